Context: an optimization exercise on an open-source flow, tuned for small area. The choices shown serve that exercise and are no tape-out recipe.
The RTL was checked by simulation tests, not by an equivalence proof against the original design.
Runs are listed by start time; runs that overlapped did not see each other's results, and the first one shown may already differ from the original design.
The series may have gaps, and a smaller design here may also do less where the tests do not look.
The flow treats the clock pin as an ideal source, which a real chip does not have.

==> flow/design.v <==
module edge_detector_s
(
  input clock, reset, din,
  output reg rising_confirma
);
  reg [16:0] contador;
  reg [1:0] EA;
  always @(posedge clock or posedge reset)
  begin
    if (reset == 1'b1) begin
	  EA <= 2'd0;
      rising_confirma <= 1'b0;
	  contador <= 17'd0;
    end
    else begin
      case (EA)
        2'd0 : begin
          if (din == 1'b1) begin
            contador <= 17'd0;
			EA <= 2'd1;
			rising_confirma <= 1'b1;
          end
        end
        2'd1 : begin
	      EA <= 2'd2;
	      rising_confirma <= 1'b0;
        end	
        default : begin
          if (din == 1'b0 && contador > 1300) begin  
            EA <= 2'd0;
		  end
		  else begin
		    contador <= contador + 1;
          end
        end
      endcase
    end
  end
endmodule
module dspl_drv_NexysA7 
#(parameter HALF_MS_COUNT = 500)
(
  input clock, reset,
  input [6:0] d1, d2, d3, d4, d5, d6, d7, d8, 
  output reg [7:0] an, dec_ddp
);
  reg ck_1KHz;
  reg [2:0] dig_selection;
  reg [5:0] selected_dig;
  reg [31:0] count_50K;
  always @(posedge clock or posedge reset)
  begin
    if (reset == 1'b1) begin
      ck_1KHz   <= 1'b0;
      count_50K <= 32'd0;
    end
    else begin
      if (count_50K == HALF_MS_COUNT-1) begin
        ck_1KHz   <= ~ck_1KHz;
        count_50K <= 32'd0;
      end
      else begin
        count_50K <= count_50K + 1;
      end
    end
  end
  always @(posedge clock or posedge reset)
  begin
    if (reset == 1'b1) begin
      dig_selection <= 3'd0;
      selected_dig  <= 5'd0;
      an            <= 8'b11111111;  
    end
    else if (count_50K == HALF_MS_COUNT-1 && ck_1KHz == 1'b0) begin
      if (dig_selection == 3'b111) begin
        dig_selection <= 3'd0;
      end
      else begin
        dig_selection <= dig_selection + 1;
      end
      case (dig_selection) 
        3'd0 : begin
          selected_dig <= d1[5:0];
          an <= {7'b1111111, ~d1[6]};
        end
        3'd1 : begin
          selected_dig <= d2[5:0];
          an <= {6'b111111, ~d2[6], 1'b1};
        end
        3'd2 : begin
          selected_dig <= d3[5:0];
          an <= {5'b11111, ~d3[6], 2'b11};
        end
        3'd3 : begin
          selected_dig <= d4[5:0];
          an <= {4'b1111, ~d4[6], 3'b111};
        end
        3'd4 : begin
          selected_dig <= d5[5:0];
          an <= {3'b111, ~d5[6], 4'b1111};
        end
        3'd5 : begin
          selected_dig <= d6[5:0];
          an <= {2'b11, ~d6[6], 5'b11111};
        end
        3'd6 : begin
          selected_dig <= d7[5:0];
          an <= {1'b1, ~d7[6], 6'b111111};
        end
        default : begin
          selected_dig <= d8[5:0];
          an <= {~d8[6], 7'b1111111};
        end
      endcase
    end
  end
  always @*
  begin
    case (selected_dig[5:1])
      5'h0 : dec_ddp[7:1] = 7'b0000001;  
      5'h1 : dec_ddp[7:1] = 7'b1001111;  
      5'h2 : dec_ddp[7:1] = 7'b0010010;  
      5'h3 : dec_ddp[7:1] = 7'b0000110;  
      5'h4 : dec_ddp[7:1] = 7'b1001100;  
      5'h5 : dec_ddp[7:1] = 7'b1000111;  
      5'h6 : dec_ddp[7:1] = 7'b0100100;  
      5'h7 : dec_ddp[7:1] = 7'b0110000;  
      5'h8 : dec_ddp[7:1] = 7'b0001111;  
      5'h9 : dec_ddp[7:1] = 7'b1000001;  
      5'hA : dec_ddp[7:1] = 7'b0011000;  
      5'hB : dec_ddp[7:1] = 7'b1100000;  
      5'hC : dec_ddp[7:1] = 7'b0110001;  
      5'hD : dec_ddp[7:1] = 7'b1110001;  
      5'hE : dec_ddp[7:1] = 7'b1000100;  
      5'hF : dec_ddp[7:1] = 7'b0100001;  
      5'h10: dec_ddp[7:1] = 7'b1111111;  
      5'h11: dec_ddp[7:1] = 7'b1111110;  
      default : dec_ddp[7:1] = 7'b1111111;  
    endcase
    dec_ddp[0] = selected_dig[0];  
  end
endmodule
module BullsAndCows (
    input clock,  
    input reset,  
    input confirma_rising,  
    input logic[15:0] SW,     
    output logic[15:0] led,   
    output logic[6:0] d1, d2, d3, d4, d5, d6, d7, d8  
);
localparam NULL = 4'b1111;
logic [3:0] num1, num2, num3, num4;
logic is_diff;
assign is_diff = (num1 != num2 && num1 != num3 && num1 != num4 && num2 != num3 && num2 != num4 && num3 != num4) ? 1 : 0;
assign led = 16'b0;
typedef enum logic [2:0] {  
    P1SETUP,
    P2SETUP,
    P1GUESS,
    P2GUESS,
    CHECK_IF_EQUAL,
    RESULT,
    PRINT_BC,
    WIN
} state_t;
state_t EA, PE, UE;
always_ff @(posedge clock or posedge reset) begin
    if(reset)begin
    EA <= P1SETUP;
    end else
    EA <= PE;
end
logic [15:0] P1SECRET;
logic [15:0] P2SECRET;
logic switchguess;  
logic [2:0]verifica;
logic [2:0] bulls;
logic [2:0] cows;
logic check_done;  
logic [15:0] SECRET;
assign SECRET = switchguess ? P1SECRET : P2SECRET;
always_comb begin
   PE = EA;
   case(EA)
    P1SETUP:
    begin
        if(confirma_rising) PE = CHECK_IF_EQUAL;
    end
    P2SETUP:
    begin
        if(confirma_rising) PE = CHECK_IF_EQUAL;
    end
    CHECK_IF_EQUAL:
    begin
        if(is_diff) begin
                if(UE == P1SETUP) begin PE = P2SETUP; end
        else    if(UE == P2SETUP) begin PE = P1GUESS; end
        else    if(UE == P1GUESS) begin PE = RESULT; end
        else    if(UE == P2GUESS) begin PE = RESULT; end
        end else begin
            PE = UE;
        end
    end
    P1GUESS:
    begin
        if(confirma_rising) PE = CHECK_IF_EQUAL;
    end
    P2GUESS:
    begin
        if(confirma_rising) PE = CHECK_IF_EQUAL;
    end
    RESULT:
    begin
        if( confirma_rising ) begin
        if(bulls == 4) begin
            PE = WIN;
        end else if (switchguess && verifica == 4) begin
            PE = P1GUESS;
        end else if (!switchguess && verifica == 4) begin
            PE = P2GUESS;
        end
        end
    end
    PRINT_BC:
    begin
    end
    WIN:
    begin
        if(confirma_rising ) PE = P1SETUP;
    end
   endcase
end
always_ff @(posedge clock) begin
    case(EA)
        P1SETUP: UE <= P1SETUP;
        P2SETUP: UE <= P2SETUP;
        P1GUESS: UE <= P1GUESS;
        P2GUESS: UE <= P2GUESS;
        default: ;
    endcase
end
always @(posedge clock or posedge reset) begin
    if(reset)begin
        P1SECRET <= 0;
        P2SECRET <= 0;
        bulls <= 0;
        cows <= 0;
        switchguess <= 0;
        verifica <= 0;
        check_done <=0;
    end
    else begin  
        case(EA)
            P1SETUP:
            begin
                num1 <= SW[3:0];
                num2 <= SW[7:4];
                num3 <= SW[11:8];
                num4 <= SW[15:12];
                P1SECRET <= SW;
            end
            P2SETUP:
            begin
                num1 <= SW[3:0];
                num2 <= SW[7:4];
                num3 <= SW[11:8];
                num4 <= SW[15:12];
                P2SECRET <= SW;
            end
            CHECK_IF_EQUAL:
            begin
            end
            P1GUESS:
            begin
                num1 <= SW[3:0];
                num2 <= SW[7:4];
                num3 <= SW[11:8];
                num4 <= SW[15:12];
                cows <= 0;
                bulls <= 0;
                verifica <= 0;
                if(confirma_rising) switchguess <= 0;
            end
            P2GUESS:
            begin
                num1 <= SW[3:0];
                num2 <= SW[7:4];
                num3 <= SW[11:8];
                num4 <= SW[15:12];
                bulls <= 0;
                cows <=0;
                verifica <= 0;
                if(confirma_rising) switchguess <= 1;
            end
            RESULT:  
            begin
                case(verifica)
                    0: begin
                        if (num4 == SECRET[15:12]) begin
                        bulls <= bulls + 1;
                        num4 <= NULL;
                        end else if (
                        (num4 == SECRET[11:8] || num4 == SECRET[7:4] || num4 == SECRET[3:0])) begin
                        cows <= cows + 1;
                        num4 <= NULL;
                        end
                        verifica <= verifica + 1;
                    end
                    1: begin
                        if (num3 == SECRET[11:8]) begin
                            bulls <= bulls + 1;
                            num3 <= NULL;
                        end else if (
                            (num3 == SECRET[15:12] || num3 == SECRET[7:4] || num3 == SECRET[3:0])) begin
                            cows <= cows + 1;
                            num3 <= NULL;
                        end
                        verifica <= verifica + 1;
                    end
                    2: begin
                        if (num2 == SECRET[7:4]) begin
                                bulls <= bulls + 1;
                                num2 <= NULL;
                            end else if (
                                (num2 == SECRET[15:12] || num2 == SECRET[11:8] || num2 == SECRET[3:0])) begin
                                cows <= cows + 1;
                                num2 <= NULL;
                            end
                            verifica <= verifica + 1;
                    end
                    3: begin
                            if (num1 == SECRET[3:0] && verifica == 3) begin
                                bulls <= bulls + 1;
                                num1 <= NULL;
                            end else if ((num1 == SECRET[15:12] || num1 == SECRET[11:8] || num1 == SECRET[7:4])) begin
                                cows <= cows + 1;
                                num1 <= NULL;
                            end
                            verifica <= verifica + 1;
                    end
                    4: begin
                    end
                    default: ;
                endcase
            end  
                WIN:
                begin
                end
                default: ;
        endcase
        end  
    end  
    always @(posedge clock) begin
        case (EA)
            CHECK_IF_EQUAL: begin
                d8 <= {1'b1, 5'h11, 1'b1};
                d7 <= {1'b1, 5'h11, 1'b1};
                d6 <= {1'b1, 5'h11, 1'b1};
                d5 <= {1'b1, 5'h11, 1'b1};
                d4 <= {1'b1, 5'h11, 1'b1};
                d3 <= {1'b1, 5'h11, 1'b1};
                d2 <= {1'b1, 5'h11, 1'b1};
                d1 <= {1'b1, 5'h11, 1'b1};
            end
            P1SETUP: begin
                d8 <= {1'b1, 5'h5, 1'b1};
                d7 <= {1'b1, 5'h1, 1'b1};
                d6 <= {1'b1, 5'h10, 1'b1};
                d5 <= {1'b1, 5'h6, 1'b1};
                d4 <= {1'b1, 5'h7, 1'b1};
                d3 <= {1'b1, 5'h8, 1'b1};
                d2 <= {1'b1, 5'h9, 1'b1};
                d1 <= {1'b1, 5'hA, 1'b1};
            end
            P2SETUP: begin
                d8 <= {1'b1, 5'h5, 1'b1};
                d7 <= {1'b1, 5'h2, 1'b1};
                d6 <= {1'b1, 5'h10, 1'b1};
                d5 <= {1'b1, 5'h6, 1'b1};
                d4 <= {1'b1, 5'h7, 1'b1};
                d3 <= {1'b1, 5'h8, 1'b1};
                d2 <= {1'b1, 5'h9, 1'b1};
                d1 <= {1'b1, 5'hA, 1'b1};
            end
            P1GUESS: begin
                d8 <= {1'b1, 5'h5, 1'b1};
                d7 <= {1'b1, 5'h1, 1'b1};
                d6 <= {1'b1, 5'h10, 1'b1};
                d5 <= {1'b1, 5'hF, 1'b1};
                d4 <= {1'b1, 5'h9, 1'b1};
                d3 <= {1'b1, 5'h7, 1'b1};
                d2 <= {1'b1, 5'h6, 1'b1};
                d1 <= {1'b1, 5'h6, 1'b1};
            end
            P2GUESS: begin
                d8 <= {1'b1, 5'h5, 1'b1};
                d7 <= {1'b1, 5'h2, 1'b1};
                d6 <= {1'b1, 5'h10, 1'b1};
                d5 <= {1'b1, 5'hF, 1'b1};
                d4 <= {1'b1, 5'h9, 1'b1};
                d3 <= {1'b1, 5'h7, 1'b1};
                d2 <= {1'b1, 5'h6, 1'b1};
                d1 <= {1'b1, 5'h6, 1'b1};
            end
            RESULT: begin
                d8 <= {1'b1, 2'b00, bulls, 1'b1};  
                d7 <= {1'b1, 5'h10, 1'b1};  
                d6 <= {1'b1, 5'hB, 1'b1};  
                d5 <= {1'b1, 5'h10, 1'b1};  
                d4 <= {1'b1, 5'h10, 1'b1};  
                d3 <= {1'b1, 2'b00, cows, 1'b1};  
                d2 <= {1'b1, 5'h10, 1'b1};  
                d1 <= {1'b1, 5'hC, 1'b1};  
            end
            PRINT_BC:begin
                d8 <= {1'b1, 2'b00, bulls, 1'b1};  
                d7 <= {1'b1, 5'h10, 1'b1};  
                d6 <= {1'b1, 5'hB, 1'b1};  
                d5 <= {1'b1, 5'h10, 1'b1};  
                d4 <= {1'b1, 5'h10, 1'b1};  
                d3 <= {1'b1, 2'b00, cows, 1'b1};  
                d2 <= {1'b1, 5'h10, 1'b1};  
                d1 <= {1'b1, 5'hC, 1'b1};  
            end
            WIN: begin
                d8 <= {1'b1, 5'hB, 1'b1};
                d7 <= {1'b1, 5'h9, 1'b1};
                d6 <= {1'b1, 5'hD, 1'b1};
                d5 <= {1'b1, 5'hD, 1'b1};
                d4 <= {1'b1, 5'h6, 1'b1};
                d3 <= {1'b1, 5'h7, 1'b1};
                d2 <= {1'b1, 5'hE, 1'b1};
                d1 <= {1'b1, 5'h7, 1'b1};
            end
            default: begin
                d8 <= {1'b1, 5'h10, 1'b1};  
                d7 <= {1'b1, 5'h10, 1'b1};  
                d6 <= {1'b1, 5'h10, 1'b1};  
                d5 <= {1'b1, 5'h10, 1'b1};  
                d4 <= {1'b1, 5'h10, 1'b1};  
                d3 <= {1'b1, 5'h10, 1'b1};  
                d2 <= {1'b1, 5'h10, 1'b1};  
                d1 <= {1'b1, 5'h10, 1'b1};  
            end
        endcase
    end
endmodule
module top_nexys_a7 (
    input clock,  
    input reset,  
    input confirma,  
    input logic[15:0] SW,     
    output logic[15:0] LED,   
    output logic [7:0] AN,  
    output logic [7:0] DIGIT  
);
logic[6:0] d1, d2, d3, d4, d5, d6, d7, d8;
logic confirma_rising;
dspl_drv_NexysA7 display(
    .clock(clock),
    .reset(reset),
    .d1(d1),
    .d2(d2),
    .d3(d3),
    .d4(d4),
    .d5(d5),
    .d6(d6),
    .d7(d7),
    .d8(d8),
    .an(AN),
    .dec_ddp(DIGIT)
);
BullsAndCows game(
    .clock(clock),
    .reset(reset),
    .confirma_rising(confirma_rising),
    .led(LED),
    .SW(SW),
    .d1(d1),
    .d2(d2),
    .d3(d3),
    .d4(d4),
    .d5(d5),
    .d6(d6),
    .d7(d7),
    .d8(d8)
);
edge_detector_s borda(
    .clock(clock),
    .reset(reset),
    .din(confirma),
    .rising_confirma(confirma_rising)
);
endmodule
==> flow/run.sh <==
#!/bin/bash
# synth_recipe.tcl (not shown) runs the flow's synth.tcl, then flattens the netlist and writes it again
# the make line also repeats each setting of config.mk as NAME=value (left out here)
make -C /OpenROAD-flow-scripts/flow DESIGN_CONFIG=/design/flow/config.mk WORK_HOME=/design/flow/orfs CLKGATE_MAP_FILE= SYNTH_SCRIPT=/design/flow/synth_recipe.tcl finish
==> flow/config.mk <==
export PLATFORM = sky130hd
export DESIGN_NAME = top_nexys_a7
export DESIGN_NICKNAME = top_nexys_a7
export VERILOG_FILES = /design/flow/design.v
export SDC_FILE = /design/flow/constraint.sdc
export NUM_CORES = 4
export LEC_CHECK = 0
export CAP_MARGIN = 20
export CORE_MARGIN = 2
export CORE_UTILIZATION = 40
export SLEW_MARGIN = 20
==> flow/constraint.sdc <==
create_clock -name core_clock -period 10.0 [get_ports {clock}]
set_input_delay 2.0000 -clock core_clock [delete_from_list [all_inputs] [get_ports {clock}]]
set_output_delay 2.0000 -clock core_clock [all_outputs]
set_load 0.01 [all_outputs]
==> run_results.csv, run 1 <==
group,metric,value,unit
status,status,"no timing/DRC/antenna violations",
global_route,grt_use_total,15.7,%
sta,final_max_slew_viol_count,0,
floorplanning,core_area,0.0217,mm^2
synth,synth_cells,863,
cells_and_area,antenna_cells,0,
clock_network,clkLatencyLatePin,0.44,ns
global_route,grt_max_degree,71,
floorplanning,dieHeight,152,um
synth,ys_seq_area_share,45.5,%
clock_network,path_clk_slew,0.06,ns
route,wl_per_cell,15.2,um
floorplanning,ios,51,
cells_and_area,fill_cells,2030,
sta,hold_viol,0,
route,drc,0,
cells_and_area,drive_above_1_share,11.4,%
global_route,antenna_found_initial,0,
sta,max-slew-margin-rel,33.4,%
placement,hpwlAfterDp,11.8,mm
setup_path,crit_path_top_delay_cell,"dfrtp_1",
synth,synth_edf_count,18,
sta,period_share,45.8,%
synth,synthArstFlopShare,71.0,%
route,vias_per_cell,5.15,
clock_network,numCtsBuffers,17,
global_route,grt_overflow,0,
cells_and_area,nNetsFinal,917,
floorplanning,die_area,0.0232,mm^2
cells_and_area,area_delta_synth_final,11.9,%
hold_path,holdPathEnd,"display.an[6]$_DFFE_PP1P_",
placement,numPortBuffers,34,
route,dr.pass1.iters,5,
floorplanning,die_w,152,um
setup_path,cpPeakStageDelay,0.51,ns
sta,max_freq,218,MHz
clock_network,cts_resized,0,
sta,setup_viol,0,
placement,dp_cells,1131,
setup_path,critPathKind,"reg -> out",
clock_network,holdBufCountCts,0,
route,drt_wl_total,17.6,mm
synth,ys.flop_type,"dfrtp_1",
clock_network,clock_sinks,162,
placement,gp_congestion,0.821,
clock_network,postCtsSetupBuffers,0,
floorplanning,start_util,40.6,%
setup_path,cp.required,8.00,ns
sta,tightestPinTransition,0.997,ns
synth,syn_avg_cell_area,10.2,um^2
sta,period_minus_slack,4.58,ns
route,ant_nets,0,
hold_path,min_path_type,"reg -> reg",
sta,whs,0.475,ns
clock_network,cts_tree,"done",
synth,yosysWarnings,3,
setup_path,r2r_slack,6.61,ns
setup_path,cp-end-kind,"output pin",
hold_path,hold_depth,2,
clock_network,max-clock-path-buffers,2,
setup_path,cp-start-kind,"register",
route,num_vias,5984,
run,max_cap_viol_count,0,
route,drt_iter0_drc,326,
hold_path,holdCritStartpoint,"display.an[6]$_DFFE_PP1P_",
floorplanning,std_cell_rows,54,
global_route,grt_pass1_wl,30.2,mm
sta,rsz0062_at_grt,"no",
synth,ys_types,67,
global_route,grt_pass1_vias,5842,
synth,synth-seq-cells,162,
setup_path,crit_fanout,9,
sta,clock_skew,0.0185,ns
clock_network,cts_root_buf,"clkbuf_16",
clock_network,htreeDepth,4,
setup_path,worstReg2RegEnd,"game.bulls[2]$_DFFE_PP0P_",
setup_path,reg2regPathDepth,7,
setup_path,rr_startpoint,"game.EA[2]$_DFFE_PP0P_",
sta,fin_setup_tns,0,ns
setup_path,path_cells,"inv_1, ha_1, mux4_2, or2_2, clkdlybuf4s50_1",
cells_and_area,final_cells,1163,
setup_path,cp_data_arrival_time,2.58,ns
synth,syn_area,0.00881,mm^2
area by class of cell:
class	count	area, um^2	share of cell area (%)
Sequential cell	162	4010	40.7
Timing Repair Buffer	38	370	3.76
Clock inverter	12	115	1.17
Multi-Input combinational cell	616	4400	44.6
Tap cell	280	350	3.55
Clock buffer	20	479	4.86
Inverter	35	134	1.36
kinds of logic after synthesis:
| group | synth area share (%) |
|---|---|
| multiplexers | 7.84 |
| other | 0.0426 |
| buffers and inverters | 5.27 |
| AO/OA/AOI/OAI | 8.25 |
| flip-flops | 45.5 |
| AND/OR/NAND/NOR | 15.9 |
| adder cells (fa/ha/maj) | 3.98 |
| XOR/XNOR | 13.2 |
cell usage in the layout (no fill, tap or decap), drive strengths merged, types with 8 or more instances in the layout:
cell and instances:
nand3 13, o21ai 34, a21oi 27, and3 16, xor2 40, nand4 17, dfxtp 29, dfrtp 107
nor4 24, mux2 34, xnor2 93, dfstp 8, clkdlybuf4s50 34, mux2i 19, conb 16, clkbuf 20
nand2 67, nand2b 21, nor2 67, edfxtp 18, ha 28, nor2b 9, inv 40, nor3 14
state kept, by name, indices dropped and copies added, names as in the netlist, 5 cells and up:
name / cells
display.an: 8
display.count_50K: 32
borda.contador: 17
game.d3: 5
game.P2SECRET: 16
display.selected_dig: 6
game.P1SECRET: 16
game.d1: 5
Yosys cell counts (all sizes together), types with 4 or more instances:
cell	count	area, um^2
edfxtp	18	541
nand4	17	106
a222oi	5	50.1
mux2	34	383
nand2b	21	131
or2	4	25.0
a41oi	4	35.0
nand2	67	251
dfrtp	107	2680
ha	28	350
inv	34	128
a22oi	4	35.0
and3	16	100
nor2	67	254
a221oi	6	52.6
mux2i	19	263
xor2	40	350
buf	27	190
clkbuf	38	143
or3	4	25.0
o21ai	34	170
dfstp	8	210
nor4	24	163
nor3	14	70.1
a21oi	27	135
nor2b	9	56.3
a31oi	6	37.5
xnor2	93	815
dfxtp	29	581
nand3	13	65.1
worst max-delay path: cells and delay by family, from the launching register on:
kind | cells | cell delay, ns
buffers and inverters | 2 | 0.62
flip-flops | 1 | 0.51
multiplexers | 1 | 0.44
adder cells (fa/ha/maj) | 1 | 0.30
AND/OR/NAND/NOR | 1 | 0.27
per-layer routing:
metal	share of wire [%]	vias up	global-route usage [%]
li1	-	2959	-
met4	1.6	0	4.76
met5	0	-	0
met1	49	2898	21.8
met3	3.2	19	3.33
met2	46	108	24.9
stage by stage:
stage          worst slack, ns  utilization, %  area (um^2)
6_report                  5.42            45.5         9860
5_1_grt                   5.28            45.5         9860
4_1_cts                   5.40            45.5         9860
3_5_place_dp              5.87            42.7         9270
3_3_place_gp              5.89            42.7         9270
2_1_floorplan             4.97               -         8860
worst max-delay path by stage:
stage	start	endpoint	slack (ns)	cells past startpoint
3_5_place_dp	display.selected_dig[1]$_DFFE_PP0P_	DIGIT[7]	5.87	5
3_3_place_gp	display.selected_dig[1]$_DFFE_PP0P_	DIGIT[7]	5.89	5
5_1_grt	display.selected_dig[1]$_DFFE_PP0P_	DIGIT[7]	5.28	5
6_report	display.selected_dig[1]$_DFFE_PP0P_	DIGIT[7]	5.42	5
2_1_floorplan	reset	borda.EA[0]$_DFFE_PP0P_	4.97	1
4_1_cts	display.selected_dig[1]$_DFFE_PP0P_	DIGIT[7]	5.40	5
Power of run 1 is not shown: the default activity estimate is doubtful for this run.
==> run 2: changes to the inputs <==
==> flow/design.v (replaced) <==
module edge_detector_s
(
  input clock, reset, din,
  output rising_confirma
);
  reg        m;
  reg        c0;
  reg [16:1] ch;
  wire [16:0] c   = {ch, c0};
  wire [16:0] inc = c + 17'd1;
  wire rearm = !din && (c > 17'd1300);
  always @(posedge clock or posedge reset)
    if (reset) begin
      m  <= 1'b0;
      c0 <= 1'b0;
    end else begin
      m  <= m ? !rearm : c0;
      c0 <= !c0 && (m ? !rearm : din);
    end
  always @(posedge clock)
    ch <= m ? inc[16:1] : 16'd0;
  assign rising_confirma = !m && c0;
endmodule
module dspl_drv_NexysA7
(
  input clock, reset,
  input [4:0] code,           
  output reg [2:0] nxt,       
  output reg [7:0] an,
  output reg [7:0] dec_ddp
);
  reg [9:0] ph;
  reg       shown;
  reg [4:0] pend, sel;
  wire adv = (ph == 10'd499);
  always @(posedge clock or posedge reset)
    if (reset) begin
      ph    <= 10'd0;
      nxt   <= 3'd0;
      shown <= 1'b0;
    end else begin
      ph <= (ph == 10'd999) ? 10'd0 : ph + 10'd1;
      if (adv) begin
        nxt   <= nxt + 3'd1;
        shown <= 1'b1;
      end
    end
  always @(posedge clock) begin
    pend <= code;
    if (adv) sel <= pend;
  end
  wire [2:0] cur = nxt - 3'd1;
  always @* begin
    an = 8'hFF;
    if (shown) an[cur] = 1'b0;
    case (sel)
      5'h0 : dec_ddp[7:1] = 7'b0000001;  
      5'h1 : dec_ddp[7:1] = 7'b1001111;  
      5'h2 : dec_ddp[7:1] = 7'b0010010;  
      5'h3 : dec_ddp[7:1] = 7'b0000110;  
      5'h4 : dec_ddp[7:1] = 7'b1001100;  
      5'h5 : dec_ddp[7:1] = 7'b1000111;  
      5'h6 : dec_ddp[7:1] = 7'b0100100;  
      5'h7 : dec_ddp[7:1] = 7'b0110000;  
      5'h8 : dec_ddp[7:1] = 7'b0001111;  
      5'h9 : dec_ddp[7:1] = 7'b1000001;  
      5'hA : dec_ddp[7:1] = 7'b0011000;  
      5'hB : dec_ddp[7:1] = 7'b1100000;  
      5'hC : dec_ddp[7:1] = 7'b0110001;  
      5'hD : dec_ddp[7:1] = 7'b1110001;  
      5'hE : dec_ddp[7:1] = 7'b1000100;  
      5'hF : dec_ddp[7:1] = 7'b0100001;  
      5'h10: dec_ddp[7:1] = 7'b1111111;  
      default: dec_ddp[7:1] = 7'b1111110;  
    endcase
    if (!shown) dec_ddp[7:1] = 7'b0000001;
    dec_ddp[0] = shown;
  end
endmodule
module BullsAndCows (
    input clock,
    input reset,
    input confirma_rising,
    input [15:0] SW,
    input [2:0] nxt,             
    output [15:0] led,
    output reg [4:0] code        
);
localparam [3:0] S1  = 4'd0,   
                 S2  = 4'd1,   
                 G   = 4'd2,   
                 WIN = 4'd3,
                 CK1 = 4'd4,   
                 CK2 = 4'd5,
                 CKG = 4'd6,
                 R0  = 4'd8,   
                 R1  = 4'd9,
                 R2  = 4'd10,
                 R3  = 4'd11,
                 R4  = 4'd12;
assign led = 16'b0;
reg [3:0]  st;
reg        p;         
reg [15:0] sec1, sec2, g;
wire cr = confirma_rising;
wire is_diff = (g[3:0]  != g[7:4])  && (g[3:0]  != g[11:8]) && (g[3:0] != g[15:12]) &&
               (g[7:4]  != g[11:8]) && (g[7:4]  != g[15:12]) &&
               (g[11:8] != g[15:12]);
wire [15:0] sec = p ? sec1 : sec2;
wire [3:0] eq = {g[3:0] == sec[15:12], g[3:0] == sec[11:8],
                 g[3:0] == sec[7:4],   g[3:0] == sec[3:0]};
wire bull = eq[~st[1:0]];
wire cow  = !bull && (eq != 4'd0);
wire inR    = st[3];
wire load   = (st == S1) || (st == S2) || (st == G);
wire allbull = g[0] && g[4] && g[8] && g[12];
always @(posedge clock or posedge reset)
    if (reset) st <= S1;
    else case (st)
        S1:  if (cr) st <= CK1;
        S2:  if (cr) st <= CK2;
        G:   if (cr) st <= CKG;
        CK1: st <= is_diff ? S2 : S1;
        CK2: st <= is_diff ? G  : S2;
        CKG: st <= is_diff ? R0 : G;
        R0:  st <= R1;
        R1:  st <= R2;
        R2:  st <= R3;
        R3:  st <= R4;
        R4:  if (cr) st <= allbull ? WIN : G;
        WIN: if (cr) st <= S1;
        default: st <= S1;
    endcase
always @(posedge clock) begin
    if (st == CK2) p <= 1'b0;
    else if (st == R4 && cr) p <= !p;
    if (st == S1) sec1 <= SW;
    if (st == S2) sec2 <= SW;
    if (load) g <= SW;
    else begin
        g <= {g[11:0], g[15:12]};
        if (inR && !st[2]) g[5:4] <= {cow, bull};
    end
end
wire [3:0] done = {st[2] | (st[1] & st[0]), st[2] | st[1], st[2] | st[1] | st[0], st[2]} & {4{inR}};
wire [3:0] cnt_bits = (nxt == 3'd7) ? {g[12], g[8], g[4], g[0]} : {g[13], g[9], g[5], g[1]};
wire [3:0] cb = cnt_bits & {done[3], done[2], done[1], done[0]};
wire [2:0] count = cb[0] + cb[1] + cb[2] + cb[3];
localparam [4:0] C_J = 5'h5, C_S = 5'h6, C_E = 5'h7, C_T = 5'h8, C_U = 5'h9, C_P = 5'hA,
                 C_B = 5'hB, C_C = 5'hC, C_L = 5'hD, C_Y = 5'hE, C_G = 5'hF,
                 C_SP = 5'h10, C_DASH = 5'h11;
always @* begin
    code = C_SP;
    if (inR) begin
        case (nxt)
            3'd7: code = {2'b00, count};
            3'd5: code = C_B;
            3'd2: code = {2'b00, count};
            3'd0: code = C_C;
            default: code = C_SP;
        endcase
    end else if (st[2]) code = C_DASH;
    else case (st[1:0])
        2'd3:  
            case (nxt)
                3'd7: code = C_B;  3'd6: code = C_U;  3'd5: code = C_L;  3'd4: code = C_L;
                3'd3: code = C_S;  3'd2: code = C_E;  3'd1: code = C_Y;  default: code = C_E;
            endcase
        2'd2:  
            case (nxt)
                3'd7: code = C_J;  3'd6: code = p ? 5'h2 : 5'h1;  3'd5: code = C_SP;  3'd4: code = C_G;
                3'd3: code = C_U;  3'd2: code = C_E;  3'd1: code = C_S;  default: code = C_S;
            endcase
        default:  
            case (nxt)
                3'd7: code = C_J;  3'd6: code = st[0] ? 5'h2 : 5'h1;  3'd5: code = C_SP;  3'd4: code = C_S;
                3'd3: code = C_E;  3'd2: code = C_T;  3'd1: code = C_U;  default: code = C_P;
            endcase
    endcase
end
endmodule
module top_nexys_a7 (
    input clock,
    input reset,
    input confirma,
    input logic[15:0] SW,
    output logic[15:0] LED,
    output logic [7:0] AN,
    output logic [7:0] DIGIT
);
logic confirma_rising;
logic [4:0] code;
logic [2:0] nxt;
dspl_drv_NexysA7 display(
    .clock(clock),
    .reset(reset),
    .code(code),
    .nxt(nxt),
    .an(AN),
    .dec_ddp(DIGIT)
);
BullsAndCows game(
    .clock(clock),
    .reset(reset),
    .confirma_rising(confirma_rising),
    .SW(SW),
    .nxt(nxt),
    .led(LED),
    .code(code)
);
edge_detector_s borda(
    .clock(clock),
    .reset(reset),
    .din(confirma),
    .rising_confirma(confirma_rising)
);
endmodule
==> run_results.csv, run 2 <==
group,metric,value,unit
status,status,"no timing/DRC/antenna violations",
route,drt_iter0_drc,171,
cells_and_area,drive_above_1_share,7.81,%
clock_network,cts_root_buf,"clkbuf_16",
placement,hpwlAfterDp,7.81,mm
setup_path,crit_fanout,9,
hold_path,hold_depth,0,
sta,rsz0062_at_grt,"no",
setup_path,r2r_slack,6.66,ns
setup_path,cp-start-kind,"register",
sta,tightestPinTransition,0.930,ns
setup_path,cp_data_arrival_time,2.42,ns
route,dr.pass1.iters,5,
floorplanning,core_area,0.0138,mm^2
placement,numPortBuffers,34,
synth,synth_edf_count,37,
floorplanning,die_area,0.0150,mm^2
cells_and_area,area_delta_synth_final,12.5,%
clock_network,clock_sinks,102,
setup_path,cp.required,8.00,ns
setup_path,cp-end-kind,"output pin",
synth,yosysWarnings,3,
synth,synthTopCellsByArea,"edfxtp_1, dfxtp_1, dfrtp_1",
global_route,grt_use_total,15.5,%
cells_and_area,fill_cells,1301,
clock_network,clkLatencyLatePin,0.35,ns
synth,ys.flop_type,"dfxtp_1",
synth,syn_area,0.00561,mm^2
cells_and_area,antenna_cells,0,
synth,synthArstFlopShare,19.6,%
floorplanning,dieHeight,122,um
floorplanning,die_w,122,um
synth,synth_top_cells_by_count,"dfxtp_1, edfxtp_1, nor2_1, nand2_1, xnor2_1",
clock_network,holdBufCountCts,0,
synth,ys_types,63,
global_route,grt_pass1_vias,3709,
hold_path,min_path_type,"reg -> reg",
floorplanning,std_cell_rows,43,
sta,max-slew-margin-rel,37.9,%
sta,period_minus_slack,4.42,ns
synth,synth_most_common_cell,"dfxtp_1",
cells_and_area,final_cell_mix,"dfxtp_1, edfxtp_1, nor2_1, nand2_1, clkdlybuf4s50_1",
run,max_cap_viol_count,0,
clock_network,postCtsSetupBuffers,0,
setup_path,rr_startpoint,"display.nxt[0]$_DFFE_PP0P_",
cells_and_area,layout_commonest_cell,"dfxtp_1",
synth,synth_cells,553,
clock_network,cts_tree,"done",
synth,yosys.area.top_type_share,19.8,%
sta,period_share,44.2,%
setup_path,worstReg2RegEnd,"display.pend[1]$_DFF_P_",
route,vias_per_cell,5.18,
sta,clock_skew,0.00675,ns
global_route,grt_pass1_wl,18.1,mm
floorplanning,ios,51,
setup_path,startpoint,"display.nxt[0]$_DFFE_PP0P_",
route,drc,0,
sta,setup_viol,0,
synth,synth_top_area_cell,"edfxtp_1",
sta,fin_setup_tns,0,ns
clock_network,cts_resized,0,
sta,max_freq,226,MHz
hold_path,holdCritStartpoint,"display.pend[4]$_DFF_P_",
route,drt_wl_total,10.9,mm
sta,hold_viol,0,
hold_path,holdPathEnd,"display.sel[4]$_DFFE_PP_",
setup_path,critPathKind,"reg -> out",
route,ant_nets,0,
synth,ys_seq_area_share,44.8,%
floorplanning,start_util,40.7,%
sta,final_max_slew_viol_count,0,
route,num_vias,3915,
global_route,grt_max_degree,28,
route,wl_per_cell,14.4,um
global_route,antenna_found_initial,0,
synth,syn_avg_cell_area,10.1,um^2
clock_network,htreeDepth,3,
synth,synth-seq-cells,102,
cells_and_area,nNetsFinal,614,
clock_network,numCtsBuffers,9,
placement,gp_congestion,0.840,
setup_path,reg2regPathDepth,11,
clock_network,path_clk_slew,0.07,ns
global_route,grt_overflow,0,
clock_network,max-clock-path-buffers,2,
[run 2: layout make-up]
type	count	area [um^2]	area share, %
Sequential cell	102	2510	39.8
Inverter	11	41.3	0.655
Clock inverter	6	77.6	1.23
Tap cell	180	225	3.57
Timing Repair Buffer	37	363	5.75
Clock buffer	10	229	3.63
Multi-Input combinational cell	410	2860	45.3
[run 2: layer usage]
layer | global-route usage [%] | vias to the layer above | wire length [um]
met2 | 25.3 | 103 | 5240
met1 | 20.0 | 1827 | 4870
li1 | - | 1963 | -
met4 | 6.25 | 0 | 281
met3 | 3.53 | 22 | 496
met5 | 0 | - | 0
[run 2: worst max-delay path, stage by stage, from the launching register on]
cell	delay, ns
dfrtp_1	0.50
inv_1	0.17
ha_1	0.24
xnor2_1	0.23
xnor2_1	0.18
and2_1	0.19
nand2_1	0.07
clkdlybuf4s50_1	0.49
[run 2: metrics by stage]
stage	worst slack [ns]	utilization, %	hold WS, ns	instances	cell area (um^2)
after floorplan	6.56	-	0.403	568	5660
after global placement	5.99	43.6	0.421	740	6000
after detailed placement	5.93	43.6	0.427	740	6000
after CTS	5.54	45.8	0.444	756	6310
after global routing	5.36	45.8	0.456	756	6310
final	5.58	45.8	0.440	756	6310
[run 2: worst max path at each step]
stage | to | slack [ns] | cells after the start
floorplan | AN[5] | 6.56 | 6
global route | AN[1] | 5.36 | 7
CTS | AN[7] | 5.54 | 7
finish | AN[7] | 5.58 | 7
global placement | AN[5] | 5.99 | 7
detailed placement | AN[7] | 5.93 | 7
[run 2: cell families (layout without fill, tap and decap cells)]
| group | after synthesis | in the layout | share of synthesized area, % |
|---|---|---|---|
| AND/OR/NAND/NOR | 177 | 177 | 16.6 |
| flip-flops | 102 | 102 | 44.8 |
| AO/OA/AOI/OAI | 89 | 89 | 9.88 |
| XOR/XNOR | 61 | 61 | 9.53 |
| buffers and inverters | 56 | 64 | 5.33 |
| multiplexers | 43 | 43 | 8.26 |
| adder cells (fa/ha/maj) | 24 | 24 | 5.49 |
| other | 1 | 16 | 0.0669 |
Power of run 2 is not shown: the default activity estimate is doubtful for this run.
==> run 3: changes to the inputs <==
==> flow/design.v (replaced) <==
module edge_detector_s
(
  input clock, reset, din,
  output rising_confirma
);
  localparam [16:0] S1300 = 17'b11101100010001000;   
  reg        m;
  reg        s0;
  reg [16:1] sh;
  reg        rdy;
  wire [16:0] s = {sh, s0};
  wire zero15 = (s[15:0] == 16'd0);
  wire fb     = s[16] ^ s[13] ^ zero15;
  wire last   = s[16] && zero15;                     
  wire rearm  = !din && rdy;
  always @(posedge clock or posedge reset)
    if (reset) begin
      m  <= 1'b0;
      s0 <= 1'b0;
    end else begin
      m  <= m ? !rearm : s0;
      s0 <= m ? (!rearm && fb) : (!s0 && din);
    end
  always @(posedge clock) begin
    sh  <= m ? s[15:0] : 16'd0;
    rdy <= m && ((s == S1300) || (rdy && !last));
  end
  assign rising_confirma = !m && s0;
endmodule
module dspl_drv_NexysA7
(
  input clock, reset,
  input [2:0] code,           
  output reg [2:0] nxt,       
  output reg [7:0] an,
  output reg [7:0] dec_ddp
);
  localparam [9:0] PH_RESET = 10'b1111100000, PH_ADV = 10'b0000111000;
  reg [9:0] ph;
  reg       shown;
  reg [2:0] pend, sel;
  wire adv = (ph == PH_ADV);
  always @(posedge clock or posedge reset)
    if (reset) begin
      ph    <= PH_RESET;
      nxt   <= 3'd0;
      shown <= 1'b0;
    end else begin
      ph <= {ph[8:0], (ph[9] ^ ph[2]) | adv};
      if (adv) begin
        nxt   <= nxt + 3'd1;
        shown <= 1'b1;
      end
    end
  always @(posedge clock) begin
    pend <= code;
    if (adv) sel <= pend;
  end
  wire [2:0] cur = nxt - 3'd1;    
  localparam [6:0] G_0 = 7'b0000001, G_1 = 7'b1001111, G_2 = 7'b0010010, G_3 = 7'b0000110,
                   G_4 = 7'b1001100, G_J = 7'b1000111, G_S = 7'b0100100, G_E = 7'b0110000,
                   G_T = 7'b0001111, G_U = 7'b1000001, G_P = 7'b0011000, G_B = 7'b1100000,
                   G_C = 7'b0110001, G_L = 7'b1110001, G_Y = 7'b1000100, G_G = 7'b0100001,
                   G_SP = 7'b1111111, G_DASH = 7'b1111110;
  reg [6:0] seg;
  always @* begin
    if (cur == 3'd7 || cur == 3'd2)
      case (sel)
        3'd0: seg = G_0;
        3'd1: seg = G_1;
        3'd2: seg = G_2;
        3'd3: seg = G_3;
        3'd4: seg = G_4;
        3'd5: seg = G_DASH;
        3'd6: seg = (cur == 3'd7) ? G_B : G_E;
        default: seg = (cur == 3'd7) ? G_J : G_T;
      endcase
    else if (sel == 3'd5) seg = G_DASH;
    else
      case (cur)
        3'd0: case (sel) 3'd0, 3'd1: seg = G_P; 3'd2, 3'd3: seg = G_S; 3'd4: seg = G_C; default: seg = G_E; endcase
        3'd1: case (sel) 3'd0, 3'd1: seg = G_U; 3'd2, 3'd3: seg = G_S; 3'd4: seg = G_SP; default: seg = G_Y; endcase
        3'd3: case (sel) 3'd0, 3'd1: seg = G_E; 3'd2, 3'd3: seg = G_U; 3'd4: seg = G_SP; default: seg = G_S; endcase
        3'd4: case (sel) 3'd0, 3'd1: seg = G_S; 3'd2, 3'd3: seg = G_G; 3'd4: seg = G_SP; default: seg = G_L; endcase
        3'd5: case (sel) 3'd4: seg = G_B; 3'd6, 3'd7: seg = G_L; default: seg = G_SP; endcase
        default: case (sel) 3'd0, 3'd2: seg = G_1; 3'd1, 3'd3: seg = G_2; 3'd4: seg = G_SP; default: seg = G_U; endcase
      endcase
  end
  always @* begin
    an = 8'hFF;
    if (shown) an[cur] = 1'b0;
    dec_ddp = shown ? {seg, 1'b1} : 8'b00000010;
  end
endmodule
module BullsAndCows (
    input clock,
    input reset,
    input confirma_rising,
    input [15:0] SW,
    input [2:0] nxt,             
    output [15:0] led,
    output reg [2:0] code        
);
localparam [3:0] S1  = 4'd0,   
                 S2  = 4'd1,   
                 G   = 4'd2,   
                 WIN = 4'd3,
                 CK1 = 4'd4,   
                 CK2 = 4'd5,
                 CKG = 4'd6,
                 R0  = 4'd8,   
                 R1  = 4'd9,
                 R2  = 4'd10,
                 R3  = 4'd11,
                 R4  = 4'd12;
assign led = 16'b0;
reg [3:0]  st;
reg        p;         
reg [15:0] sec1, sec2, g;
wire cr = confirma_rising;
wire is_diff = (g[3:0]  != g[7:4])  && (g[3:0]  != g[11:8]) && (g[3:0] != g[15:12]) &&
               (g[7:4]  != g[11:8]) && (g[7:4]  != g[15:12]) &&
               (g[11:8] != g[15:12]);
wire [15:0] sec = p ? sec1 : sec2;
wire [3:0] eq = {g[3:0] == sec[15:12], g[3:0] == sec[11:8],
                 g[3:0] == sec[7:4],   g[3:0] == sec[3:0]};
wire bull = eq[~st[1:0]];
wire cow  = !bull && (eq != 4'd0);
wire inR    = st[3];
wire load   = (st == S1) || (st == S2) || (st == G);
wire allbull = g[0] && g[4] && g[8] && g[12];
always @(posedge clock or posedge reset)
    if (reset) st <= S1;
    else case (st)
        S1:  if (cr) st <= CK1;
        S2:  if (cr) st <= CK2;
        G:   if (cr) st <= CKG;
        CK1: st <= is_diff ? S2 : S1;
        CK2: st <= is_diff ? G  : S2;
        CKG: st <= is_diff ? R0 : G;
        R0:  st <= R1;
        R1:  st <= R2;
        R2:  st <= R3;
        R3:  st <= R4;
        R4:  if (cr) st <= allbull ? WIN : G;
        WIN: if (cr) st <= S1;
        default: st <= S1;
    endcase
always @(posedge clock) begin
    if (st == CK2) p <= 1'b0;
    else if (st == R4 && cr) p <= !p;
    if (st == S1) sec1 <= SW;
    if (st == S2) sec2 <= SW;
    if (load) g <= SW;
    else begin
        g <= {g[11:0], g[15:12]};
        if (inR && !st[2]) g[5:4] <= {cow, bull};
    end
end
wire [3:0] done = {st[2] | (st[1] & st[0]), st[2] | st[1], st[2] | st[1] | st[0], st[2]} & {4{inR}};
wire [3:0] cnt_bits = (nxt == 3'd7) ? {g[12], g[8], g[4], g[0]} : {g[13], g[9], g[5], g[1]};
wire [3:0] cb = cnt_bits & {done[3], done[2], done[1], done[0]};
wire [2:0] count = cb[0] + cb[1] + cb[2] + cb[3];
wire cpos = (nxt == 3'd7) || (nxt == 3'd2);
always @* begin
    if (inR)                 code = cpos ? count : 3'd4;
    else if (st[2])          code = 3'd5;
    else case (st[1:0])
        2'd3:    code = 3'd6;                                         
        2'd2:    code = (nxt == 3'd7) ? 3'd7 : cpos ? 3'd6 : {2'b01, p};  
        default: code = cpos ? 3'd7 : {2'b00, st[0]};                 
    endcase
end
endmodule
module top_nexys_a7 (
    input clock,
    input reset,
    input confirma,
    input logic[15:0] SW,
    output logic[15:0] LED,
    output logic [7:0] AN,
    output logic [7:0] DIGIT
);
logic confirma_rising;
logic [2:0] code;
logic [2:0] nxt;
dspl_drv_NexysA7 display(
    .clock(clock),
    .reset(reset),
    .code(code),
    .nxt(nxt),
    .an(AN),
    .dec_ddp(DIGIT)
);
BullsAndCows game(
    .clock(clock),
    .reset(reset),
    .confirma_rising(confirma_rising),
    .SW(SW),
    .nxt(nxt),
    .led(LED),
    .code(code)
);
edge_detector_s borda(
    .clock(clock),
    .reset(reset),
    .din(confirma),
    .rising_confirma(confirma_rising)
);
endmodule
--- a/flow/config.mk
+++ b/flow/config.mk
@@ -8,4 +8,5 @@
 export CAP_MARGIN = 20
 export CORE_MARGIN = 2
 export CORE_UTILIZATION = 40
+export CTS_BUF_LIST = sky130_fd_sc_hd__clkbuf_8
 export SLEW_MARGIN = 20
==> run_results.csv, run 3 <==
group,metric,value,unit
setup_path,cp.required,8.00,ns
sta,clock_skew,0.00918,ns
setup_path,cp_data_arrival_time,3.56,ns
route,drt_iter0_drc,332,
cells_and_area,layout_commonest_cell,"nand2_1",
clock_network,htreeDepth,3,
sta,max-slew-margin-rel,44.3,%
cells_and_area,final_core_util,45.0,%
clock_network,clkLatencyLatePin,0.35,ns
sta,period_minus_slack,5.56,ns
clock_network,cts_tree,"done",
clock_network,cts_root_buf,"clkbuf_8",
run,max_cap_viol_count,0,
sta,whs,0.370,ns
clock_network,holdBufCountCts,0,
route,wl_per_cell,15.7,um
cells_and_area,drive_above_1_share,9.29,%
setup_path,path_common_cell,"ha_1",
sta,tightestPinTransition,0.836,ns
synth,synth_cells,473,
placement,gp_congestion,0.878,
sta,hold_viol,0,
synth,ys_seq_area_share,47.4,%
global_route,grt_pass1_vias,3306,
global_route,grt_use_total,16.4,%
clock_network,path_clk_slew,0.07,ns
clock_network,cts_resized,0,
synth,synth_edf_count,35,
synth,ys_types,56,
cells_and_area,nNetsFinal,522,
route,drc,0,
synth,synth_top_family_by_area,"simple AND/OR/NAND/NOR gates",
global_route,antenna_found_initial,0,
synth,synthTopCellsByArea,"edfxtp_1, dfxtp_1, dfrtp_1",
synth,synthArstFlopShare,21.7,%
synth,synth-compound-area-share,11.4,%
synth,ys.flop_type,"dfxtp_1",
route,dr.pass1.iters,4,
hold_path,min_path_type,"reg -> reg",
route,vias_per_cell,5.36,
synth,synth-simple-area-share,15.7,%
setup_path,critPathKind,"reg -> out",
synth,synth-seq-cells,92,
setup_path,crit_family,"compound AO/OA/AOI/OAI gates",
synth,synth_most_common_cell,"nand2_1",
synth,syn_area,0.00485,mm^2
floorplanning,start_util,40.7,%
synth,synth_xor_area_share,7.95,%
global_route,grt_overflow,0,
floorplanning,dieHeight,114,um
floorplanning,die_w,114,um
cells_and_area,antenna_cells,0,
global_route,grt_pass1_wl,16.9,mm
setup_path,path_cells,"inv_1, ha_1, xor2_1, inv_2, ha_1, a21oi_1, nand2_1, a221oi_1, o21a_1, clkdlybuf4s50_1",
setup_path,crit_buf_inv,3,
global_route,grt_max_degree,21,
floorplanning,ios,51,
placement,hpwlAfterDp,7.11,mm
sta,fin_setup_tns,0,ns
clock_network,numCtsBuffers,9,
synth,yosys.area_share.adder,3.51,%
setup_path,cp-start-kind,"register",
route,ant_nets,0,
clock_network,max-clock-path-buffers,2,
synth,yosys.area.top_type_share,21.7,%
clock_network,postCtsSetupBuffers,0,
synth,muxShareOfSynthArea,7.59,%
floorplanning,die_area,0.0130,mm^2
setup_path,cpPeakStageDelay,0.52,ns
sta,final_max_slew_viol_count,0,
status,status,"no timing/DRC/antenna violations",
floorplanning,core_area,0.0119,mm^2
route,drt_wl_total,10.1,mm
sta,period_share,55.6,%
synth,syn_avg_cell_area,10.2,um^2
synth,synth_top_cells_by_count,"nand2_1, dfxtp_1, xor2_1, edfxtp_1",
synth,yosysWarnings,3,
sta,max_freq,180,MHz
cells_and_area,final_cell_mix,"nand2_1, xor2_1, dfxtp_1, edfxtp_1, clkdlybuf4s50_1",
sta,rsz0062_at_grt,"no",
placement,pre_cts_ws,4.86,ns
setup_path,crit_fanout,16,
setup_path,crit_path_top_delay_cell,"clkdlybuf4s50_1",
placement,numPortBuffers,34,
setup_path,cp-end-kind,"output pin",
clock_network,clock_sinks,92,
route,num_vias,3439,
synth,synth_top_area_cell,"edfxtp_1",
sta,layout_setup_ws,4.44,ns
sta,setup_viol,0,
floorplanning,std_cell_rows,40,
cells_and_area,area_delta_synth_final,10.6,%
## run 3: worst paths after layout
path | endpoint | startpoint | cells after the start | slack (ns)
max | DIGIT[6] | display.nxt[0]$_DFFE_PP0P_ | 10 | 4.44
min | display.ph[9]$_DFF_PP1_ | display.ph[8]$_DFF_PP1_ | 0 | 0.37
max reg2reg | display.pend[1]$_DFF_P_ | display.nxt[1]$_DFFE_PP0P_ | 9 | 7.20
min reg2reg | display.ph[9]$_DFF_PP1_ | display.ph[8]$_DFF_PP1_ | 0 | 0.37
max in group asynchronous | display.ph[3]$_DFF_PP0_ | reset | 2 | 7.39
min in group asynchronous | display.nxt[1]$_DFFE_PP0P_ | reset | 2 | 2.10
## run 3: layer usage
metal,global-route usage (%),vias to the layer above,share of wire [%]
met4,5.77,0,1.5
met3,2.81,9,3.6
met1,23.4,1658,50
met2,25.2,85,45
li1,-,1687,-
met5,0,-,0
## run 3: final cells by class
type,instances,area [um^2]
clock buffers,9,124
fillers,1128,6550
well taps,147,184
flip-flops and latches,92,2300
multi-input cells,338,2310
repair buffers,37,363
inverters,12,45.0
clock inverters,7,36.3
## run 3: through the flow
step / cells / area [um^2]
2_1_floorplan: 488 / 4900
3_3_place_gp: 626 / 5200
3_5_place_dp: 626 / 5200
4_1_cts: 642 / 5360
5_1_grt: 642 / 5360
6_report: 642 / 5360
## run 3: logic make-up after synthesis
family          after synthesis
xor+xnor                     44
other cells                   1
compound gates               87
mux                          35
flops                        92
buf+inv                      58
simple gates                143
fa+ha+maj                    13
## run 3: worst register-to-register path: cells and delay by family, from the launching register on
kind	cells	cell delay, ns
simple gates	1	0.07
compound gates	2	0.34
flops	1	0.43
fa+ha+maj	5	1.70
mux	1	0.12
Power of run 3 is not shown: the default activity estimate is doubtful for this run.
==> run 4: changes to the inputs <==
==> flow/flow/run.sh (new file) <==
#!/bin/bash
# The standard layout (standard.sh), with three changes: ports are buffered
# with the smallest buffer, clock tree synthesis inserts no dummy loads, and
# the single constant driver of LED is not split into one tie cell per port.
set -euo pipefail
export BUFFER_PORTS_ARGS="-buffer_cell sky130_fd_sc_hd__buf_1"
export CTS_ARGS="-sink_clustering_enable -repair_clock_nets -buf_list sky130_fd_sc_hd__clkbuf_8 -dont_use_dummy_load"
export SKIP_REPAIR_TIE_FANOUT=1
bash standard.sh > standard.log 2>&1
==> flow/standard.sh (new file) <==
#!/bin/bash
# synth_recipe.tcl (not shown) runs the flow's synth.tcl, then flattens the netlist and writes it again
# the make line also repeats each setting of config.mk as NAME=value (left out here)
make -C /OpenROAD-flow-scripts/flow DESIGN_CONFIG=/design/flow/config.mk WORK_HOME=/design/flow/orfs CLKGATE_MAP_FILE= SYNTH_SCRIPT=/design/flow/synth_recipe.tcl "${@:-finish}"
removed: flow/run.sh
==> run_results.csv, run 4 <==
group,metric,value,unit
status,status,"no timing/DRC/antenna violations",
route,wl_per_cell,15.8,um
floorplanning,dieHeight,114,um
sta,max_freq,192,MHz
setup_path,path_common_cell,"ha_1",
sta,fin_setup_tns,0,ns
global_route,grt_use_total,15.9,%
synth,ys_types,56,
sta,max-slew-margin-rel,41.8,%
placement,numPortBuffers,34,
route,drt_wl_total,9.76,mm
floorplanning,ios,51,
sta,hold_viol,0,
synth,synthArstFlopShare,21.7,%
floorplanning,core_area,0.0119,mm^2
setup_path,r2r_slack,7.18,ns
floorplanning,start_util,40.7,%
setup_path,worstReg2RegEnd,"display.pend[2]$_DFF_P_",
hold_path,holdPathEnd,"display.ph[7]$_DFF_PP1_",
hold_path,hold_depth,0,
setup_path,cpPeakStageDelay,0.52,ns
synth,yosysWarnings,3,
sta,period_share,52.1,%
setup_path,crit_buf_inv,3,
synth,ys_seq_area_share,47.4,%
sta,tightestPinTransition,0.874,ns
synth,syn_area,0.00485,mm^2
clock_network,cts_resized,0,
floorplanning,std_cell_rows,40,
synth,yosys.area.top_type_share,21.7,%
cells_and_area,drive_above_1_share,9.11,%
sta,rsz0062_at_grt,"no",
global_route,grt_overflow,0,
sta,layout_setup_ws,4.79,ns
setup_path,reg2regPathDepth,9,
synth,synth_top_cells_by_count,"nand2_1, dfxtp_1, xor2_1, edfxtp_1",
cells_and_area,final_cell_mix,"nand2_1, xor2_1, dfxtp_1, edfxtp_1, buf_1",
placement,pre_cts_ws,5.22,ns
clock_network,path_clk_slew,0.07,ns
cells_and_area,antenna_cells,0,
clock_network,numCtsBuffers,9,
setup_path,rr_startpoint,"display.nxt[0]$_DFFE_PP0P_",
run,max_cap_viol_count,0,
synth,synth_top_area_cell,"edfxtp_1",
global_route,grt_max_degree,21,
synth,synth_most_common_cell,"nand2_1",
setup_path,cp.required,8.00,ns
hold_path,min_path_type,"reg -> reg",
setup_path,cp-end-kind,"output pin",
clock_network,postCtsSetupBuffers,0,
synth,ys.flop_type,"dfxtp_1",
clock_network,htreeDepth,3,
placement,hpwlAfterDp,6.89,mm
cells_and_area,layout_commonest_cell,"nand2_1",
global_route,grt_pass1_wl,16.3,mm
clock_network,max-clock-path-buffers,2,
synth,synth_cells,473,
setup_path,critPathKind,"reg -> out",
route,num_vias,3394,
global_route,grt_pass1_vias,3352,
placement,gp_congestion,0.855,
setup_path,crit_family,"compound AO/OA/AOI/OAI gates",
setup_path,cp-start-kind,"register",
hold_path,holdCritStartpoint,"display.ph[6]$_DFF_PP1_",
synth,syn_avg_cell_area,10.2,um^2
floorplanning,die_area,0.0130,mm^2
setup_path,crit_fanout,16,
setup_path,cp_data_arrival_time,3.21,ns
synth,synth_edf_count,35,
clock_network,cts_root_buf,"clkbuf_8",
route,vias_per_cell,5.48,
cells_and_area,area_delta_synth_final,4.18,%
synth,synthTopCellsByArea,"edfxtp_1, dfxtp_1, dfrtp_1",
synth,synth-seq-cells,92,
route,drt_iter0_drc,355,
global_route,antenna_found_initial,0,
clock_network,clock_sinks,92,
clock_network,clkLatencyLatePin,0.36,ns
floorplanning,die_w,114,um
placement,place_area,0.00492,mm^2
sta,final_max_slew_viol_count,0,
cells_and_area,nNetsFinal,506,
cells_and_area,finalInstanceArea,0.00505,mm^2
sta,clock_skew,0.0227,ns
setup_path,crit_path_top_delay_cell,"a21oi_1",
clock_network,cts_tree,"done",
setup_path,path_cells,"inv_1, ha_1, xor2_1, inv_2, ha_1, a21oi_1, nand2_1, a222oi_1, o21ai_0, buf_1",
route,drc,0,
sta,setup_viol,0,
route,ant_nets,0,
clock_network,holdBufCountCts,0,
route,dr.pass1.iters,5,
sta,period_minus_slack,5.21,ns
==> run 4: cell counts after synthesis <==
No cell type changed its count.
==> run 4: cell families (layout without fill, tap and decap cells) <==
logic type / count (synthesis) / after routing / synth area share, %
fa+ha+maj: 13 / 13 / 3.51
compound gates: 87 / 87 / 11.4
flops: 92 / 92 / 47.4
other cells: 1 / 1 / 0.0774
simple gates: 143 / 143 / 15.7
buf+inv: 58 / 57 / 6.30
xor+xnor: 44 / 44 / 7.95
mux: 35 / 35 / 7.59
==> run 4: worst max-delay path by stage <==
stage                                          start        to  cells past startpoint
after floorplan           display.nxt[0]$_DFFE_PP0P_  DIGIT[5]                     12
after global placement    display.nxt[0]$_DFFE_PP0P_  DIGIT[5]                     12
after detailed placement  display.nxt[0]$_DFFE_PP0P_  DIGIT[6]                     10
after CTS                 display.nxt[0]$_DFFE_PP0P_  DIGIT[6]                     10
after global routing      display.nxt[0]$_DFFE_PP0P_  DIGIT[1]                     10
final                     display.nxt[0]$_DFFE_PP0P_  DIGIT[1]                     10
==> run 4: layout make-up <==
cell class	instances	area, um^2
multi-input cells	323	2250
inverters	12	45.0
clock buffers	9	124
well taps	147	184
repair buffers	36	143
fillers	1154	6860
flip-flops and latches	92	2300
==> run 4: metal layers <==
layer / vias to the layer above / wire length (um) / global-route usage, %
met2: 87 / 4560 / 25.0
met5: - / 0 / 0
li1: 1661 / - / -
met1: 1630 / 4640 / 21.9
met4: 0 / 165 / 6.10
met3: 16 / 395 / 2.75
==> run 4: through the flow <==
stage | hold slack [ns] | instances | utilization (%)
CTS | 0.368 | 619 | 42.4
detailed placement | 0.359 | 610 | 41.3
finish | 0.368 | 619 | 42.4
global route | 0.373 | 619 | 42.4
global placement | 0.356 | 610 | 41.3
floorplan | 0.346 | 473 | -
Power of run 4 is not shown: the default activity estimate is doubtful for this run.
==> run 5: changes to the inputs <==
==> flow/flow/run.sh (replaced) <==
#!/bin/bash
# The standard layout (standard.sh), with three changes: ports are buffered
# with the smallest buffer, clock tree synthesis inserts no dummy loads, and
# the single constant driver of LED is not split into one tie cell per port.
set -euo pipefail
export BUFFER_PORTS_ARGS="-buffer_cell sky130_fd_sc_hd__buf_1"
export CTS_ARGS="-sink_clustering_enable -sink_clustering_size 100 -sink_clustering_max_diameter 1000 -repair_clock_nets -buf_list sky130_fd_sc_hd__clkbuf_16 -root_buf sky130_fd_sc_hd__clkbuf_16 -dont_use_dummy_load"
export SKIP_REPAIR_TIE_FANOUT=1
bash standard.sh > standard.log 2>&1
==> run_results.csv, run 5 <==
group,metric,value,unit
setup_path,cp-end-kind,"output pin",
synth,yosys.area_share.adder,3.51,%
clock_network,clkLatencyLatePin,0.34,ns
route,drt_wl_total,9.87,mm
route,drc,0,
floorplanning,die_w,114,um
sta,hold_viol,0,
sta,period_share,51.7,%
global_route,grt_pass1_vias,3362,
clock_network,holdBufCountCts,0,
run,max_cap_viol_count,0,
synth,ys.flop_type,"dfxtp_1",
clock_network,numCtsBuffers,9,
cells_and_area,seq_area,0.00230,mm^2
synth,ys_types,56,
clock_network,cts_tree,"done",
synth,synth-simple-area-share,15.7,%
clock_network,clock_sinks,92,
cells_and_area,fill_cells,1142,
hold_path,hold_depth,0,
sta,rsz0062_at_grt,"no",
clock_network,path_clk_slew,0.05,ns
clock_network,cts_root_buf,"clkbuf_16",
synth,muxShareOfSynthArea,7.59,%
setup_path,crit_fanout,16,
global_route,grt_overflow,0,
cells_and_area,final_cell_mix,"nand2_1, xor2_1, dfxtp_1, edfxtp_1, buf_1",
sta,max_freq,194,MHz
synth,yosysWarnings,3,
global_route,grt_max_degree,21,
global_route,grt_pass1_wl,16.5,mm
floorplanning,ios,51,
synth,synth_top_family_by_area,"simple AND/OR/NAND/NOR gates",
sta,period_minus_slack,5.17,ns
sta,setup_viol,0,
sta,max-slew-margin-rel,41.0,%
cells_and_area,multi_input_area,0.00225,mm^2
cells_and_area,final_core_util,43.2,%
synth,synth_xor_area_share,7.95,%
synth,synth_cells,473,
clock_network,htreeDepth,3,
route,wl_per_cell,15.9,um
sta,final_max_slew_viol_count,0,
clock_network,max-clock-path-buffers,2,
clock_network,postCtsSetupBuffers,0,
synth,synthTopCellsByArea,"edfxtp_1, dfxtp_1, dfrtp_1",
synth,synth-seq-cells,92,
route,vias_per_cell,5.47,
sta,fin_setup_tns,0,ns
placement,hpwlAfterDp,6.89,mm
route,dr.pass1.iters,4,
synth,synth_most_common_cell,"nand2_1",
cells_and_area,drive_above_1_share,9.11,%
setup_path,cp.required,8.00,ns
cells_and_area,nNetsFinal,506,
clock_network,cts_resized,0,
global_route,antenna_found_initial,0,
sta,clock_skew,0.0145,ns
setup_path,cp_data_arrival_time,3.17,ns
synth,ys_seq_area_share,47.4,%
route,drt_iter0_drc,351,
placement,gp_congestion,0.855,
sta,tightestPinTransition,0.886,ns
setup_path,reg2regPathDepth,9,
synth,syn_avg_cell_area,10.2,um^2
status,status,"no timing/DRC/antenna violations",
synth,synthArstFlopShare,21.7,%
setup_path,cp-start-kind,"register",
floorplanning,die_area,0.0130,mm^2
route,ant_nets,0,
cells_and_area,antenna_cells,0,
synth,syn_area,0.00485,mm^2
route,num_vias,3388,
synth,synth_top_area_cell,"edfxtp_1",
floorplanning,core_area,0.0119,mm^2
floorplanning,dieHeight,114,um
floorplanning,start_util,40.7,%
placement,numPortBuffers,34,
global_route,grt_use_total,16.1,%
floorplanning,std_cell_rows,40,
synth,synth_top_cells_by_count,"nand2_1, dfxtp_1, xor2_1, edfxtp_1",
synth,yosys.area.top_type_share,21.7,%
synth,synth-compound-area-share,11.4,%
cells_and_area,area_delta_synth_final,6.27,%
hold_path,min_path_type,"reg -> reg",
synth,synth_edf_count,35,
cells_and_area,layout_commonest_cell,"nand2_1",
setup_path,critPathKind,"reg -> out",
-- run 5: critical path, cell delays in order, from the launching register on --
cell	delay, ns
dfrtp_1	0.44
inv_1	0.17
ha_1	0.18
xor2_1	0.30
inv_2	0.19
ha_1	0.33
a21oi_1	0.51
nand2_1	0.15
a222oi_1	0.28
o21ai_0	0.12
buf_1	0.15
-- run 5: logic make-up after synthesis --
family,count (synthesis)
buffers and inverters,58
muxes,35
AOI/OAI and AO/OA,87
other,1
adders and majority gates,13
xor gates and xnor gates,44
DFF,92
and+or+nand+nor,143
-- run 5: final timing paths --
kind | startpoint | end | slack [ns]
min reg2reg | display.ph[8]$_DFF_PP1_ | display.ph[9]$_DFF_PP1_ | 0.37
max reg2reg | display.nxt[0]$_DFFE_PP0P_ | display.pend[2]$_DFF_P_ | 7.19
min in group asynchronous | reset | display.nxt[2]$_DFFE_PP0P_ | 1.75
max | display.nxt[0]$_DFFE_PP0P_ | DIGIT[1] | 4.83
min | display.ph[8]$_DFF_PP1_ | display.ph[9]$_DFF_PP1_ | 0.37
max in group asynchronous | reset | game.st[0]$_DFFE_PP0P_ | 7.78
-- run 5: cell type report --
class,count,share of cell area (%)
flip-flops and latches,92,44.6
multi-input cells,323,43.8
clock buffers,9,4.37
well taps,147,3.57
repair buffers,36,2.77
inverters,12,0.874
-- run 5: layer usage --
layer	routed length, um	GRT usage [%]	part of all wire [%]
met1	4620	22.2	47
met2	4680	25.2	47
met3	401	2.75	4.1
met4	169	6.59	1.7
met5	0	0	0
-- run 5: stage by stage --
| stage | worst slack, ns | area, um^2 | instances | hold WS (ns) |
|---|---|---|---|---|
| detailed placement | 5.22 | 4920 | 610 | 0.359 |
| CTS | 4.85 | 5150 | 619 | 0.366 |
| global route | 4.54 | 5150 | 619 | 0.370 |
| floorplan | 5.51 | 4850 | 473 | 0.346 |
| finish | 4.83 | 5150 | 619 | 0.365 |
| global placement | 5.34 | 4920 | 610 | 0.356 |
Power of run 5 is not shown: the default activity estimate is doubtful for this run.
==> run 6: changes to the inputs <==
==> flow/flow/run.sh (replaced) <==
#!/bin/bash
# The standard layout (standard.sh), with three changes: ports are buffered
# with the smallest buffer, clock tree synthesis inserts no dummy loads, and
# the single constant driver of LED is not split into one tie cell per port.
set -euo pipefail
export BUFFER_PORTS_ARGS="-buffer_cell sky130_fd_sc_hd__buf_1"
export CTS_ARGS="-sink_clustering_enable -sink_clustering_size 50 -sink_clustering_max_diameter 1000 -repair_clock_nets -buf_list sky130_fd_sc_hd__clkbuf_8 -root_buf sky130_fd_sc_hd__clkbuf_8 -dont_use_dummy_load"
export SKIP_REPAIR_TIE_FANOUT=1
bash standard.sh > standard.log 2>&1
==> run_results.csv, run 6 <==
group,metric,value,unit
clock_network,postCtsSetupBuffers,0,
setup_path,cp.required,8.00,ns
sta,hold_viol,0,
setup_path,critPathKind,"reg -> out",
setup_path,cp_data_arrival_time,3.21,ns
setup_path,worstReg2RegEnd,"display.pend[2]$_DFF_P_",
route,wl_met2,4.56,mm
placement,gp_congestion,0.855,
clock_network,numCtsBuffers,9,
floorplanning,die_area,0.0130,mm^2
synth,synthArstFlopShare,21.7,%
clock_network,cts_resized,0,
route,ant_nets,0,
setup_path,r2r_slack,7.18,ns
setup_path,path_cells,"inv_1, ha_1, xor2_1, inv_2, ha_1, a21oi_1, nand2_1, a222oi_1, o21ai_0, buf_1",
clock_network,clkLatencyLatePin,0.36,ns
sta,fin_setup_tns,0,ns
floorplanning,ios,51,
synth,ys_types,56,
sta,setup_viol,0,
sta,clock_skew,0.0227,ns
clock_network,cts_root_buf,"clkbuf_8",
floorplanning,die_w,114,um
setup_path,crit_fanout,16,
global_route,grt_max_degree,21,
floorplanning,std_cell_rows,40,
floorplanning,core_area,0.0119,mm^2
floorplanning,start_util,40.7,%
clock_network,clock_sinks,92,
global_route,grt_pass1_wl,16.3,mm
sta,max_freq,192,MHz
synth,synth_most_common_cell,"nand2_1",
placement,hpwlAfterDp,6.89,mm
global_route,grt_overflow,0,
cells_and_area,antenna_cells,0,
cells_and_area,final_cell_mix,"nand2_1, xor2_1, dfxtp_1, edfxtp_1, buf_1",
synth,synth_top_cells_by_count,"nand2_1, dfxtp_1, xor2_1, edfxtp_1",
cells_and_area,nNetsFinal,506,
route,met3_length,395,um
setup_path,rr_startpoint,"display.nxt[0]$_DFFE_PP0P_",
clock_network,cts_tree,"done",
sta,tightestPinTransition,0.874,ns
sta,rsz0062_at_grt,"no",
synth,yosys.area.top_type_share,21.7,%
synth,syn_area,0.00485,mm^2
clock_network,holdBufCountCts,0,
synth,syn_avg_cell_area,10.2,um^2
route,wl_per_cell,15.8,um
route,num_vias,3394,
cells_and_area,area_delta_synth_final,4.18,%
cells_and_area,layout_commonest_cell,"nand2_1",
global_route,grt_pass1_vias,3352,
route,drt_iter0_drc,355,
global_route,grt_use_total,15.9,%
synth,ys_seq_area_share,47.4,%
clock_network,path_clk_slew,0.07,ns
global_route,antenna_found_initial,0,
synth,ys.flop_type,"dfxtp_1",
status,status,"no timing/DRC/antenna violations",
sta,final_max_slew_viol_count,0,
setup_path,crit_path_top_delay_cell,"a21oi_1",
synth,synth_edf_count,35,
synth,synth-seq-cells,92,
route,vias_per_cell,5.48,
setup_path,cp-start-kind,"register",
sta,period_share,52.1,%
run,max_cap_viol_count,0,
hold_path,holdCritStartpoint,"display.ph[6]$_DFF_PP1_",
synth,synthTopCellsByArea,"edfxtp_1, dfxtp_1, dfrtp_1",
clock_network,htreeDepth,3,
sta,max-slew-margin-rel,41.8,%
synth,synth_top_area_cell,"edfxtp_1",
placement,numPortBuffers,34,
setup_path,path_common_cell,"ha_1",
hold_path,holdPathEnd,"display.ph[7]$_DFF_PP1_",
route,top_layer,"met4",
clock_network,max-clock-path-buffers,2,
cells_and_area,drive_above_1_share,9.11,%
setup_path,cp-end-kind,"output pin",
setup_path,cpPeakStageDelay,0.52,ns
synth,yosysWarnings,3,
hold_path,min_path_type,"reg -> reg",
sta,period_minus_slack,5.21,ns
setup_path,reg2regPathDepth,9,
route,drc,0,
hold_path,hold_depth,0,
floorplanning,dieHeight,114,um
route,wl_met1,4.64,mm
route,dr.pass1.iters,5,
synth,synth_cells,473,
route,drt_wl_total,9.76,mm
[run 6: worst max path at each step]
stage	cells past startpoint	endpoint	slack, ns	startpoint
finish	10	DIGIT[1]	4.79	display.nxt[0]$_DFFE_PP0P_
global route	10	DIGIT[1]	4.51	display.nxt[0]$_DFFE_PP0P_
CTS	10	DIGIT[6]	4.82	display.nxt[0]$_DFFE_PP0P_
detailed placement	10	DIGIT[6]	5.22	display.nxt[0]$_DFFE_PP0P_
global placement	12	DIGIT[5]	5.34	display.nxt[0]$_DFFE_PP0P_
floorplan	12	DIGIT[5]	5.51	display.nxt[0]$_DFFE_PP0P_
[run 6: metrics by stage]
step                instance area (um^2)  hold WS (ns)  instances  util, %  worst slack, ns
floorplan                           4850         0.346        473        -             5.51
global placement                    4920         0.356        610     41.3             5.34
detailed placement                  4920         0.359        610     41.3             5.22
CTS                                 5050         0.368        619     42.4             4.82
global route                        5050         0.373        619     42.4             4.51
finish                              5050         0.368        619     42.4             4.79
[run 6: logic make-up after synthesis]
group | share of synthesized area, %
other | 0.0774
AND/OR/NAND/NOR | 15.7
multiplexers | 7.59
XOR/XNOR | 7.95
buffers and inverters | 6.30
flip-flops | 47.4
AO/OA/AOI/OAI | 11.4
adder cells (fa/ha/maj) | 3.51
[run 6: metal layers]
layer | track usage (%) | up-vias
met5 | 0 | -
met4 | 6.10 | 0
met3 | 2.75 | 16
met2 | 25.0 | 87
met1 | 21.9 | 1630
li1 | - | 1661
[run 6: worst max-delay path, delay by kind of cell, from the launching register on]
kind | cells | cell delay [ns]
AND/OR/NAND/NOR | 1 | 0.15
XOR/XNOR | 1 | 0.30
AO/OA/AOI/OAI | 3 | 0.92
buffers and inverters | 3 | 0.51
adder cells (fa/ha/maj) | 2 | 0.51
flip-flops | 1 | 0.45
[run 6: cell type report]
class	instances	area (um^2)
well taps	147	184
clock buffers	9	124
flip-flops and latches	92	2300
fillers	1154	6860
inverters	12	45.0
multi-input cells	323	2250
repair buffers	36	143
Power of run 6 is not shown: the default activity estimate is doubtful for this run.
==> run 7: changes to the inputs <==
--- a/flow/design.v
+++ b/flow/design.v
@@ -38,7 +38,7 @@
   localparam [9:0] PH_RESET = 10'b1111100000, PH_ADV = 10'b0000111000;
   reg [9:0] ph;
   reg       shown;
-  reg [2:0] pend, sel;
+  reg [2:0] sel;
   wire adv = (ph == PH_ADV);
   always @(posedge clock or posedge reset)
     if (reset) begin
@@ -52,10 +52,8 @@
         shown <= 1'b1;
       end
     end
-  always @(posedge clock) begin
-    pend <= code;
-    if (adv) sel <= pend;
-  end
+  always @(posedge clock)
+    if (adv) sel <= code;
   wire [2:0] cur = nxt - 3'd1;    
   localparam [6:0] G_0 = 7'b0000001, G_1 = 7'b1001111, G_2 = 7'b0010010, G_3 = 7'b0000110,
                    G_4 = 7'b1001100, G_J = 7'b1000111, G_S = 7'b0100100, G_E = 7'b0110000,
@@ -117,17 +115,19 @@
 reg [3:0]  st;
 reg        p;         
 reg [15:0] sec1, sec2, g;
-wire cr = confirma_rising;
+reg crd;       
+always @(posedge clock) crd <= confirma_rising;
+wire cr = crd;
 wire is_diff = (g[3:0]  != g[7:4])  && (g[3:0]  != g[11:8]) && (g[3:0] != g[15:12]) &&
                (g[7:4]  != g[11:8]) && (g[7:4]  != g[15:12]) &&
                (g[11:8] != g[15:12]);
 wire [15:0] sec = p ? sec1 : sec2;
-wire [3:0] eq = {g[3:0] == sec[15:12], g[3:0] == sec[11:8],
-                 g[3:0] == sec[7:4],   g[3:0] == sec[3:0]};
+wire [3:0] eq = {g[7:4] == sec[15:12], g[7:4] == sec[11:8],
+                 g[7:4] == sec[7:4],   g[7:4] == sec[3:0]};
 wire bull = eq[~st[1:0]];
 wire cow  = !bull && (eq != 4'd0);
 wire inR    = st[3];
-wire load   = (st == S1) || (st == S2) || (st == G);
+wire load   = ((st == S1) || (st == S2) || (st == G)) && !cr;
 wire allbull = g[0] && g[4] && g[8] && g[12];
 always @(posedge clock or posedge reset)
     if (reset) st <= S1;
@@ -149,15 +149,15 @@
 always @(posedge clock) begin
     if (st == CK2) p <= 1'b0;
     else if (st == R4 && cr) p <= !p;
-    if (st == S1) sec1 <= SW;
-    if (st == S2) sec2 <= SW;
+    if (st == S1 && !cr) sec1 <= SW;
+    if (st == S2 && !cr) sec2 <= SW;
     if (load) g <= SW;
     else begin
         g <= {g[11:0], g[15:12]};
-        if (inR && !st[2]) g[5:4] <= {cow, bull};
+        if (inR && !st[2]) g[9:8] <= {cow, bull};
     end
 end
-wire [3:0] done = {st[2] | (st[1] & st[0]), st[2] | st[1], st[2] | st[1] | st[0], st[2]} & {4{inR}};
+wire [3:0] done = {st[2] | st[1], st[2] | st[1] | st[0], st[2], st[2] | (st[1] & st[0])} & {4{inR}};
 wire [3:0] cnt_bits = (nxt == 3'd7) ? {g[12], g[8], g[4], g[0]} : {g[13], g[9], g[5], g[1]};
 wire [3:0] cb = cnt_bits & {done[3], done[2], done[1], done[0]};
 wire [2:0] count = cb[0] + cb[1] + cb[2] + cb[3];
==> flow/flow/run.sh (replaced) <==
#!/bin/bash
# The standard layout (standard.sh), with three changes: ports are buffered
# with the smallest buffer, clock tree synthesis inserts no dummy loads, and
# the single constant driver of LED is not split into one tie cell per port.
set -euo pipefail
export BUFFER_PORTS_ARGS="-buffer_cell sky130_fd_sc_hd__buf_1"
export CTS_ARGS="-sink_clustering_enable -repair_clock_nets -buf_list sky130_fd_sc_hd__clkbuf_8 -dont_use_dummy_load"
export SKIP_REPAIR_TIE_FANOUT=1
bash standard.sh > standard.log 2>&1
==> run_results.csv, run 7 <==
group,metric,value,unit
sta,rsz0062_at_grt,"no",
status,status,"no timing/DRC/antenna violations",
route,drt_wl_total,9.62,mm
synth,yosysWarnings,3,
synth,ys.flop_type,"edfxtp_1",
sta,layout_setup_ws,4.89,ns
route,wl_per_cell,15.5,um
floorplanning,std_cell_rows,40,
setup_path,cp.required,8.00,ns
placement,pre_cts_ws,5.31,ns
synth,synth_cells,472,
cells_and_area,drive_above_1_share,8.26,%
synth,synthTopCellsByArea,"edfxtp_1, dfxtp_1, dfrtp_1",
floorplanning,core_area,0.0119,mm^2
setup_path,critPathKind,"reg -> out",
sta,max-slew-margin-rel,43.4,%
placement,hpwlAfterDp,6.85,mm
cells_and_area,area_delta_synth_final,4.41,%
clock_network,holdBufCountCts,0,
setup_path,path_common_cell,"ha_1",
synth,synth-seq-cells,90,
synth,synth_top_cells_by_count,"dfxtp_1, edfxtp_1, nand2_1, xor2_1, o21ai_0",
setup_path,cp-start-kind,"register",
clock_network,cts_root_buf,"clkbuf_8",
floorplanning,ios,51,
floorplanning,start_util,40.5,%
sta,period_minus_slack,5.11,ns
synth,yosys.area.top_type_share,21.8,%
clock_network,cts_resized,0,
clock_network,cts_tree,"done",
global_route,grt_overflow,0,
clock_network,postCtsSetupBuffers,0,
clock_network,numCtsBuffers,9,
floorplanning,die_w,114,um
clock_network,path_clk_slew,0.08,ns
floorplanning,die_area,0.0129,mm^2
route,num_vias,3381,
route,dr.pass1.iters,7,
global_route,antenna_found_initial,0,
synth,synth_edf_count,35,
placement,gp_congestion,0.930,
sta,fin_setup_tns,0,ns
cells_and_area,nNetsFinal,506,
route,ant_nets,0,
synth,syn_area,0.00482,mm^2
sta,tightestPinTransition,0.848,ns
global_route,grt_pass1_wl,16.3,mm
route,vias_per_cell,5.46,
synth,ys_types,60,
synth,syn_avg_cell_area,10.2,um^2
sta,period_share,51.1,%
floorplanning,dieHeight,114,um
cells_and_area,antenna_cells,0,
setup_path,crit_path_top_delay_cell,"dfrtp_1",
sta,max_freq,196,MHz
clock_network,clock_sinks,90,
setup_path,crit_fanout,16,
sta,clock_skew,0.0260,ns
setup_path,cp_data_arrival_time,3.11,ns
placement,numPortBuffers,34,
route,drc,0,
global_route,grt_pass1_vias,3289,
setup_path,path_cells,"inv_1, ha_1, xor2_2, inv_2, ha_1, a21o_1, o2111ai_1, o41ai_1, o21ai_1, and3_1, buf_1",
setup_path,cp-end-kind,"output pin",
run,max_cap_viol_count,0,
route,drt_iter0_drc,325,
sta,setup_viol,0,
synth,ys_seq_area_share,46.8,%
global_route,grt_max_degree,25,
hold_path,min_path_type,"reg -> reg",
clock_network,max-clock-path-buffers,2,
synth,synth_top_area_cell,"edfxtp_1",
clock_network,clkLatencyLatePin,0.36,ns
cells_and_area,final_cell_mix,"dfxtp_1, edfxtp_1, buf_1, nand2_1, xor2_1",
clock_network,htreeDepth,3,
synth,synthArstFlopShare,22.2,%
sta,hold_viol,0,
global_route,grt_use_total,15.6,%
sta,final_max_slew_viol_count,0,
setup_path,cpPeakStageDelay,0.44,ns
==> run 7: final timing paths <==
path,startpoint,endpoint,slack (ns),cells past startpoint
worst max-delay path,display.nxt[0]$_DFFE_PP0P_,DIGIT[7],4.89,11
worst min-delay path,display.ph[6]$_DFF_PP1_,display.ph[7]$_DFF_PP1_,0.37,0
worst max register to register,display.nxt[0]$_DFFE_PP0P_,display.sel[1]$_DFFE_PP_,7.07,9
worst min register to register,display.ph[6]$_DFF_PP1_,display.ph[7]$_DFF_PP1_,0.37,0
max in group asynchronous,reset,display.ph[0]$_DFF_PP0_,7.72,2
min in group asynchronous,reset,display.nxt[1]$_DFFE_PP0P_,1.77,2
==> run 7: area by class of cell <==
| cell class | instances | area (um^2) |
|---|---|---|
| clock buffer | 9 | 124 |
| inverter | 11 | 41.3 |
| fill | 1169 | 6880 |
| timing repair buffer | 37 | 150 |
| multi-input combinational | 325 | 2280 |
| sequential | 90 | 2260 |
| tap | 147 | 184 |
==> run 7: critical path: cells and delay by family, from the launching register on <==
| family | cells | cell delay, ns |
|---|---|---|
| compound gates | 4 | 0.85 |
| simple gates | 1 | 0.19 |
| flops | 1 | 0.44 |
| buf+inv | 3 | 0.50 |
| fa+ha+maj | 2 | 0.57 |
| xor+xnor | 1 | 0.20 |
==> run 7: per-stage QoR <==
step / util, % / hold slack, ns / cell area (um^2) / instances
after detailed placement: 41.2 / 0.358 / 4910 / 610
after floorplan: - / 0.346 / 4820 / 472
after CTS: 42.3 / 0.369 / 5030 / 619
after global routing: 42.3 / 0.372 / 5030 / 619
final: 42.3 / 0.369 / 5030 / 619
after global placement: 41.2 / 0.356 / 4910 / 610
==> run 7: cell families (layout without fill, tap and decap cells) <==
| family | count (synthesis) | after routing | share of synthesized area, % |
|---|---|---|---|
| AND/OR/NAND/NOR | 135 | 135 | 14.9 |
| adder cells (fa/ha/maj) | 13 | 13 | 3.53 |
| multiplexers | 39 | 39 | 8.49 |
| XOR/XNOR | 44 | 44 | 8.15 |
| AO/OA/AOI/OAI | 93 | 93 | 12.1 |
| other | 1 | 1 | 0.0778 |
| flip-flops | 90 | 90 | 46.8 |
| buffers and inverters | 57 | 57 | 5.94 |
==> run 7: routing by layer <==
| metal | wire length, um | vias up | track usage [%] |
|---|---|---|---|
| met5 | 0 | - | 0 |
| met1 | 4570 | 1595 | 20.8 |
| met2 | 4450 | 98 | 25.7 |
| li1 | - | 1671 | - |
| met3 | 417 | 17 | 2.60 |
| met4 | 178 | 0 | 5.69 |
Power of run 7 is not shown: the default activity estimate is doubtful for this run.
==> run 8: changes to the inputs <==
--- a/flow/config.mk
+++ b/flow/config.mk
@@ -7,6 +7,7 @@
 export LEC_CHECK = 0
 export CAP_MARGIN = 20
 export CORE_MARGIN = 2
-export CORE_UTILIZATION = 40
+export CORE_UTILIZATION = 70
 export CTS_BUF_LIST = sky130_fd_sc_hd__clkbuf_8
+export PLACE_DENSITY = 0.8
 export SLEW_MARGIN = 20
==> run_results.csv, run 8 <==
group,metric,value,unit
clock_network,htreeDepth,3,
clock_network,path_clk_slew,0.07,ns
setup_path,crit_family,"compound AO/OA/AOI/OAI gates",
route,drt_wl_total,9.75,mm
sta,period_minus_slack,5.07,ns
synth,synth_edf_count,35,
sta,hold_viol,0,
clock_network,clock_sinks,90,
synth,synth_top_cells_by_count,"dfxtp_1, edfxtp_1, nand2_1, xor2_1, o21ai_0",
cells_and_area,final_cells,552,
clock_network,cts_tree,"done",
setup_path,path_cells,"inv_1, ha_1, xor2_2, inv_2, ha_1, a21o_1, o2111ai_1, o41ai_1, o21ai_1, and3_1, buf_1",
setup_path,crit_fanout,16,
cells_and_area,nNetsFinal,506,
synth,synth_xor_area_share,8.15,%
run,max_cap_viol_count,0,
synth,synthTopCellsByArea,"edfxtp_1, dfxtp_1, dfrtp_1",
setup_path,critPathKind,"reg -> out",
clock_network,max-clock-path-buffers,2,
setup_path,reg2regPathDepth,9,
synth,syn_area,0.00482,mm^2
synth,ys_types,60,
sta,setup_viol,0,
setup_path,path_common_cell,"ha_1",
synth,muxShareOfSynthArea,8.49,%
setup_path,cp-start-kind,"register",
placement,gp_congestion,0.914,
clock_network,numCtsBuffers,9,
cells_and_area,final_core_util,73.7,%
global_route,grt_pass1_vias,3308,
hold_path,min_path_type,"reg -> reg",
route,wl_per_cell,17.7,um
setup_path,r2r_slack,6.99,ns
clock_network,cts_root_buf,"clkbuf_8",
synth,synth-simple-area-share,14.9,%
sta,tightestPinTransition,0.840,ns
floorplanning,core_area,0.00672,mm^2
setup_path,worstReg2RegEnd,"display.sel[2]$_DFFE_PP_",
synth,ys.flop_type,"edfxtp_1",
setup_path,rr_startpoint,"display.nxt[1]$_DFFE_PP0P_",
clock_network,postCtsSetupBuffers,0,
cells_and_area,antenna_cells,0,
sta,rsz0062_at_grt,"no",
synth,yosys.area.top_type_share,21.8,%
cells_and_area,final_cell_mix,"dfxtp_1, edfxtp_1, buf_1, nand2_1, xor2_1",
placement,dp_cells,543,
setup_path,cp-end-kind,"output pin",
sta,fin_setup_tns,0,ns
route,drt_iter0_drc,173,
floorplanning,die_area,0.00757,mm^2
global_route,antenna_found_initial,0,
route,dr.pass1.iters,5,
floorplanning,dieHeight,87.0,um
cells_and_area,drive_above_1_share,8.26,%
hold_path,holdPathEnd,"display.ph[7]$_DFF_PP1_",
cells_and_area,area_delta_synth_final,2.67,%
floorplanning,std_cell_rows,30,
hold_path,holdCritStartpoint,"display.ph[6]$_DFF_PP1_",
setup_path,cp_data_arrival_time,3.07,ns
floorplanning,start_util,71.8,%
synth,ys_seq_area_share,46.8,%
setup_path,crit_buf_inv,3,
placement,hpwlAfterDp,6.99,mm
sta,max_freq,197,MHz
setup_path,cp.required,8.00,ns
synth,yosys.area_share.adder,3.53,%
route,drc,0,
synth,synth_top_family_by_area,"simple AND/OR/NAND/NOR gates",
synth,synth-seq-cells,90,
synth,synth_top_area_cell,"edfxtp_1",
route,num_vias,3454,
sta,period_share,50.7,%
global_route,grt_max_degree,25,
clock_network,cts_resized,0,
route,ant_nets,0,
clock_network,clkLatencyLatePin,0.36,ns
route,vias_per_cell,6.26,
sta,max-slew-margin-rel,44.0,%
global_route,grt_overflow,0,
floorplanning,ios,51,
clock_network,holdBufCountCts,0,
status,status,"no timing/DRC/antenna violations",
synth,synthArstFlopShare,22.2,%
synth,synth_cells,472,
synth,yosysWarnings,3,
synth,synth-compound-area-share,12.1,%
sta,clock_skew,0.0256,ns
hold_path,hold_depth,0,
placement,numPortBuffers,34,
global_route,grt_use_total,27.1,%
sta,final_max_slew_viol_count,0,
floorplanning,die_w,87.0,um
global_route,grt_pass1_wl,15.8,mm
setup_path,crit_path_top_delay_cell,"dfrtp_1",
synth,syn_avg_cell_area,10.2,um^2
setup_path,cpPeakStageDelay,0.43,ns
## run 8: cell counts in the layout (fill, tap and decap cells not counted)
No cell type changed its count.
## run 8: kinds of logic after synthesis
family / Yosys count
flip-flops: 90
buffers and inverters: 57
AND/OR/NAND/NOR: 135
AO/OA/AOI/OAI: 93
adder cells (fa/ha/maj): 13
multiplexers: 39
XOR/XNOR: 44
other: 1
## run 8: final cells by class
type,count,area (um^2)
Clock buffer,9,124
Timing Repair Buffer,37,150
Sequential cell,90,2260
Tap cell,80,100
Fill cell,505,1770
Inverter,11,41.3
Multi-Input combinational cell,325,2280
## run 8: worst max path at each step
stage | startpoint | endpoint | slack (ns) | depth (start not counted)
6_report | display.nxt[0]$_DFFE_PP0P_ | DIGIT[7] | 4.93 | 11
5_1_grt | display.nxt[0]$_DFFE_PP0P_ | DIGIT[7] | 4.68 | 11
2_1_floorplan | display.nxt[0]$_DFFE_PP0P_ | DIGIT[7] | 5.51 | 12
3_3_place_gp | display.nxt[0]$_DFFE_PP0P_ | DIGIT[7] | 5.43 | 11
4_1_cts | display.nxt[0]$_DFFE_PP0P_ | DIGIT[7] | 4.96 | 11
3_5_place_dp | display.nxt[0]$_DFFE_PP0P_ | DIGIT[7] | 5.32 | 11
## run 8: stage by stage
step           setup WS (ns)  cell area [um^2]  hold WS (ns)
2_1_floorplan           5.51              4820         0.346
3_3_place_gp            5.43              4830         0.357
3_5_place_dp            5.32              4830         0.359
4_1_cts                 4.96              4950         0.370
5_1_grt                 4.68              4950         0.376
6_report                4.93              4950         0.370
## run 8: layer usage
layer,share of wire [%],wire [um],GRT usage [%],up-vias
met5,0,0,0,-
met4,2.7,262,10.2,0
met3,5.1,494,5.31,24
met2,48,4700,44.2,117
met1,44,4290,35.9,1644
li1,-,-,-,1669
Power of run 8 is not shown: the default activity estimate is doubtful for this run.
==> run 9: changes to the inputs <==
--- a/flow/design.v
+++ b/flow/design.v
@@ -6,12 +6,13 @@
   localparam [16:0] S1300 = 17'b11101100010001000;   
   reg        m;
   reg        s0;
-  reg [16:1] sh;
+  reg [16:1] sh;      
   reg        rdy;
-  wire [16:0] s = {sh, s0};
-  wire zero15 = (s[15:0] == 16'd0);
-  wire fb     = s[16] ^ s[13] ^ zero15;
-  wire last   = s[16] && zero15;                     
+  localparam [16:1] INV = 16'b0101010101010101;
+  wire [16:0] s = {sh ^ INV, s0};
+  wire zero16 = (s[15:0] == 16'd0);
+  wire fb     = s[16] ^ s[13] ^ zero16;
+  wire last   = s[16] && zero16;                     
   wire rearm  = !din && rdy;
   always @(posedge clock or posedge reset)
     if (reset) begin
@@ -22,7 +23,7 @@
       s0 <= m ? (!rearm && fb) : (!s0 && din);
     end
   always @(posedge clock) begin
-    sh  <= m ? s[15:0] : 16'd0;
+    sh  <= (m ? s[15:0] : 16'd0) ^ INV;
     rdy <= m && ((s == S1300) || (rdy && !last));
   end
   assign rising_confirma = !m && s0;
@@ -118,9 +119,10 @@
 reg crd;       
 always @(posedge clock) crd <= confirma_rising;
 wire cr = crd;
-wire is_diff = (g[3:0]  != g[7:4])  && (g[3:0]  != g[11:8]) && (g[3:0] != g[15:12]) &&
-               (g[7:4]  != g[11:8]) && (g[7:4]  != g[15:12]) &&
-               (g[11:8] != g[15:12]);
+wire half_diff = (g[3:0] != g[7:4]) && (g[11:8] != g[15:12]) && (g[3:0] != g[11:8]);
+reg  diff1;
+always @(posedge clock) diff1 <= half_diff;
+wire is_diff = diff1 && half_diff;
 wire [15:0] sec = p ? sec1 : sec2;
 wire [3:0] eq = {g[7:4] == sec[15:12], g[7:4] == sec[11:8],
                  g[7:4] == sec[7:4],   g[7:4] == sec[3:0]};
--- a/flow/config.mk
+++ b/flow/config.mk
@@ -7,7 +7,6 @@
 export LEC_CHECK = 0
 export CAP_MARGIN = 20
 export CORE_MARGIN = 2
-export CORE_UTILIZATION = 70
+export CORE_UTILIZATION = 40
 export CTS_BUF_LIST = sky130_fd_sc_hd__clkbuf_8
-export PLACE_DENSITY = 0.8
 export SLEW_MARGIN = 20
==> run_results.csv, run 9 <==
group,metric,value,unit
global_route,grt_pass1_vias,3128,
clock_network,cts_tree,"done",
placement,place_area,0.00475,mm^2
setup_path,crit_path_top_delay_cell,"dfrtp_1",
hold_path,min_path_type,"reg -> reg",
placement,numPortBuffers,34,
sta,clock_skew,0.0170,ns
synth,syn_area,0.00467,mm^2
run,max_cap_viol_count,0,
cells_and_area,final_cell_mix,"nand2_1, dfxtp_1, edfxtp_1, buf_1, xor2_1",
setup_path,cp_data_arrival_time,3.25,ns
route,drt_wl_total,9.12,mm
floorplanning,ios,51,
floorplanning,std_cell_rows,39,
setup_path,path_common_cell,"ha_1",
sta,max_freq,190,MHz
cells_and_area,final_core_util,42.7,%
clock_network,holdBufCountCts,0,
setup_path,worstReg2RegEnd,"display.sel[1]$_DFFE_PP_",
global_route,antenna_found_initial,0,
floorplanning,dieHeight,112,um
sta,tightestPinTransition,1.13,ns
global_route,grt_overflow,0,
synth,ys_types,60,
route,drc,0,
sta,fin_setup_tns,0,ns
sta,hold_viol,0,
synth,synthArstFlopShare,22.0,%
setup_path,cp_num_cells,11,
placement,gp_congestion,0.842,
synth,synth-seq-cells,91,
setup_path,crit_fanout,14,
setup_path,r2r_slack,7.09,ns
clock_network,postCtsSetupBuffers,0,
placement,hpwlAfterDp,6.37,mm
status,status,"no timing/DRC/antenna violations",
global_route,grt_use_total,15.0,%
cells_and_area,finalInstanceArea,0.00487,mm^2
clock_network,clock_sinks,91,
clock_network,path_clk_slew,0.08,ns
synth,yosysWarnings,3,
global_route,grt_pass1_wl,15.2,mm
synth,synth_top_cells_by_count,"nand2_1, dfxtp_1, edfxtp_1, xor2_1, a21oi_1",
setup_path,cp-end-kind,"output pin",
synth,synth_edf_count,35,
clock_network,cts_root_buf,"clkbuf_8",
setup_path,path_cells,"inv_1, ha_1, xor2_2, inv_2, ha_1, a211oi_1, buf_4, a21oi_1, a2111oi_0, nor3b_1, buf_1",
synth,synth_cells,450,
clock_network,cts_resized,0,
setup_path,crit_buf_inv,4,
sta,period_share,52.5,%
setup_path,cpPeakStageDelay,0.45,ns
setup_path,rr_startpoint,"display.nxt[0]$_DFFE_PP0P_",
clock_network,numCtsBuffers,9,
sta,max-slew-margin-rel,24.8,%
synth,synthTopCellsByArea,"edfxtp_1, dfxtp_1, dfrtp_1",
route,ant_nets,0,
sta,final_max_slew_viol_count,0,
cells_and_area,area_delta_synth_final,4.34,%
cells_and_area,multi_input_area,0.00210,mm^2
clock_network,htreeDepth,3,
synth,ys.flop_type,"dfxtp_1",
setup_path,reg2regPathDepth,9,
route,vias_per_cell,5.44,
floorplanning,die_w,112,um
setup_path,critPathKind,"reg -> out",
setup_path,cp.required,8.00,ns
setup_path,startpoint,"display.nxt[0]$_DFFE_PP0P_",
cells_and_area,fill_cells,1120,
synth,synth_top_area_cell,"edfxtp_1",
cells_and_area,drive_above_1_share,9.58,%
synth,ys_seq_area_share,48.8,%
cells_and_area,antenna_cells,0,
sta,period_minus_slack,5.25,ns
floorplanning,die_area,0.0126,mm^2
clock_network,max-clock-path-buffers,2,
route,dr.pass1.iters,4,
setup_path,cp-start-kind,"register",
route,drt_iter0_drc,278,
cells_and_area,layout_commonest_cell,"nand2_1",
sta,setup_viol,0,
hold_path,holdCritStartpoint,"display.ph[5]$_DFF_PP1_",
setup_path,crit_family,"compound AO/OA/AOI/OAI gates",
cells_and_area,nNetsFinal,483,
sta,rsz0062_at_grt,"no",
setup_path,setup.worst_path.end,"DIGIT[4]",
synth,syn_avg_cell_area,10.4,um^2
floorplanning,core_area,0.0114,mm^2
route,num_vias,3219,
synth,synth_most_common_cell,"nand2_1",
floorplanning,start_util,40.9,%
synth,yosys.area.top_type_share,22.5,%
clock_network,clkLatencyLatePin,0.36,ns
global_route,grt_max_degree,26,
route,wl_per_cell,15.4,um
cells_and_area,seq_area,0.00228,mm^2
-- run 9: stage by stage --
stage / worst slack [ns] / hold slack, ns / cells
after floorplan: 5.13 / 0.346 / 450
after global placement: 5.28 / 0.354 / 583
after detailed placement: 5.14 / 0.358 / 583
after CTS: 4.73 / 0.373 / 592
after global routing: 4.41 / 0.380 / 592
final: 4.75 / 0.372 / 592
-- run 9: final cells by class --
class                   count  share of cell area, %
multi-input cells         301                   43.1
clock buffers               9                   2.54
flip-flops and latches     91                   46.8
repair buffers             37                   3.08
well taps                 143                   3.67
inverters                  11                  0.847
-- run 9: kinds of logic after synthesis --
group                      synth area share, %
xor gates and xnor gates                  6.54
AOI/OAI and AO/OA                         11.7
and+or+nand+nor                           14.3
muxes                                     8.57
DFF                                       48.8
other                                   0.0803
buffers and inverters                     6.40
adders and majority gates                 3.64
-- run 9: worst min-delay path by stage --
stage / slack (ns) / to / cells after the start
after floorplan: 0.35 / display.ph[4]$_DFF_PP0_ / 0
after global placement: 0.35 / display.ph[4]$_DFF_PP0_ / 0
after detailed placement: 0.36 / display.ph[8]$_DFF_PP1_ / 0
after CTS: 0.37 / display.ph[9]$_DFF_PP1_ / 0
after global routing: 0.38 / display.ph[8]$_DFF_PP1_ / 0
final: 0.37 / display.ph[6]$_DFF_PP1_ / 0
-- run 9: layer usage --
metal | GRT usage [%] | up-vias | wire (um)
met3 | 2.92 | 15 | 391
met5 | 0 | - | 0
li1 | - | 1575 | -
met1 | 20.9 | 1559 | 4350
met2 | 23.5 | 70 | 4230
met4 | 5.69 | 0 | 156
Power of run 9 is not shown: the default activity estimate is doubtful for this run.
==> run 10: changes to the inputs <==
==> flow/flow/run.sh (replaced) <==
#!/bin/bash
# The standard layout (standard.sh), with these changes: ports are buffered
# with the smallest buffer; the clock tree is built from small buffers with
# no dummy loads, and flow/cts_pre.tcl then upsizes the clock buffers whose
# loads see too large a slew; the single constant driver of LED is not split
# into one tie cell per port.
set -euo pipefail
export BUFFER_PORTS_ARGS="-buffer_cell sky130_fd_sc_hd__buf_1"
export CTS_ARGS="-sink_clustering_enable -repair_clock_nets -buf_list sky130_fd_sc_hd__clkbuf_4 -dont_use_dummy_load"
export PRE_CTS_TCL="$(pwd)/flow/cts_pre.tcl"
export CLK_SLEW_LIMIT_NS=0.110 CLK_UPSIZE=sky130_fd_sc_hd__clkbuf_8
export SKIP_REPAIR_TIE_FANOUT=1
bash standard.sh > standard.log 2>&1
==> flow/flow/cts_pre.tcl (new file) <==
# Clock tree: clock_tree_synthesis builds the tree from small buffers
# (CTS_ARGS), then each clock buffer whose loads see a slew above
# CLK_SLEW_LIMIT_NS (placement estimate) is upsized to CLK_UPSIZE, the
# largest slews first, until none is left above the limit.
rename clock_tree_synthesis orig_clock_tree_synthesis
proc clock_tree_synthesis {args} {
  orig_clock_tree_synthesis {*}$args
  set limit $::env(CLK_SLEW_LIMIT_NS)
  set big $::env(CLK_UPSIZE)
  set_propagated_clock [all_clocks]
  for {set round 0} {$round < 20} {incr round} {
    estimate_parasitics -placement
    set worst 0; set worst_buf ""
    foreach b [get_cells -filter "ref_name =~ sky130_fd_sc_hd__clkbuf_*"] {
      if {[get_property $b ref_name] eq $big} { continue }
      set net [get_nets -of_objects [get_pins -of_objects $b -filter "direction == output"]]
      set w 0
      foreach p [get_pins -of_objects $net -filter "direction == input"] {
        foreach e {rise fall} { set s [get_property $p slew_max_$e]; if {$s > $w} { set w $s } }
      }
      if {$w > $limit && $w > $worst} { set worst $w; set worst_buf $b }
    }
    if {$worst_buf eq ""} { break }
    puts "clock buffer [get_full_name $worst_buf]: load slew $worst ns, upsized to $big"
    replace_cell $worst_buf $big
  }
}
--- a/flow/config.mk
+++ b/flow/config.mk
@@ -7,6 +7,6 @@
 export LEC_CHECK = 0
 export CAP_MARGIN = 20
 export CORE_MARGIN = 2
-export CORE_UTILIZATION = 40
-export CTS_BUF_LIST = sky130_fd_sc_hd__clkbuf_8
+export CORE_UTILIZATION = 80
+export PLACE_DENSITY = 0.9
 export SLEW_MARGIN = 20
==> run_results.csv, run 10 <==
group,metric,value,unit
setup_path,cpPeakStageDelay,0.47,ns
sta,max-slew-margin-rel,28.4,%
synth,synth_xor_area_share,6.54,%
clock_network,numCtsBuffers,9,
floorplanning,dieHeight,80.4,um
floorplanning,die_area,0.00647,mm^2
synth,ys.flop_type,"dfxtp_1",
placement,hpwlAfterDp,6.54,mm
setup_path,crit_path_top_delay_cell,"a2111oi_0",
setup_path,critPathKind,"reg -> out",
clock_network,postCtsSetupBuffers,0,
cells_and_area,multi_input_area,0.00210,mm^2
synth,syn_avg_cell_area,10.4,um^2
route,num_vias,3337,
floorplanning,die_w,80.4,um
synth,ys_seq_area_share,48.8,%
global_route,grt_overflow,0,
setup_path,crit_family,"compound AO/OA/AOI/OAI gates",
sta,tightestPinTransition,1.07,ns
cells_and_area,layout_commonest_cell,"nand2_1",
global_route,grt_pass1_vias,3162,
synth,synth_top_cells_by_count,"nand2_1, dfxtp_1, edfxtp_1, xor2_1, a21oi_1",
setup_path,crit_fanout,14,
sta,max_freq,190,MHz
route,vias_per_cell,6.39,
cells_and_area,drive_above_1_share,9.56,%
setup_path,r2r_slack,7.02,ns
clock_network,path_clk_slew,0.10,ns
synth,synth_top_area_cell,"edfxtp_1",
floorplanning,start_util,83.8,%
clock_network,holdBufCountCts,0,
setup_path,path_common_cell,"ha_1",
synth,syn_area,0.00467,mm^2
sta,clock_skew,0.0354,ns
synth,synthArstFlopShare,22.0,%
synth,synth_top_family_by_area,"simple AND/OR/NAND/NOR gates",
sta,final_max_slew_viol_count,0,
sta,setup_viol,0,
run,max_cap_viol_count,0,
synth,synthTopCellsByArea,"edfxtp_1, dfxtp_1, dfrtp_1",
setup_path,rr_startpoint,"display.nxt[0]$_DFFE_PP0P_",
sta,period_minus_slack,5.26,ns
floorplanning,core_area,0.00557,mm^2
hold_path,min_path_type,"reg -> reg",
clock_network,cts_resized,0,
setup_path,startpoint,"display.nxt[0]$_DFFE_PP0P_",
sta,fin_setup_tns,0,ns
synth,muxShareOfSynthArea,8.57,%
cells_and_area,nNetsFinal,484,
synth,yosys.area.top_type_share,22.5,%
placement,gp_congestion,0.901,
clock_network,cts_tree,"done",
synth,ys_types,60,
cells_and_area,area_delta_synth_final,2.01,%
route,dr.pass1.iters,5,
synth,synth-seq-cells,91,
placement,numPortBuffers,34,
cells_and_area,fill_cells,315,
route,drt_iter0_drc,257,
synth,synth_most_common_cell,"nand2_1",
floorplanning,ios,51,
route,wl_per_cell,17.6,um
status,status,"no timing/DRC/antenna violations",
sta,period_share,52.6,%
synth,synth-compound-area-share,11.7,%
cells_and_area,seq_area,0.00228,mm^2
clock_network,clkLatencyLatePin,0.36,ns
synth,yosys.area_share.adder,3.64,%
cells_and_area,antenna_cells,0,
route,ant_nets,0,
route,drc,0,
setup_path,path_cells,"inv_1, ha_1, xor2_2, inv_2, ha_1, a211oi_1, buf_4, a21oi_1, a2111oi_0, nor3b_1, buf_1",
cells_and_area,final_cell_mix,"nand2_1, dfxtp_1, edfxtp_1, buf_1, xor2_1",
setup_path,cp-end-kind,"output pin",
synth,synth_cells,450,
synth,synth_edf_count,35,
sta,hold_viol,0,
clock_network,clock_sinks,91,
hold_path,holdCritStartpoint,"display.ph[6]$_DFF_PP1_",
floorplanning,std_cell_rows,27,
global_route,grt_use_total,31.3,%
global_route,grt_pass1_wl,15.2,mm
synth,yosysWarnings,3,
global_route,grt_max_degree,26,
sta,rsz0062_at_grt,"no",
sta,whs,0.351,ns
setup_path,crit_buf_inv,4,
setup_path,cp.required,8.00,ns
synth,synth-simple-area-share,14.3,%
setup_path,cp_data_arrival_time,3.26,ns
setup_path,cp-start-kind,"register",
route,drt_wl_total,9.18,mm
global_route,antenna_found_initial,0,
==> run 10: final cells by class <==
cell class | count | area share [%]
Clock buffer | 9 | 2.07
Sequential cell | 91 | 47.8
Timing Repair Buffer | 38 | 3.31
Multi-Input combinational cell | 301 | 44.0
Tap cell | 72 | 1.89
Inverter | 11 | 0.867
==> run 10: cells by family after synthesis <==
logic type                 Yosys count
and+or+nand+nor                    134
other                                1
AOI/OAI and AO/OA                   81
muxes                               38
buffers and inverters               58
adders and majority gates           13
DFF                                 91
xor gates and xnor gates            34
==> run 10: worst register-to-register path, delay by kind of cell (launching register included) <==
kind | cells | cell delay, ns
fa+ha+maj | 5 | 1.70
flops | 1 | 0.45
simple gates | 2 | 0.26
mux | 1 | 0.24
compound gates | 1 | 0.06
==> run 10: path summary, 6_finish.rpt <==
kind                       cells past startpoint                        to
max reg2reg                                    9  display.sel[2]$_DFFE_PP_
min                                            0   display.ph[7]$_DFF_PP1_
min reg2reg                                    0   display.ph[7]$_DFF_PP1_
max                                           11                  DIGIT[4]
min in group asynchronous                      2    game.st[1]$_DFFE_PP0P_
max in group asynchronous                      2        borda.s0$_DFF_PP0_
==> run 10: through the flow <==
stage / worst slack, ns / area, um^2 / utilization, % / cells
finish: 4.74 / 4760 / 85.5 / 522
detailed placement: 5.12 / 4670 / 83.7 / 513
global route: 4.49 / 4760 / 85.5 / 522
global placement: 5.19 / 4670 / 83.7 / 513
floorplan: 5.13 / 4670 / - / 450
CTS: 4.71 / 4760 / 85.5 / 522
==> run 10: per-layer routing <==
layer	part of all wire [%]	vias up	routed length [um]	track usage (%)
met2	49	139	4540	52.3
met3	6.5	18	593	7.98
met5	0	-	0	0
li1	-	1592	-	-
met1	43	1588	3910	40.5
met4	1.6	0	144	9.32
Power of run 10 is not shown: the default activity estimate is doubtful for this run.
==> run 11: changes to the inputs <==
--- a/flow/config.mk
+++ b/flow/config.mk
@@ -7,6 +7,5 @@
 export LEC_CHECK = 0
 export CAP_MARGIN = 20
 export CORE_MARGIN = 2
-export CORE_UTILIZATION = 80
-export PLACE_DENSITY = 0.9
+export CORE_UTILIZATION = 40
 export SLEW_MARGIN = 20
==> run_results.csv, run 11 <==
group,metric,value,unit
clock_network,clkLatencyLatePin,0.37,ns
setup_path,cp-start-kind,"register",
setup_path,critPathKind,"reg -> out",
clock_network,clock_sinks,91,
sta,whs,0.369,ns
sta,final_max_slew_viol_count,0,
cells_and_area,layout_commonest_cell,"nand2_1",
global_route,grt_pass1_wl,15.2,mm
setup_path,rr_startpoint,"display.nxt[0]$_DFFE_PP0P_",
placement,hpwlAfterDp,6.37,mm
setup_path,r2r_slack,7.13,ns
floorplanning,ios,51,
synth,synth_edf_count,35,
floorplanning,start_util,40.9,%
cells_and_area,drive_above_1_share,9.58,%
hold_path,min_path_type,"reg -> reg",
setup_path,cp.required,8.00,ns
clock_network,path_clk_slew,0.10,ns
setup_path,reg2regPathDepth,9,
route,drc,0,
hold_path,holdCritStartpoint,"borda.sh[2]$_SDFF_PN0_",
synth,synth_top_cells_by_count,"nand2_1, dfxtp_1, edfxtp_1, xor2_1, a21oi_1",
floorplanning,core_area,0.0114,mm^2
sta,period_share,52.3,%
cells_and_area,final_core_util,42.5,%
hold_path,holdPathEnd,"borda.sh[3]$_DFF_P_",
route,wl_per_cell,15.5,um
sta,max_freq,191,MHz
run,max_cap_viol_count,0,
cells_and_area,antenna_cells,0,
clock_network,cts_tree,"done",
synth,yosysWarnings,3,
placement,gp_congestion,0.842,
route,ant_nets,0,
global_route,antenna_found_initial,0,
global_route,grt_pass1_vias,3128,
placement,numPortBuffers,34,
synth,synth_top_area_cell,"edfxtp_1",
clock_network,holdBufCountCts,0,
sta,clock_skew,0.0334,ns
synth,synthTopCellsByArea,"edfxtp_1, dfxtp_1, dfrtp_1",
synth,ys_types,60,
floorplanning,std_cell_rows,39,
clock_network,postCtsSetupBuffers,0,
sta,max-slew-margin-rel,25.8,%
clock_network,cts_resized,0,
sta,period_minus_slack,5.23,ns
setup_path,cp-end-kind,"output pin",
global_route,grt_max_degree,26,
global_route,grt_overflow,0,
cells_and_area,area_delta_synth_final,3.80,%
synth,synthArstFlopShare,22.0,%
synth,synth_cells,450,
sta,setup_viol,0,
setup_path,crit_fanout,14,
route,drt_wl_total,9.15,mm
synth,synth-seq-cells,91,
synth,yosys.area.top_type_share,22.5,%
route,dr.pass1.iters,4,
floorplanning,dieHeight,112,um
cells_and_area,nNetsFinal,483,
hold_path,hold_depth,1,
synth,ys_seq_area_share,48.8,%
synth,syn_area,0.00467,mm^2
clock_network,numCtsBuffers,9,
setup_path,cp_data_arrival_time,3.23,ns
setup_path,worstReg2RegEnd,"display.sel[1]$_DFFE_PP_",
route,drt_iter0_drc,267,
floorplanning,die_w,112,um
synth,synth_most_common_cell,"nand2_1",
synth,ys.flop_type,"dfxtp_1",
sta,rsz0062_at_grt,"no",
sta,fin_setup_tns,0,ns
sta,tightestPinTransition,1.11,ns
synth,syn_avg_cell_area,10.4,um^2
sta,hold_viol,0,
floorplanning,die_area,0.0126,mm^2
status,status,"no timing/DRC/antenna violations",
cells_and_area,final_cell_mix,"nand2_1, dfxtp_1, edfxtp_1, buf_1, xor2_1",
global_route,grt_use_total,15.0,%
route,vias_per_cell,5.48,
route,num_vias,3243,
-- run 11: layout make-up --
class	instances	area, um^2
multi-input cells	301	2100
repair buffers	37	150
inverters	11	41.3
well taps	143	179
flip-flops and latches	91	2280
fillers	1126	6570
clock buffers	9	98.8
-- run 11: logic make-up after synthesis --
| group | after synthesis | share of synthesized area, % |
|---|---|---|
| AO/OA/AOI/OAI | 81 | 11.7 |
| XOR/XNOR | 34 | 6.54 |
| adder cells (fa/ha/maj) | 13 | 3.64 |
| buffers and inverters | 58 | 6.40 |
| flip-flops | 91 | 48.8 |
| multiplexers | 38 | 8.57 |
| other | 1 | 0.0803 |
| AND/OR/NAND/NOR | 134 | 14.3 |
-- run 11: worst max path at each step --
stage / from / endpoint / slack (ns) / cells past startpoint
2_1_floorplan: display.nxt[0]$_DFFE_PP0P_ / DIGIT[5] / 5.13 / 13
3_5_place_dp: display.nxt[0]$_DFFE_PP0P_ / DIGIT[4] / 5.14 / 11
4_1_cts: display.nxt[1]$_DFFE_PP0P_ / DIGIT[4] / 4.74 / 11
3_3_place_gp: display.nxt[0]$_DFFE_PP0P_ / DIGIT[4] / 5.28 / 11
6_report: display.nxt[1]$_DFFE_PP0P_ / DIGIT[4] / 4.77 / 11
5_1_grt: display.nxt[0]$_DFFE_PP0P_ / DIGIT[4] / 4.43 / 11
-- run 11: worst max-delay path: stages, from the launching register on --
cell and delay, ns:
dfrtp_1 0.42, inv_1 0.16, ha_1 0.22, xor2_2 0.32, inv_2 0.18, ha_1 0.35, a211oi_1 0.25, buf_4 0.24
a21oi_1 0.08, a2111oi_0 0.42, nor3b_1 0.09, buf_1 0.14
-- run 11: per-layer routing --
metal  GRT usage, %  wire length, um  vias up  share of wire [%]
li1               -                -     1580                  -
met1           20.9             4440     1568                 48
met2           23.5             4160       78                 45
met3           2.75              389       17                4.2
met4           5.69              165        0                1.8
met5              0                0        -                  0
-- run 11: through the flow --
step	cells	worst slack [ns]	instance area (um^2)
floorplan	450	5.13	4670
global placement	583	5.28	4750
detailed placement	583	5.14	4750
CTS	592	4.74	4850
global route	592	4.43	4850
finish	592	4.77	4850
Power of run 11 is not shown: the default activity estimate is doubtful for this run.
==> run 12: changes to the inputs <==
--- a/flow/design.v
+++ b/flow/design.v
@@ -56,35 +56,15 @@
   always @(posedge clock)
     if (adv) sel <= code;
   wire [2:0] cur = nxt - 3'd1;    
-  localparam [6:0] G_0 = 7'b0000001, G_1 = 7'b1001111, G_2 = 7'b0010010, G_3 = 7'b0000110,
-                   G_4 = 7'b1001100, G_J = 7'b1000111, G_S = 7'b0100100, G_E = 7'b0110000,
-                   G_T = 7'b0001111, G_U = 7'b1000001, G_P = 7'b0011000, G_B = 7'b1100000,
-                   G_C = 7'b0110001, G_L = 7'b1110001, G_Y = 7'b1000100, G_G = 7'b0100001,
-                   G_SP = 7'b1111111, G_DASH = 7'b1111110;
-  reg [6:0] seg;
-  always @* begin
-    if (cur == 3'd7 || cur == 3'd2)
-      case (sel)
-        3'd0: seg = G_0;
-        3'd1: seg = G_1;
-        3'd2: seg = G_2;
-        3'd3: seg = G_3;
-        3'd4: seg = G_4;
-        3'd5: seg = G_DASH;
-        3'd6: seg = (cur == 3'd7) ? G_B : G_E;
-        default: seg = (cur == 3'd7) ? G_J : G_T;
-      endcase
-    else if (sel == 3'd5) seg = G_DASH;
-    else
-      case (cur)
-        3'd0: case (sel) 3'd0, 3'd1: seg = G_P; 3'd2, 3'd3: seg = G_S; 3'd4: seg = G_C; default: seg = G_E; endcase
-        3'd1: case (sel) 3'd0, 3'd1: seg = G_U; 3'd2, 3'd3: seg = G_S; 3'd4: seg = G_SP; default: seg = G_Y; endcase
-        3'd3: case (sel) 3'd0, 3'd1: seg = G_E; 3'd2, 3'd3: seg = G_U; 3'd4: seg = G_SP; default: seg = G_S; endcase
-        3'd4: case (sel) 3'd0, 3'd1: seg = G_S; 3'd2, 3'd3: seg = G_G; 3'd4: seg = G_SP; default: seg = G_L; endcase
-        3'd5: case (sel) 3'd4: seg = G_B; 3'd6, 3'd7: seg = G_L; default: seg = G_SP; endcase
-        default: case (sel) 3'd0, 3'd2: seg = G_1; 3'd1, 3'd3: seg = G_2; 3'd4: seg = G_SP; default: seg = G_U; endcase
-      endcase
-  end
+  wire [5:0] x = {cur, sel};
+  wire [6:0] seg;
+  assign seg[6] = (x[0] & !x[1]) | (x[2] & x[5]) | (!x[2] & x[3] & !x[4]) | (!x[1] & !x[3] & x[5]) | (!x[1] & x[2] & x[4]) | (!x[0] & x[2] & x[3]);
+  assign seg[5] = (x[0] & x[2]) | (!x[4] & x[5]) | (!x[0] & !x[3] & !x[4]) | (!x[2] & x[3] & x[4] & !x[5]) | (x[0] & !x[1] & !x[4]);
+  assign seg[4] = (x[0] & x[2] & !x[3]) | (x[0] & !x[1] & x[2]) | (!x[0] & x[1] & !x[2] & x[4]) | (!x[1] & !x[4] & x[5]) | (x[1] & !x[3] & !x[4] & !x[5]) | (x[0] & !x[1] & x[3] & !x[5]);
+  assign seg[3] = (x[0] & !x[1]) | (x[2] & !x[3] & x[5]) | (!x[1] & x[2] & x[3]) | (!x[0] & x[2] & !x[3] & x[4]) | (x[0] & !x[2] & !x[3] & !x[4] & !x[5]);
+  assign seg[2] = (x[0] & !x[1]) | (!x[1] & x[2]) | (x[0] & x[3] & !x[5]) | (x[0] & !x[3] & x[5]) | (x[0] & !x[2] & x[4]) | (!x[0] & x[2] & x[5]) | (!x[0] & x[2] & !x[3]);
+  assign seg[1] = (x[0] & !x[1]) | (!x[0] & x[1] & x[4] & x[5]) | (x[2] & !x[3] & x[5]) | (x[0] & !x[2] & x[4]) | (!x[0] & x[1] & !x[3] & x[4]) | (!x[1] & x[2] & x[3] & !x[4]);
+  assign seg[0] = (!x[1] & !x[2]) | (!x[0] & x[1] & x[2]) | (!x[0] & !x[4] & x[5]) | (x[1] & x[2] & !x[3] & !x[4]) | (x[1] & x[2] & !x[3] & x[5]);
   always @* begin
     an = 8'hFF;
     if (shown) an[cur] = 1'b0;
@@ -164,15 +144,13 @@
 wire [3:0] cb = cnt_bits & {done[3], done[2], done[1], done[0]};
 wire [2:0] count = cb[0] + cb[1] + cb[2] + cb[3];
 wire cpos = (nxt == 3'd7) || (nxt == 3'd2);
-always @* begin
-    if (inR)                 code = cpos ? count : 3'd4;
-    else if (st[2])          code = 3'd5;
-    else case (st[1:0])
-        2'd3:    code = 3'd6;                                         
-        2'd2:    code = (nxt == 3'd7) ? 3'd7 : cpos ? 3'd6 : {2'b01, p};  
-        default: code = cpos ? 3'd7 : {2'b00, st[0]};                 
-    endcase
-end
+wire [2:0] mode = inR ? 3'd4 : st[2] ? 3'd5 : (st[1:0] == 2'd3) ? 3'd6 : st[1] ? {2'b01, p} : {2'b00, st[0]};
+wire [5:0] y = {nxt, mode};
+wire [2:0] mcode;
+assign mcode[0] = (!y[1] & y[2]) | (!y[1] & !y[3] & !y[4]) | (y[1] & y[3] & !y[4] & !y[5]) | (y[1] & !y[3] & y[4] & !y[5]) | (y[2] & y[3] & y[4]);
+assign mcode[1] = (!y[2] & y[4]) | (!y[0] & !y[1] & !y[3]) | (y[1] & y[3] & !y[5]) | (!y[2] & !y[3] & y[5]) | (y[1] & y[2] & !y[5]) | (!y[1] & !y[2] & !y[3]) | (y[1] & y[3] & y[4]) | (!y[0] & !y[1] & y[2] & y[5]);
+assign mcode[2] = (y[0] & y[2]) | (y[1] & !y[2] & y[3]) | (!y[1] & y[3] & y[5]) | (!y[3] & y[4] & !y[5]) | (!y[1] & y[2] & !y[3]) | (y[1] & !y[2] & !y[5]) | (y[1] & y[3] & y[4]) | (!y[0] & !y[2] & y[4] & y[5]);
+always @* code = (inR && cpos) ? count : mcode;
 endmodule
 module top_nexys_a7 (
     input clock,
--- a/flow/flow/run.sh
+++ b/flow/flow/run.sh
@@ -8,6 +8,6 @@
 export BUFFER_PORTS_ARGS="-buffer_cell sky130_fd_sc_hd__buf_1"
 export CTS_ARGS="-sink_clustering_enable -repair_clock_nets -buf_list sky130_fd_sc_hd__clkbuf_4 -dont_use_dummy_load"
 export PRE_CTS_TCL="$(pwd)/flow/cts_pre.tcl"
-export CLK_SLEW_LIMIT_NS=0.110 CLK_UPSIZE=sky130_fd_sc_hd__clkbuf_8
+export CLK_SLEW_LIMIT_NS=0.120 CLK_UPSIZE=sky130_fd_sc_hd__clkbuf_8
 export SKIP_REPAIR_TIE_FANOUT=1
 bash standard.sh > standard.log 2>&1
==> run_results.csv, run 12 <==
group,metric,value,unit
status,status,"no timing/DRC/antenna violations",
synth,synthTopCellsByArea,"edfxtp_1, dfxtp_1, dfrtp_1",
global_route,grt_pass1_vias,2791,
route,drt_wl_total,8.21,mm
sta,hold_viol,0,
cells_and_area,multi_input_area,0.00188,mm^2
sta,setup_viol,0,
placement,numPortBuffers,34,
floorplanning,start_util,41.2,%
cells_and_area,area_delta_synth_final,2.93,%
synth,synth_most_common_cell,"nand2_1",
setup_path,crit_fanout,20,
global_route,grt_pass1_wl,13.6,mm
floorplanning,core_area,0.0109,mm^2
synth,yosys.area.top_type_share,23.4,%
route,vias_per_cell,5.26,
clock_network,path_clk_slew,0.10,ns
route,ant_nets,0,
floorplanning,std_cell_rows,38,
sta,max-slew-margin-rel,40.1,%
clock_network,clkLatencyLatePin,0.36,ns
synth,synth_top_area_cell,"edfxtp_1",
cells_and_area,seq_area,0.00228,mm^2
setup_path,reg2regPathDepth,11,
floorplanning,ios,51,
synth,yosysWarnings,3,
route,dr.pass1.iters,4,
sta,rsz0062_at_grt,"no",
synth,ys_seq_area_share,50.8,%
floorplanning,dieHeight,110,um
setup_path,cp-end-kind,"output pin",
setup_path,cp_data_arrival_time,3.16,ns
floorplanning,die_area,0.0121,mm^2
route,num_vias,2926,
cells_and_area,nNetsFinal,447,
synth,synth_top_cells_by_count,"nand2_1, dfxtp_1, edfxtp_1, xor2_1",
route,drt_iter0_drc,310,
setup_path,r2r_slack,6.84,ns
synth,synth_edf_count,35,
setup_path,critPathKind,"reg -> out",
clock_network,postCtsSetupBuffers,0,
cells_and_area,final_cell_mix,"nand2_1, dfxtp_1, edfxtp_1, buf_1, xor2_1",
global_route,grt_max_degree,26,
sta,max_freq,194,MHz
setup_path,worstReg2RegEnd,"display.sel[1]$_DFFE_PP_",
route,wl_per_cell,14.8,um
setup_path,cp.required,8.00,ns
synth,synthArstFlopShare,22.0,%
synth,synth_cells,417,
synth,synth-seq-cells,91,
sta,period_minus_slack,5.16,ns
clock_network,clock_sinks,91,
synth,syn_avg_cell_area,10.8,um^2
setup_path,rr_startpoint,"display.nxt[0]$_DFFE_PP0P_",
placement,hpwlAfterDp,5.62,mm
floorplanning,die_w,110,um
sta,period_share,51.6,%
hold_path,min_path_type,"reg -> reg",
sta,fin_setup_tns,0,ns
synth,ys_types,58,
cells_and_area,antenna_cells,0,
sta,clock_skew,0.0303,ns
setup_path,cp-start-kind,"register",
synth,ys.flop_type,"dfxtp_1",
global_route,grt_overflow,0,
clock_network,cts_tree,"done",
cells_and_area,fill_cells,1032,
run,max_cap_viol_count,0,
route,drc,0,
setup_path,setup.worst_path.end,"DIGIT[5]",
cells_and_area,drive_above_1_share,9.38,%
sta,tightestPinTransition,0.898,ns
clock_network,numCtsBuffers,9,
clock_network,cts_resized,0,
placement,gp_congestion,0.778,
cells_and_area,layout_commonest_cell,"nand2_1",
global_route,antenna_found_initial,0,
sta,final_max_slew_viol_count,0,
setup_path,startpoint,"display.nxt[0]$_DFFE_PP0P_",
clock_network,holdBufCountCts,0,
global_route,grt_use_total,14.6,%
synth,syn_area,0.00448,mm^2
-- run 12: through the flow --
stage / worst slack, ns / area (um^2) / cells / hold WS, ns / util, %
after CTS: 4.88 / 4610 / 556 / 0.366 / 42.4
after floorplan: 6.04 / 4480 / 417 / 0.346 / -
final: 4.84 / 4620 / 556 / 0.366 / 42.4
after global placement: 5.39 / 4520 / 547 / 0.354 / 41.5
after detailed placement: 5.26 / 4520 / 547 / 0.357 / 41.5
after global routing: 4.53 / 4620 / 556 / 0.375 / 42.4
-- run 12: worst min-delay path by stage --
stage / from / endpoint / slack [ns] / depth (start not counted)
after floorplan: display.ph[3]$_DFF_PP0_ / display.ph[4]$_DFF_PP0_ / 0.35 / 0
after global placement: display.ph[3]$_DFF_PP0_ / display.ph[4]$_DFF_PP0_ / 0.35 / 0
after detailed placement: display.ph[8]$_DFF_PP1_ / display.ph[9]$_DFF_PP1_ / 0.36 / 0
after CTS: display.ph[0]$_DFF_PP0_ / display.ph[1]$_DFF_PP0_ / 0.37 / 0
after global routing: display.ph[6]$_DFF_PP1_ / display.ph[7]$_DFF_PP1_ / 0.37 / 0
final: display.ph[0]$_DFF_PP0_ / display.ph[1]$_DFF_PP0_ / 0.37 / 0
-- run 12: final cells by class --
type	count	share of cell area, %
Sequential cell	91	49.4
Multi-Input combinational cell	268	40.8
Clock buffer	9	2.01
Timing Repair Buffer	35	2.93
Inverter	13	1.06
Tap cell	140	3.80
-- run 12: cell families (layout without fill, tap and decap cells) --
group	Yosys count	after routing	share of synthesized area [%]
xor gates and xnor gates	36	36	7.03
and+or+nand+nor	118	118	12.9
other	1	1	0.0836
muxes	36	36	8.48
adders and majority gates	10	10	2.96
AOI/OAI and AO/OA	67	67	10.4
DFF	91	91	50.8
buffers and inverters	58	57	7.34
-- run 12: critical path: stages, from the launching register on --
cell and delay [ns]:
dfrtp_1 0.78, inv_1 0.32, ha_1 0.32, xor2_1 0.61
nor2_1 0.15, o21ai_0 0.18, a21oi_1 0.08, a211oi_1 0.19
nor2_1 0.06, buf_1 0.13
-- run 12: per-layer routing --
layer	track usage (%)	vias to the layer above	share of wire, %
met5	0	-	0
met2	23.5	70	46
li1	-	1455	-
met4	5.52	0	1.7
met3	2.96	11	5.1
met1	19.3	1390	47
Power of run 12 is not shown: the default activity estimate is doubtful for this run.
==> run 13: changes to the inputs <==
--- a/flow/config.mk
+++ b/flow/config.mk
@@ -5,7 +5,7 @@
 export SDC_FILE = /design/flow/constraint.sdc
 export NUM_CORES = 4
 export LEC_CHECK = 0
-export CAP_MARGIN = 20
+export CAP_MARGIN = 0
 export CORE_MARGIN = 2
 export CORE_UTILIZATION = 40
-export SLEW_MARGIN = 20
+export SLEW_MARGIN = 0
==> run_results.csv, run 13 <==
group,metric,value,unit
sta,max_freq,194,MHz
floorplanning,dieHeight,110,um
setup_path,crit_fanout,20,
global_route,grt_pass1_wl,13.6,mm
global_route,grtUsageMet2,23.5,%
setup_path,cpPeakStageDelay,0.77,ns
global_route,met3_usage,2.96,%
clock_network,cts_resized,0,
global_route,grt_use_total,14.6,%
placement,hpwlAfterDp,5.62,mm
placement,place_area,0.00452,mm^2
synth,synth_cells,417,
sta,fin_setup_tns,0,ns
cells_and_area,finalInstanceArea,0.00461,mm^2
route,drt_iter0_drc,330,
synth,synth_most_common_cell,"nand2_1",
cells_and_area,antenna_cells,0,
route,drt_wl_total,8.21,mm
route,vias_per_cell,5.25,
synth,ys_seq_area_share,50.8,%
hold_path,min_path_type,"reg -> reg",
cells_and_area,layout_commonest_cell,"nand2_1",
setup_path,path_common_cell,"nor2_1",
sta,period_share,51.5,%
sta,final_max_slew_viol_count,0,
sta,clock_skew,0.0303,ns
clock_network,postCtsSetupBuffers,0,
setup_path,critPathKind,"reg -> out",
clock_network,clock_sinks,91,
global_route,met1_usage,19.3,%
setup_path,path_cells,"inv_1, ha_1, xor2_1, nor2_1, o21ai_0, a21oi_1, a211oi_1, nor2_1, buf_1",
floorplanning,ios,51,
sta,hold_viol,0,
clock_network,path_clk_slew,0.11,ns
route,dr.pass1.iters,4,
sta,tightestPinTransition,1.10,ns
status,status,"no timing/DRC/antenna violations",
sta,rsz0062_at_grt,"no",
clock_network,holdBufCountCts,0,
sta,setup_viol,0,
run,max_cap_viol_count,0,
synth,synth_edf_count,35,
route,num_vias,2919,
placement,pre_cts_ws,5.26,ns
synth,syn_avg_cell_area,10.8,um^2
clock_network,clkLatencyLatePin,0.36,ns
global_route,grt_max_degree,26,
global_route,antenna_found_initial,0,
floorplanning,die_w,110,um
setup_path,cp-end-kind,"output pin",
setup_path,cp_data_arrival_time,3.15,ns
floorplanning,std_cell_rows,38,
global_route,grt_overflow,0,
synth,ys_types,58,
sta,period_minus_slack,5.15,ns
synth,yosys.area.top_type_share,23.4,%
setup_path,cp.required,8.00,ns
synth,syn_area,0.00448,mm^2
floorplanning,start_util,41.2,%
clock_network,cts_tree,"done",
cells_and_area,area_delta_synth_final,2.90,%
cells_and_area,nNetsFinal,447,
synth,synthArstFlopShare,22.0,%
synth,synth_top_cells_by_count,"nand2_1, dfxtp_1, edfxtp_1, xor2_1",
synth,synth-seq-cells,91,
sta,max-slew-margin-rel,26.7,%
floorplanning,die_area,0.0121,mm^2
cells_and_area,final_cell_mix,"nand2_1, dfxtp_1, edfxtp_1, buf_1, xor2_1",
route,wl_per_cell,14.8,um
placement,numPortBuffers,34,
global_route,grt_pass1_vias,2791,
floorplanning,core_area,0.0109,mm^2
route,ant_nets,0,
route,drc,0,
synth,ys.flop_type,"dfxtp_1",
synth,synth_top_area_cell,"edfxtp_1",
synth,synthTopCellsByArea,"edfxtp_1, dfxtp_1, dfrtp_1",
setup_path,cp-start-kind,"register",
placement,gp_congestion,0.778,
clock_network,numCtsBuffers,9,
global_route,gr-max-usage-layer,"met2",
cells_and_area,drive_above_1_share,9.13,%
setup_path,crit_path_top_delay_cell,"dfrtp_1",
sta,layout_setup_ws,4.85,ns
synth,yosysWarnings,3,
==> run 13: worst paths after layout <==
path / slack, ns / to / start / cells past startpoint
worst min register to register: 0.36 / display.ph[1]$_DFF_PP0_ / display.ph[0]$_DFF_PP0_ / 0
worst min-delay path: 0.36 / display.ph[1]$_DFF_PP0_ / display.ph[0]$_DFF_PP0_ / 0
max in group asynchronous: 7.79 / display.ph[4]$_DFF_PP0_ / reset / 2
worst max register to register: 6.85 / display.sel[1]$_DFFE_PP_ / display.nxt[0]$_DFFE_PP0P_ / 11
worst max-delay path: 4.85 / DIGIT[5] / display.nxt[0]$_DFFE_PP0P_ / 9
min in group asynchronous: 1.73 / game.st[1]$_DFFE_PP0P_ / reset / 2
==> run 13: metal layers <==
layer	vias up	part of all wire, %
met2	60	46
met1	1394	48
li1	1454	-
met5	-	0
met3	11	4.4
met4	0	1.7
==> run 13: kinds of logic after synthesis <==
group	count (synthesis)	share of synthesized area [%]
buffers and inverters	58	7.34
multiplexers	36	8.48
flip-flops	91	50.8
AO/OA/AOI/OAI	67	10.4
XOR/XNOR	36	7.03
adder cells (fa/ha/maj)	10	2.96
other	1	0.0836
AND/OR/NAND/NOR	118	12.9
==> run 13: critical path: cells and delay by family, from the launching register on <==
kind,cells,cell delay (ns)
XOR/XNOR,1,0.61
AND/OR/NAND/NOR,2,0.21
flip-flops,1,0.77
AO/OA/AOI/OAI,3,0.45
adder cells (fa/ha/maj),1,0.32
buffers and inverters,2,0.45
==> run 13: final cells by class <==
cell class | count | area (um^2)
tap | 140 | 175
multi-input combinational | 268 | 1880
timing repair buffer | 35 | 135
clock buffer | 9 | 92.6
inverter | 13 | 48.8
sequential | 91 | 2280
fill | 1029 | 6270
==> run 13: through the flow <==
step                hold WS (ns)  util, %  std cells
CTS                        0.366     42.4        556
global placement           0.354     41.5        547
global route               0.375     42.4        556
finish                     0.364     42.4        556
floorplan                  0.346        -        417
detailed placement         0.357     41.5        547
Power of run 13 is not shown: the default activity estimate is doubtful for this run.
==> run 14: changes to the inputs <==
--- a/flow/flow/run.sh
+++ b/flow/flow/run.sh
@@ -10,4 +10,5 @@
 export PRE_CTS_TCL="$(pwd)/flow/cts_pre.tcl"
 export CLK_SLEW_LIMIT_NS=0.120 CLK_UPSIZE=sky130_fd_sc_hd__clkbuf_8
 export SKIP_REPAIR_TIE_FANOUT=1
+export PRE_GLOBAL_PLACE_TCL="$(pwd)/flow/downsize.tcl"
 bash standard.sh > standard.log 2>&1
==> flow/flow/downsize.tcl (new file) <==
# Before global placement: put every upsized combinational cell that
# synthesis left (drive _2 and up) back to its drive-1 version (drive 0
# where there is no drive 1); placement's repair then upsizes what needs it.
set n 0
foreach inst [get_cells *] {
  set ref [get_property $inst ref_name]
  if {![regexp {^(sky130_fd_sc_hd__[a-z0-9]+)_([0-9]+)$} $ref -> base size]} { continue }
  if {$size <= 1} { continue }
  if {[regexp {__(df|edf|sdf|sedf|dl|clk|conb|tap|fill|decap)} $base]} { continue }
  foreach s {1 0} {
    set lc [get_lib_cells -quiet */${base}_$s]
    if {[llength $lc] && ![get_property [lindex $lc 0] dont_use]} {
      replace_cell $inst [lindex $lc 0]
      incr n
      break
    }
  }
}
puts "downsize.tcl: $n cells set back to drive 1"
==> run_results.csv, run 14 <==
group,metric,value,unit
route,num_vias,2956,
sta,tightestPinTransition,1.07,ns
sta,setup_viol,0,
synth,synth_cells,417,
synth,yosysWarnings,3,
route,drt_iter0_drc,447,
sta,clock_skew,0.0309,ns
synth,synth_edf_count,35,
sta,hold_viol,0,
global_route,grt_max_degree,26,
floorplanning,die_w,110,um
hold_path,min_path_type,"reg -> reg",
sta,max_freq,195,MHz
sta,period_share,51.4,%
sta,period_minus_slack,5.14,ns
synth,syn_area,0.00448,mm^2
sta,final_max_slew_viol_count,0,
sta,max-slew-margin-rel,28.7,%
synth,syn_avg_cell_area,10.8,um^2
clock_network,cts_tree,"done",
clock_network,clkLatencyLatePin,0.36,ns
floorplanning,core_area,0.0109,mm^2
route,drt_wl_total,8.22,mm
synth,ys_types,58,
floorplanning,dieHeight,110,um
setup_path,worstReg2RegEnd,"display.sel[1]$_DFFE_PP_",
run,max_cap_viol_count,0,
setup_path,r2r_slack,6.88,ns
setup_path,rr_startpoint,"display.nxt[0]$_DFFE_PP0P_",
setup_path,crit_fanout,20,
cells_and_area,final_core_util,42.3,%
cells_and_area,layout_commonest_cell,"nand2_1",
clock_network,cts_resized,0,
synth,yosys.area.top_type_share,23.4,%
route,drc,0,
floorplanning,start_util,41.2,%
clock_network,clock_sinks,91,
setup_path,cp-end-kind,"output pin",
cells_and_area,nNetsFinal,448,
synth,ys_seq_area_share,50.8,%
global_route,grt_pass1_vias,2877,
cells_and_area,area_delta_synth_final,2.79,%
global_route,grt_use_total,14.8,%
floorplanning,die_area,0.0121,mm^2
synth,synth_top_cells_by_count,"nand2_1, dfxtp_1, edfxtp_1, xor2_1",
synth,ys.flop_type,"dfxtp_1",
sta,layout_setup_ws,4.86,ns
placement,gp_congestion,0.793,
synth,synth-seq-cells,91,
clock_network,numCtsBuffers,9,
cells_and_area,final_cell_mix,"nand2_1, dfxtp_1, edfxtp_1, buf_1, xor2_1",
synth,synthArstFlopShare,22.0,%
setup_path,critPathKind,"reg -> out",
setup_path,cp-start-kind,"register",
route,wl_per_cell,14.8,um
placement,hpwlAfterDp,5.74,mm
cells_and_area,fill_cells,1040,
global_route,grt_overflow,0,
placement,numPortBuffers,34,
global_route,grt_pass1_wl,13.8,mm
setup_path,startpoint,"display.nxt[0]$_DFFE_PP0P_",
status,status,"no timing/DRC/antenna violations",
setup_path,cp.required,8.00,ns
setup_path,setup.worst_path.end,"DIGIT[5]",
floorplanning,std_cell_rows,38,
synth,synth_most_common_cell,"nand2_1",
synth,synthTopCellsByArea,"edfxtp_1, dfxtp_1, dfrtp_1",
clock_network,postCtsSetupBuffers,0,
cells_and_area,drive_above_1_share,4.32,%
synth,synth_top_area_cell,"edfxtp_1",
global_route,antenna_found_initial,0,
clock_network,path_clk_slew,0.10,ns
route,ant_nets,0,
setup_path,reg2regPathDepth,11,
cells_and_area,antenna_cells,0,
setup_path,cp_data_arrival_time,3.14,ns
placement,pre_cts_ws,5.29,ns
clock_network,holdBufCountCts,0,
sta,fin_setup_tns,0,ns
sta,rsz0062_at_grt,"no",
route,vias_per_cell,5.31,
route,dr.pass1.iters,4,
floorplanning,ios,51,
run 14: cell counts after synthesis:
Identical to the previous run, type by type.
run 14: critical path, cell delays in order (launching register included):
cell      delay, ns
dfrtp_1        0.75
inv_1          0.32
ha_1           0.31
xor2_1         0.61
nor2_1         0.14
o21ai_0        0.19
a21oi_1        0.09
a211oi_1       0.18
nor2_1         0.06
buf_1          0.13
run 14: area by class of cell:
cell class	count	area (um^2)	area share, %
Clock buffer	9	98.8	2.14
Multi-Input combinational cell	268	1870	40.5
Timing Repair Buffer	36	143	3.09
Tap cell	140	175	3.80
Inverter	13	48.8	1.06
Sequential cell	91	2280	49.4
run 14: worst min path at each step:
stage / from / end / cells past startpoint
2_1_floorplan: display.ph[3]$_DFF_PP0_ / display.ph[4]$_DFF_PP0_ / 0
3_3_place_gp: display.ph[3]$_DFF_PP0_ / display.ph[4]$_DFF_PP0_ / 0
3_5_place_dp: display.ph[6]$_DFF_PP1_ / display.ph[7]$_DFF_PP1_ / 0
4_1_cts: display.ph[6]$_DFF_PP1_ / display.ph[7]$_DFF_PP1_ / 0
5_1_grt: display.ph[6]$_DFF_PP1_ / display.ph[7]$_DFF_PP1_ / 0
6_report: display.ph[7]$_DFF_PP1_ / display.ph[8]$_DFF_PP1_ / 0
run 14: kinds of logic after synthesis:
kind of cell | share of synthesized area, %
adders and majority gates | 2.96
muxes | 8.48
other | 0.0836
AOI/OAI and AO/OA | 10.4
and+or+nand+nor | 12.9
xor gates and xnor gates | 7.03
DFF | 50.8
buffers and inverters | 7.34
run 14: per-layer routing:
metal	wire length [um]	GRT usage (%)	vias to the layer above
met5	0	0	-
met4	132	5.97	0
met3	371	2.96	8
met2	3840	23.5	63
met1	3870	19.7	1431
li1	-	-	1454
run 14: stage by stage:
step                      area [um^2]  hold WS (ns)  instances
final                            4610         0.367        557
after global routing             4610         0.372        557
after CTS                        4610         0.369        557
after detailed placement         4510         0.357        548
after global placement           4510         0.355        548
after floorplan                  4480         0.346        417
Power of run 14 is not shown: the default activity estimate is doubtful for this run.
==> run 15: changes to the inputs <==
==> flow/design.v (replaced) <==
module edge_detector_s
(
  input clock, reset, din,
  output rising_confirma
);
  localparam [16:0] S1300 = 17'b11101100010001000;   
  reg        m;
  reg        s0;
  reg [16:1] sh;      
  reg        rdy;
  localparam [16:1] INV = 16'b0101010101010101;
  wire [16:0] s = {sh ^ INV, s0};
  wire zero16 = (s[15:0] == 16'd0);
  wire fb     = s[16] ^ s[13] ^ zero16;
  wire last   = s[16] && zero16;                     
  wire rearm  = !din && rdy;
  always @(posedge clock or posedge reset)
    if (reset) begin
      m  <= 1'b0;
      s0 <= 1'b0;
    end else begin
      m  <= m ? !rearm : s0;
      s0 <= m ? (!rearm && fb) : (!s0 && din);
    end
  always @(posedge clock) begin
    sh  <= (m ? s[15:0] : 16'd0) ^ INV;
    rdy <= m && ((s == S1300) || (rdy && !last));
  end
  assign rising_confirma = !m && s0;
endmodule
module dspl_drv_NexysA7
(
  input clock, reset,
  input [2:0] code,           
  output reg [2:0] nxt,       
  output reg [7:0] an,
  output reg [7:0] dec_ddp
);
  localparam [9:0] PH_RESET = 10'b1111100000, PH_ADV = 10'b0000111000;
  reg [9:0] ph;
  reg       shown;
  reg [2:0] sel;
  wire adv = (ph == PH_ADV);
  always @(posedge clock or posedge reset)
    if (reset) begin
      ph    <= PH_RESET;
      nxt   <= 3'd0;
      shown <= 1'b0;
    end else begin
      ph <= {ph[8:0], (ph[9] ^ ph[2]) | adv};
      if (adv) begin
        nxt   <= nxt + 3'd1;
        shown <= 1'b1;
      end
    end
  always @(posedge clock)
    if (adv) sel <= code;
  wire [2:0] cur = nxt - 3'd1;    
  wire [5:0] x = {cur, sel};
  wire [6:0] seg;
  assign seg[6] = (x[0] & !x[1]) | (x[2] & x[5]) | (!x[1] & !x[4]) | (!x[1] & x[2]) | (!x[1] & !x[3] & x[5]) | (!x[2] & x[3] & !x[4]) | (!x[0] & x[2] & x[3]);
  assign seg[5] = (x[0] & x[2]) | (!x[4] & x[5]) | (!x[0] & !x[3] & !x[4]) | (!x[2] & x[3] & x[4] & !x[5]) | (x[0] & !x[1] & !x[4]);
  assign seg[4] = (x[0] & x[2] & !x[3]) | (x[0] & !x[1] & x[2]) | (!x[0] & x[1] & !x[2] & x[4]) | (!x[1] & !x[4] & x[5]) | (x[0] & !x[1] & x[3] & !x[5]) | (!x[2] & !x[3] & !x[4] & !x[5]);
  assign seg[3] = (x[0] & !x[1]) | (!x[1] & x[2]) | (x[2] & !x[3] & x[5]) | (!x[0] & x[2] & !x[3] & x[4]) | (x[0] & !x[2] & !x[3] & !x[4] & !x[5]);
  assign seg[2] = (x[0] & !x[1]) | (!x[0] & x[2] & x[5]) | (x[0] & x[3] & !x[5]) | (x[0] & !x[3] & x[5]) | (!x[0] & x[2] & !x[3]) | (x[0] & !x[2] & x[4]);
  assign seg[1] = (x[0] & !x[1]) | (!x[0] & x[1] & x[4] & x[5]) | (x[2] & !x[3] & x[5]) | (x[0] & !x[2] & x[4]) | (!x[0] & x[1] & !x[3] & x[4]) | (!x[1] & x[2] & !x[4]);
  assign seg[0] = (!x[1] & !x[2]) | (!x[0] & x[1] & x[2] & x[4]) | (!x[0] & !x[4] & x[5]) | (x[1] & x[2] & !x[3] & x[5]) | (x[0] & x[1] & x[2] & !x[3] & !x[4]);
  always @* begin
    an = 8'hFF;
    if (shown) an[cur] = 1'b0;
    dec_ddp = shown ? {seg, 1'b1} : 8'b00000010;
  end
endmodule
module BullsAndCows (
    input clock,
    input reset,
    input confirma_rising,
    input [15:0] SW,
    input [2:0] nxt,             
    output [15:0] led,
    output reg [2:0] code        
);
localparam [3:0] S1  = 4'd0,
                 S2  = 4'd12,
                 G   = 4'd2,
                 WIN = 4'd3,
                 CK1 = 4'd4,
                 CK2 = 4'd5,
                 CKG = 4'd6,
                 R0  = 4'd8,
                 R1  = 4'd9,
                 R2  = 4'd10,
                 R3  = 4'd11,
                 R4  = 4'd1;
assign led = 16'b0;
reg [3:0]  st;
reg        p;         
reg [15:0] sec1, sec2, g;
reg crd;       
always @(posedge clock) crd <= confirma_rising;
wire cr = crd;
wire half_diff = (g[3:0] != g[7:4]) && (g[11:8] != g[15:12]) && (g[3:0] != g[11:8]);
reg  diff1;
always @(posedge clock) diff1 <= half_diff;
wire is_diff = diff1 && half_diff;
wire in_load = (!st[0] & !st[2] & !st[3]) | (st[2] & st[3]);
wire in_s1 = (!st[0] & !st[1] & !st[2] & !st[3]);
wire in_s2 = (st[2] & st[3]);
wire in_ck2 = (st[0] & st[2]);
wire in_r4 = (st[0] & !st[1] & !st[2] & !st[3]);
wire inR = (!st[2] & st[3]) | (st[0] & !st[1] & !st[2]);
wire in_step = (!st[2] & st[3]);
wire bidx0 = (!st[0]);
wire bidx1 = (!st[1]);
wire done2 = (st[0]) | (st[1]);
wire done3 = (st[1]) | (!st[3]);
wire done0 = (!st[3]) | (st[0] & st[1]);
wire done1 = (!st[3]);
wire modeb0 = (st[2]);
wire modeb1 = (st[1] & !st[2] & !st[3]);
wire modeb2 = (st[0]) | (!st[2] & st[3]) | (st[2] & !st[3]);
wire in_g = (!st[0] & st[1] & !st[2] & !st[3]);
wire st_n0 = (st[1] & st[3]) | (!st[0] & !st[2] & st[3]) | (st[0] & !st[2] & !st[3] & !cr) | (st[2] & st[3] & cr) | (st[0] & !st[1] & !st[2] & !st[3] & allbull);
wire st_n1 = (!st[0] & st[1] & !st[2]) | (st[0] & !st[1] & st[3]) | (st[0] & st[2] & is_diff) | (st[1] & st[2] & !is_diff) | (st[1] & !st[2] & !st[3] & !cr) | (st[0] & !st[1] & !st[2] & cr);
wire st_n2 = (st[2] & st[3]) | (!st[0] & !st[2] & !st[3] & cr) | (st[0] & st[2] & !is_diff) | (!st[0] & !st[1] & st[2] & is_diff);
wire st_n3 = (!st[0] & !st[2] & st[3]) | (!st[1] & !st[2] & st[3]) | (!st[0] & st[2] & !st[3] & is_diff) | (st[2] & st[3] & !cr) | (st[0] & st[2] & !is_diff);
wire [15:0] sec = p ? sec1 : sec2;
wire [3:0] eq = {g[7:4] == sec[15:12], g[7:4] == sec[11:8],
                 g[7:4] == sec[7:4],   g[7:4] == sec[3:0]};
wire bull = eq[{bidx1, bidx0}];
wire cow  = !bull && (eq != 4'd0);
wire load   = in_load && !cr;
wire allbull = g[0] && g[4] && g[8] && g[12];
always @(posedge clock or posedge reset)
    if (reset) st <= S1;
    else st <= {st_n3, st_n2, st_n1, st_n0};
always @(posedge clock) begin
    if (in_ck2) p <= 1'b0;
    else if (in_r4 && cr) p <= !p;
    if (in_s1 && !cr) sec1 <= SW;
    if (in_s2 && !cr) sec2 <= SW;
    if (load) g <= SW;
    else begin
        g <= {g[11:0], g[15:12]};
        if (in_step) g[9:8] <= {cow, bull};
    end
end
wire [3:0] done = {done3, done2, done1, done0};
wire [3:0] cnt_bits = (nxt == 3'd7) ? {g[12], g[8], g[4], g[0]} : {g[13], g[9], g[5], g[1]};
wire [3:0] cb = cnt_bits & {done[3], done[2], done[1], done[0]};
wire [2:0] count = cb[0] + cb[1] + cb[2] + cb[3];
wire cpos = (nxt == 3'd7) || (nxt == 3'd2);
wire [2:0] mode = {modeb2, modeb1, modeb0 | (in_g & p)};
wire [5:0] y = {nxt, mode};
wire [2:0] mcode;
assign mcode[0] = (!y[1] & y[2]) | (!y[1] & !y[3] & !y[4]) | (y[1] & y[3] & !y[4] & !y[5]) | (y[1] & !y[3] & y[4] & !y[5]) | (y[2] & y[3] & y[4]);
assign mcode[1] = (!y[2] & !y[3]) | (y[1] & !y[5]) | (!y[2] & y[4]) | (!y[0] & !y[1] & !y[3]) | (y[1] & y[3] & y[4]) | (!y[0] & !y[1] & y[2] & y[5]);
assign mcode[2] = (y[0] & y[2]) | (y[1] & !y[2] & y[3]) | (!y[1] & y[3] & y[5]) | (!y[3] & y[4] & !y[5]) | (!y[1] & y[2] & !y[3]) | (y[1] & !y[2] & !y[5]) | (y[1] & y[3] & y[4]) | (!y[0] & !y[2] & y[4] & y[5]);
always @* code = (inR && cpos) ? count : mcode;
endmodule
module top_nexys_a7 (
    input clock,
    input reset,
    input confirma,
    input logic[15:0] SW,
    output logic[15:0] LED,
    output logic [7:0] AN,
    output logic [7:0] DIGIT
);
logic confirma_rising;
logic [2:0] code;
logic [2:0] nxt;
dspl_drv_NexysA7 display(
    .clock(clock),
    .reset(reset),
    .code(code),
    .nxt(nxt),
    .an(AN),
    .dec_ddp(DIGIT)
);
BullsAndCows game(
    .clock(clock),
    .reset(reset),
    .confirma_rising(confirma_rising),
    .SW(SW),
    .nxt(nxt),
    .led(LED),
    .code(code)
);
edge_detector_s borda(
    .clock(clock),
    .reset(reset),
    .din(confirma),
    .rising_confirma(confirma_rising)
);
endmodule
--- a/flow/flow/run.sh
+++ b/flow/flow/run.sh
@@ -3,7 +3,8 @@
 # with the smallest buffer; the clock tree is built from small buffers with
 # no dummy loads, and flow/cts_pre.tcl then upsizes the clock buffers whose
 # loads see too large a slew; the single constant driver of LED is not split
-# into one tie cell per port.
+# into one tie cell per port; before global placement, flow/downsize.tcl sets
+# upsized logic cells back to drive 1 (placement's repair upsizes as needed).
 set -euo pipefail
 export BUFFER_PORTS_ARGS="-buffer_cell sky130_fd_sc_hd__buf_1"
 export CTS_ARGS="-sink_clustering_enable -repair_clock_nets -buf_list sky130_fd_sc_hd__clkbuf_4 -dont_use_dummy_load"
==> run_results.csv, run 15 <==
group,metric,value,unit
synth,ys.flop_type,"dfxtp_1",
placement,dp_cells,551,
setup_path,cp_data_arrival_time,3.40,ns
floorplanning,dieHeight,109,um
sta,max-slew-margin-rel,31.4,%
cells_and_area,seq_area,0.00228,mm^2
synth,syn_area,0.00440,mm^2
synth,synth_cells,414,
route,wl_per_cell,14.9,um
global_route,grt_overflow,0,
setup_path,critPathKind,"reg -> out",
floorplanning,die_area,0.0119,mm^2
sta,period_share,54.0,%
global_route,grt_use_total,15.4,%
floorplanning,start_util,40.8,%
clock_network,postCtsSetupBuffers,0,
cells_and_area,final_cells,560,
cells_and_area,fill_cells,1053,
synth,synth_edf_count,35,
sta,max_freq,185,MHz
cells_and_area,finalInstanceArea,0.00459,mm^2
route,vias_per_cell,5.21,
setup_path,cp-start-kind,"register",
placement,hpwlAfterDp,5.97,mm
clock_network,holdBufCountCts,0,
synth,synth_most_common_cell,"nand2_1",
cells_and_area,antenna_cells,0,
clock_network,numCtsBuffers,9,
global_route,grt_pass1_wl,14.1,mm
run,max_cap_viol_count,0,
synth,syn_avg_cell_area,10.6,um^2
clock_network,path_clk_slew,0.10,ns
cells_and_area,drive_above_1_share,4.52,%
cells_and_area,final_cell_mix,"nand2_1, dfxtp_1, edfxtp_1, buf_1, nor2_1",
clock_network,clock_sinks,91,
synth,synthTopCellsByArea,"edfxtp_1, dfxtp_1, dfrtp_1",
synth,synth-seq-cells,91,
placement,gp_congestion,0.786,
route,drt_wl_total,8.36,mm
clock_network,clkLatencyLatePin,0.36,ns
floorplanning,core_area,0.0108,mm^2
global_route,grt_max_degree,22,
route,drc,0,
synth,ys_types,51,
sta,tightestPinTransition,1.03,ns
route,ant_nets,0,
sta,final_max_slew_viol_count,0,
clock_network,cts_resized,0,
cells_and_area,layout_commonest_cell,"nand2_1",
hold_path,min_path_type,"reg -> reg",
sta,hold_viol,0,
sta,fin_setup_tns,0,ns
floorplanning,ios,51,
cells_and_area,area_delta_synth_final,4.15,%
sta,rsz0062_at_grt,"no",
synth,ys_seq_area_share,51.7,%
global_route,grt_pass1_vias,2895,
floorplanning,std_cell_rows,38,
global_route,antenna_found_initial,0,
synth,synth_top_cells_by_count,"nand2_1, dfxtp_1, edfxtp_1, nor2_1, xnor2_1",
sta,setup_viol,0,
status,status,"no timing/DRC/antenna violations",
clock_network,cts_tree,"done",
synth,synth_top_area_cell,"edfxtp_1",
floorplanning,die_w,109,um
route,drt_iter0_drc,254,
cells_and_area,multi_input_area,0.00184,mm^2
synth,synthArstFlopShare,22.0,%
route,num_vias,2920,
setup_path,crit_fanout,19,
synth,yosysWarnings,3,
sta,period_minus_slack,5.40,ns
sta,clock_skew,0.0291,ns
placement,place_area,0.00449,mm^2
setup_path,cp-end-kind,"output pin",
cells_and_area,nNetsFinal,451,
placement,numPortBuffers,34,
setup_path,cp.required,8.00,ns
route,dr.pass1.iters,4,
synth,yosys.area.top_type_share,23.9,%
-- run 15: changes by cell type in the layout (fill, tap and decap cells not counted), sizes merged, moves of 5 or more --
cell | previous run | this run
nor2 | 16 | 26
nor4 | 7 | 12
xor2 | 28 | 13
xnor2 | 8 | 22
o211ai | 5 | 0
a31oi | 1 | 6
-- run 15: final cells by class --
| cell class | count | area share, % |
|---|---|---|
| Inverter | 10 | 0.818 |
| Timing Repair Buffer | 38 | 3.44 |
| Tap cell | 140 | 3.82 |
| Multi-Input combinational cell | 272 | 40.1 |
| Clock buffer | 9 | 2.15 |
| Sequential cell | 91 | 49.7 |
-- run 15: through the flow --
step                util [%]  worst slack [ns]  hold slack, ns
CTS                     42.5              4.61           0.359
global placement        41.6              5.24           0.356
floorplan                  -              5.97           0.346
finish                  42.5              4.60           0.356
detailed placement      41.6              5.00           0.357
global route            42.5              4.30           0.374
-- run 15: cell families (layout without fill, tap and decap cells) --
kind of cell             after synthesis  in the layout  share of synthesized area [%]
adder cells (fa/ha/maj)               10             10                           3.01
AND/OR/NAND/NOR                      127            127                           14.1
multiplexers                          36             36                           8.64
buffers and inverters                 51             57                           6.25
flip-flops                            91             91                           51.7
other                                  1              1                         0.0851
XOR/XNOR                              35             35                           6.96
AO/OA/AOI/OAI                         63             63                           9.23
-- run 15: critical path, cell delays in order, from the launching register on --
cell and delay (ns):
dfrtp_1 0.76, inv_1 0.30, ha_1 0.28, xor2_1 0.80, nor2_1 0.15, o21ai_0 0.20
a21oi_1 0.10, a221oi_1 0.26, nor2_1 0.07, buf_1 0.13
-- run 15: final timing paths --
check | startpoint | depth (start not counted) | to | slack [ns]
min in group asynchronous | reset | 2 | game.st[1]$_DFF_PP0_ | 1.75
max in group asynchronous | reset | 2 | borda.m$_DFF_PP0_ | 7.75
hold / removal | display.ph[1]$_DFF_PP0_ | 0 | display.ph[2]$_DFF_PP0_ | 0.36
setup / recovery | display.nxt[0]$_DFFE_PP0P_ | 9 | DIGIT[5] | 4.60
hold reg to reg | display.ph[1]$_DFF_PP0_ | 0 | display.ph[2]$_DFF_PP0_ | 0.36
setup reg to reg | display.nxt[0]$_DFFE_PP0P_ | 10 | display.sel[1]$_DFFE_PP_ | 6.68
-- run 15: layer usage --
metal | part of all wire, % | vias to the layer above | global-route usage, %
met5 | 0 | - | 0
li1 | - | 1461 | -
met3 | 4.4 | 15 | 2.33
met4 | 2.0 | 0 | 6.41
met2 | 45 | 68 | 24.4
met1 | 49 | 1376 | 21.0
Power of run 15 is not shown: the default activity estimate is doubtful for this run.
==> run 16: changes to the inputs <==
==> flow/flow/run.sh (replaced) <==
#!/bin/bash
# The standard layout (standard.sh), with these changes:
# - synthesis runs flow/synth.tcl: the standard flow's synthesis script with ABC on the
#   area-oriented script flow/abc_area.script (standard.sh is then called for
#   the remaining steps and finds synthesis done);
# - ports are buffered with the smallest buffer;
# - the clock tree is built from small buffers with no dummy loads, and
#   flow/cts_pre.tcl then upsizes the clock buffers whose loads see too large
#   a slew;
# - the single constant driver of LED is not split into one tie cell per port;
# - before global placement, flow/downsize.tcl sets upsized logic cells back
#   to drive 1 (placement's repair upsizes what needs it).
set -euo pipefail
export BUFFER_PORTS_ARGS="-buffer_cell sky130_fd_sc_hd__buf_1"
export CTS_ARGS="-sink_clustering_enable -repair_clock_nets -buf_list sky130_fd_sc_hd__clkbuf_4 -dont_use_dummy_load"
export PRE_CTS_TCL="$(pwd)/flow/cts_pre.tcl"
export CLK_SLEW_LIMIT_NS=0.120 CLK_UPSIZE=sky130_fd_sc_hd__clkbuf_8
export SKIP_REPAIR_TIE_FANOUT=1
export PRE_GLOBAL_PLACE_TCL="$(pwd)/flow/downsize.tcl"
export ABC_SCRIPT="$(pwd)/flow/abc_area.script"
sed "s#SYNTH_SCRIPT=[^ ]*#SYNTH_SCRIPT=$(pwd)/flow/synth.tcl#" standard.sh > flow_synth.sh
bash flow_synth.sh synth > synth.log 2>&1
bash standard.sh > standard.log 2>&1
==> flow/flow/abc_area.script (new file) <==
strash
dc2
dch
amap
topo
stime -c
==> flow/flow/synth.tcl (new file) <==
# The standard flow's synthesis script (synth_recipe.tcl: ORFS's synthesis without the fsm
# and share passes, then flattened and renamed), with one change: ABC maps
# the logic with the area-oriented script in ABC_SCRIPT instead of ORFS's
# speed script. Registers are mapped before ABC and are not affected.
proc synth {args} { yosys synth -nofsm -noshare {*}$args }
proc abc {args} {
  set i [lsearch -exact $args -script]
  if {$i >= 0} { lset args [expr {$i + 1}] $::env(ABC_SCRIPT) }
  yosys abc {*}$args
}
source $::env(SCRIPTS_DIR)/synth.tcl
# left out here: clear keep_hierarchy, flatten, clean up, hide names made inside functions, write 1_2_yosys.v
==> run_results.csv, run 16 <==
group,metric,value,unit
cells_and_area,antenna_cells,0,
cells_and_area,nNetsFinal,504,
hold_path,holdCritStartpoint,"display.ph[7]$_DFF_PP1_",
synth,yosysWarnings,3,
global_route,grt_use_total,16.7,%
global_route,grt_pass1_vias,3040,
setup_path,cp-end-kind,"output pin",
clock_network,holdBufCountCts,0,
sta,whs,0.365,ns
setup_path,startpoint,"display.nxt[0]$_DFFE_PP0P_",
sta,hold_viol,0,
synth,synth_most_common_cell,"nor2_1",
sta,final_max_slew_viol_count,0,
synth,ys.flop_type,"dfxtp_1",
route,drt_iter0_drc,288,
synth,synth_cells,443,
placement,hpwlAfterDp,6.60,mm
cells_and_area,final_cell_mix,"nor2_1, clkinv_1, nand2_1, a21oi_1, dfxtp_1",
global_route,grt_max_degree,33,
sta,fin_setup_tns,0,ns
sta,period_share,49.7,%
synth,synth_top_cells_by_count,"nor2_1, clkinv_1, nand2_1, a21oi_1, dfxtp_1",
clock_network,cts_resized,0,
floorplanning,std_cell_rows,37,
synth,synth_xor_area_share,0,%
synth,synthTopCellsByArea,"edfxtp_1, dfxtp_1, dfrtp_1",
hold_path,min_path_type,"reg -> reg",
setup_path,r2r_slack,6.69,ns
floorplanning,start_util,40.7,%
clock_network,postCtsSetupBuffers,0,
floorplanning,dieHeight,106,um
synth,muxShareOfSynthArea,0,%
sta,setup_viol,0,
synth,ys_seq_area_share,55.0,%
route,wl_per_cell,14.9,um
route,dr.pass1.iters,5,
run,max_cap_viol_count,0,
setup_path,crit_fanout,15,
cells_and_area,fill_cells,1023,
sta,max-slew-margin-rel,45.6,%
route,drc,0,
cells_and_area,multi_input_area,0.00158,mm^2
setup_path,cp_data_arrival_time,2.97,ns
route,ant_nets,0,
synth,ys_types,42,
setup_path,cp-start-kind,"register",
hold_path,holdPathEnd,"display.ph[8]$_DFF_PP1_",
synth,syn_area,0.00414,mm^2
setup_path,critPathKind,"reg -> out",
global_route,grt_overflow,0,
hold_path,hold_depth,0,
synth,synth_edf_count,35,
clock_network,path_clk_slew,0.09,ns
synth,syn_avg_cell_area,9.35,um^2
global_route,grt_pass1_wl,14.9,mm
cells_and_area,layout_commonest_cell,"nor2_1",
status,status,"no timing/DRC/antenna violations",
clock_network,clkLatencyLatePin,0.36,ns
global_route,antenna_found_initial,0,
synth,synth_top_family_by_area,"compound AO/OA/AOI/OAI gates",
synth,synth-compound-area-share,17.9,%
cells_and_area,seq_area,0.00228,mm^2
clock_network,cts_tree,"done",
cells_and_area,area_delta_synth_final,7.61,%
sta,period_minus_slack,4.97,ns
floorplanning,die_w,106,um
synth,yosys.area_share.adder,3.20,%
synth,yosys.area.top_type_share,25.4,%
placement,gp_congestion,0.883,
setup_path,reg2regPathDepth,8,
floorplanning,die_area,0.0112,mm^2
cells_and_area,drive_above_1_share,4.44,%
clock_network,numCtsBuffers,9,
route,num_vias,3322,
floorplanning,core_area,0.0102,mm^2
setup_path,cp.required,8.00,ns
synth,synthArstFlopShare,22.0,%
route,vias_per_cell,5.45,
floorplanning,ios,51,
placement,numPortBuffers,34,
synth,synth-simple-area-share,16.6,%
clock_network,clock_sinks,91,
route,drt_wl_total,9.09,mm
sta,tightestPinTransition,0.815,ns
sta,max_freq,201,MHz
synth,synth-seq-cells,91,
sta,rsz0062_at_grt,"no",
setup_path,worstReg2RegEnd,"game.g[9]$_DFF_P_",
setup_path,rr_startpoint,"game.p$_SDFFE_PP0P_",
sta,clock_skew,0.0380,ns
synth,synth_top_area_cell,"edfxtp_1",
[run 16: cell types whose count changed after synthesis, sizes merged, moves of 5 or more]
cell | before | now
xor2 | 13 | 0
nand2b | 5 | 0
buf | 27 | 17
clkinv | 2 | 45
o22ai | 6 | 26
xnor2 | 22 | 0
mux2 | 16 | 0
a21oi | 13 | 37
nor2 | 26 | 79
nor2b | 14 | 2
clkbuf | 14 | 0
inv | 8 | 0
mux2i | 20 | 0
[run 16: worst max-delay path: stages, from the launching register on]
cell	delay, ns
dfrtp_1	0.66
clkinv_1	0.36
ha_1	0.31
a21oi_1	0.26
clkinv_1	0.21
o21ai_0	0.44
nor2_1	0.14
nand2_1	0.10
buf_1	0.15
[run 16: layout make-up]
class	instances	area share [%]
multi-input cells	290	35.5
inverters	45	3.79
flip-flops and latches	91	51.1
repair buffers	38	3.54
well taps	136	3.82
clock buffers	9	2.22
[run 16: how the worst max path moves through the flow]
stage | end | slack [ns] | cells after the start
after floorplan | AN[1] | 5.98 | 7
final | AN[2] | 5.03 | 8
after detailed placement | AN[3] | 5.45 | 8
after global routing | AN[3] | 4.75 | 8
after CTS | AN[3] | 5.07 | 8
after global placement | AN[2] | 5.58 | 8
[run 16: cells by family (layout without fill, tap and decap cells)]
family                     count (synthesis)  in the layout
AOI/OAI and AO/OA                        119            119
adders and majority gates                 10             10
buffers and inverters                     62             92
DFF                                       91             91
other                                      1              1
and+or+nand+nor                          160            160
[run 16: per-layer routing]
metal	up-vias	GRT usage [%]	part of all wire [%]
met5	-	0	0
met2	109	24.5	43
met4	0	6.39	1.3
li1	1642	-	-
met3	10	3.40	6.1
met1	1561	24.4	49
[run 16: through the flow]
| step | std cells | utilization, % | instance area [um^2] | worst slack, ns |
|---|---|---|---|---|
| floorplan | 443 | - | 4140 | 5.98 |
| global placement | 600 | 42.8 | 4360 | 5.58 |
| detailed placement | 600 | 42.8 | 4360 | 5.45 |
| CTS | 609 | 43.8 | 4460 | 5.07 |
| global route | 609 | 43.8 | 4460 | 4.75 |
| finish | 609 | 43.8 | 4460 | 5.03 |
Power of run 16 is not shown: the default activity estimate is doubtful for this run.
==> run 17: changes to the inputs <==
==> flow/flow/abc_area.script (replaced) <==
strash
&get -n
&st
&deepsyn -T 20
&put
dch
amap
topo
stime -c
==> run_results.csv, run 17 <==
group,metric,value,unit
global_route,gr-max-usage-layer,"met2",
sta,period_minus_slack,5.05,ns
sta,tightestPinTransition,0.991,ns
synth,synthTopCellsByArea,"edfxtp_1, dfxtp_1, dfrtp_1",
sta,max-slew-margin-rel,33.8,%
synth,ys.flop_type,"dfxtp_1",
clock_network,clock_sinks,91,
clock_network,holdBufCountCts,0,
synth,synthArstFlopShare,22.0,%
cells_and_area,final_cell_mix,"nor2_1, clkinv_1, a21oi_1, dfxtp_1, edfxtp_1",
placement,hpwlAfterDp,6.42,mm
placement,numPortBuffers,34,
global_route,grt_max_degree,29,
synth,syn_avg_cell_area,9.51,um^2
sta,setup_viol,0,
setup_path,path_common_cell,"clkinv_1",
setup_path,cpPeakStageDelay,0.62,ns
floorplanning,die_w,105,um
route,ant_nets,0,
sta,max_freq,198,MHz
route,num_vias,3229,
setup_path,cp.required,8.00,ns
synth,synth_edf_count,35,
global_route,grt_use_total,16.9,%
sta,rsz0062_at_grt,"no",
synth,synth_top_cells_by_count,"nor2_1, clkinv_1, a21oi_1, dfxtp_1, edfxtp_1",
route,drt_wl_total,8.94,mm
floorplanning,start_util,41.6,%
floorplanning,std_cell_rows,36,
global_route,met3_usage,4.33,%
clock_network,path_clk_slew,0.12,ns
cells_and_area,area_delta_synth_final,6.68,%
route,vias_per_cell,5.46,
status,status,"no timing/DRC/antenna violations",
global_route,antenna_found_initial,0,
floorplanning,ios,51,
route,drt_iter0_drc,188,
floorplanning,core_area,0.00986,mm^2
setup_path,cp_data_arrival_time,3.05,ns
global_route,grt_pass1_wl,14.9,mm
cells_and_area,antenna_cells,0,
synth,syn_area,0.00410,mm^2
sta,clock_skew,0.0363,ns
clock_network,cts_resized,0,
cells_and_area,drive_above_1_share,3.71,%
sta,fin_setup_tns,0,ns
synth,yosys.area.top_type_share,25.6,%
sta,final_max_slew_viol_count,0,
floorplanning,dieHeight,105,um
setup_path,critPathKind,"reg -> out",
setup_path,path_cells,"clkinv_1, ha_1, a21oi_1, clkinv_1, o21ai_0, clkinv_1, nand3_1, buf_1",
setup_path,cp-start-kind,"register",
run,max_cap_viol_count,0,
setup_path,crit_path_top_delay_cell,"dfrtp_1",
synth,synth_top_area_cell,"edfxtp_1",
sta,period_share,50.5,%
clock_network,cts_tree,"done",
global_route,grtUsageMet2,25.9,%
synth,ys_seq_area_share,55.6,%
synth,synth_cells,431,
synth,ys_types,44,
synth,yosysWarnings,3,
setup_path,crit_fanout,14,
sta,hold_viol,0,
floorplanning,die_area,0.0111,mm^2
clock_network,numCtsBuffers,9,
route,wl_per_cell,15.1,um
global_route,grt_overflow,0,
cells_and_area,layout_commonest_cell,"nor2_1",
route,drc,0,
setup_path,cp-end-kind,"output pin",
clock_network,postCtsSetupBuffers,0,
clock_network,clkLatencyLatePin,0.37,ns
global_route,met1_usage,23.4,%
synth,synth-seq-cells,91,
synth,synth_most_common_cell,"nor2_1",
cells_and_area,nNetsFinal,489,
placement,gp_congestion,0.846,
hold_path,min_path_type,"reg -> reg",
global_route,grt_pass1_vias,3112,
route,dr.pass1.iters,5,
-- run 17: cell types whose count changed after synthesis, sizes merged, moves of 3 or more --
cell and change:
o221ai -3, nor3 +4, or3 +4, clkinv +6, nor4 -7, a22oi -3
o21ai -5, or4 +3, nor2 -9, nand2 -8, nand3 +3
-- run 17: path summary, 6_finish.rpt --
kind                                       startpoint                    endpoint  slack, ns  cells past startpoint
max                        display.nxt[0]$_DFFE_PP0P_                       AN[7]       4.95                      8
min                            borda.sh[2]$_SDFF_PN0_         borda.sh[3]$_DFF_P_       0.35                      1
max reg2reg                       game.p$_SDFFE_PP0P_           game.g[9]$_DFF_P_       6.49                      8
min reg2reg                    borda.sh[2]$_SDFF_PN0_         borda.sh[3]$_DFF_P_       0.35                      1
max in group asynchronous                       reset           borda.m$_DFF_PP0_       8.01                      2
min in group asynchronous                       reset  display.nxt[2]$_DFFE_PP0P_       1.61                      2
-- run 17: layout make-up --
| type | instances | area [um^2] |
|---|---|---|
| Sequential cell | 91 | 2280 |
| Clock buffer | 9 | 86.3 |
| Fill cell | 972 | 5490 |
| Tap cell | 133 | 166 |
| Multi-Input combinational cell | 272 | 1520 |
| Timing Repair Buffer | 35 | 135 |
| Inverter | 51 | 191 |
-- run 17: cell families after synthesis --
logic type	count (synthesis)	synth area share, %
buf+inv	68	7.78
fa+ha+maj	10	3.23
flops	91	55.6
compound gates	114	17.7
other cells	1	0.0915
simple gates	147	15.6
-- run 17: layer usage --
| layer | routed length [um] | vias up | part of all wire, % |
|---|---|---|---|
| met5 | 0 | - | 0 |
| met2 | 4030 | 93 | 45 |
| li1 | - | 1587 | - |
| met3 | 435 | 11 | 4.9 |
| met4 | 102 | 0 | 1.1 |
| met1 | 4370 | 1538 | 49 |
-- run 17: per-stage QoR --
stage	hold slack (ns)	cell area [um^2]	utilization, %	std cells	setup WS, ns
floorplan	0.350	4100	-	431	5.91
global placement	0.354	4290	43.5	582	5.56
detailed placement	0.356	4290	43.5	582	5.40
CTS	0.356	4370	44.3	591	4.96
global route	0.365	4370	44.3	591	4.49
finish	0.354	4370	44.3	591	4.95
-- run 17: critical path: cells and delay by family (launching register included) --
kind | cells | cell delay, ns
buf+inv | 4 | 0.88
compound gates | 2 | 0.76
flops | 1 | 0.62
fa+ha+maj | 1 | 0.28
simple gates | 1 | 0.13
Power of run 17 is not shown: the default activity estimate is doubtful for this run.
==> run 18: changes to the inputs <==
--- a/flow/design.v
+++ b/flow/design.v
@@ -55,19 +55,18 @@
     end
   always @(posedge clock)
     if (adv) sel <= code;
-  wire [2:0] cur = nxt - 3'd1;    
-  wire [5:0] x = {cur, sel};
+  wire [5:0] x = {nxt, sel};
   wire [6:0] seg;
-  assign seg[6] = (x[0] & !x[1]) | (x[2] & x[5]) | (!x[1] & !x[4]) | (!x[1] & x[2]) | (!x[1] & !x[3] & x[5]) | (!x[2] & x[3] & !x[4]) | (!x[0] & x[2] & x[3]);
-  assign seg[5] = (x[0] & x[2]) | (!x[4] & x[5]) | (!x[0] & !x[3] & !x[4]) | (!x[2] & x[3] & x[4] & !x[5]) | (x[0] & !x[1] & !x[4]);
-  assign seg[4] = (x[0] & x[2] & !x[3]) | (x[0] & !x[1] & x[2]) | (!x[0] & x[1] & !x[2] & x[4]) | (!x[1] & !x[4] & x[5]) | (x[0] & !x[1] & x[3] & !x[5]) | (!x[2] & !x[3] & !x[4] & !x[5]);
-  assign seg[3] = (x[0] & !x[1]) | (!x[1] & x[2]) | (x[2] & !x[3] & x[5]) | (!x[0] & x[2] & !x[3] & x[4]) | (x[0] & !x[2] & !x[3] & !x[4] & !x[5]);
-  assign seg[2] = (x[0] & !x[1]) | (!x[0] & x[2] & x[5]) | (x[0] & x[3] & !x[5]) | (x[0] & !x[3] & x[5]) | (!x[0] & x[2] & !x[3]) | (x[0] & !x[2] & x[4]);
-  assign seg[1] = (x[0] & !x[1]) | (!x[0] & x[1] & x[4] & x[5]) | (x[2] & !x[3] & x[5]) | (x[0] & !x[2] & x[4]) | (!x[0] & x[1] & !x[3] & x[4]) | (!x[1] & x[2] & !x[4]);
-  assign seg[0] = (!x[1] & !x[2]) | (!x[0] & x[1] & x[2] & x[4]) | (!x[0] & !x[4] & x[5]) | (x[1] & x[2] & !x[3] & x[5]) | (x[0] & x[1] & x[2] & !x[3] & !x[4]);
+  assign seg[6] = (x[0] & !x[1]) | (!x[1] & x[5]) | (x[2] & x[3] & x[5]) | (!x[0] & x[2] & !x[3]) | (!x[2] & !x[3] & x[4]) | (!x[1] & x[2]) | (!x[3] & x[4] & x[5]) | (x[2] & !x[3] & !x[4] & !x[5]);
+  assign seg[5] = (x[0] & x[2]) | (!x[2] & !x[4] & x[5]) | (!x[1] & !x[3] & x[5]) | (!x[0] & x[3] & !x[4]) | (x[0] & !x[1] & !x[3] & x[4]);
+  assign seg[4] = (x[0] & !x[1] & x[2]) | (x[0] & x[2] & x[3]) | (!x[1] & !x[3] & x[5]) | (!x[0] & x[1] & !x[2] & !x[5]) | (!x[1] & !x[4] & x[5]) | (!x[2] & !x[3] & x[5]) | (x[1] & !x[2] & x[4] & x[5]) | (!x[2] & x[3] & !x[4] & !x[5]) | (x[0] & !x[1] & !x[3] & x[4]);
+  assign seg[3] = (x[0] & !x[1]) | (!x[0] & x[2] & x[4]) | (x[2] & x[3] & x[5]) | (!x[1] & x[2]) | (x[0] & !x[2] & x[3] & !x[4] & !x[5]);
+  assign seg[2] = (x[0] & !x[1]) | (!x[0] & x[2] & !x[5]) | (x[2] & x[3] & x[5]) | (x[0] & !x[4] & x[5]) | (x[0] & !x[2] & x[4]) | (!x[1] & x[2]) | (x[0] & !x[2] & !x[3]) | (x[0] & !x[3] & x[4] & !x[5]);
+  assign seg[1] = (x[0] & !x[1]) | (!x[0] & x[1] & x[4]) | (x[2] & x[3] & x[5]) | (!x[0] & x[1] & !x[3] & !x[5]) | (!x[1] & x[2] & x[5]) | (x[0] & !x[2] & !x[3] & !x[4]) | (x[1] & !x[2] & x[3] & x[4]);
+  assign seg[0] = (!x[1] & !x[2]) | (!x[0] & x[2] & x[5]) | (x[1] & x[2] & x[3] & x[5]) | (!x[0] & x[1] & x[2] & x[4]) | (!x[0] & x[1] & x[2] & !x[3]) | (!x[0] & x[3] & !x[4] & x[5]) | (x[0] & x[1] & x[2] & x[3] & !x[4]);
   always @* begin
-    an = 8'hFF;
-    if (shown) an[cur] = 1'b0;
+    an = {!(shown && nxt == 3'd0), !(shown && nxt == 3'd7), !(shown && nxt == 3'd6), !(shown && nxt == 3'd5),
+          !(shown && nxt == 3'd4), !(shown && nxt == 3'd3), !(shown && nxt == 3'd2), !(shown && nxt == 3'd1)};
     dec_ddp = shown ? {seg, 1'b1} : 8'b00000010;
   end
 endmodule
@@ -146,7 +145,7 @@
     end
 end
 wire [3:0] done = {done3, done2, done1, done0};
-wire [3:0] cnt_bits = (nxt == 3'd7) ? {g[12], g[8], g[4], g[0]} : {g[13], g[9], g[5], g[1]};
+wire [3:0] cnt_bits = nxt[0] ? {g[12], g[8], g[4], g[0]} : {g[13], g[9], g[5], g[1]};
 wire [3:0] cb = cnt_bits & {done[3], done[2], done[1], done[0]};
 wire [2:0] count = cb[0] + cb[1] + cb[2] + cb[3];
 wire cpos = (nxt == 3'd7) || (nxt == 3'd2);
--- a/flow/flow/run.sh
+++ b/flow/flow/run.sh
@@ -14,7 +14,7 @@
 export BUFFER_PORTS_ARGS="-buffer_cell sky130_fd_sc_hd__buf_1"
 export CTS_ARGS="-sink_clustering_enable -repair_clock_nets -buf_list sky130_fd_sc_hd__clkbuf_4 -dont_use_dummy_load"
 export PRE_CTS_TCL="$(pwd)/flow/cts_pre.tcl"
-export CLK_SLEW_LIMIT_NS=0.120 CLK_UPSIZE=sky130_fd_sc_hd__clkbuf_8
+export CLK_SLEW_LIMIT_NS=0.110 CLK_UPSIZE=sky130_fd_sc_hd__clkbuf_8
 export SKIP_REPAIR_TIE_FANOUT=1
 export PRE_GLOBAL_PLACE_TCL="$(pwd)/flow/downsize.tcl"
 export ABC_SCRIPT="$(pwd)/flow/abc_area.script"
==> run_results.csv, run 18 <==
group,metric,value,unit
sta,max_freq,213,MHz
sta,layout_setup_ws,5.31,ns
global_route,antenna_found_initial,0,
synth,synthArstFlopShare,22.0,%
cells_and_area,antenna_cells,0,
sta,rsz0062_at_grt,"no",
clock_network,path_clk_slew,0.10,ns
synth,yosys.area.top_type_share,25.9,%
sta,final_max_slew_viol_count,0,
setup_path,r2r_slack,6.76,ns
sta,clock_skew,0.0304,ns
setup_path,reg2regPathDepth,8,
setup_path,cpPeakStageDelay,0.58,ns
setup_path,crit_fanout,15,
hold_path,hold_depth,1,
hold_path,min_path_type,"reg -> reg",
clock_network,clkLatencyLatePin,0.36,ns
synth,synth-seq-cells,91,
hold_path,holdPathEnd,"borda.sh[9]$_DFF_P_",
synth,syn_avg_cell_area,9.54,um^2
setup_path,cp-start-kind,"register",
setup_path,cp-end-kind,"output pin",
cells_and_area,layout_commonest_cell,"nor2_1",
synth,ys.flop_type,"dfxtp_1",
floorplanning,core_area,0.00982,mm^2
setup_path,critPathKind,"reg -> out",
cells_and_area,fill_cells,1011,
floorplanning,start_util,41.3,%
global_route,grt_overflow,0,
synth,syn_area,0.00406,mm^2
placement,gp_congestion,0.942,
route,wl_per_cell,14.7,um
placement,hpwlAfterDp,6.18,mm
clock_network,numCtsBuffers,9,
setup_path,rr_startpoint,"game.p$_SDFFE_PP0P_",
setup_path,cp.required,8.00,ns
synth,synth_top_cells_by_count,"nor2_1, nand2_1, clkinv_1, dfxtp_1, o21ai_0",
status,status,"no timing/DRC/antenna violations",
global_route,grt_pass1_vias,3037,
clock_network,clock_sinks,91,
cells_and_area,final_cell_mix,"nor2_1, nand2_1, clkinv_1, o21ai_0, dfxtp_1",
route,dr.pass1.iters,5,
setup_path,crit_family,"compound AO/OA/AOI/OAI gates",
cells_and_area,nNetsFinal,485,
global_route,grt_use_total,16.3,%
synth,synth_edf_count,35,
route,vias_per_cell,5.37,
clock_network,holdBufCountCts,0,
synth,ys_seq_area_share,56.2,%
cells_and_area,drive_above_1_share,4.41,%
route,ant_nets,0,
clock_network,cts_tree,"done",
floorplanning,ios,51,
synth,synth_cells,425,
placement,place_area,0.00426,mm^2
cells_and_area,finalInstanceArea,0.00436,mm^2
sta,max-slew-margin-rel,32.7,%
floorplanning,die_area,0.0110,mm^2
sta,setup_viol,0,
setup_path,crit_buf_inv,2,
route,drt_iter0_drc,197,
placement,numPortBuffers,34,
synth,synthTopCellsByArea,"edfxtp_1, dfxtp_1, dfrtp_1",
synth,synth_most_common_cell,"nor2_1",
synth,ys_types,39,
route,drt_wl_total,8.64,mm
floorplanning,std_cell_rows,36,
cells_and_area,area_delta_synth_final,7.40,%
hold_path,holdCritStartpoint,"borda.sh[8]$_SDFF_PN0_",
placement,pre_cts_ws,5.75,ns
sta,hold_viol,0,
floorplanning,dieHeight,105,um
setup_path,cp_data_arrival_time,2.69,ns
clock_network,postCtsSetupBuffers,0,
setup_path,crit_path_top_delay_cell,"dfrtp_1",
route,drc,0,
setup_path,path_common_cell,"nor2_1",
setup_path,path_cells,"clkinv_1, nor2_1, nor2_1, o21a_1, a2111oi_0, a221oi_1, buf_1",
sta,tightestPinTransition,1.01,ns
sta,period_minus_slack,4.69,ns
synth,synth_top_area_cell,"edfxtp_1",
global_route,grt_pass1_wl,14.4,mm
synth,yosysWarnings,3,
floorplanning,die_w,105,um
setup_path,worstReg2RegEnd,"game.g[9]$_DFF_P_",
sta,period_share,46.9,%
global_route,grt_max_degree,31,
sta,fin_setup_tns,0,ns
run,max_cap_viol_count,0,
clock_network,cts_resized,0,
route,num_vias,3154,
cells_and_area,final_core_util,44.4,%
run 18: through the flow:
step                hold WS (ns)  instances
finish                     0.357        587
global route               0.363        587
global placement           0.353        578
CTS                        0.354        587
detailed placement         0.355        578
floorplan                  0.350        425
run 18: worst max-delay path by stage:
stage	start	to	slack, ns	cells after the start
floorplan	display.nxt[0]$_DFFE_PP0P_	DIGIT[3]	6.23	6
global placement	display.nxt[0]$_DFFE_PP0P_	DIGIT[3]	5.88	7
detailed placement	display.nxt[0]$_DFFE_PP0P_	DIGIT[3]	5.75	7
CTS	display.nxt[0]$_DFFE_PP0P_	DIGIT[3]	5.34	7
global route	display.nxt[0]$_DFFE_PP0P_	DIGIT[3]	5.16	7
finish	display.nxt[0]$_DFFE_PP0P_	DIGIT[3]	5.31	7
run 18: area by class of cell:
cell class | instances | area (um^2) | area share (%)
flip-flops and latches | 91 | 2280 | 52.3
multi-input cells | 274 | 1500 | 34.5
well taps | 133 | 166 | 3.82
inverters | 43 | 161 | 3.70
repair buffers | 37 | 150 | 3.45
clock buffers | 9 | 98.8 | 2.27
run 18: cells by family after synthesis:
group / count (synthesis) / synth area share (%)
other: 1 / 0.0924
DFF: 91 / 56.2
adders and majority gates: 10 / 3.27
and+or+nand+nor: 148 / 15.8
AOI/OAI and AO/OA: 115 / 17.6
buffers and inverters: 60 / 7.13
run 18: metal layers:
metal  track usage (%)  share of wire [%]  wire (um)  vias up
met5                 0                  0          0        -
li1                  -                  -          -     1581
met2              25.2                 44       3820      114
met4              7.33                1.6        137        0
met3              2.43                6.5        562       11
met1              22.7                 48       4120     1448
Power of run 18 is not shown: the default activity estimate is doubtful for this run.
==> run 19: changes to the inputs <==
--- a/flow/flow/run.sh
+++ b/flow/flow/run.sh
@@ -1,8 +1,9 @@
 #!/bin/bash
 # The standard layout (standard.sh), with these changes:
 # - synthesis runs flow/synth.tcl: the standard flow's synthesis script with ABC on the
-#   area-oriented script flow/abc_area.script (standard.sh is then called for
-#   the remaining steps and finds synthesis done);
+#   area-oriented script flow/abc_area.script, and with no adder cells
+#   (ADDER_MAP_FILE empty, so ABC maps that logic too); standard.sh is then
+#   called for the remaining steps and finds synthesis done;
 # - ports are buffered with the smallest buffer;
 # - the clock tree is built from small buffers with no dummy loads, and
 #   flow/cts_pre.tcl then upsizes the clock buffers whose loads see too large
@@ -18,6 +19,6 @@
 export SKIP_REPAIR_TIE_FANOUT=1
 export PRE_GLOBAL_PLACE_TCL="$(pwd)/flow/downsize.tcl"
 export ABC_SCRIPT="$(pwd)/flow/abc_area.script"
-sed "s#SYNTH_SCRIPT=[^ ]*#SYNTH_SCRIPT=$(pwd)/flow/synth.tcl#" standard.sh > flow_synth.sh
+sed "s#SYNTH_SCRIPT=[^ ]*#SYNTH_SCRIPT=$(pwd)/flow/synth.tcl ADDER_MAP_FILE=#" standard.sh > flow_synth.sh
 bash flow_synth.sh synth > synth.log 2>&1
 bash standard.sh > standard.log 2>&1
==> run_results.csv, run 19 <==
group,metric,value,unit
route,dr.pass1.iters,4,
synth,ys_seq_area_share,57.4,%
floorplanning,core_area,0.00968,mm^2
hold_path,min_path_type,"reg -> reg",
cells_and_area,final_cell_mix,"nor2_1, clkinv_1, nand2_1, o21ai_0, dfxtp_1",
sta,hold_viol,0,
setup_path,r2r_slack,6.75,ns
sta,setup_viol,0,
floorplanning,dieHeight,104,um
clock_network,clkLatencyLatePin,0.36,ns
synth,synthArstFlopShare,22.0,%
cells_and_area,multi_input_area,0.00139,mm^2
clock_network,cts_tree,"done",
cells_and_area,layout_commonest_cell,"nor2_1",
placement,numPortBuffers,34,
global_route,grt_max_degree,31,
clock_network,path_clk_slew,0.08,ns
route,drt_wl_total,8.80,mm
cells_and_area,drive_above_1_share,4.22,%
clock_network,numCtsBuffers,9,
setup_path,cp.required,8.00,ns
sta,final_max_slew_viol_count,0,
route,ant_nets,0,
clock_network,holdBufCountCts,0,
cells_and_area,seq_area,0.00228,mm^2
setup_path,cp-start-kind,"register",
setup_path,crit_fanout,14,
floorplanning,ios,51,
status,status,"no timing/DRC/antenna violations",
route,vias_per_cell,5.28,
clock_network,postCtsSetupBuffers,0,
global_route,grt_pass1_wl,15.0,mm
floorplanning,std_cell_rows,36,
placement,place_area,0.00417,mm^2
route,wl_per_cell,15.1,um
placement,gp_congestion,0.857,
sta,tightestPinTransition,0.810,ns
sta,fin_setup_tns,0,ns
synth,synthTopCellsByArea,"edfxtp_1, dfxtp_1, dfrtp_1",
sta,max_freq,213,MHz
floorplanning,start_util,41.0,%
global_route,grt_pass1_vias,3110,
clock_network,cts_resized,0,
cells_and_area,fill_cells,983,
synth,yosysWarnings,3,
cells_and_area,nNetsFinal,471,
cells_and_area,antenna_cells,0,
floorplanning,die_w,104,um
sta,clock_skew,0.0319,ns
synth,ys.flop_type,"dfxtp_1",
cells_and_area,area_delta_synth_final,7.89,%
global_route,grt_use_total,17.3,%
route,drc,0,
setup_path,critPathKind,"reg -> out",
sta,period_minus_slack,4.69,ns
synth,ys_types,35,
run,max_cap_viol_count,0,
synth,synth_top_cells_by_count,"nor2_1, clkinv_1, nand2_1, o21ai_0, dfxtp_1",
cells_and_area,finalInstanceArea,0.00428,mm^2
synth,yosys.area.top_type_share,26.5,%
clock_network,clock_sinks,91,
route,drt_iter0_drc,221,
synth,synth-seq-cells,91,
setup_path,cp-end-kind,"output pin",
synth,synth_most_common_cell,"nor2_1",
floorplanning,die_area,0.0107,mm^2
synth,synth_cells,420,
synth,synth_edf_count,35,
sta,max-slew-margin-rel,45.9,%
synth,syn_avg_cell_area,9.44,um^2
synth,synth_top_area_cell,"edfxtp_1",
cells_and_area,final_cells,583,
sta,rsz0062_at_grt,"no",
setup_path,cp_data_arrival_time,2.69,ns
global_route,antenna_found_initial,0,
sta,period_share,46.9,%
placement,hpwlAfterDp,6.24,mm
route,num_vias,3080,
synth,syn_area,0.00397,mm^2
placement,dp_cells,574,
global_route,grt_overflow,0,
[run 19: cell types whose count changed after synthesis, sizes merged, moves of 3 or more]
cell / delta
clkinv: +3
ha: -9
nand3: +3
o221ai: +7
nor2: -8
or4: -3
nand4: +5
a31oi: +3
[run 19: worst paths after layout]
kind	start	endpoint	cells past startpoint
hold / removal	display.ph[8]$_DFF_PP1_	display.ph[9]$_DFF_PP1_	0
setup reg to reg	game.p$_SDFFE_PP0P_	game.g[9]$_DFF_P_	8
hold reg to reg	display.ph[8]$_DFF_PP1_	display.ph[9]$_DFF_PP1_	0
min in group asynchronous	reset	borda.s0$_DFF_PP0_	2
setup / recovery	display.nxt[0]$_DFFE_PP0P_	DIGIT[5]	9
max in group asynchronous	reset	display.ph[5]$_DFF_PP1_	2
[run 19: through the flow]
stage	hold slack, ns	utilization [%]	setup slack (ns)
after floorplan	0.350	-	6.04
final	0.367	44.2	5.31
after global placement	0.353	43.0	5.79
after detailed placement	0.354	43.0	5.67
after CTS	0.368	44.2	5.28
after global routing	0.374	44.2	4.98
[run 19: layout make-up]
cell class                      count  share of cell area (%)
Tap cell                          133                    3.89
Inverter                           46                    4.04
Multi-Input combinational cell    266                    32.5
Clock buffer                        9                    2.60
Timing Repair Buffer               38                    3.68
Sequential cell                    91                    53.2
[run 19: kinds of logic after synthesis]
group / share of synthesized area (%)
flip-flops: 57.4
AND/OR/NAND/NOR: 16.4
buffers and inverters: 7.57
other: 0.0945
AO/OA/AOI/OAI: 18.5
[run 19: per-layer routing]
metal / vias up / wire length, um / global-route usage, %
li1: 1578 / - / -
met3: 12 / 439 / 4.41
met5: - / 0 / 0
met2: 77 / 3930 / 27.5
met1: 1413 / 4310 / 22.9
met4: 0 / 112 / 6.85
[run 19: worst max-delay path, stage by stage, from the launching register on]
cell      delay, ns
dfrtp_1        0.62
clkinv_1       0.36
nor2_1         0.44
clkinv_1       0.16
nor2_1         0.15
clkinv_1       0.08
a31oi_1        0.16
o21a_1         0.15
a41o_1         0.09
buf_1          0.14
Power of run 19 is not shown: the default activity estimate is doubtful for this run.
==> run 20: changes to the inputs <==
--- a/flow/design.v
+++ b/flow/design.v
@@ -80,13 +80,13 @@
     output reg [2:0] code        
 );
 localparam [3:0] S1  = 4'd0,
-                 S2  = 4'd12,
+                 S2  = 4'd3,
                  G   = 4'd2,
-                 WIN = 4'd3,
-                 CK1 = 4'd4,
+                 WIN = 4'd12,
+                 CK1 = 4'd6,
                  CK2 = 4'd5,
-                 CKG = 4'd6,
-                 R0  = 4'd8,
+                 CKG = 4'd4,
+                 R0  = 4'd14,
                  R1  = 4'd9,
                  R2  = 4'd10,
                  R3  = 4'd11,
@@ -102,27 +102,27 @@
 reg  diff1;
 always @(posedge clock) diff1 <= half_diff;
 wire is_diff = diff1 && half_diff;
-wire in_load = (!st[0] & !st[2] & !st[3]) | (st[2] & st[3]);
-wire in_s1 = (!st[0] & !st[1] & !st[2] & !st[3]);
-wire in_s2 = (st[2] & st[3]);
+wire in_load = (!st[0] & !st[2] & !st[3]) | (st[1] & !st[2] & !st[3]);
+wire in_s1 = (!st[0] & !st[1] & !st[2]);
+wire in_s2 = (st[0] & st[1] & !st[3]);
 wire in_ck2 = (st[0] & st[2]);
 wire in_r4 = (st[0] & !st[1] & !st[2] & !st[3]);
-wire inR = (!st[2] & st[3]) | (st[0] & !st[1] & !st[2]);
-wire in_step = (!st[2] & st[3]);
+wire inR = (!st[2] & st[3]) | (st[1] & st[3]) | (st[0] & !st[1] & !st[2]);
+wire in_step = (!st[2] & st[3]) | (st[1] & st[3]);
 wire bidx0 = (!st[0]);
-wire bidx1 = (!st[1]);
-wire done2 = (st[0]) | (st[1]);
-wire done3 = (st[1]) | (!st[3]);
+wire bidx1 = (!st[1]) | (st[2]);
+wire done2 = (!st[2]);
+wire done3 = (st[1] & !st[2]) | (!st[3]);
 wire done0 = (!st[3]) | (st[0] & st[1]);
 wire done1 = (!st[3]);
-wire modeb0 = (st[2]);
-wire modeb1 = (st[1] & !st[2] & !st[3]);
-wire modeb2 = (st[0]) | (!st[2] & st[3]) | (st[2] & !st[3]);
+wire modeb0 = (st[2] & !st[3]) | (st[0] & st[1] & !st[3]);
+wire modeb1 = (!st[1] & st[2] & st[3]) | (!st[0] & st[1] & !st[2] & !st[3]);
+wire modeb2 = (st[3]) | (st[2]) | (st[0] & !st[1]);
 wire in_g = (!st[0] & st[1] & !st[2] & !st[3]);
-wire st_n0 = (st[1] & st[3]) | (!st[0] & !st[2] & st[3]) | (st[0] & !st[2] & !st[3] & !cr) | (st[2] & st[3] & cr) | (st[0] & !st[1] & !st[2] & !st[3] & allbull);
-wire st_n1 = (!st[0] & st[1] & !st[2]) | (st[0] & !st[1] & st[3]) | (st[0] & st[2] & is_diff) | (st[1] & st[2] & !is_diff) | (st[1] & !st[2] & !st[3] & !cr) | (st[0] & !st[1] & !st[2] & cr);
-wire st_n2 = (st[2] & st[3]) | (!st[0] & !st[2] & !st[3] & cr) | (st[0] & st[2] & !is_diff) | (!st[0] & !st[1] & st[2] & is_diff);
-wire st_n3 = (!st[0] & !st[2] & st[3]) | (!st[1] & !st[2] & st[3]) | (!st[0] & st[2] & !st[3] & is_diff) | (st[2] & st[3] & !cr) | (st[0] & st[2] & !is_diff);
+wire st_n0 = (st[1] & st[3]) | (st[0] & st[1]) | (st[0] & st[2] & !is_diff) | (st[1] & st[2] & is_diff) | (st[0] & !st[2] & !st[3] & !cr);
+wire st_n1 = (!st[1] & st[2] & !st[3]) | (!st[0] & !st[2] & st[3]) | (!st[1] & !st[2] & st[3]) | (st[1] & !st[2] & !st[3] & !cr) | (st[2] & !st[3] & is_diff) | (!st[0] & !st[1] & !st[3] & cr) | (!st[1] & !st[3] & cr & !allbull);
+wire st_n2 = (st[1] & !st[2] & !st[3] & cr) | (!st[1] & st[2] & st[3] & !cr) | (!st[2] & !st[3] & cr & allbull) | (!st[0] & !st[1] & st[2] & !st[3] & is_diff) | (!st[0] & !st[2] & !st[3] & cr);
+wire st_n3 = (!st[0] & st[1] & st[3]) | (!st[1] & st[3] & !cr) | (!st[1] & !st[2] & st[3]) | (!st[0] & !st[1] & st[2] & !st[3] & is_diff) | (st[0] & !st[1] & !st[2] & cr & allbull);
 wire [15:0] sec = p ? sec1 : sec2;
 wire [3:0] eq = {g[7:4] == sec[15:12], g[7:4] == sec[11:8],
                  g[7:4] == sec[7:4],   g[7:4] == sec[3:0]};
--- a/flow/flow/run.sh
+++ b/flow/flow/run.sh
@@ -15,7 +15,7 @@
 export BUFFER_PORTS_ARGS="-buffer_cell sky130_fd_sc_hd__buf_1"
 export CTS_ARGS="-sink_clustering_enable -repair_clock_nets -buf_list sky130_fd_sc_hd__clkbuf_4 -dont_use_dummy_load"
 export PRE_CTS_TCL="$(pwd)/flow/cts_pre.tcl"
-export CLK_SLEW_LIMIT_NS=0.110 CLK_UPSIZE=sky130_fd_sc_hd__clkbuf_8
+export CLK_SLEW_LIMIT_NS=0.115 CLK_UPSIZE=sky130_fd_sc_hd__clkbuf_8
 export SKIP_REPAIR_TIE_FANOUT=1
 export PRE_GLOBAL_PLACE_TCL="$(pwd)/flow/downsize.tcl"
 export ABC_SCRIPT="$(pwd)/flow/abc_area.script"
==> run_results.csv, run 20 <==
group,metric,value,unit
synth,ys_seq_area_share,57.6,%
setup_path,cp_data_arrival_time,2.71,ns
synth,synth_most_common_cell,"nor2_1",
clock_network,cts_tree,"done",
route,drt_wl_total,8.72,mm
sta,period_minus_slack,4.71,ns
clock_network,numCtsBuffers,9,
synth,synthTopCellsByArea,"edfxtp_1, dfxtp_1, dfrtp_1",
global_route,antenna_found_initial,0,
hold_path,holdCritStartpoint,"display.ph[8]$_DFF_PP1_",
cells_and_area,finalInstanceArea,0.00425,mm^2
route,wl_per_cell,14.9,um
cells_and_area,final_cell_mix,"nor2_1, nand2_1, clkinv_1, o21ai_0, dfxtp_1",
clock_network,path_clk_slew,0.11,ns
cells_and_area,final_core_util,43.8,%
floorplanning,die_w,103,um
synth,syn_area,0.00396,mm^2
synth,synth_top_area_cell,"edfxtp_1",
clock_network,cts_resized,0,
cells_and_area,fill_cells,966,
setup_path,startpoint,"display.nxt[0]$_DFFE_PP0P_",
synth,synth_edf_count,35,
floorplanning,std_cell_rows,36,
clock_network,holdBufCountCts,0,
route,drt_iter0_drc,169,
placement,gp_congestion,0.863,
placement,numPortBuffers,34,
hold_path,min_path_type,"reg -> reg",
synth,ys.flop_type,"dfxtp_1",
setup_path,rr_startpoint,"game.p$_SDFFE_PP0P_",
synth,yosys.area.top_type_share,26.6,%
route,dr.pass1.iters,6,
synth,synth_cells,424,
placement,hpwlAfterDp,6.25,mm
setup_path,cp-start-kind,"register",
floorplanning,core_area,0.00968,mm^2
global_route,grt_pass1_wl,14.0,mm
global_route,grt_use_total,17.0,%
cells_and_area,nNetsFinal,473,
sta,period_share,47.1,%
sta,final_max_slew_viol_count,0,
cells_and_area,layout_commonest_cell,"nor2_1",
route,num_vias,3088,
synth,synthArstFlopShare,22.0,%
route,vias_per_cell,5.28,
synth,synth_top_cells_by_count,"nor2_1, nand2_1, clkinv_1, o21ai_0, dfxtp_1",
global_route,grt_max_degree,32,
cells_and_area,antenna_cells,0,
sta,max-slew-margin-rel,31.1,%
cells_and_area,area_delta_synth_final,7.31,%
run,max_cap_viol_count,0,
setup_path,cp.required,8.00,ns
global_route,grt_pass1_vias,2929,
clock_network,clock_sinks,91,
synth,yosysWarnings,3,
clock_network,postCtsSetupBuffers,0,
route,ant_nets,0,
sta,hold_viol,0,
setup_path,cp-end-kind,"output pin",
setup_path,critPathKind,"reg -> out",
floorplanning,start_util,40.9,%
status,status,"no timing/DRC/antenna violations",
sta,max_freq,212,MHz
route,drc,0,
sta,rsz0062_at_grt,"no",
synth,ys_types,36,
placement,place_area,0.00415,mm^2
setup_path,worstReg2RegEnd,"game.g[9]$_DFF_P_",
setup_path,setup.worst_path.end,"DIGIT[1]",
clock_network,clkLatencyLatePin,0.36,ns
cells_and_area,drive_above_1_share,4.20,%
sta,setup_viol,0,
setup_path,crit_fanout,14,
sta,tightestPinTransition,1.03,ns
setup_path,r2r_slack,6.69,ns
synth,syn_avg_cell_area,9.33,um^2
global_route,grt_overflow,0,
sta,clock_skew,0.0331,ns
floorplanning,ios,51,
setup_path,reg2regPathDepth,8,
floorplanning,dieHeight,103,um
sta,fin_setup_tns,0,ns
synth,synth-seq-cells,91,
floorplanning,die_area,0.0107,mm^2
==> run 20: cell types whose count changed in the layout (fill, tap and decap cells not counted), moves of 4 or more <==
cell / before / now
a211oi_1: 0 / 5
a21oi_1: 21 / 16
nand2_1: 46 / 50
nand3_1: 14 / 6
nor2_1: 51 / 61
o21ai_0: 37 / 41
o221ai_1: 8 / 4
==> run 20: logic make-up after synthesis <==
family,Yosys count,synth area share (%)
and+or+nand+nor,155,17.1
buffers and inverters,62,7.50
DFF,91,57.6
AOI/OAI and AO/OA,115,17.7
other,1,0.0948
==> run 20: per-stage QoR <==
stage	setup slack, ns	hold WS [ns]	std cells
floorplan	6.24	0.350	424
CTS	5.33	0.368	585
global route	5.09	0.375	585
detailed placement	5.75	0.356	576
global placement	5.82	0.354	576
finish	5.29	0.367	585
==> run 20: layer usage <==
| layer | GRT usage (%) | up-vias | wire (um) | share of wire, % |
|---|---|---|---|---|
| met4 | 6.38 | 0 | 147 | 1.7 |
| li1 | - | 1579 | - | - |
| met5 | 0 | - | 0 | 0 |
| met3 | 3.70 | 14 | 335 | 3.8 |
| met2 | 27.3 | 60 | 4150 | 48 |
| met1 | 22.5 | 1435 | 4080 | 47 |
==> run 20: how the worst min path moves through the flow <==
| stage | endpoint | cells past startpoint |
|---|---|---|
| after floorplan | display.ph[9]$_DFF_PP1_ | 0 |
| after global placement | display.ph[7]$_DFF_PP1_ | 0 |
| after detailed placement | display.ph[9]$_DFF_PP1_ | 0 |
| after CTS | display.ph[9]$_DFF_PP1_ | 0 |
| after global routing | display.ph[7]$_DFF_PP1_ | 0 |
| final | display.ph[9]$_DFF_PP1_ | 0 |
==> run 20: final cells by class <==
type | count | area, um^2 | area share [%]
Timing Repair Buffer | 36 | 143 | 3.36
Sequential cell | 91 | 2280 | 53.7
Tap cell | 133 | 166 | 3.92
Clock buffer | 9 | 92.6 | 2.18
Inverter | 45 | 169 | 3.98
Multi-Input combinational cell | 271 | 1400 | 32.9
==> run 20: critical path: stages, from the launching register on <==
cell      delay, ns
dfrtp_1        0.55
clkinv_1       0.41
nor2_1         0.37
clkinv_1       0.21
nor3_1         0.22
or2_0          0.18
nor3_1         0.07
a21oi_1        0.11
o211ai_1       0.09
buf_1          0.15
Power of run 20 is not shown: the default activity estimate is doubtful for this run.

[static timing again, ports no longer ideal]
The results above use ideal ports. As a check the final layouts listed here were re-extracted and re-timed, cells and wires unchanged. Step 1 sets driving cells, clkbuf_16 on the clock port and buf_2 on the other inputs (assumed; they add their load-dependent delay and slew). Step 2 times the ports against the registers' clock, not the clock port: input delays grow and output delays shrink by t, the midpoint of the rising clock arrivals with the driver on. a / b / c = ideal ports / drivers / drivers and shift; a / b = the first two.
| run | shift t [ns] | setup WS [ns] | worst setup path after step 2 | clock arrival spread, ns | pins driven straight from the clock port |
|---|---|---|---|---|---|
| run 1 | 0.471 | 5.422 / 5.378 / 5.849 | register to output | 0.019 / 0.019 | 1 |
| run 2 | 0.390 | 5.580 / 5.538 / 5.928 | register to output | 0.008 / 0.008 | 1 |
| run 3 | 0.376 | 4.440 / 4.409 / 4.785 | register to output | 0.009 / 0.009 | 1 |
| run 4 | 0.380 | 4.795 / 4.764 / 5.143 | register to output | 0.023 / 0.023 | 1 |
| run 5 | 0.368 | 4.834 / 4.799 / 5.167 | register to output | 0.015 / 0.015 | 1 |
| run 6 | 0.380 | 4.795 / 4.764 / 5.143 | register to output | 0.023 / 0.023 | 1 |
| run 7 | 0.375 | 4.894 / 4.862 / 5.237 | register to output | 0.027 / 0.026 | 1 |
| run 8 | 0.378 | 4.932 / 4.900 / 5.278 | register to output | 0.025 / 0.026 | 1 |
| run 9 | 0.386 | 4.748 / 4.719 / 5.105 | register to output | 0.018 / 0.017 | 1 |
| run 10 | 0.377 | 4.736 / 4.706 / 5.082 | register to output | 0.035 / 0.035 | 1 |
| run 11 | 0.380 | 4.766 / 4.736 / 5.116 | register to output | 0.033 / 0.034 | 1 |
| run 12 | 0.371 | 4.839 / 4.810 / 5.181 | register to output | 0.031 / 0.031 | 1 |
| run 13 | 0.372 | 4.850 / 4.821 / 5.193 | register to output | 0.030 / 0.030 | 1 |
| run 14 | 0.377 | 4.863 / 4.828 / 5.205 | register to output | 0.032 / 0.032 | 1 |
| run 15 | 0.374 | 4.601 / 4.569 / 4.944 | register to output | 0.030 / 0.029 | 1 |
| run 16 | 0.376 | 5.030 / 4.998 / 5.374 | register to output | 0.038 / 0.038 | 1 |
| run 17 | 0.381 | 4.955 / 4.926 / 5.306 | register to output | 0.039 / 0.039 | 1 |
| run 18 | 0.373 | 5.309 / 5.275 / 5.648 | register to output | 0.037 / 0.037 | 1 |
| run 19 | 0.378 | 5.313 / 5.282 / 5.659 | register to output | 0.033 / 0.033 | 1 |
| run 20 | 0.377 | 5.285 / 5.254 / 5.630 | register to output | 0.033 / 0.033 | 1 |
After both steps every run listed still meets setup and hold.
